Context: an optimization exercise on an open-source flow, tuned for small area. The choices shown serve that exercise and are no tape-out recipe.
Where RTL was checked, it was by simulation tests only, not by an equivalence proof against the original.
The runs stand in the order in which they began. Some may have run side by side, so a run need not build on the results above it, and the first need not be the original design.
Some runs may be left out. An edit can pass the tests and still lose a function that they never use.
The RTL of runs 5, 8 and 12 was laid out without a check of its function.

## flow/config.mk

```make
export PLATFORM = sky130hd
export DESIGN_NAME = pid
export DESIGN_NICKNAME = pid
export VERILOG_FILES = /design/flow/design.v
export SDC_FILE = /design/flow/constraint.sdc
export NUM_CORES = 4
export LEC_CHECK = 0
export CAP_MARGIN = 20
export CORE_MARGIN = 2
export CORE_UTILIZATION = 40
export SLEW_MARGIN = 20
```

## flow/constraint.sdc

```tcl
create_clock -name core_clock -period 12.0 [get_ports {clock}]
set_input_delay 2.4000 -clock core_clock [delete_from_list [all_inputs] [get_ports {clock}]]
set_output_delay 2.4000 -clock core_clock [all_outputs]
set_load 0.01 [all_outputs]
```

## flow/design.v

```verilog
module calculate_delta (
    input               reset_n,         
    input               clock,           
    input               enable_calc,     
    input       [11:0]  target_angle,    
    input       [11:0]  current_angle,   
    output  reg         dir_shortest,    
    output  reg [11:0]  delta_angle,     
    output  reg         calc_updated     
);
localparam IDLE         = 4'd0;
localparam CALC_DELTA   = 4'd1;
localparam CALC_MIN     = 4'd2;
localparam REPORT       = 4'd3;
localparam UPDATED      = 4'd4;
reg   [3:0]     ps, ns;
reg   [1:0]     calc_cnt;
reg  [12:0]     calc1, calc2, calc3, calc4;
reg  [11:0]     delta_angle_int;
reg             dir_shortest_int;
always @(posedge clock or negedge reset_n) begin
    if(~reset_n) begin
        ps                      <= IDLE;
        calc1[12:0]             <= 13'b0;
        calc2[12:0]             <= 13'b0;
        calc3[12:0]             <= 13'b0;
        calc4[12:0]             <= 13'b0;
        calc_cnt[1:0]           <= 2'b0;
        delta_angle_int[11:0]   <= 12'b0;
        dir_shortest_int        <= 1'b0;
        delta_angle[11:0]       <= 12'b0;
        dir_shortest            <= 1'b0;
    end 
    else begin
        ps              <= ns;
        calc_updated    <= 1'b0;
        if(ps == CALC_DELTA) begin
            calc1[12:0] <= current_angle - target_angle;
            calc2[12:0] <= target_angle - current_angle;
            calc3[12:0] <= (4096 - target_angle) + current_angle;
            calc4[12:0] <= (4096 - current_angle) + target_angle;
        end
        else if(ps == CALC_MIN) begin
            case(calc_cnt[1:0])
                2'b00: begin
                    delta_angle_int         <= calc1[11:0];
                    dir_shortest_int        <= 1'b1;  
                end
                2'b01: begin
                    if(calc2[11:0] < delta_angle_int) begin
                        delta_angle_int     <= calc2[11:0];
                        dir_shortest_int    <= 1'b0;  
                    end
                end
                2'b10: begin
                    if(calc3[11:0] < delta_angle_int) begin
                        delta_angle_int     <= calc3[11:0];
                        dir_shortest_int    <= 1'b1;  
                    end
                end
                2'b11: begin
                    if(calc4[11:0] < delta_angle_int) begin
                        delta_angle_int     <= calc4[11:0];
                        dir_shortest_int    <= 1'b0;  
                    end
                end
            endcase
            calc_cnt[1:0] <= calc_cnt[1:0] + 2'b1;
        end
        else if(ps == REPORT) begin
            delta_angle[11:0]   <= delta_angle_int[11:0];
            dir_shortest        <= dir_shortest_int;
        end
        else if(ps == UPDATED) begin
            calc_updated        <= 1'b1;
        end
    end
end
always @(*) begin
    case(ps) 
        IDLE: begin
            if(enable_calc)
                ns = CALC_DELTA;
            else
                ns = IDLE;
        end
        CALC_DELTA: begin
            ns = CALC_MIN;
        end 
        CALC_MIN: begin
            if(calc_cnt[1:0] == 2'b11)
                ns = REPORT;
            else
                ns = CALC_MIN;
        end
        REPORT: begin
            ns = UPDATED;
        end
        UPDATED: begin
            ns = IDLE;
        end
        default: ns = IDLE;
    endcase
end
endmodule
module pid(
    input               reset_n,             
    input               clock,               
    input       [11:0]  target_angle,        
    input       [11:0]  current_angle,       
    input               pwm_enable,          
    input               pwm_done,            
    input               i2c_rd_done,         
    input               angle_update,        
    input               abort_angle,         
    input               enable_stall_chk,    
    output reg          stalled,             
    input       [7:0]   kp,                  
    input       [3:0]   ki,                  
    input       [3:0]   kd,                  
    output      [15:0]  debug_signals,  
    output reg          angle_done,          
    output reg          pwm_update,          
    output reg  [7:0]   pwm_ratio,           
    output              pwm_direction        
);
localparam          IDLE    = 2'b00;
localparam          ACCEL   = 2'b01;
localparam          CRUISE  = 2'b10;
localparam          DECEL   = 2'b11; 
reg     [1:0]       state;
reg     [5:0]       curr_step;
wire    [31:0]      proportional_error;              
wire    [31:0]      integral_error;                  
wire    [31:0]      derivative_error;                
reg     [15:0]      elapsed_time;                    
wire    [19:0]      delta_12p8;                      
reg     [19:0]      last_delta_12p8;                 
wire    [11:0]      delta_angle;                     
wire                calc_updated;                    
reg                 rd_done, i2c_rd_done_ff;         
wire    [15:0]      ratio_int;
assign delta_12p8   = delta_angle << 8;
assign debug_signals[15:0] = {7'b0, curr_step[5:0], pwm_direction, state[1:0]};
always @(negedge reset_n or posedge clock) begin
    if(~reset_n) begin
        angle_done          <= 1'b0; 
        pwm_update          <= 1'b0; 
        stalled             <= 1'b0; 
        elapsed_time        <= 16'b1;
        last_delta_12p8     <= 20'b0;
        rd_done             <= 1'b0;
        i2c_rd_done_ff      <= 1'b0;
        state               <= IDLE;
        curr_step           <= 6'b0;
        pwm_ratio           <= 8'b0;
    end
    else begin
        i2c_rd_done_ff  <= i2c_rd_done;
        rd_done         <= !i2c_rd_done_ff & i2c_rd_done; 
        case (state)
            IDLE: begin
                if(angle_update) begin
                    state       <= ACCEL;
                    angle_done  <= 1'b0;
                end
                pwm_update  <= 1'b0; 
                curr_step   <= 6'b0;
                pwm_ratio   <= 8'b0;
            end
            ACCEL: begin
                if(~pwm_enable)
                    state <= IDLE;
                pwm_update  <= 1'b1; 
                if(rd_done) begin
                    if(curr_step[5:3] <= 3'b111) begin
                        case(curr_step)
                            3'b000, 3'b001, 3'b010: pwm_ratio   <= (ratio_int >> 8) & 8'hFF;
                            3'b011, 3'b100: pwm_ratio           <= (ratio_int >> 7) & 8'hFF;
                            3'b101, 3'b110: pwm_ratio           <= (ratio_int >> 6) & 8'hFF;
                            default:        pwm_ratio           <= (ratio_int >> 5) & 8'hFF;   
                        endcase
                    end
                    if(curr_step[5:0] < 6'b111111) 
                        curr_step <= curr_step + 6'b1;    
                    else
                        state <= CRUISE;
                end
            end 
            CRUISE: begin
                if(~pwm_enable)
                    state <= IDLE;
                if(delta_angle < 12'd40)
                    state <= DECEL;
                pwm_ratio <= (ratio_int >> 5) & 8'hFF;
            end 
            DECEL: begin
                if(~pwm_enable)
                    state <= IDLE;
                if(delta_angle > 12'd30)
                    pwm_ratio   <= ratio_int >> 6;
                else if(delta_angle > 12'd20)
                    pwm_ratio   <= ratio_int >> 7;
                else if(delta_angle > 12'd10) begin
                    state       <= IDLE;
                    angle_done  <= 1'b1;
                    pwm_ratio <= (ratio_int >> 6) & 8'hFF;
                end
                else 
                    pwm_ratio <= (ratio_int >> 5) & 8'hFF;
            end 
            default: 
                state <= IDLE;
        endcase
        if (rd_done) begin
            elapsed_time            <= elapsed_time + 16'b1;
            last_delta_12p8         <= delta_12p8;
        end 
    end
end
assign proportional_error       = (kp << 4) * delta_12p8;
assign integral_error           = '0; 
assign derivative_error         =  kd * (last_delta_12p8 - delta_12p8);  
assign ratio_int                = derivative_error[31] ?    ((proportional_error + integral_error + (~derivative_error[30:0])) >> 16): 
                                                            ((proportional_error + integral_error - derivative_error) >> 16);
calculate_delta calc (
    .reset_n        (reset_n),      
    .clock          (clock),        
    .enable_calc    (rd_done),  
    .target_angle   (target_angle[11:0]), 
    .current_angle  (current_angle[11:0]),
    .dir_shortest   (pwm_direction), 
    .delta_angle    (delta_angle[11:0]),  
    .calc_updated   (calc_updated)
);
endmodule
```

## flow/run.sh

```bash
#!/bin/bash
# synth_recipe.tcl (not shown) runs the flow's synth.tcl, then flattens the netlist and writes it again
# the make line also repeats each setting of config.mk as NAME=value (left out here)
make -C /OpenROAD-flow-scripts/flow DESIGN_CONFIG=/design/flow/config.mk WORK_HOME=/design/flow/orfs CLKGATE_MAP_FILE= SYNTH_SCRIPT=/design/flow/synth_recipe.tcl finish
```

==> results of run 1 <==
[final timing paths]
check                               startpoint       endpoint  slack [ns]  depth (start not counted)
hold / removal                  i2c_rd_done_ff        rd_done        0.40                          1
setup / recovery                         kp[7]   pwm_ratio[5]        2.52                         21
min in group asynchronous              reset_n   pwm_ratio[1]        2.04                          1
hold reg to reg                 i2c_rd_done_ff        rd_done        0.40                          1
setup reg to reg           calc.delta_angle[2]   pwm_ratio[3]        3.42                         33
max in group asynchronous              reset_n  calc.calc4[5]        8.99                          2
[routing by layer]
layer | vias to the layer above | wire, µm | track usage
li1 | 4660 | - | -
met1 | 4520 | 12400 | 0.236
met2 | 139 | 13300 | 0.331
met3 | 37 | 625 | 0.0146
met4 | 0 | 546 | 0.0497
met5 | - | 0 | 0
[flip-flops by register name (all words and copies together) (netlist names), 2 cells and up]
register,cells
calc.calc1,12
calc.calc4,10
calc.calc_cnt,2
calc.delta_angle,12
calc.delta_angle_int,12
calc.ps,3
curr_step,6
last_delta_12p8,12
pwm_ratio,8
state,2
[cells in the mapped netlist, types with 4 or more instances]
| cell | instances | area [µm²] |
|---|---|---|
| and2_1 | 86 | 538 |
| dfrtp_1 | 86 | 2150 |
| o21a_1 | 9 | 67.6 |
| or2_2 | 6 | 37.5 |
| a21o_1 | 25 | 188 |
| or3_1 | 7 | 43.8 |
| o211ai_1 | 12 | 90.1 |
| a211oi_1 | 8 | 60.1 |
| a31oi_1 | 6 | 37.5 |
| a211o_1 | 5 | 43.8 |
| mux2i_1 | 14 | 140 |
| a31o_2 | 5 | 43.8 |
| xor2_1 | 19 | 166 |
| o221ai_1 | 5 | 43.8 |
| nor2b_1 | 25 | 156 |
| a22oi_1 | 13 | 97.6 |
| mux2_2 | 11 | 124 |
| a21boi_0 | 6 | 45.0 |
| inv_1 | 177 | 664 |
| a21oi_1 | 61 | 305 |
| o21ai_0 | 72 | 360 |
| a221o_1 | 5 | 50.1 |
| nand4_1 | 6 | 37.5 |
| and3_1 | 11 | 68.8 |
| o31ai_1 | 12 | 90.1 |
| ha_1 | 142 | 1780 |
| nand2_1 | 159 | 597 |
| o22ai_1 | 6 | 37.5 |
| nor2_1 | 74 | 278 |
| o21bai_1 | 4 | 30.0 |
| buf_4 | 10 | 75.1 |
| nand3_1 | 26 | 130 |
| nor3b_1 | 4 | 30.0 |
| xnor2_1 | 41 | 359 |
| nor3_1 | 17 | 85.1 |
| clkbuf_1 | 50 | 188 |
| fa_1 | 91 | 1820 |
| nand2b_1 | 15 | 93.8 |
[layout make-up]
type | instances | share of cell area
Inverter | 177 | 0.0520
Sequential cell | 86 | 0.168
Multi-Input combinational cell | 1066 | 0.671
Tap cell | 384 | 0.0376
Clock inverter | 6 | 0.00411
Clock buffer | 10 | 0.0187
Timing Repair Buffer | 62 | 0.0480
[cell families (layout without fill, tap and decap cells)]
logic type / count (synthesis) / count (layout) / share of synthesized area
fa+ha+maj: 233 / 233 / 0.309
buf+inv: 242 / 255 / 0.0820
compound gates: 287 / 287 / 0.164
mux: 25 / 25 / 0.0227
simple gates: 452 / 452 / 0.191
flops: 86 / 86 / 0.185
xor+xnor: 61 / 61 / 0.0465
other cells: 1 / 8 / 0.000322
[critical path, stage by stage]
cell and delay [ns]:
clkdlybuf4s50_1 0.74, nand2_1 0.14, fa_1 0.55, inv_1 0.06, fa_1 0.50, fa_1 0.52
fa_1 0.50, ha_1 0.38, nand3_1 0.11, o211ai_1 0.12, o41ai_1 0.60, o211ai_1 0.31
or2_2 0.35, a21oi_1 0.18, xnor2_1 0.17, ha_1 0.37, nor2b_1 0.19, a2111oi_0 0.55
o311ai_2 0.31, a221o_1 0.42, a22o_1 0.25
[through the flow]
stage	std cells	utilization	hold slack [ns]	cell area (µm²)	worst slack, ns
after global placement	1775	0.435	0.381	12500	2.19
final	1791	0.445	0.399	12800	2.52
after CTS	1791	0.445	0.401	12800	2.52
after floorplan	1394	-	0.378	11700	3.38
after global routing	1791	0.445	0.417	12800	1.98
after detailed placement	1775	0.435	0.394	12500	2.17
==> impl_metrics.tcl, run 1 <==
set metrics [dict create \
    seq_area_frac_synth 0.185 \
    area.growth.synth_to_final_pct 9.61 \
    synth-edff-count 0 \
    cts_inserted_buffers 9 \
    tns_ns 0 \
    nNetsFinal 1683 \
    grt_usage 0.184 \
    end_kind "flip-flop" \
    clock_sinks 86 \
    mostFrequentLayoutCells "inv_1 (177), nand2_1 (159), ha_1 (142)" \
    relSlewSlack 0.395 \
    route.detailed.drc 0 \
    avgViaCountPerCell 5.22 \
    first_pass_iters 5 \
    worst_pin_slew_ns 0.908 \
    first_global_vias 9415 \
    clockBufferDepth 2 \
    finClkSkew_ns 0.00911 \
    seq_area_mm2 0.00215 \
    drt-total-wl_mm 26.9 \
    drv_slew 0 \
    cts_tree "done" \
    ys_async_sr_fraction 1.00 \
    pin_count 76 \
    hold_path_class "reg -> reg" \
    io_buffers 60 \
    cts_root_buf "clkbuf_16" \
    max_cap_violations 0 \
    ys.flop_type "dfrtp_1" \
    grt_max_degree 46 \
    diodes 0 \
    timing.fmax_mhz 105 \
    synth_area_mm2 0.0117 \
    synth_cells 1387 \
    via_count 9356 \
    finalCritPeriodShare 0.790 \
    wl_per_cell_um 15.0 \
    die_w_um 175 \
    min_period_ns 9.48 \
    grt_pass1_wl_mm 46.2 \
    gp_congestion 0.879 \
    synth_cell_type_count 78 \
    gr-total-overflow 0 \
    dieHeight_um 175 \
    rows 62 \
    design.die.area_mm2 0.0305 \
    core_area_mm2 0.0287 \
    multi_input_area_mm2 0.00857 \
    start_util 0.406 \
    hold_buffers 0 \
    critPathKind "in -> reg" \
    status "complete, no violations" \
    antenna_left 0 \
    finalSetupViolations 0 \
    start_kind "input pin" \
    clk_latency_ns 0.35 \
    arrival_ns 9.72 \
    ys_ff_latch 86 \
    drtIter0Drc 480 \
    antenna_found_initial 0 \
    fill_cells 2827 \
    htreeDepth 3 \
    path_max_fanout 12 \
    rsz0062_at_grt "no" \
    yosys_warnings 2 \
    cts_setup_buffers 0 \
    finalHoldViolCount 0 \
    clk_pin_slew_ns 0.07 \
    dp_hpwl_mm 21.4 \
    crit_required_ns 12.24 \
    cts_resized 0 \
    syn_avg_cell_area_um2 8.40 \
    layout_commonest_cell "inv_1" \
    drive_above_1_share 0.0377 \
]
Power of run 1 is left out: the tool's default activity adds up to more than one toggle a clock period on the data nets, which glitch-free logic cannot reach.
==> inputs of run 2 (changes only) <==
==> flow/design.v (replaced) <==
module pid_fa (input a, input b, input c, output s, output co);
    assign s  = a ^ b ^ c;
    assign co = (a & b) | (a & c) | (b & c);
endmodule
module pid_ha (input a, input b, output s, output co);
    assign s  = a ^ b;
    assign co = a & b;
endmodule
module pid(
    input               reset_n,             
    input               clock,               
    input       [11:0]  target_angle,
    input       [11:0]  current_angle,
    input               pwm_enable,
    input               pwm_done,
    input               i2c_rd_done,
    input               angle_update,
    input               abort_angle,
    input               enable_stall_chk,
    output              stalled,
    input       [7:0]   kp,
    input       [3:0]   ki,
    input       [3:0]   kd,
    output      [15:0]  debug_signals,
    output reg          angle_done,
    output reg          pwm_update,
    output reg  [7:0]   pwm_ratio,
    output reg          pwm_direction
);
localparam          IDLE    = 2'b00;
localparam          ACCEL   = 2'b01;
localparam          CRUISE  = 2'b10;
localparam          DECEL   = 2'b11;
reg     [1:0]       state;
reg     [5:0]       curr_step;
reg                 rd_done, i2c_rd_done_ff;
reg     [11:0]      delta_angle;         
reg     [2:0]       seq;                 
reg     [11:0]      diff;                
reg     [12:0]      e;
assign stalled = 1'b0;
assign debug_signals = {7'b0, curr_step, pwm_direction, state};
wire    [11:0]      diff_in;
wire    [12:0]      e_new;
wire                dmin_dir = ~diff[11] | (diff[10:0] == 11'd0);
wire    [11:0]      dmin     = dmin_dir ? diff : (12'd0 - diff);
wire                c = (|kd) & ~e[12] & (|e[11:0]);
wire    [23:13]     x;
    wire ds438;
    wire dc439;
    pid_fa u_ds438 (.a(current_angle[0]), .b(~target_angle[0]), .c(1'b1), .s(ds438), .co(dc439));
    wire ds440;
    wire dc441;
    pid_fa u_ds440 (.a(current_angle[1]), .b(~target_angle[1]), .c(dc439), .s(ds440), .co(dc441));
    wire ds442;
    wire dc443;
    pid_fa u_ds442 (.a(current_angle[2]), .b(~target_angle[2]), .c(dc441), .s(ds442), .co(dc443));
    wire ds444;
    wire dc445;
    pid_fa u_ds444 (.a(current_angle[3]), .b(~target_angle[3]), .c(dc443), .s(ds444), .co(dc445));
    wire ds446;
    wire dc447;
    pid_fa u_ds446 (.a(current_angle[4]), .b(~target_angle[4]), .c(dc445), .s(ds446), .co(dc447));
    wire ds448;
    wire dc449;
    pid_fa u_ds448 (.a(current_angle[5]), .b(~target_angle[5]), .c(dc447), .s(ds448), .co(dc449));
    wire ds450;
    wire dc451;
    pid_fa u_ds450 (.a(current_angle[6]), .b(~target_angle[6]), .c(dc449), .s(ds450), .co(dc451));
    wire ds452;
    wire dc453;
    pid_fa u_ds452 (.a(current_angle[7]), .b(~target_angle[7]), .c(dc451), .s(ds452), .co(dc453));
    wire ds454;
    wire dc455;
    pid_fa u_ds454 (.a(current_angle[8]), .b(~target_angle[8]), .c(dc453), .s(ds454), .co(dc455));
    wire ds456;
    wire dc457;
    pid_fa u_ds456 (.a(current_angle[9]), .b(~target_angle[9]), .c(dc455), .s(ds456), .co(dc457));
    wire ds458;
    wire dc459;
    pid_fa u_ds458 (.a(current_angle[10]), .b(~target_angle[10]), .c(dc457), .s(ds458), .co(dc459));
    wire ds460;
    wire dc461;
    pid_fa u_ds460 (.a(current_angle[11]), .b(~target_angle[11]), .c(dc459), .s(ds460), .co(dc461));
    assign diff_in = {ds460, ds458, ds456, ds454, ds452, ds450, ds448, ds446, ds444, ds442, ds440, ds438};
    wire fs462;
    wire fc463;
    pid_fa u_fs462 (.a(~dmin[0]), .b(delta_angle[0]), .c(1'b0), .s(fs462), .co(fc463));
    wire fs464;
    wire fc465;
    pid_fa u_fs464 (.a(~dmin[1]), .b(delta_angle[1]), .c(fc463), .s(fs464), .co(fc465));
    wire fs466;
    wire fc467;
    pid_fa u_fs466 (.a(~dmin[2]), .b(delta_angle[2]), .c(fc465), .s(fs466), .co(fc467));
    wire fs468;
    wire fc469;
    pid_fa u_fs468 (.a(~dmin[3]), .b(delta_angle[3]), .c(fc467), .s(fs468), .co(fc469));
    wire fs470;
    wire fc471;
    pid_fa u_fs470 (.a(~dmin[4]), .b(delta_angle[4]), .c(fc469), .s(fs470), .co(fc471));
    wire fs472;
    wire fc473;
    pid_fa u_fs472 (.a(~dmin[5]), .b(delta_angle[5]), .c(fc471), .s(fs472), .co(fc473));
    wire fs474;
    wire fc475;
    pid_fa u_fs474 (.a(~dmin[6]), .b(delta_angle[6]), .c(fc473), .s(fs474), .co(fc475));
    wire fs476;
    wire fc477;
    pid_fa u_fs476 (.a(~dmin[7]), .b(delta_angle[7]), .c(fc475), .s(fs476), .co(fc477));
    wire fs478;
    wire fc479;
    pid_fa u_fs478 (.a(~dmin[8]), .b(delta_angle[8]), .c(fc477), .s(fs478), .co(fc479));
    wire fs480;
    wire fc481;
    pid_fa u_fs480 (.a(~dmin[9]), .b(delta_angle[9]), .c(fc479), .s(fs480), .co(fc481));
    wire fs482;
    wire fc483;
    pid_fa u_fs482 (.a(~dmin[10]), .b(delta_angle[10]), .c(fc481), .s(fs482), .co(fc483));
    wire fs484;
    wire fc485;
    pid_fa u_fs484 (.a(~dmin[11]), .b(delta_angle[11]), .c(fc483), .s(fs484), .co(fc485));
    assign e_new = {fc485, ~fs484, ~fs482, ~fs480, ~fs478, ~fs476, ~fs474, ~fs472, ~fs470, ~fs468, ~fs466, ~fs464, ~fs462};
    wire p1;
    assign p1 = ~(kp[0] & delta_angle[0]);
    wire p2;
    assign p2 = ~(kp[0] & delta_angle[1]);
    wire p3;
    assign p3 = ~(kp[0] & delta_angle[2]);
    wire p4;
    assign p4 = ~(kp[0] & delta_angle[3]);
    wire p5;
    assign p5 = ~(kp[0] & delta_angle[4]);
    wire p6;
    assign p6 = ~(kp[0] & delta_angle[5]);
    wire p7;
    assign p7 = ~(kp[0] & delta_angle[6]);
    wire p8;
    assign p8 = ~(kp[0] & delta_angle[7]);
    wire p9;
    assign p9 = ~(kp[0] & delta_angle[8]);
    wire p10;
    assign p10 = ~(kp[0] & delta_angle[9]);
    wire p11;
    assign p11 = ~(kp[0] & delta_angle[10]);
    wire p12;
    assign p12 = ~(kp[0] & delta_angle[11]);
    wire p13;
    assign p13 = ~(kp[1] & delta_angle[0]);
    wire p14;
    assign p14 = ~(kp[1] & delta_angle[1]);
    wire p15;
    assign p15 = ~(kp[1] & delta_angle[2]);
    wire p16;
    assign p16 = ~(kp[1] & delta_angle[3]);
    wire p17;
    assign p17 = ~(kp[1] & delta_angle[4]);
    wire p18;
    assign p18 = ~(kp[1] & delta_angle[5]);
    wire p19;
    assign p19 = ~(kp[1] & delta_angle[6]);
    wire p20;
    assign p20 = ~(kp[1] & delta_angle[7]);
    wire p21;
    assign p21 = ~(kp[1] & delta_angle[8]);
    wire p22;
    assign p22 = ~(kp[1] & delta_angle[9]);
    wire p23;
    assign p23 = ~(kp[1] & delta_angle[10]);
    wire p24;
    assign p24 = ~(kp[1] & delta_angle[11]);
    wire p25;
    assign p25 = ~(kp[2] & delta_angle[0]);
    wire p26;
    assign p26 = ~(kp[2] & delta_angle[1]);
    wire p27;
    assign p27 = ~(kp[2] & delta_angle[2]);
    wire p28;
    assign p28 = ~(kp[2] & delta_angle[3]);
    wire p29;
    assign p29 = ~(kp[2] & delta_angle[4]);
    wire p30;
    assign p30 = ~(kp[2] & delta_angle[5]);
    wire p31;
    assign p31 = ~(kp[2] & delta_angle[6]);
    wire p32;
    assign p32 = ~(kp[2] & delta_angle[7]);
    wire p33;
    assign p33 = ~(kp[2] & delta_angle[8]);
    wire p34;
    assign p34 = ~(kp[2] & delta_angle[9]);
    wire p35;
    assign p35 = ~(kp[2] & delta_angle[10]);
    wire p36;
    assign p36 = ~(kp[2] & delta_angle[11]);
    wire p37;
    assign p37 = ~(kp[3] & delta_angle[0]);
    wire p38;
    assign p38 = ~(kp[3] & delta_angle[1]);
    wire p39;
    assign p39 = ~(kp[3] & delta_angle[2]);
    wire p40;
    assign p40 = ~(kp[3] & delta_angle[3]);
    wire p41;
    assign p41 = ~(kp[3] & delta_angle[4]);
    wire p42;
    assign p42 = ~(kp[3] & delta_angle[5]);
    wire p43;
    assign p43 = ~(kp[3] & delta_angle[6]);
    wire p44;
    assign p44 = ~(kp[3] & delta_angle[7]);
    wire p45;
    assign p45 = ~(kp[3] & delta_angle[8]);
    wire p46;
    assign p46 = ~(kp[3] & delta_angle[9]);
    wire p47;
    assign p47 = ~(kp[3] & delta_angle[10]);
    wire p48;
    assign p48 = ~(kp[3] & delta_angle[11]);
    wire p49;
    assign p49 = ~(kp[4] & delta_angle[0]);
    wire p50;
    assign p50 = ~(kp[4] & delta_angle[1]);
    wire p51;
    assign p51 = ~(kp[4] & delta_angle[2]);
    wire p52;
    assign p52 = ~(kp[4] & delta_angle[3]);
    wire p53;
    assign p53 = ~(kp[4] & delta_angle[4]);
    wire p54;
    assign p54 = ~(kp[4] & delta_angle[5]);
    wire p55;
    assign p55 = ~(kp[4] & delta_angle[6]);
    wire p56;
    assign p56 = ~(kp[4] & delta_angle[7]);
    wire p57;
    assign p57 = ~(kp[4] & delta_angle[8]);
    wire p58;
    assign p58 = ~(kp[4] & delta_angle[9]);
    wire p59;
    assign p59 = ~(kp[4] & delta_angle[10]);
    wire p60;
    assign p60 = ~(kp[4] & delta_angle[11]);
    wire p61;
    assign p61 = ~(kp[5] & delta_angle[0]);
    wire p62;
    assign p62 = ~(kp[5] & delta_angle[1]);
    wire p63;
    assign p63 = ~(kp[5] & delta_angle[2]);
    wire p64;
    assign p64 = ~(kp[5] & delta_angle[3]);
    wire p65;
    assign p65 = ~(kp[5] & delta_angle[4]);
    wire p66;
    assign p66 = ~(kp[5] & delta_angle[5]);
    wire p67;
    assign p67 = ~(kp[5] & delta_angle[6]);
    wire p68;
    assign p68 = ~(kp[5] & delta_angle[7]);
    wire p69;
    assign p69 = ~(kp[5] & delta_angle[8]);
    wire p70;
    assign p70 = ~(kp[5] & delta_angle[9]);
    wire p71;
    assign p71 = ~(kp[5] & delta_angle[10]);
    wire p72;
    assign p72 = ~(kp[5] & delta_angle[11]);
    wire p73;
    assign p73 = ~(kp[6] & delta_angle[0]);
    wire p74;
    assign p74 = ~(kp[6] & delta_angle[1]);
    wire p75;
    assign p75 = ~(kp[6] & delta_angle[2]);
    wire p76;
    assign p76 = ~(kp[6] & delta_angle[3]);
    wire p77;
    assign p77 = ~(kp[6] & delta_angle[4]);
    wire p78;
    assign p78 = ~(kp[6] & delta_angle[5]);
    wire p79;
    assign p79 = ~(kp[6] & delta_angle[6]);
    wire p80;
    assign p80 = ~(kp[6] & delta_angle[7]);
    wire p81;
    assign p81 = ~(kp[6] & delta_angle[8]);
    wire p82;
    assign p82 = ~(kp[6] & delta_angle[9]);
    wire p83;
    assign p83 = ~(kp[6] & delta_angle[10]);
    wire p84;
    assign p84 = ~(kp[6] & delta_angle[11]);
    wire p85;
    assign p85 = ~(kp[7] & delta_angle[0]);
    wire p86;
    assign p86 = ~(kp[7] & delta_angle[1]);
    wire p87;
    assign p87 = ~(kp[7] & delta_angle[2]);
    wire p88;
    assign p88 = ~(kp[7] & delta_angle[3]);
    wire p89;
    assign p89 = ~(kp[7] & delta_angle[4]);
    wire p90;
    assign p90 = ~(kp[7] & delta_angle[5]);
    wire p91;
    assign p91 = ~(kp[7] & delta_angle[6]);
    wire p92;
    assign p92 = ~(kp[7] & delta_angle[7]);
    wire p93;
    assign p93 = ~(kp[7] & delta_angle[8]);
    wire p94;
    assign p94 = ~(kp[7] & delta_angle[9]);
    wire p95;
    assign p95 = ~(kp[7] & delta_angle[10]);
    wire p96;
    assign p96 = ~(kp[7] & delta_angle[11]);
    wire q97;
    assign q97 = ~(kd[0] & e[0]);
    wire q98;
    assign q98 = ~(kd[0] & e[1]);
    wire q99;
    assign q99 = ~(kd[0] & e[2]);
    wire q100;
    assign q100 = ~(kd[0] & e[3]);
    wire q101;
    assign q101 = ~(kd[0] & e[4]);
    wire q102;
    assign q102 = ~(kd[0] & e[5]);
    wire q103;
    assign q103 = ~(kd[0] & e[6]);
    wire q104;
    assign q104 = ~(kd[0] & e[7]);
    wire q105;
    assign q105 = ~(kd[0] & e[8]);
    wire q106;
    assign q106 = ~(kd[0] & e[9]);
    wire q107;
    assign q107 = ~(kd[0] & e[10]);
    wire q108;
    assign q108 = ~(kd[0] & e[11]);
    wire q109;
    assign q109 = kd[0] & e[12];
    wire q110;
    assign q110 = ~(kd[1] & e[0]);
    wire q111;
    assign q111 = ~(kd[1] & e[1]);
    wire q112;
    assign q112 = ~(kd[1] & e[2]);
    wire q113;
    assign q113 = ~(kd[1] & e[3]);
    wire q114;
    assign q114 = ~(kd[1] & e[4]);
    wire q115;
    assign q115 = ~(kd[1] & e[5]);
    wire q116;
    assign q116 = ~(kd[1] & e[6]);
    wire q117;
    assign q117 = ~(kd[1] & e[7]);
    wire q118;
    assign q118 = ~(kd[1] & e[8]);
    wire q119;
    assign q119 = ~(kd[1] & e[9]);
    wire q120;
    assign q120 = ~(kd[1] & e[10]);
    wire q121;
    assign q121 = ~(kd[1] & e[11]);
    wire q122;
    assign q122 = kd[1] & e[12];
    wire q123;
    assign q123 = ~(kd[2] & e[0]);
    wire q124;
    assign q124 = ~(kd[2] & e[1]);
    wire q125;
    assign q125 = ~(kd[2] & e[2]);
    wire q126;
    assign q126 = ~(kd[2] & e[3]);
    wire q127;
    assign q127 = ~(kd[2] & e[4]);
    wire q128;
    assign q128 = ~(kd[2] & e[5]);
    wire q129;
    assign q129 = ~(kd[2] & e[6]);
    wire q130;
    assign q130 = ~(kd[2] & e[7]);
    wire q131;
    assign q131 = ~(kd[2] & e[8]);
    wire q132;
    assign q132 = ~(kd[2] & e[9]);
    wire q133;
    assign q133 = ~(kd[2] & e[10]);
    wire q134;
    assign q134 = ~(kd[2] & e[11]);
    wire q135;
    assign q135 = kd[2] & e[12];
    wire q136;
    assign q136 = ~(kd[3] & e[0]);
    wire q137;
    assign q137 = ~(kd[3] & e[1]);
    wire q138;
    assign q138 = ~(kd[3] & e[2]);
    wire q139;
    assign q139 = ~(kd[3] & e[3]);
    wire q140;
    assign q140 = ~(kd[3] & e[4]);
    wire q141;
    assign q141 = ~(kd[3] & e[5]);
    wire q142;
    assign q142 = ~(kd[3] & e[6]);
    wire q143;
    assign q143 = ~(kd[3] & e[7]);
    wire q144;
    assign q144 = ~(kd[3] & e[8]);
    wire q145;
    assign q145 = ~(kd[3] & e[9]);
    wire q146;
    assign q146 = ~(kd[3] & e[10]);
    wire q147;
    assign q147 = ~(kd[3] & e[11]);
    wire q148;
    assign q148 = kd[3] & e[12];
    wire s149;
    wire k150;
    pid_ha u_s149 (.a(q97), .b(c), .s(s149), .co(k150));
    wire s151;
    wire k152;
    pid_ha u_s151 (.a(q98), .b(q110), .s(s151), .co(k152));
    wire s153;
    wire k154;
    pid_ha u_s153 (.a(q99), .b(q111), .s(s153), .co(k154));
    wire s155;
    wire k156;
    pid_fa u_s155 (.a(q123), .b(k152), .c(s153), .s(s155), .co(k156));
    wire s157;
    wire k158;
    pid_ha u_s157 (.a(q100), .b(q112), .s(s157), .co(k158));
    wire s159;
    wire k160;
    pid_fa u_s159 (.a(q124), .b(q136), .c(k154), .s(s159), .co(k160));
    wire s161;
    wire k162;
    pid_fa u_s161 (.a(s157), .b(k156), .c(s159), .s(s161), .co(k162));
    wire s163;
    wire k164;
    pid_ha u_s163 (.a(p1), .b(q101), .s(s163), .co(k164));
    wire s165;
    wire k166;
    pid_fa u_s165 (.a(q113), .b(q125), .c(q137), .s(s165), .co(k166));
    wire s167;
    wire k168;
    pid_fa u_s167 (.a(k158), .b(s163), .c(s165), .s(s167), .co(k168));
    wire s169;
    wire k170;
    pid_fa u_s169 (.a(k160), .b(s167), .c(k162), .s(s169), .co(k170));
    wire s171;
    wire k172;
    pid_ha u_s171 (.a(p2), .b(p13), .s(s171), .co(k172));
    wire s173;
    wire k174;
    pid_fa u_s173 (.a(q102), .b(q114), .c(q126), .s(s173), .co(k174));
    wire s175;
    wire k176;
    pid_fa u_s175 (.a(q138), .b(k164), .c(s171), .s(s175), .co(k176));
    wire s177;
    wire k178;
    pid_fa u_s177 (.a(k166), .b(s173), .c(s175), .s(s177), .co(k178));
    wire s179;
    wire k180;
    pid_fa u_s179 (.a(k168), .b(s177), .c(k170), .s(s179), .co(k180));
    wire s181;
    wire k182;
    pid_ha u_s181 (.a(p3), .b(p14), .s(s181), .co(k182));
    wire s183;
    wire k184;
    pid_fa u_s183 (.a(p25), .b(q103), .c(q115), .s(s183), .co(k184));
    wire s185;
    wire k186;
    pid_fa u_s185 (.a(q127), .b(q139), .c(k172), .s(s185), .co(k186));
    wire s187;
    wire k188;
    pid_fa u_s187 (.a(s181), .b(k174), .c(s183), .s(s187), .co(k188));
    wire s189;
    wire k190;
    pid_fa u_s189 (.a(k176), .b(s185), .c(s187), .s(s189), .co(k190));
    wire s191;
    wire k192;
    pid_fa u_s191 (.a(k178), .b(s189), .c(k180), .s(s191), .co(k192));
    wire s193;
    wire k194;
    pid_ha u_s193 (.a(p4), .b(p15), .s(s193), .co(k194));
    wire s195;
    wire k196;
    pid_fa u_s195 (.a(p26), .b(p37), .c(q104), .s(s195), .co(k196));
    wire s197;
    wire k198;
    pid_fa u_s197 (.a(q116), .b(q128), .c(q140), .s(s197), .co(k198));
    wire s199;
    wire k200;
    pid_fa u_s199 (.a(k182), .b(s193), .c(k184), .s(s199), .co(k200));
    wire s201;
    wire k202;
    pid_fa u_s201 (.a(s195), .b(s197), .c(k186), .s(s201), .co(k202));
    wire s203;
    wire k204;
    pid_fa u_s203 (.a(k188), .b(s199), .c(s201), .s(s203), .co(k204));
    wire s205;
    wire k206;
    pid_fa u_s205 (.a(k190), .b(s203), .c(k192), .s(s205), .co(k206));
    wire s207;
    wire k208;
    pid_ha u_s207 (.a(p5), .b(p16), .s(s207), .co(k208));
    wire s209;
    wire k210;
    pid_fa u_s209 (.a(p27), .b(p38), .c(p49), .s(s209), .co(k210));
    wire s211;
    wire k212;
    pid_fa u_s211 (.a(q105), .b(q117), .c(q129), .s(s211), .co(k212));
    wire s213;
    wire k214;
    pid_fa u_s213 (.a(q141), .b(k194), .c(s207), .s(s213), .co(k214));
    wire s215;
    wire k216;
    pid_fa u_s215 (.a(k196), .b(k198), .c(s209), .s(s215), .co(k216));
    wire s217;
    wire k218;
    pid_fa u_s217 (.a(s211), .b(s213), .c(k200), .s(s217), .co(k218));
    wire s219;
    wire k220;
    pid_fa u_s219 (.a(s215), .b(k202), .c(s217), .s(s219), .co(k220));
    wire s221;
    wire k222;
    pid_fa u_s221 (.a(k204), .b(s219), .c(k206), .s(s221), .co(k222));
    wire s223;
    wire k224;
    pid_ha u_s223 (.a(p6), .b(p17), .s(s223), .co(k224));
    wire s225;
    wire k226;
    pid_fa u_s225 (.a(p28), .b(p39), .c(p50), .s(s225), .co(k226));
    wire s227;
    wire k228;
    pid_fa u_s227 (.a(p61), .b(q106), .c(q118), .s(s227), .co(k228));
    wire s229;
    wire k230;
    pid_fa u_s229 (.a(q130), .b(q142), .c(k208), .s(s229), .co(k230));
    wire s231;
    wire k232;
    pid_fa u_s231 (.a(s223), .b(k210), .c(k212), .s(s231), .co(k232));
    wire s233;
    wire k234;
    pid_fa u_s233 (.a(s225), .b(s227), .c(k214), .s(s233), .co(k234));
    wire s235;
    wire k236;
    pid_fa u_s235 (.a(s229), .b(k216), .c(s231), .s(s235), .co(k236));
    wire s237;
    wire k238;
    pid_fa u_s237 (.a(s233), .b(k218), .c(s235), .s(s237), .co(k238));
    wire s239;
    wire k240;
    pid_fa u_s239 (.a(k220), .b(s237), .c(k222), .s(s239), .co(k240));
    wire s241;
    wire k242;
    pid_ha u_s241 (.a(p7), .b(p18), .s(s241), .co(k242));
    wire s243;
    wire k244;
    pid_fa u_s243 (.a(p29), .b(p40), .c(p51), .s(s243), .co(k244));
    wire s245;
    wire k246;
    pid_fa u_s245 (.a(p62), .b(p73), .c(q107), .s(s245), .co(k246));
    wire s247;
    wire k248;
    pid_fa u_s247 (.a(q119), .b(q131), .c(q143), .s(s247), .co(k248));
    wire s249;
    wire k250;
    pid_fa u_s249 (.a(k224), .b(s241), .c(k226), .s(s249), .co(k250));
    wire s251;
    wire k252;
    pid_fa u_s251 (.a(k228), .b(s243), .c(s245), .s(s251), .co(k252));
    wire s253;
    wire k254;
    pid_fa u_s253 (.a(s247), .b(k230), .c(k232), .s(s253), .co(k254));
    wire s255;
    wire k256;
    pid_fa u_s255 (.a(s249), .b(s251), .c(k234), .s(s255), .co(k256));
    wire s257;
    wire k258;
    pid_fa u_s257 (.a(k236), .b(s253), .c(s255), .s(s257), .co(k258));
    wire s259;
    wire k260;
    pid_fa u_s259 (.a(k238), .b(s257), .c(k240), .s(s259), .co(k260));
    wire s261;
    wire k262;
    pid_ha u_s261 (.a(p8), .b(p19), .s(s261), .co(k262));
    wire s263;
    wire k264;
    pid_fa u_s263 (.a(p30), .b(p41), .c(p52), .s(s263), .co(k264));
    wire s265;
    wire k266;
    pid_fa u_s265 (.a(p63), .b(p74), .c(p85), .s(s265), .co(k266));
    wire s267;
    wire k268;
    pid_fa u_s267 (.a(q108), .b(q120), .c(q132), .s(s267), .co(k268));
    wire s269;
    wire k270;
    pid_fa u_s269 (.a(q144), .b(k242), .c(s261), .s(s269), .co(k270));
    wire s271;
    wire k272;
    pid_fa u_s271 (.a(k244), .b(k246), .c(k248), .s(s271), .co(k272));
    wire s273;
    wire k274;
    pid_fa u_s273 (.a(s263), .b(s265), .c(s267), .s(s273), .co(k274));
    wire s275;
    wire k276;
    pid_fa u_s275 (.a(s269), .b(k250), .c(k252), .s(s275), .co(k276));
    wire s277;
    wire k278;
    pid_fa u_s277 (.a(s271), .b(s273), .c(k254), .s(s277), .co(k278));
    wire s279;
    wire k280;
    pid_fa u_s279 (.a(s275), .b(k256), .c(s277), .s(s279), .co(k280));
    wire s281;
    wire k282;
    pid_fa u_s281 (.a(k258), .b(s279), .c(k260), .s(s281), .co(k282));
    wire s283;
    wire k284;
    pid_fa u_s283 (.a(p9), .b(p20), .c(p31), .s(s283), .co(k284));
    wire s285;
    wire k286;
    pid_fa u_s285 (.a(p42), .b(p53), .c(p64), .s(s285), .co(k286));
    wire s287;
    wire k288;
    pid_fa u_s287 (.a(p75), .b(p86), .c(q109), .s(s287), .co(k288));
    wire s289;
    wire k290;
    pid_fa u_s289 (.a(q121), .b(q133), .c(q145), .s(s289), .co(k290));
    wire s291;
    wire k292;
    pid_fa u_s291 (.a(k262), .b(k264), .c(k266), .s(s291), .co(k292));
    wire s293;
    wire k294;
    pid_fa u_s293 (.a(k268), .b(s283), .c(s285), .s(s293), .co(k294));
    wire s295;
    wire k296;
    pid_fa u_s295 (.a(s287), .b(s289), .c(k270), .s(s295), .co(k296));
    wire s297;
    wire k298;
    pid_fa u_s297 (.a(k272), .b(k274), .c(s291), .s(s297), .co(k298));
    wire s299;
    wire k300;
    pid_fa u_s299 (.a(s293), .b(s295), .c(k276), .s(s299), .co(k300));
    wire s301;
    wire k302;
    pid_fa u_s301 (.a(s297), .b(k278), .c(s299), .s(s301), .co(k302));
    wire s303;
    wire k304;
    pid_fa u_s303 (.a(k280), .b(s301), .c(k282), .s(s303), .co(k304));
    wire s305;
    wire k306;
    pid_fa u_s305 (.a(p10), .b(p21), .c(p32), .s(s305), .co(k306));
    wire s307;
    wire k308;
    pid_fa u_s307 (.a(p43), .b(p54), .c(p65), .s(s307), .co(k308));
    wire s309;
    wire k310;
    pid_fa u_s309 (.a(p76), .b(p87), .c(q122), .s(s309), .co(k310));
    wire s311;
    wire k312;
    pid_fa u_s311 (.a(q134), .b(q146), .c(k284), .s(s311), .co(k312));
    wire s313;
    wire k314;
    pid_fa u_s313 (.a(k286), .b(k288), .c(k290), .s(s313), .co(k314));
    wire s315;
    wire k316;
    pid_fa u_s315 (.a(s305), .b(s307), .c(s309), .s(s315), .co(k316));
    wire s317;
    wire k318;
    pid_fa u_s317 (.a(k292), .b(k294), .c(s311), .s(s317), .co(k318));
    wire s319;
    wire k320;
    pid_fa u_s319 (.a(s313), .b(s315), .c(k296), .s(s319), .co(k320));
    wire s321;
    wire k322;
    pid_fa u_s321 (.a(k298), .b(s317), .c(s319), .s(s321), .co(k322));
    wire s323;
    wire k324;
    pid_fa u_s323 (.a(k300), .b(s321), .c(k302), .s(s323), .co(k324));
    wire s325;
    wire k326;
    pid_fa u_s325 (.a(p11), .b(p22), .c(p33), .s(s325), .co(k326));
    wire s327;
    wire k328;
    pid_fa u_s327 (.a(p44), .b(p55), .c(p66), .s(s327), .co(k328));
    wire s329;
    wire k330;
    pid_fa u_s329 (.a(p77), .b(p88), .c(q135), .s(s329), .co(k330));
    wire s331;
    wire k332;
    pid_fa u_s331 (.a(q147), .b(k306), .c(k308), .s(s331), .co(k332));
    wire s333;
    wire k334;
    pid_fa u_s333 (.a(k310), .b(s325), .c(s327), .s(s333), .co(k334));
    wire s335;
    wire k336;
    pid_fa u_s335 (.a(s329), .b(k312), .c(k314), .s(s335), .co(k336));
    wire s337;
    wire k338;
    pid_fa u_s337 (.a(k316), .b(s331), .c(s333), .s(s337), .co(k338));
    wire s339;
    wire k340;
    pid_fa u_s339 (.a(k318), .b(s335), .c(s337), .s(s339), .co(k340));
    wire s341;
    wire k342;
    pid_fa u_s341 (.a(k320), .b(s339), .c(k322), .s(s341), .co(k342));
    wire s343;
    wire k344;
    pid_fa u_s343 (.a(p12), .b(p23), .c(p34), .s(s343), .co(k344));
    wire s345;
    wire k346;
    pid_fa u_s345 (.a(p45), .b(p56), .c(p67), .s(s345), .co(k346));
    wire s347;
    wire k348;
    pid_fa u_s347 (.a(p78), .b(p89), .c(q148), .s(s347), .co(k348));
    wire s349;
    wire k350;
    pid_fa u_s349 (.a(k326), .b(k328), .c(k330), .s(s349), .co(k350));
    wire s351;
    wire k352;
    pid_fa u_s351 (.a(s343), .b(s345), .c(s347), .s(s351), .co(k352));
    wire s353;
    wire k354;
    pid_fa u_s353 (.a(k332), .b(k334), .c(s349), .s(s353), .co(k354));
    wire s355;
    wire k356;
    pid_fa u_s355 (.a(s351), .b(k336), .c(k338), .s(s355), .co(k356));
    wire s357;
    wire k358;
    pid_fa u_s357 (.a(s353), .b(k340), .c(s355), .s(s357), .co(k358));
    wire s359;
    wire k360;
    pid_ha u_s359 (.a(p24), .b(p35), .s(s359), .co(k360));
    wire s361;
    wire k362;
    pid_fa u_s361 (.a(p46), .b(p57), .c(p68), .s(s361), .co(k362));
    wire s363;
    wire k364;
    pid_fa u_s363 (.a(p79), .b(p90), .c(s359), .s(s363), .co(k364));
    wire s365;
    wire k366;
    pid_fa u_s365 (.a(k344), .b(k346), .c(k348), .s(s365), .co(k366));
    wire s367;
    wire k368;
    pid_fa u_s367 (.a(s361), .b(s363), .c(k350), .s(s367), .co(k368));
    wire s369;
    wire k370;
    pid_fa u_s369 (.a(k352), .b(s365), .c(k354), .s(s369), .co(k370));
    wire s371;
    wire k372;
    pid_fa u_s371 (.a(s367), .b(s369), .c(k356), .s(s371), .co(k372));
    wire s373;
    wire k374;
    pid_ha u_s373 (.a(p36), .b(p47), .s(s373), .co(k374));
    wire s375;
    wire k376;
    pid_fa u_s375 (.a(p58), .b(p69), .c(p80), .s(s375), .co(k376));
    wire s377;
    wire k378;
    pid_fa u_s377 (.a(p91), .b(k360), .c(s373), .s(s377), .co(k378));
    wire s379;
    wire k380;
    pid_fa u_s379 (.a(k362), .b(s375), .c(k364), .s(s379), .co(k380));
    wire s381;
    wire k382;
    pid_fa u_s381 (.a(s377), .b(k366), .c(s379), .s(s381), .co(k382));
    wire s383;
    wire k384;
    pid_fa u_s383 (.a(k368), .b(s381), .c(k370), .s(s383), .co(k384));
    wire s385;
    wire k386;
    pid_ha u_s385 (.a(p48), .b(p59), .s(s385), .co(k386));
    wire s387;
    wire k388;
    pid_fa u_s387 (.a(p70), .b(p81), .c(p92), .s(s387), .co(k388));
    wire s389;
    wire k390;
    pid_fa u_s389 (.a(k374), .b(s385), .c(k376), .s(s389), .co(k390));
    wire s391;
    wire k392;
    pid_fa u_s391 (.a(s387), .b(k378), .c(s389), .s(s391), .co(k392));
    wire s393;
    wire k394;
    pid_fa u_s393 (.a(k380), .b(s391), .c(k382), .s(s393), .co(k394));
    wire s395;
    wire k396;
    pid_ha u_s395 (.a(p60), .b(p71), .s(s395), .co(k396));
    wire s397;
    wire k398;
    pid_fa u_s397 (.a(p82), .b(p93), .c(k386), .s(s397), .co(k398));
    wire s399;
    wire k400;
    pid_fa u_s399 (.a(s395), .b(k388), .c(s397), .s(s399), .co(k400));
    wire s401;
    wire k402;
    pid_fa u_s401 (.a(k390), .b(s399), .c(k392), .s(s401), .co(k402));
    wire s403;
    wire k404;
    pid_ha u_s403 (.a(p72), .b(p83), .s(s403), .co(k404));
    wire s405;
    wire k406;
    pid_fa u_s405 (.a(p94), .b(k396), .c(s403), .s(s405), .co(k406));
    wire s407;
    wire k408;
    pid_fa u_s407 (.a(k398), .b(s405), .c(k400), .s(s407), .co(k408));
    wire s409;
    wire k410;
    pid_ha u_s409 (.a(p84), .b(p95), .s(s409), .co(k410));
    wire s411;
    wire k412;
    pid_fa u_s411 (.a(k404), .b(s409), .c(k406), .s(s411), .co(k412));
    wire s413;
    wire k414;
    pid_ha u_s413 (.a(p96), .b(k410), .s(s413), .co(k414));
    wire y415;
    assign y415 = 1'b0;
    wire y416;
    assign y416 = (~k150 & ~s151) | (y415 & (~k150 | ~s151));
    wire y417;
    assign y417 = ~s155 & y416;
    wire y418;
    assign y418 = ~s161 & y417;
    wire y419;
    assign y419 = ~s169 & y418;
    wire y420;
    assign y420 = ~s179 & y419;
    wire y421;
    assign y421 = ~s191 & y420;
    wire y422;
    assign y422 = ~s205 & y421;
    wire y423;
    assign y423 = ~s221 & y422;
    wire y424;
    assign y424 = ~s239 & y423;
    wire y425;
    assign y425 = ~s259 & y424;
    wire y426;
    assign y426 = ~s281 & y425;
    wire y427;
    assign y427 = ~s303 & y426;
    assign x[13] = ~k304 ^ ~s323 ^ y427;
    wire y428;
    assign y428 = (~k304 & ~s323) | (y427 & (~k304 | ~s323));
    assign x[14] = ~k324 ^ ~s341 ^ y428;
    wire y429;
    assign y429 = (~k324 & ~s341) | (y428 & (~k324 | ~s341));
    assign x[15] = ~k342 ^ ~s357 ^ y429;
    wire y430;
    assign y430 = (~k342 & ~s357) | (y429 & (~k342 | ~s357));
    assign x[16] = ~k358 ^ ~s371 ^ y430;
    wire y431;
    assign y431 = (~k358 & ~s371) | (y430 & (~k358 | ~s371));
    assign x[17] = ~k372 ^ ~s383 ^ y431;
    wire y432;
    assign y432 = (~k372 & ~s383) | (y431 & (~k372 | ~s383));
    assign x[18] = ~k384 ^ ~s393 ^ y432;
    wire y433;
    assign y433 = (~k384 & ~s393) | (y432 & (~k384 | ~s393));
    assign x[19] = ~k394 ^ ~s401 ^ y433;
    wire y434;
    assign y434 = (~k394 & ~s401) | (y433 & (~k394 | ~s401));
    assign x[20] = ~k402 ^ ~s407 ^ y434;
    wire y435;
    assign y435 = (~k402 & ~s407) | (y434 & (~k402 | ~s407));
    assign x[21] = ~k408 ^ ~s411 ^ y435;
    wire y436;
    assign y436 = (~k408 & ~s411) | (y435 & (~k408 | ~s411));
    assign x[22] = ~k412 ^ ~s413 ^ y436;
    wire y437;
    assign y437 = (~k412 & ~s413) | (y436 & (~k412 | ~s413));
    assign x[23] = 1'b1 ^ ~k414 ^ y437;
wire    [7:0]       r5  = x[20:13];
wire    [7:0]       r6  = x[21:14];
wire    [7:0]       r7  = x[22:15];
wire    [7:0]       r8  = {x[23] ^ c, x[22:16]};
always @(posedge clock) begin
    if(seq == 3'd1)
        diff <= diff_in;
end
always @(negedge reset_n or posedge clock) begin
    if(~reset_n) begin
        angle_done          <= 1'b0;
        pwm_update          <= 1'b0;
        e                   <= 13'b0;
        rd_done             <= 1'b0;
        i2c_rd_done_ff      <= 1'b0;
        state               <= IDLE;
        curr_step           <= 6'b0;
        pwm_ratio           <= 8'b0;
        seq                 <= 3'd0;
        delta_angle         <= 12'b0;
        pwm_direction       <= 1'b0;
    end
    else begin
        i2c_rd_done_ff  <= i2c_rd_done;
        rd_done         <= !i2c_rd_done_ff & i2c_rd_done;
        if(seq != 3'd0 || rd_done)
            seq <= seq + 3'd1;
        if(seq == 3'd6) begin
            delta_angle   <= dmin;
            pwm_direction <= dmin_dir;
            e             <= e_new;
        end
        else if(rd_done)
            e             <= 13'b0;
        case (state)
            IDLE: begin
                if(angle_update) begin
                    state       <= ACCEL;
                    angle_done  <= 1'b0;
                end
                pwm_update  <= 1'b0;
                curr_step   <= 6'b0;
                pwm_ratio   <= 8'b0;
            end
            ACCEL: begin
                if(~pwm_enable)
                    state <= IDLE;
                pwm_update  <= 1'b1;
                if(rd_done) begin
                    if(curr_step < 6'd3)        pwm_ratio <= r8;
                    else if(curr_step < 6'd5)   pwm_ratio <= r7;
                    else if(curr_step < 6'd7)   pwm_ratio <= r6;
                    else                        pwm_ratio <= r5;
                    if(curr_step != 6'b111111)
                        curr_step <= curr_step + 6'b1;
                    else
                        state <= CRUISE;
                end
            end
            CRUISE: begin
                if(~pwm_enable)
                    state <= IDLE;
                if(delta_angle < 12'd40)
                    state <= DECEL;
                pwm_ratio <= r5;
            end
            DECEL: begin
                if(~pwm_enable)
                    state <= IDLE;
                if(delta_angle > 12'd30)
                    pwm_ratio   <= r6;
                else if(delta_angle > 12'd20)
                    pwm_ratio   <= r7;
                else if(delta_angle > 12'd10) begin
                    state       <= IDLE;
                    angle_done  <= 1'b1;
                    pwm_ratio   <= r6;
                end
                else
                    pwm_ratio   <= r5;
            end
        endcase
    end
end
endmodule
--- a/flow/config.mk
+++ b/flow/config.mk
@@ -9,3 +9,4 @@
 export CORE_MARGIN = 2
 export CORE_UTILIZATION = 40
 export SLEW_MARGIN = 20
+export SYNTH_HIERARCHICAL = 1
==> run 2 against run 1 <==
- count of clock-buffer cells in the layout is the same
- hold slack got worse by 0.0067 ns
- core utilization grew 2.6 points
- die area decreased by 34%
- still clean on timing, DRC and antenna
- synthesized area is 35% lower
- clock skew is 0.0012 ns lower
- synthesized cell count down 45%
- via count down 38%
- critical path type unchanged
==> impl_metrics.tcl, run 2 <==
set metrics [dict create \
    antenna_left 0 \
    cpPeakStageDelay_ns 0.45 \
    arrival_ns 11.76 \
    first_global_vias 5849 \
    relSlewSlack 0.363 \
    via_count 5808 \
    gr-total-overflow 0 \
    seq_area_frac_synth 0.209 \
    top_register "e" \
    min_from "i2c_rd_done_ff" \
    regToRegEndpoint "pwm_ratio[6]" \
    drive_above_1_share 0.0883 \
    cp_common_cell "fa_1" \
    cts_inserted_buffers 9 \
    status "complete, no violations" \
    min_period_ns 11.58 \
    core_area_mm2 0.0186 \
    layout_commonest_cell "nand2_1" \
    hold_path_class "reg -> reg" \
    final_cell_count_no_fill 1049 \
    start_util 0.406 \
    synth_top_area_frac 0.391 \
    synth-edff-count 12 \
    diodes 0 \
    route.detailed.drc 0 \
    grt_usage 0.200 \
    drv_slew 0 \
    htreeDepth 3 \
    clockBufferDepth 2 \
    finalCritPeriodShare 0.965 \
    ys_async_sr_fraction 0.803 \
    grt_pass1_wl_mm 31.1 \
    finalHoldViolCount 0 \
    io_buffers 60 \
    design.die.area_mm2 0.0201 \
    die_w_um 142 \
    antenna_found_initial 0 \
    hold_depth 1 \
    synth_cell_type_count 63 \
    cts_tree "done" \
    min_to "rd_done" \
    end_kind "flip-flop" \
    ys_ff_latch 61 \
    clock_sinks 61 \
    finalSetupViolations 0 \
    synth_cells 759 \
    start_kind "input pin" \
    pin_count 76 \
    timing.fmax_mhz 86.4 \
    grt_max_degree 52 \
    clk_latency_ns 0.34 \
    r2r_slack_ns 2.17 \
    timing.rr.start "e[2]" \
    crit_required_ns 12.19 \
    dp_hpwl_mm 15.0 \
    fill_cells 1768 \
    syn_avg_cell_area_um2 9.98 \
    critPathKind "in -> reg" \
    drt-total-wl_mm 19.2 \
    post-route-util 0.471 \
    first_pass_iters 7 \
    max_cap_violations 0 \
    worst_path_max_delay_cell "fa_1" \
    reg.largest.list "e x13, delta_angle x12, diff x12" \
    synth_area_mm2 0.00758 \
    rsz0062_at_grt "no" \
    dieHeight_um 142 \
    place_inst 1033 \
    yosysTopAreaCell "fa_1" \
    synth_most_common_cell "nand2_1" \
    cts_setup_buffers 0 \
    ys.flop_type "dfrtp_1" \
    path_max_fanout 4 \
    synth_common_cells "nand2_1 (175), fa_1 (148), o21ai_0 (58), dfrtp_1 (49), nor2_1 (37)" \
    area.growth.synth_to_final_pct 15.9 \
    largest_reg_flops 13 \
    wl_per_cell_um 18.3 \
    gp_congestion 0.861 \
    reg2reg_depth 34 \
    avgViaCountPerCell 5.54 \
    yosys_warnings 7 \
    nNetsFinal 1032 \
    synth.area.top_cells "fa_1 (39%), dfrtp_1 (16%), nand2_1 (8.7%), edfxtp_1 (4.8%), ha_1 (4.3%)" \
    drtIter0Drc 437 \
    cts_root_buf "clkbuf_16" \
    worst_pin_slew_ns 0.954 \
    rows 50 \
    clk_pin_slew_ns 0.06 \
    finClkSkew_ns 0.00787 \
    mostFrequentLayoutCells "nand2_1 (175), fa_1 (139), o21ai_0 (58)" \
]
==> run 2: routing by layer <==
layer / vias to the layer above / track usage / wire (µm)
li1: 2620 / - / -
met1: 2929 / 0.281 / 8490
met2: 236 / 0.319 / 9040
met3: 23 / 0.0415 / 1320
met4: 0 / 0.0489 / 325
met5: - / 0 / 0
==> run 2: layout make-up <==
cell class / count / area (µm²) / area share
multi-input cells: 615 / 5650 / 0.644
inverters: 37 / 139 / 0.0158
repair buffers: 86 / 790 / 0.0899
clock inverters: 6 / 87.6 / 0.00998
clock buffers: 10 / 229 / 0.0261
well taps: 234 / 293 / 0.0334
flip-flops and latches: 61 / 1590 / 0.181
==> run 2: cells by family after synthesis <==
family | count (synthesis) | share of synthesized area
flops | 61 | 0.209
other cells | 2 | 0.000991
xor+xnor | 11 | 0.0127
simple gates | 277 | 0.158
fa+ha+maj | 174 | 0.434
buf+inv | 91 | 0.0528
mux | 7 | 0.0101
compound gates | 136 | 0.122
==> run 2: modules after synthesis (local to each module, per instance) <==
module  times used  cell area, µm²  flops+latches  cells inside
pid_ha          19            12.5              0             1
pid              1            4580             61           602
pid_fa         138            20.0              0             1
==> run 2: worst max path at each step <==
stage | start | to | slack, ns
global route | kd[0] | pwm_ratio[6] | 0.02
finish | kd[0] | pwm_ratio[6] | 0.42
floorplan | kd[0] | pwm_ratio[6] | 0.009
CTS | kp[2] | pwm_ratio[6] | 0.004
detailed placement | kd[1] | pwm_ratio[6] | -0.87
global placement | kd[1] | pwm_ratio[6] | -0.81
==> run 2: critical path, delay by kind of cell <==
kind            cells  cell delay, ns
buf+inv             6            0.62
compound gates      2            0.22
simple gates        5            0.83
fa+ha+maj          22            7.70
==> run 2: timing repair <==
action                                  in CTS  in global routing
gates resized for setup                     19                  8
endpoints found under the setup margin       3                  3
hold buffers                                 0                  0
pin swaps                                    2                  2
==> run 2: per-stage QoR <==
step	hold WS (ns)	worst slack, ns	area (µm²)	TNS, ns
2_1_floorplan	0.378	0.00931	7610	0
3_3_place_gp	0.381	-0.806	8430	-2.11
3_5_place_dp	0.389	-0.870	8430	-2.42
4_1_cts	0.397	0.00428	8760	0
5_1_grt	0.426	0.0221	8780	0
6_report	0.392	0.424	8780	0
Power of run 2 is left out for the same reason.
==> inputs of run 3 (changes only) <==
--- a/flow/design.v
+++ b/flow/design.v
@@ -48,7 +48,8 @@
 wire    [23:13]     x;
     wire ds438;
     wire dc439;
-    pid_fa u_ds438 (.a(current_angle[0]), .b(~target_angle[0]), .c(1'b1), .s(ds438), .co(dc439));
+    assign ds438 = current_angle[0] ^ target_angle[0];
+    assign dc439 = current_angle[0] | ~target_angle[0];
     wire ds440;
     wire dc441;
     pid_fa u_ds440 (.a(current_angle[1]), .b(~target_angle[1]), .c(dc439), .s(ds440), .co(dc441));
@@ -85,7 +86,8 @@
     assign diff_in = {ds460, ds458, ds456, ds454, ds452, ds450, ds448, ds446, ds444, ds442, ds440, ds438};
     wire fs462;
     wire fc463;
-    pid_fa u_fs462 (.a(~dmin[0]), .b(delta_angle[0]), .c(1'b0), .s(fs462), .co(fc463));
+    assign fs462 = ~dmin[0] ^ delta_angle[0];
+    assign fc463 = ~dmin[0] & delta_angle[0];
     wire fs464;
     wire fc465;
     pid_fa u_fs464 (.a(~dmin[1]), .b(delta_angle[1]), .c(fc463), .s(fs464), .co(fc465));
--- a/flow/config.mk
+++ b/flow/config.mk
@@ -8,5 +8,6 @@
 export CAP_MARGIN = 20
 export CORE_MARGIN = 2
 export CORE_UTILIZATION = 40
+export CTS_BUF_LIST = sky130_fd_sc_hd__clkbuf_4
 export SLEW_MARGIN = 20
 export SYNTH_HIERARCHICAL = 1
==> run 3 against run 2 <==
- still clean on timing, DRC and antenna
- cell area down 4.2%
- non-clock buffer count down 7
- core utilization down 0.45 points
- clock skew up 0.0086 ns
- via count down 4.6%
- routed wire length down 4.9%
- synthesized cell count down 4.0%
- flip-flop and latch count unchanged
==> impl_metrics.tcl, run 3 <==
set metrics [dict create \
    met1_usage 0.263 \
    nNetsFinal 993 \
    min_to "rd_done" \
    avgViaCountPerCell 5.51 \
    mostFrequentLayoutCells "nand2_1 (179), fa_1 (140), clkdlybuf4s50_1 (55)" \
    drt-total-wl_mm 18.2 \
    arrival_ns 11.98 \
    htreeDepth 3 \
    tns_ns 0 \
    dpl_cell_area_mm2 0.00819 \
    pin_count 76 \
    cp_common_cell "fa_1" \
    seq_area_frac_synth 0.214 \
    stdcell_area_mm2 0.00841 \
    wl_per_cell_um 18.1 \
    seq_area_mm2 0.00159 \
    grt_usage 0.196 \
    gr-total-overflow 0 \
    synth_area_mm2 0.00740 \
    hold_path_class "reg -> reg" \
    timing.rr.start "delta_angle[0]" \
    end_kind "flip-flop" \
    grt_max_degree 52 \
    path_max_fanout 3 \
    synth_top_area_frac 0.395 \
    antenna_found_initial 1 \
    finClkSkew_ns 0.0165 \
    rsz0062_at_grt "no" \
    start_util 0.410 \
    use_met3 0.0393 \
    rows 49 \
    drive_above_1_share 0.0722 \
    synth_cell_type_count 55 \
    design.die.area_mm2 0.0196 \
    worst_path_max_delay_cell "clkdlybuf4s50_1" \
    ys_async_sr_fraction 0.803 \
    die_w_um 140 \
    ys.flop_type "dfrtp_1" \
    io_buffers 60 \
    max_cap_violations 0 \
    via_count 5540 \
    min_from "i2c_rd_done_ff" \
    ys_ff_latch 61 \
    crit_start "kp[0]" \
    drv_slew 0 \
    first_pass_iters 5 \
    clk_latency_ns 0.46 \
    largest_reg_flops 13 \
    finalSetupViolations 0 \
    core_area_mm2 0.0180 \
    route.detailed.drc 0 \
    timing.fmax_mhz 85.8 \
    regToRegEndpoint "pwm_ratio[7]" \
    yosysTopAreaCell "fa_1" \
    cpPeakStageDelay_ns 0.52 \
    multi_input_area_mm2 0.00549 \
    clock_sinks 61 \
    cts_tree "done" \
    grt_pass1_wl_mm 30.6 \
    relSlewSlack 0.313 \
    status "complete, no violations" \
    dp_hpwl_mm 14.4 \
    synth.area.top_cells "fa_1 (40%), dfrtp_1 (17%), nand2_1 (9.1%), edfxtp_1 (4.9%), ha_1 (4.7%)" \
    clockBufferDepth 2 \
    worst_pin_slew_ns 1.02 \
    synth_cells 729 \
    gp_congestion 0.903 \
    finalCritPeriodShare 0.971 \
    antenna_left 0 \
    area.growth.synth_to_final_pct 13.7 \
    reg.largest.list "e x13, delta_angle x12, diff x12" \
    top_register "e" \
    clk_pin_slew_ns 0.11 \
    dieHeight_um 140 \
    hold_buffers 0 \
    met2_usage 0.331 \
    synth_most_common_cell "nand2_1" \
    crit_required_ns 12.33 \
    drtIter0Drc 402 \
    finalHoldViolCount 0 \
    hold_depth 1 \
    yosys_warnings 7 \
    r2r_slack_ns 1.99 \
    synth-edff-count 12 \
    start_kind "input pin" \
    fill_cells 1708 \
    cts_inserted_buffers 9 \
    reg2reg_depth 31 \
    setup_ws_ns 0.343 \
    post-place-ws_ns -0.716 \
    layout_commonest_cell "nand2_1" \
    min_period_ns 11.66 \
    worst_hold_slack_ns 0.404 \
    synth_common_cells "nand2_1 (179), fa_1 (146), dfrtp_1 (49), o21ai_0 (41), clkbuf_1 (38)" \
    cts_root_buf "clkbuf_4" \
    critPathKind "in -> reg" \
    first_global_vias 6009 \
    grt_busiest_layer "met2" \
    cts_setup_buffers 0 \
    syn_avg_cell_area_um2 10.1 \
]
[run 3: cell count changes after synthesis, sizes merged, moves of 12 or more]
cell    before  now
nor2        37   19
o311ai      13    1
nand3b       1   13
o21ai       61   42
[run 3: routing by layer]
| layer | part of all wire | vias to the layer above |
|---|---|---|
| met5 | 0 | - |
| met3 | 0.073 | 14 |
| met1 | 0.42 | 2802 |
| met4 | 0.0097 | 0 |
| met2 | 0.50 | 230 |
| li1 | - | 2494 |
[run 3: through the flow]
stage	instances	utilization
after detailed placement	989	0.454
after global placement	989	0.454
final	1006	0.466
after global routing	1006	0.466
after CTS	1005	0.464
after floorplan	736	-
[run 3: what timing repair did]
item	in CTS	in global routing
endpoints found under the hold margin	0	0
pin swaps	1	4
endpoints found under the setup margin	2	3
gates resized for setup	3	15
[run 3: per-module statistics from Yosys, one instance, submodules excluded]
module	cells	area, µm²	flops+latches
pid_ha	1	12.5	0
pid_fa	1	20.0	0
pid	574	4440	61
[run 3: cells by family after synthesis]
group           Yosys count  share of synthesized area
other cells               1                   0.000507
simple gates            262                      0.156
flops                    61                      0.214
buf+inv                  92                     0.0543
mux                       8                     0.0112
compound gates          117                      0.105
xor+xnor                 14                     0.0166
fa+ha+maj               174                      0.442
[run 3: worst max-delay path by stage]
stage	endpoint	slack, ns	cells after the start
after floorplan	pwm_ratio[7]	0.16	33
after global placement	pwm_ratio[7]	-0.63	33
after detailed placement	pwm_ratio[7]	-0.72	33
after CTS	pwm_ratio[7]	0.003	32
after global routing	pwm_ratio[7]	0.02	32
final	pwm_ratio[7]	0.34	32
[run 3: worst max-delay path, delay by kind of cell]
kind                     cells  cell delay (ns)
adder cells (fa/ha/maj)     21             7.93
buffers and inverters        5             0.79
AND/OR/NAND/NOR              3             0.47
AO/OA/AOI/OAI                3             0.37
[run 3: final cells by class]
cell class | instances | share of cell area
flip-flops and latches | 61 | 0.189
repair buffers | 79 | 0.0872
diodes | 1 | 0.000298
multi-input cells | 583 | 0.653
clock inverters | 7 | 0.0119
inverters | 37 | 0.0165
clock buffers | 9 | 0.00804
well taps | 229 | 0.0341
Power of run 3 is left out for the same reason.
==> inputs of run 4 (changes only) <==
==> flow/flow/run.sh (new file) <==
#!/bin/bash
set -euo pipefail
bash standard.sh BUFFER_PORTS_ARGS="-buffer_cell sky130_fd_sc_hd__buf_1" finish > flow_make.log 2>&1
==> flow/standard.sh (new file) <==
#!/bin/bash
# synth_recipe.tcl (not shown) runs the flow's synth.tcl, then flattens the netlist and writes it again
# the make line also repeats each setting of config.mk as NAME=value (left out here)
make -C /OpenROAD-flow-scripts/flow DESIGN_CONFIG=/design/flow/config.mk WORK_HOME=/design/flow/orfs CLKGATE_MAP_FILE= SYNTH_SCRIPT=/design/flow/synth_recipe.tcl "${@:-finish}"
removed: flow/run.sh
==> run 4 against run 3 <==
- still clean
- flip-flop and latch count is the same
- hold slack lost 0.0010 ns
- synthesized area did not move
- die area is the same
- fmax grew 0.83%
- critical path depth is 1 higher
- setup slack better by 0.096 ns
- synthesized cell count unchanged
- register-to-register slack improved by 0.02 ns
- clock skew increased by 0.00089 ns
- global-route usage shrank 0.48 points
- core utilization is 2.5 points lower
- largest cell class unchanged
==> impl_metrics.tcl, run 4 <==
set metrics [dict create \
    end_kind "flip-flop" \
    synth-edff-count 12 \
    cts_tree "done" \
    first_pass_iters 5 \
    seq_area_mm2 0.00159 \
    finalSetupViolations 0 \
    path_max_fanout 5 \
    drtIter0Drc 341 \
    yosys.area_share.xor_xnor 0.0166 \
    relSlewSlack 0.368 \
    synth_top_area_frac 0.395 \
    ys_ff_latch 61 \
    syn_avg_cell_area_um2 10.1 \
    start_kind "input pin" \
    route.detailed.drc 0 \
    synth_area_mm2 0.00740 \
    reg.largest.list "e x13, delta_angle x12, diff x12" \
    worst_hold_slack_ns 0.403 \
    mostFrequentLayoutCells "nand2_1 (179), fa_1 (141), buf_1 (56)" \
    status "complete, no violations" \
    dp_hpwl_mm 13.9 \
    ys.flop_type "dfrtp_1" \
    start_util 0.410 \
    clockBufferDepth 2 \
    fill_cells 1774 \
    r2r_slack_ns 2.01 \
    synth_top_family_by_area "adder cells" \
    synth_common_cells "nand2_1 (179), fa_1 (146), dfrtp_1 (49), o21ai_0 (41), clkbuf_1 (38)" \
    finalHoldViolCount 0 \
    core_area_mm2 0.0180 \
    avgViaCountPerCell 5.40 \
    grt_max_degree 52 \
    grt_usage 0.191 \
    synth.area.top_cells "fa_1 (40%), dfrtp_1 (17%), nand2_1 (9.1%), edfxtp_1 (4.9%), ha_1 (4.7%)" \
    stdcell_area_mm2 0.00796 \
    clock_sinks 61 \
    gp_congestion 0.875 \
    tns_ns 0 \
    drive_above_1_share 0.0682 \
    synth-simple-area-share 0.156 \
    gr-total-overflow 0 \
    drt-total-wl_mm 17.6 \
    synthMuxAreaShare 0.0112 \
    synth_cell_type_count 55 \
    synth_cells 729 \
    clk_latency_ns 0.40 \
    diodes 0 \
    cp_common_cell "fa_1" \
    nNetsFinal 995 \
    rows 49 \
    via_count 5433 \
    cts_inserted_buffers 9 \
    first_global_vias 5642 \
    hold_path_class "reg -> reg" \
    synth_most_common_cell "nand2_1" \
    arrival_ns 11.83 \
    htreeDepth 3 \
    io_buffers 60 \
    cts_root_buf "clkbuf_4" \
    multi_input_area_mm2 0.00546 \
    layout_commonest_cell "nand2_1" \
    critPathKind "in -> reg" \
    die_w_um 140 \
    drv_slew 0 \
    dieHeight_um 140 \
    dpl_cell_area_mm2 0.00784 \
    worst_pin_slew_ns 0.947 \
    worst_path_max_delay_cell "fa_1" \
    area.growth.synth_to_final_pct 7.66 \
    finClkSkew_ns 0.0174 \
    grt_pass1_wl_mm 29.8 \
    crit_required_ns 12.27 \
    max_cap_violations 0 \
    min_period_ns 11.56 \
    wl_per_cell_um 17.5 \
    seq_area_frac_synth 0.214 \
    synth_compound_area_frac 0.105 \
    finalCritPeriodShare 0.963 \
    largest_reg_flops 13 \
    design.die.area_mm2 0.0196 \
    cpPeakStageDelay_ns 0.47 \
    ys_async_sr_fraction 0.803 \
    antenna_left 0 \
    yosys_warnings 7 \
    synth_fa_ha_area_frac 0.442 \
    pin_count 76 \
    top_register "e" \
    antenna_found_initial 0 \
    rsz0062_at_grt "no" \
    clk_pin_slew_ns 0.11 \
    timing.fmax_mhz 86.5 \
    yosysTopAreaCell "fa_1" \
]
==> run 4: cell counts after synthesis <==
No cell type changed its count.
==> run 4: cells by family after synthesis <==
logic type	after synthesis
AND/OR/NAND/NOR	262
adder cells (fa/ha/maj)	174
AO/OA/AOI/OAI	117
buffers and inverters	92
flip-flops	61
XOR/XNOR	14
multiplexers	8
other	1
==> run 4: final timing paths <==
kind                                start             end  depth (start not counted)
hold reg to reg            i2c_rd_done_ff         rd_done                          1
hold / removal             i2c_rd_done_ff         rd_done                          1
setup / recovery                    kd[1]    pwm_ratio[7]                         33
setup reg to reg           delta_angle[0]    pwm_ratio[7]                         31
max in group asynchronous         reset_n  delta_angle[9]                          2
min in group asynchronous         reset_n    curr_step[5]                          2
==> run 4: repair_timing <==
item | CTS | global route
resized for setup | 0 | 10
hold buffers | 0 | 0
setup endpoints to repair | 0 | 2
setup buffers | 0 | 0
==> run 4: per-stage QoR <==
step	utilization	instances	setup slack, ns
2_1_floorplan	-	736	0.158
3_3_place_gp	0.435	991	-0.317
3_5_place_dp	0.435	991	-0.409
4_1_cts	0.440	1006	0.0300
5_1_grt	0.442	1006	0.0401
6_report	0.442	1006	0.439
==> run 4: critical path: cells and delay by family <==
family | cells | cell delay, ns
buffers and inverters | 5 | 0.46
adders and majority gates | 22 | 8.19
AOI/OAI and AO/OA | 2 | 0.34
muxes | 1 | 0.07
and+or+nand+nor | 3 | 0.39
==> run 4: layout make-up <==
class | count | area share
sequential | 61 | 0.199
clock inverter | 4 | 0.00220
tap | 229 | 0.0360
timing repair buffer | 81 | 0.0487
inverter | 37 | 0.0174
multi-input combinational | 583 | 0.686
clock buffer | 11 | 0.0104
==> run 4: per-layer routing <==
| metal | vias up | part of all wire | wire length, µm | GRT usage |
|---|---|---|---|---|
| met3 | 16 | 0.040 | 704 | 0.0236 |
| li1 | 2495 | - | - | - |
| met4 | 0 | 0.013 | 231 | 0.0400 |
| met2 | 164 | 0.50 | 8830 | 0.325 |
| met5 | - | 0 | 0 | 0 |
| met1 | 2758 | 0.44 | 7800 | 0.266 |
==> run 4: Yosys stat by module (local to each module, per instance) <==
module	flops+latches	cells inside
pid	61	574
pid_fa	0	1
pid_ha	0	1
Power of run 4 is left out for the same reason.
==> inputs of run 5 (changes only) <==
--- a/flow/design.v
+++ b/flow/design.v
@@ -42,8 +42,14 @@
 assign debug_signals = {7'b0, curr_step, pwm_direction, state};
 wire    [11:0]      diff_in;
 wire    [12:0]      e_new;
-wire                dmin_dir = ~diff[11] | (diff[10:0] == 11'd0);
-wire    [11:0]      dmin     = dmin_dir ? diff : (12'd0 - diff);
+wire    [11:0]      orp;
+assign orp[0] = 1'b0;
+genvar gi;
+generate for (gi = 1; gi < 12; gi = gi + 1) begin : g_orp
+    assign orp[gi] = orp[gi-1] | diff[gi-1];
+end endgenerate
+wire                dmin_dir = ~diff[11] | ~orp[11];
+wire    [11:0]      dmin     = diff ^ (orp & {12{~dmin_dir}});
 wire                c = (|kd) & ~e[12] & (|e[11:0]);
 wire    [23:13]     x;
     wire ds438;
==> run 5 against run 4 <==
- synthesized cell count grew 2.2%
- routed wire length grew 7.7%
- die area grew 1.7%
- non-clock buffer count grew 1
- critical path depth is the same
- cell area grew 1.9%
- synthesized area grew 1.7%
- sequential share of layout area shrank 0.36 points
- fmax shrank 0.59%
- global-route usage grew 0.97 points
- first-iteration DRC count shrank 5.0%
- largest cell class unchanged
==> impl_metrics.tcl, run 5 <==
set metrics [dict create \
    cts_inserted_buffers 9 \
    crit_start "kd[0]" \
    wl_per_cell_um 18.4 \
    core_area_mm2 0.0186 \
    worst_pin_slew_ns 0.938 \
    relSlewSlack 0.373 \
    clock_sinks 61 \
    dieHeight_um 141 \
    antenna_left 0 \
    timing.fmax_mhz 86.0 \
    clk_latency_ns 0.39 \
    hold_buffers 0 \
    drtIter0Drc 324 \
    cts_root_buf "clkbuf_4" \
    ys.flop_type "dfrtp_1" \
    pin_count 76 \
    regToRegEndpoint "pwm_ratio[7]" \
    clk_pin_slew_ns 0.11 \
    rows 50 \
    synth-edff-count 12 \
    finalSetupViolations 0 \
    fill_cells 1808 \
    first_pass_iters 5 \
    via_count 5572 \
    arrival_ns 11.97 \
    largest_reg_flops 13 \
    area.growth.synth_to_final_pct 7.80 \
    yosysTopAreaCell "fa_1" \
    drive_above_1_share 0.0984 \
    antenna_found_initial 0 \
    r2r_slack_ns 1.83 \
    crit_required_ns 12.34 \
    route.detailed.drc 0 \
    dp_hpwl_mm 14.7 \
    diodes 0 \
    endpoint "pwm_ratio[7]" \
    timing.rr.start "delta_angle[0]" \
    layout_commonest_cell "nand2_1" \
    ys_ff_latch 61 \
    worst_path_max_delay_cell "fa_1" \
    path_max_fanout 4 \
    htreeDepth 3 \
    synth_area_mm2 0.00752 \
    critPathKind "in -> reg" \
    synth_cells 745 \
    hold_path_class "reg -> reg" \
    gr-total-overflow 0 \
    min_period_ns 11.63 \
    worst_hold_slack_ns 0.403 \
    ys_async_sr_fraction 0.803 \
    nNetsFinal 1009 \
    reg2reg_depth 31 \
    drt-total-wl_mm 18.9 \
    finClkSkew_ns 0.00796 \
    design.die.area_mm2 0.0199 \
    synth_top_area_frac 0.388 \
    grt_pass1_wl_mm 31.1 \
    cpPeakStageDelay_ns 0.50 \
    cp_common_cell "fa_2" \
    end_kind "flip-flop" \
    first_global_vias 5811 \
    drv_slew 0 \
    finalCritPeriodShare 0.969 \
    cts_tree "done" \
    rsz0062_at_grt "no" \
    start_kind "input pin" \
    max_cap_violations 0 \
    grt_usage 0.201 \
    start_util 0.405 \
    synth_common_cells "nand2_1 (193), fa_1 (146), dfrtp_1 (49), o21ai_0 (42), clkbuf_1 (36)" \
    finalHoldViolCount 0 \
    die_w_um 141 \
    mostFrequentLayoutCells "nand2_1 (192), fa_1 (133), buf_1 (54)" \
    clockBufferDepth 2 \
    status "complete, no violations" \
    grt_max_degree 51 \
    yosys_warnings 7 \
    reg.largest.list "e x13, delta_angle x12, diff x12" \
    avgViaCountPerCell 5.43 \
    gp_congestion 0.854 \
    synth.area.top_cells "fa_1 (39%), dfrtp_1 (16%), nand2_1 (9.6%), edfxtp_1 (4.8%), ha_1 (4.5%)" \
    io_buffers 60 \
    syn_avg_cell_area_um2 10.1 \
    seq_area_frac_synth 0.211 \
    synth_cell_type_count 61 \
    top_register "e" \
    synth_most_common_cell "nand2_1" \
]
## run 5: changes by cell type after synthesis, moves of 6 or more
cell     previous run  this run
mux2i_1             6         0
nand3_1            14         5
inv_1              37        30
o32ai_1             7         0
nand2_1           179       193
a21oi_1            21        12
nor3_1              4        13
## run 5: worst min path at each step
stage	start	endpoint	slack (ns)	cells past startpoint
global route	i2c_rd_done_ff	rd_done	0.42	1
global placement	i2c_rd_done_ff	rd_done	0.38	1
finish	i2c_rd_done_ff	rd_done	0.40	1
detailed placement	i2c_rd_done_ff	rd_done	0.40	1
floorplan	i2c_rd_done_ff	rd_done	0.38	1
CTS	i2c_rd_done_ff	rd_done	0.41	1
## run 5: what timing repair did
item,in CTS,in global routing
pin swaps,7,7
setup buffers,0,0
endpoints found under the setup margin,1,1
gates resized for setup,11,9
cloned,0,0
## run 5: metrics by stage
step | std cells | TNS (ns) | util | instance area, µm² | worst slack (ns)
2_1_floorplan | 752 | 0 | - | 7550 | 0.00384
3_3_place_gp | 1011 | -0.830 | 0.428 | 7960 | -0.598
3_5_place_dp | 1011 | -1.14 | 0.428 | 7960 | -0.743
4_1_cts | 1027 | 0 | 0.435 | 8090 | 0.0121
5_1_grt | 1027 | 0 | 0.437 | 8110 | 0.0300
6_report | 1027 | 0 | 0.437 | 8110 | 0.369
## run 5: final cells by class
| class | instances | area, µm² | area share |
|---|---|---|---|
| clock buffers | 10 | 75.1 | 0.00925 |
| clock inverters | 6 | 30.0 | 0.00370 |
| inverters | 30 | 113 | 0.0139 |
| multi-input cells | 604 | 5620 | 0.692 |
| flip-flops and latches | 61 | 1590 | 0.196 |
| well taps | 234 | 293 | 0.0361 |
| repair buffers | 82 | 398 | 0.0491 |
## run 5: Yosys stat by module, one instance, submodules excluded
module / times used / cells inside / flops+latches
pid: 1 / 590 / 61
pid_ha: 19 / 1 / 0
pid_fa: 136 / 1 / 0
## run 5: logic make-up (layout without fill, tap and decap cells)
group | count (synthesis) | in the layout | share of synthesized area
AO/OA/AOI/OAI | 113 | 113 | 0.104
XOR/XNOR | 14 | 14 | 0.0163
adder cells (fa/ha/maj) | 173 | 173 | 0.433
buffers and inverters | 87 | 128 | 0.0517
flip-flops | 61 | 61 | 0.211
multiplexers | 7 | 7 | 0.0105
other | 1 | 8 | 0.000498
AND/OR/NAND/NOR | 289 | 289 | 0.173
## run 5: per-layer routing
metal	wire length, µm	track usage
met3	966	0.0282
met4	311	0.0537
met5	0	0
met2	9130	0.333
met1	8510	0.280
## run 5: worst max-delay path: cells and delay by family
kind	cells	cell delay (ns)
AO/OA/AOI/OAI	2	0.44
adder cells (fa/ha/maj)	22	7.84
XOR/XNOR	1	0.16
AND/OR/NAND/NOR	5	0.86
buffers and inverters	3	0.26
Power of run 5 is left out for the same reason.
==> inputs of run 6 (changes only) <==
--- a/flow/design.v
+++ b/flow/design.v
@@ -36,8 +36,10 @@
 reg                 rd_done, i2c_rd_done_ff;
 reg     [11:0]      delta_angle;         
 reg     [2:0]       seq;                 
-reg     [11:0]      diff;                
 reg     [12:0]      e;
+reg                 ez;
+wire    [11:0]      diff = e[11:0];
+wire    [3:0]       kdz  = kd & {4{~ez}};
 assign stalled = 1'b0;
 assign debug_signals = {7'b0, curr_step, pwm_direction, state};
 wire    [11:0]      diff_in;
@@ -50,7 +52,7 @@
 end endgenerate
 wire                dmin_dir = ~diff[11] | ~orp[11];
 wire    [11:0]      dmin     = diff ^ (orp & {12{~dmin_dir}});
-wire                c = (|kd) & ~e[12] & (|e[11:0]);
+wire                c = (|kdz) & ~e[12] & (|e[11:0]);
 wire    [23:13]     x;
     wire ds438;
     wire dc439;
@@ -321,109 +323,109 @@
     wire p96;
     assign p96 = ~(kp[7] & delta_angle[11]);
     wire q97;
-    assign q97 = ~(kd[0] & e[0]);
+    assign q97 = ~(kdz[0] & e[0]);
     wire q98;
-    assign q98 = ~(kd[0] & e[1]);
+    assign q98 = ~(kdz[0] & e[1]);
     wire q99;
-    assign q99 = ~(kd[0] & e[2]);
+    assign q99 = ~(kdz[0] & e[2]);
     wire q100;
-    assign q100 = ~(kd[0] & e[3]);
+    assign q100 = ~(kdz[0] & e[3]);
     wire q101;
-    assign q101 = ~(kd[0] & e[4]);
+    assign q101 = ~(kdz[0] & e[4]);
     wire q102;
-    assign q102 = ~(kd[0] & e[5]);
+    assign q102 = ~(kdz[0] & e[5]);
     wire q103;
-    assign q103 = ~(kd[0] & e[6]);
+    assign q103 = ~(kdz[0] & e[6]);
     wire q104;
-    assign q104 = ~(kd[0] & e[7]);
+    assign q104 = ~(kdz[0] & e[7]);
     wire q105;
-    assign q105 = ~(kd[0] & e[8]);
+    assign q105 = ~(kdz[0] & e[8]);
     wire q106;
-    assign q106 = ~(kd[0] & e[9]);
+    assign q106 = ~(kdz[0] & e[9]);
     wire q107;
-    assign q107 = ~(kd[0] & e[10]);
+    assign q107 = ~(kdz[0] & e[10]);
     wire q108;
-    assign q108 = ~(kd[0] & e[11]);
+    assign q108 = ~(kdz[0] & e[11]);
     wire q109;
-    assign q109 = kd[0] & e[12];
+    assign q109 = kdz[0] & e[12];
     wire q110;
-    assign q110 = ~(kd[1] & e[0]);
+    assign q110 = ~(kdz[1] & e[0]);
     wire q111;
-    assign q111 = ~(kd[1] & e[1]);
+    assign q111 = ~(kdz[1] & e[1]);
     wire q112;
-    assign q112 = ~(kd[1] & e[2]);
+    assign q112 = ~(kdz[1] & e[2]);
     wire q113;
-    assign q113 = ~(kd[1] & e[3]);
+    assign q113 = ~(kdz[1] & e[3]);
     wire q114;
-    assign q114 = ~(kd[1] & e[4]);
+    assign q114 = ~(kdz[1] & e[4]);
     wire q115;
-    assign q115 = ~(kd[1] & e[5]);
+    assign q115 = ~(kdz[1] & e[5]);
     wire q116;
-    assign q116 = ~(kd[1] & e[6]);
+    assign q116 = ~(kdz[1] & e[6]);
     wire q117;
-    assign q117 = ~(kd[1] & e[7]);
+    assign q117 = ~(kdz[1] & e[7]);
     wire q118;
-    assign q118 = ~(kd[1] & e[8]);
+    assign q118 = ~(kdz[1] & e[8]);
     wire q119;
-    assign q119 = ~(kd[1] & e[9]);
+    assign q119 = ~(kdz[1] & e[9]);
     wire q120;
-    assign q120 = ~(kd[1] & e[10]);
+    assign q120 = ~(kdz[1] & e[10]);
     wire q121;
-    assign q121 = ~(kd[1] & e[11]);
+    assign q121 = ~(kdz[1] & e[11]);
     wire q122;
-    assign q122 = kd[1] & e[12];
+    assign q122 = kdz[1] & e[12];
     wire q123;
-    assign q123 = ~(kd[2] & e[0]);
+    assign q123 = ~(kdz[2] & e[0]);
     wire q124;
-    assign q124 = ~(kd[2] & e[1]);
+    assign q124 = ~(kdz[2] & e[1]);
     wire q125;
-    assign q125 = ~(kd[2] & e[2]);
+    assign q125 = ~(kdz[2] & e[2]);
     wire q126;
-    assign q126 = ~(kd[2] & e[3]);
+    assign q126 = ~(kdz[2] & e[3]);
     wire q127;
-    assign q127 = ~(kd[2] & e[4]);
+    assign q127 = ~(kdz[2] & e[4]);
     wire q128;
-    assign q128 = ~(kd[2] & e[5]);
+    assign q128 = ~(kdz[2] & e[5]);
     wire q129;
-    assign q129 = ~(kd[2] & e[6]);
+    assign q129 = ~(kdz[2] & e[6]);
     wire q130;
-    assign q130 = ~(kd[2] & e[7]);
+    assign q130 = ~(kdz[2] & e[7]);
     wire q131;
-    assign q131 = ~(kd[2] & e[8]);
+    assign q131 = ~(kdz[2] & e[8]);
     wire q132;
-    assign q132 = ~(kd[2] & e[9]);
+    assign q132 = ~(kdz[2] & e[9]);
     wire q133;
-    assign q133 = ~(kd[2] & e[10]);
+    assign q133 = ~(kdz[2] & e[10]);
     wire q134;
-    assign q134 = ~(kd[2] & e[11]);
+    assign q134 = ~(kdz[2] & e[11]);
     wire q135;
-    assign q135 = kd[2] & e[12];
+    assign q135 = kdz[2] & e[12];
     wire q136;
-    assign q136 = ~(kd[3] & e[0]);
+    assign q136 = ~(kdz[3] & e[0]);
     wire q137;
-    assign q137 = ~(kd[3] & e[1]);
+    assign q137 = ~(kdz[3] & e[1]);
     wire q138;
-    assign q138 = ~(kd[3] & e[2]);
+    assign q138 = ~(kdz[3] & e[2]);
     wire q139;
-    assign q139 = ~(kd[3] & e[3]);
+    assign q139 = ~(kdz[3] & e[3]);
     wire q140;
-    assign q140 = ~(kd[3] & e[4]);
+    assign q140 = ~(kdz[3] & e[4]);
     wire q141;
-    assign q141 = ~(kd[3] & e[5]);
+    assign q141 = ~(kdz[3] & e[5]);
     wire q142;
-    assign q142 = ~(kd[3] & e[6]);
+    assign q142 = ~(kdz[3] & e[6]);
     wire q143;
-    assign q143 = ~(kd[3] & e[7]);
+    assign q143 = ~(kdz[3] & e[7]);
     wire q144;
-    assign q144 = ~(kd[3] & e[8]);
+    assign q144 = ~(kdz[3] & e[8]);
     wire q145;
-    assign q145 = ~(kd[3] & e[9]);
+    assign q145 = ~(kdz[3] & e[9]);
     wire q146;
-    assign q146 = ~(kd[3] & e[10]);
+    assign q146 = ~(kdz[3] & e[10]);
     wire q147;
-    assign q147 = ~(kd[3] & e[11]);
+    assign q147 = ~(kdz[3] & e[11]);
     wire q148;
-    assign q148 = kd[3] & e[12];
+    assign q148 = kdz[3] & e[12];
     wire s149;
     wire k150;
     pid_ha u_s149 (.a(q97), .b(c), .s(s149), .co(k150));
@@ -886,13 +888,15 @@
 wire    [7:0]       r8  = {x[23] ^ c, x[22:16]};
 always @(posedge clock) begin
     if(seq == 3'd1)
-        diff <= diff_in;
+        e <= {1'b0, diff_in};
+    else if(seq == 3'd6)
+        e <= e_new;
 end
 always @(negedge reset_n or posedge clock) begin
     if(~reset_n) begin
         angle_done          <= 1'b0;
         pwm_update          <= 1'b0;
-        e                   <= 13'b0;
+        ez                  <= 1'b1;
         rd_done             <= 1'b0;
         i2c_rd_done_ff      <= 1'b0;
         state               <= IDLE;
@@ -910,10 +914,10 @@
         if(seq == 3'd6) begin
             delta_angle   <= dmin;
             pwm_direction <= dmin_dir;
-            e             <= e_new;
+            ez            <= 1'b0;
         end
         else if(rd_done)
-            e             <= 13'b0;
+            ez            <= 1'b1;
         case (state)
             IDLE: begin
                 if(angle_update) begin
--- a/flow/config.mk
+++ b/flow/config.mk
@@ -8,6 +8,6 @@
 export CAP_MARGIN = 20
 export CORE_MARGIN = 2
 export CORE_UTILIZATION = 40
-export CTS_BUF_LIST = sky130_fd_sc_hd__clkbuf_4
+export CTS_BUF_LIST = sky130_fd_sc_hd__clkbuf_8
 export SLEW_MARGIN = 20
 export SYNTH_HIERARCHICAL = 1
==> run 6 against run 5 <==
- routed wire length is 6.5% lower
- clock skew is 0.0045 ns higher
- synthesized area shrank 5.4%
- flip-flop and latch count decreased by 11
- register-to-register slack improved by 0.31 ns
- cell area fell by 4.5%
- largest cell class unchanged
==> impl_metrics.tcl, run 6 <==
set metrics [dict create \
    status "complete, no violations" \
    clockBufferDepth 2 \
    design.die.area_mm2 0.0189 \
    critPathKind "in -> reg" \
    io_buffers 60 \
    drtIter0Drc 500 \
    gr-total-overflow 0 \
    largest_reg_flops 13 \
    clk_latency_ns 0.34 \
    finalSetupViolations 0 \
    grt_max_degree 38 \
    wl_per_cell_um 17.6 \
    finClkSkew_ns 0.0125 \
    worst_path_max_delay_cell "fa_1" \
    rsz0062_at_grt "yes" \
    die_w_um 137 \
    fill_cells 1673 \
    seq_area_mm2 0.00131 \
    arrival_ns 11.78 \
    path_max_fanout 4 \
    core_area_mm2 0.0174 \
    clk_pin_slew_ns 0.10 \
    cts_inserted_buffers 5 \
    drt-total-wl_mm 17.7 \
    ys_async_sr_fraction 0.740 \
    yosysTopAreaCell "fa_1" \
    synth_cell_type_count 63 \
    ys_ff_latch 50 \
    min_period_ns 11.55 \
    start_kind "input pin" \
    cts_tree "done" \
    crit_required_ns 12.23 \
    area.growth.synth_to_final_pct 8.88 \
    syn_avg_cell_area_um2 9.62 \
    synth_cells 740 \
    tns_ns 0 \
    hold_path_class "reg -> reg" \
    cp_common_cell "fa_2" \
    worst_hold_slack_ns 0.396 \
    first_pass_iters 5 \
    pin_count 76 \
    ys.flop_type "dfrtp_1" \
    yosys_warnings 7 \
    start_util 0.410 \
    end_kind "flip-flop" \
    clock_sinks 50 \
    grt_pass1_wl_mm 29.6 \
    top_register "e" \
    worst_pin_slew_ns 0.944 \
    synth-edff-count 12 \
    antenna_left 0 \
    multi_input_area_mm2 0.00549 \
    synth_common_cells "nand2_1 (195), fa_1 (146), clkbuf_1 (48), o21ai_0 (46), inv_1 (40)" \
    drive_above_1_share 0.0783 \
    first_global_vias 5737 \
    finalCritPeriodShare 0.963 \
    layout_commonest_cell "nand2_1" \
    dp_hpwl_mm 13.8 \
    route.detailed.drc 0 \
    cts_root_buf "clkbuf_8" \
    nNetsFinal 999 \
    dieHeight_um 137 \
    antenna_found_initial 0 \
    synth_area_mm2 0.00712 \
    grt_usage 0.205 \
    relSlewSlack 0.371 \
    post-route-util 0.446 \
    avgViaCountPerCell 5.43 \
    drv_slew 0 \
    synth_top_area_frac 0.411 \
    max_cap_violations 0 \
    mostFrequentLayoutCells "nand2_1 (195), fa_1 (133), buf_1 (59)" \
    reg.largest.list "e x13, delta_angle x12, pwm_ratio x8" \
    hold_buffers 0 \
    htreeDepth 2 \
    timing.fmax_mhz 86.6 \
    gp_congestion 0.837 \
    synth.area.top_cells "fa_1 (41%), dfrtp_1 (13%), nand2_1 (10%), edfxtp_1 (5.1%), ha_1 (4.7%)" \
    seq_area_frac_synth 0.184 \
    cpPeakStageDelay_ns 0.58 \
    synth_most_common_cell "nand2_1" \
    via_count 5454 \
    diodes 0 \
    finalHoldViolCount 0 \
    rows 48 \
]
==> run 6: cells by family (layout without fill, tap and decap cells) <==
kind of cell | Yosys count | after routing | synth area share
fa+ha+maj | 173 | 173 | 0.458
mux | 2 | 2 | 0.00299
other cells | 1 | 8 | 0.000527
compound gates | 128 | 128 | 0.115
flops | 50 | 50 | 0.184
xor+xnor | 15 | 15 | 0.0195
buf+inv | 99 | 131 | 0.0582
simple gates | 272 | 272 | 0.162
==> run 6: worst paths after layout <==
path | from | to | slack (ns) | depth (start not counted)
min in group asynchronous | reset_n | curr_step[3] | 2.20 | 1
max in group asynchronous | reset_n | delta_angle[7] | 9.21 | 1
hold / removal | i2c_rd_done_ff | rd_done | 0.40 | 1
hold reg to reg | i2c_rd_done_ff | rd_done | 0.40 | 1
setup / recovery | kd[1] | pwm_ratio[7] | 0.45 | 35
setup reg to reg | ez | pwm_ratio[7] | 2.14 | 34
==> run 6: cell type report <==
| cell class | count | area share |
|---|---|---|
| Tap cell | 225 | 0.0363 |
| Clock inverter | 3 | 0.00630 |
| Clock buffer | 5 | 0.00888 |
| Multi-Input combinational cell | 598 | 0.709 |
| Timing Repair Buffer | 83 | 0.0515 |
| Inverter | 40 | 0.0194 |
| Sequential cell | 50 | 0.169 |
==> run 6: modules after synthesis, one instance, submodules excluded <==
module  cells inside  copies in the design  flops+latches
pid_ha             1                    19              0
pid              585                     1             50
pid_fa             1                   136              0
==> run 6: critical path: cells and delay by family <==
family / cells / cell delay, ns
adders and majority gates: 21 / 7.71
and+or+nand+nor: 5 / 0.65
buffers and inverters: 7 / 0.56
AOI/OAI and AO/OA: 2 / 0.43
==> run 6: what timing repair did <==
| item | CTS | global route |
|---|---|---|
| buffers inserted | 1 | 1 |
| gates resized for setup | 16 | 5 |
| endpoints found under the setup margin | 2 | 3 |
| pin swaps | 8 | 8 |
==> run 6: per-layer routing <==
metal | wire length (µm) | global-route usage | vias up
met3 | 816 | 0.0235 | 31
met2 | 8740 | 0.347 | 183
met1 | 7780 | 0.283 | 2766
met5 | 0 | 0 | -
li1 | - | - | 2474
met4 | 340 | 0.0510 | 0
==> run 6: metrics by stage <==
step	instance area (µm²)	std cells	setup WS [ns]
2_1_floorplan	7160	747	0.0970
3_3_place_gp	7550	994	-0.588
3_5_place_dp	7550	994	-0.702
4_1_cts	7720	1003	0.0388
5_1_grt	7750	1004	-0.0407
6_report	7750	1004	0.450
Power of run 6 is left out for the same reason.
==> inputs of run 7 (changes only) <==
--- a/flow/config.mk
+++ b/flow/config.mk
@@ -5,9 +5,10 @@
 export SDC_FILE = /design/flow/constraint.sdc
 export NUM_CORES = 4
 export LEC_CHECK = 0
-export CAP_MARGIN = 20
+export CAP_MARGIN = 0
 export CORE_MARGIN = 2
 export CORE_UTILIZATION = 40
 export CTS_BUF_LIST = sky130_fd_sc_hd__clkbuf_8
-export SLEW_MARGIN = 20
+export GPL_TIMING_DRIVEN = 0
+export SLEW_MARGIN = 0
 export SYNTH_HIERARCHICAL = 1
==> run 7 against run 6 <==
- hold slack improved by 0.0020 ns
- critical endpoint unchanged
- count of clock-buffer cells in the layout did not move
- critical path depth unchanged
- highest routed layer unchanged
- non-clock buffer count up 43
- synthesized cell count did not move
- cell area grew 2.8%
==> impl_metrics.tcl, run 7 <==
set metrics [dict create \
    first_global_vias 5939 \
    final_cell_count_no_fill 1047 \
    regToRegEndpoint "pwm_ratio[7]" \
    nNetsFinal 1042 \
    drtIter0Drc 408 \
    gp_congestion 0.879 \
    synth-edff-count 12 \
    wl_per_cell_um 17.8 \
    cts_inserted_buffers 5 \
    avgViaCountPerCell 5.41 \
    reg.largest.list "e x13, delta_angle x12, pwm_ratio x8" \
    cts_tree "done" \
    synth_most_common_cell "nand2_1" \
    clockBufferDepth 2 \
    worst_pin_slew_ns 0.897 \
    critPathKind "in -> reg" \
    r2r_slack_ns 1.88 \
    clk_pin_slew_ns 0.09 \
    arrival_ns 11.91 \
    grt_max_degree 38 \
    clk_latency_ns 0.33 \
    seq_area_mm2 0.00131 \
    top_register "e" \
    pin_count 76 \
    crit_required_ns 12.21 \
    path_max_fanout 3 \
    start_kind "input pin" \
    cpPeakStageDelay_ns 0.57 \
    synth_top_family_by_area "adder cells" \
    drive_above_1_share 0.0852 \
    timing.fmax_mhz 85.5 \
    io_buffers 60 \
    grt_pass1_wl_mm 31.0 \
    gr-total-overflow 0 \
    core_area_mm2 0.0174 \
    grt_usage 0.214 \
    area.growth.synth_to_final_pct 11.9 \
    cp_common_cell "fa_2" \
    synth_fa_ha_area_frac 0.458 \
    yosys_warnings 7 \
    first_pass_iters 5 \
    worst_hold_slack_ns 0.398 \
    synth-simple-area-share 0.162 \
    post-route-util 0.459 \
    die_w_um 137 \
    dp_hpwl_mm 14.7 \
    rsz0062_at_grt "no" \
    synth_common_cells "nand2_1 (195), fa_1 (146), clkbuf_1 (48), o21ai_0 (46), inv_1 (40)" \
    largest_reg_flops 13 \
    status "complete, no violations" \
    synth_cells 740 \
    max_cap_violations 0 \
    mostFrequentLayoutCells "nand2_1 (193), fa_1 (128), buf_1 (59)" \
    yosysTopAreaCell "fa_1" \
    ys_ff_latch 50 \
    synth_area_mm2 0.00712 \
    relSlewSlack 0.402 \
    crit_start "kd[3]" \
    finClkSkew_ns 0.0126 \
    multi_input_area_mm2 0.00554 \
    synth_top_area_frac 0.411 \
    drv_slew 0 \
    hold_path_class "reg -> reg" \
    yosys.area_share.xor_xnor 0.0195 \
    rows 48 \
    diodes 0 \
    reg2reg_depth 35 \
    cts_root_buf "clkbuf_8" \
    antenna_left 0 \
    endpoint "pwm_ratio[7]" \
    dieHeight_um 137 \
    ys_async_sr_fraction 0.740 \
    timing.rr.start "ez" \
    ys.flop_type "dfrtp_1" \
    route.detailed.drc 0 \
    finalCritPeriodShare 0.975 \
    min_period_ns 11.70 \
    antenna_found_initial 0 \
    layout_commonest_cell "nand2_1" \
    via_count 5669 \
    tns_ns 0 \
    syn_avg_cell_area_um2 9.62 \
    drt-total-wl_mm 18.6 \
    synth_compound_area_frac 0.115 \
    synthMuxAreaShare 0.00299 \
    place_inst 1032 \
    synth_cell_type_count 63 \
    seq_area_frac_synth 0.184 \
    finalHoldViolCount 0 \
    design.die.area_mm2 0.0189 \
    synth.area.top_cells "fa_1 (41%), dfrtp_1 (13%), nand2_1 (10%), edfxtp_1 (5.1%), ha_1 (4.7%)" \
    clock_sinks 50 \
    fill_cells 1652 \
    worst_path_max_delay_cell "fa_1" \
    start_util 0.410 \
    finalSetupViolations 0 \
    htreeDepth 2 \
    end_kind "flip-flop" \
]
[run 7: changes by cell type in the layout (fill, tap and decap cells not counted), sizes merged]
cell	before	now
clkbuf	5	50
clkinvlp	1	0
clkinv	0	1
buf	83	81
[run 7: how the worst min path moves through the flow]
stage,depth (start not counted),end,start,slack (ns)
global placement,1,rd_done,i2c_rd_done_ff,0.39
CTS,1,rd_done,i2c_rd_done_ff,0.41
floorplan,1,rd_done,i2c_rd_done_ff,0.38
global route,1,rd_done,i2c_rd_done_ff,0.41
detailed placement,1,rd_done,i2c_rd_done_ff,0.39
finish,1,rd_done,i2c_rd_done_ff,0.40
[run 7: cells by family after synthesis]
family	count (synthesis)
flops	50
buf+inv	99
simple gates	272
compound gates	128
mux	2
other cells	1
fa+ha+maj	173
xor+xnor	15
[run 7: layout make-up]
cell class,instances,area share
Tap cell,225,0.0353
Multi-Input combinational cell,598,0.695
Clock inverter,3,0.00534
Clock buffer,5,0.00864
Sequential cell,50,0.164
Inverter,40,0.0189
Timing Repair Buffer,69,0.0369
Buffer,57,0.0353
[run 7: Yosys stat by module (local to each module, per instance)]
module,cells,cell area [µm²]
pid,585,4160
pid_ha,1,12.5
pid_fa,1,20.0
[run 7: per-layer routing]
layer  vias up  routed length (µm)  track usage
met3        24                 898       0.0166
met5         -                   0            0
li1       2559                   -            -
met2       175                8790        0.348
met1      2911                8540        0.314
met4         0                 397       0.0521
[run 7: critical path, delay by kind of cell]
kind / cells / cell delay [ns]
buffers and inverters: 7 / 0.55
and+or+nand+nor: 5 / 0.85
AOI/OAI and AO/OA: 2 / 0.47
adders and majority gates: 21 / 7.60
[run 7: timing repair]
item	4_1_cts	5_1_grt
endpoints found under the hold margin	0	0
endpoints found under the setup margin	4	2
pin swaps	11	15
setup buffers	6	3
resized for setup	34	8
hold buffers	0	0
[run 7: stage by stage]
step | worst slack (ns) | cell area (µm²)
5_1_grt | 0.0169 | 7960
4_1_cts | -0.0583 | 7950
6_report | 0.300 | 7960
3_3_place_gp | -1.25 | 7670
2_1_floorplan | 0.0970 | 7160
3_5_place_dp | -1.28 | 7670
Power of run 7 is left out for the same reason.
==> inputs of run 8 (changes only) <==
--- a/flow/design.v
+++ b/flow/design.v
@@ -882,10 +882,20 @@
     wire y437;
     assign y437 = (~k412 & ~s413) | (y436 & (~k412 | ~s413));
     assign x[23] = 1'b1 ^ ~k414 ^ y437;
-wire    [7:0]       r5  = x[20:13];
-wire    [7:0]       r6  = x[21:14];
-wire    [7:0]       r7  = x[22:15];
-wire    [7:0]       r8  = {x[23] ^ c, x[22:16]};
+wire    [10:0]      xx = {x[23] ^ c, x[22:13]};
+reg     [1:0]       sh;
+always @(*) begin
+    if(state == ACCEL)
+        sh = (curr_step < 6'd3) ? 2'd3 : (curr_step < 6'd5) ? 2'd2 :
+             (curr_step < 6'd7) ? 2'd1 : 2'd0;
+    else if(state == DECEL)
+        sh = (delta_angle > 12'd30) ? 2'd1 : (delta_angle > 12'd20) ? 2'd2 :
+             (delta_angle > 12'd10) ? 2'd1 : 2'd0;
+    else
+        sh = 2'd0;
+end
+wire    [9:0]       xs1 = sh[0] ? xx[10:1] : xx[9:0];
+wire    [7:0]       rsel = sh[1] ? xs1[9:2] : xs1[7:0];
 always @(posedge clock) begin
     if(seq == 3'd1)
         e <= {1'b0, diff_in};
@@ -933,10 +943,7 @@
                     state <= IDLE;
                 pwm_update  <= 1'b1;
                 if(rd_done) begin
-                    if(curr_step < 6'd3)        pwm_ratio <= r8;
-                    else if(curr_step < 6'd5)   pwm_ratio <= r7;
-                    else if(curr_step < 6'd7)   pwm_ratio <= r6;
-                    else                        pwm_ratio <= r5;
+                    pwm_ratio <= rsel;
                     if(curr_step != 6'b111111)
                         curr_step <= curr_step + 6'b1;
                     else
@@ -948,22 +955,16 @@
                     state <= IDLE;
                 if(delta_angle < 12'd40)
                     state <= DECEL;
-                pwm_ratio <= r5;
+                pwm_ratio <= rsel;
             end
             DECEL: begin
                 if(~pwm_enable)
                     state <= IDLE;
-                if(delta_angle > 12'd30)
-                    pwm_ratio   <= r6;
-                else if(delta_angle > 12'd20)
-                    pwm_ratio   <= r7;
-                else if(delta_angle > 12'd10) begin
+                pwm_ratio <= rsel;
+                if(delta_angle <= 12'd20 && delta_angle > 12'd10) begin
                     state       <= IDLE;
                     angle_done  <= 1'b1;
-                    pwm_ratio   <= r6;
                 end
-                else
-                    pwm_ratio   <= r5;
             end
         endcase
     end
==> flow/config.mk (replaced) <==
export PLATFORM = sky130hd
export DESIGN_NAME = pid
export DESIGN_NICKNAME = pid
export VERILOG_FILES = /design/flow/design.v
export SDC_FILE = /design/flow/constraint.sdc
export NUM_CORES = 4
export LEC_CHECK = 0
export CAP_MARGIN = 20
export CORE_MARGIN = 2
export CORE_UTILIZATION = 40
export CTS_BUF_LIST = sky130_fd_sc_hd__clkbuf_8
export SLEW_MARGIN = 20
export SYNTH_HIERARCHICAL = 1
==> run 8 against run 7 <==
- critical endpoint unchanged
- first-iteration DRC count decreased by 28%
- setup slack improved by 0.043 ns
- sequential share of layout area increased by 1.4 points
- cell area fell by 7.7%
- routed wire length shrank 10%
- highest routed layer unchanged
==> impl_metrics.tcl, run 8 <==
set metrics [dict create \
    rows 47 \
    wl_per_cell_um 18.1 \
    hold_path_class "reg -> reg" \
    drive_above_1_share 0.0866 \
    largest_reg_flops 13 \
    ys_async_sr_fraction 0.740 \
    first_global_vias 5577 \
    syn_avg_cell_area_um2 10.2 \
    top_register "e" \
    grt_pass1_wl_mm 27.6 \
    die_w_um 134 \
    gr-total-overflow 0 \
    synth_cell_type_count 54 \
    io_buffers 60 \
    synth_cells 662 \
    nNetsFinal 924 \
    dieHeight_um 134 \
    ys_ff_latch 50 \
    arrival_ns 11.89 \
    yosys_warnings 7 \
    avgViaCountPerCell 5.30 \
    cp_num_buf_inv 3 \
    seq_area_frac_synth 0.193 \
    gp_congestion 0.840 \
    max_cap_violations 0 \
    start_kind "input pin" \
    cts_inserted_buffers 5 \
    htreeDepth 2 \
    first_pass_iters 7 \
    critPathKind "in -> reg" \
    drtIter0Drc 293 \
    route.detailed.drc 0 \
    core_area_mm2 0.0166 \
    clk_latency_ns 0.32 \
    ys.flop_type "dfrtp_1" \
    finalCritPeriodShare 0.971 \
    reg.largest.list "e x13, delta_angle x12, pwm_ratio x8" \
    synth_area_mm2 0.00677 \
    rsz0062_at_grt "no" \
    drv_slew 0 \
    finalHoldViolCount 0 \
    synth_common_cells "nand2_1 (180), fa_1 (146), dfrtp_1 (36), clkbuf_1 (35), inv_1 (28)" \
    worst_pin_slew_ns 0.955 \
    finalSetupViolations 0 \
    mostFrequentLayoutCells "nand2_1 (180), fa_1 (132), buf_1 (56)" \
    antenna_left 0 \
    end_kind "flip-flop" \
    via_count 4894 \
    pin_count 76 \
    dpl_cell_area_mm2 0.00718 \
    relSlewSlack 0.363 \
    finClkSkew_ns 0.0119 \
    path_max_fanout 5 \
    worst_path_max_delay_cell "fa_1" \
    critical-path-top-delay-family "adder cells" \
    grt_max_degree 38 \
    synth_most_common_cell "nand2_1" \
    clk_pin_slew_ns 0.10 \
    cts_root_buf "clkbuf_8" \
    design.die.area_mm2 0.0180 \
    area.growth.synth_to_final_pct 8.62 \
    synth_top_area_frac 0.432 \
    status "complete, no violations" \
    cpPeakStageDelay_ns 0.57 \
    yosysTopAreaCell "fa_1" \
    dp_hpwl_mm 13.3 \
    cts_tree "done" \
    drt-total-wl_mm 16.7 \
    cp_common_cell "fa_2" \
    synth.area.top_cells "fa_1 (43%), dfrtp_1 (13%), nand2_1 (10%), edfxtp_1 (5.3%), ha_1 (5.0%)" \
    clockBufferDepth 2 \
    diodes 0 \
    clock_sinks 50 \
    crit_required_ns 12.23 \
    stdcell_area_mm2 0.00735 \
    min_period_ns 11.66 \
    layout_commonest_cell "nand2_1" \
    timing.fmax_mhz 85.8 \
    start_util 0.408 \
    grt_usage 0.197 \
    antenna_found_initial 0 \
    synth-edff-count 12 \
]
## run 8: changes by cell type in the layout (fill, tap and decap cells not counted), moves of 6 or more
cell	before	now
clkbuf_1	41	0
a32oi_1	6	0
o21ai_0	46	23
inv_1	40	29
nand2_1	193	180
a21oi_1	28	21
## run 8: worst paths after layout
| path | to | cells past startpoint | start | slack, ns |
|---|---|---|---|---|
| max | pwm_ratio[7] | 32 | kd[1] | 0.34 |
| min | rd_done | 1 | i2c_rd_done_ff | 0.41 |
| max reg2reg | pwm_ratio[7] | 32 | ez | 1.96 |
| min reg2reg | rd_done | 1 | i2c_rd_done_ff | 0.41 |
| max in group asynchronous | delta_angle[2] | 1 | reset_n | 9.19 |
| min in group asynchronous | pwm_ratio[6] | 1 | reset_n | 2.21 |
## run 8: cell families (layout without fill, tap and decap cells)
kind of cell | count (synthesis) | in the layout | synth area share
buffers and inverters | 79 | 114 | 0.0523
other | 1 | 8 | 0.000554
flip-flops | 50 | 50 | 0.193
AO/OA/AOI/OAI | 80 | 80 | 0.0782
multiplexers | 7 | 7 | 0.0117
adder cells (fa/ha/maj) | 173 | 173 | 0.482
XOR/XNOR | 15 | 15 | 0.0194
AND/OR/NAND/NOR | 257 | 257 | 0.163
## run 8: layer usage
metal / wire (µm) / part of all wire / track usage
met5: 0 / 0 / 0
met4: 470 / 0.028 / 0.0620
met3: 872 / 0.052 / 0.0302
met2: 8430 / 0.51 / 0.332
met1: 6920 / 0.41 / 0.263
## run 8: Yosys stat by module (local to each module, per instance)
| module | area (µm²) | flops+latches | copies in the design | cells inside |
|---|---|---|---|---|
| pid_ha | 12.5 | 0 | 19 | 1 |
| pid | 3800 | 50 | 1 | 507 |
| pid_fa | 20.0 | 0 | 136 | 1 |
## run 8: what timing repair did
action / CTS / global route
setup endpoints to repair: 2 / 2
gates cloned: 0 / 0
gates resized for setup: 17 / 7
endpoints found under the hold margin: 0 / 0
hold buffers: 0 / 0
pin swaps: 4 / 6
buffers inserted: 1 / 0
## run 8: layout make-up
class,instances,area (µm²)
inverter,28,105
timing repair buffer,78,365
multi-input combinational,540,5210
tap,220,275
clock inverter,3,17.5
clock buffer,5,68.8
fill,1601,9240
sequential,50,1310
## run 8: stage by stage
stage	hold slack, ns	instances	util	worst slack [ns]	setup TNS, ns
final	0.408	924	0.443	0.343	0
after CTS	0.411	924	0.442	0.0375	0
after detailed placement	0.398	915	0.433	-0.706	-1.32
after global routing	0.417	924	0.443	0.00885	0
after floorplan	0.378	669	-	0.0136	0
after global placement	0.386	915	0.433	-0.489	-0.751
Power of run 8 is left out for the same reason.
==> inputs of run 9 (changes only) <==
==> flow/design.v (replaced) <==
module pid_fa (input a, input b, input c, output s, output co);
    assign s  = a ^ b ^ c;
    assign co = (a & b) | (a & c) | (b & c);
endmodule
module pid_ha (input a, input b, output s, output co);
    assign s  = a ^ b;
    assign co = a & b;
endmodule
module pid(
    input               reset_n,             
    input               clock,               
    input       [11:0]  target_angle,
    input       [11:0]  current_angle,
    input               pwm_enable,
    input               pwm_done,
    input               i2c_rd_done,
    input               angle_update,
    input               abort_angle,
    input               enable_stall_chk,
    output              stalled,
    input       [7:0]   kp,
    input       [3:0]   ki,
    input       [3:0]   kd,
    output      [15:0]  debug_signals,
    output reg          angle_done,
    output reg          pwm_update,
    output reg  [7:0]   pwm_ratio,
    output reg          pwm_direction
);
localparam          IDLE    = 2'b00;
localparam          ACCEL   = 2'b01;
localparam          CRUISE  = 2'b10;
localparam          DECEL   = 2'b11;
reg     [1:0]       state;
reg     [5:0]       curr_step;
reg                 rd_done, i2c_rd_done_ff;
reg     [11:0]      delta_angle;         
reg     [2:0]       seq;                 
reg     [12:0]      e;
reg                 ez;
wire    [11:0]      diff = e[11:0];
wire    [3:0]       kdz  = kd & {4{~ez}};
assign stalled = 1'b0;
assign debug_signals = {7'b0, curr_step, pwm_direction, state};
wire    [11:0]      diff_in;
wire    [12:0]      e_new;
wire    [11:0]      orp;
assign orp[0] = 1'b0;
genvar gi;
generate for (gi = 1; gi < 12; gi = gi + 1) begin : g_orp
    assign orp[gi] = orp[gi-1] | diff[gi-1];
end endgenerate
wire                dmin_dir = ~diff[11] | ~orp[11];
wire    [11:0]      dmin     = diff ^ (orp & {12{~dmin_dir}});
wire                c = (|kdz) & ~e[12] & (|e[11:0]);
wire    [23:13]     x;
    wire ds436;
    wire dc437;
    assign ds436 = current_angle[0] ^ target_angle[0];
    assign dc437 = current_angle[0] | ~target_angle[0];
    wire ds438;
    wire dc439;
    pid_fa u_ds438 (.a(current_angle[1]), .b(~target_angle[1]), .c(dc437), .s(ds438), .co(dc439));
    wire ds440;
    wire dc441;
    pid_fa u_ds440 (.a(current_angle[2]), .b(~target_angle[2]), .c(dc439), .s(ds440), .co(dc441));
    wire ds442;
    wire dc443;
    pid_fa u_ds442 (.a(current_angle[3]), .b(~target_angle[3]), .c(dc441), .s(ds442), .co(dc443));
    wire ds444;
    wire dc445;
    pid_fa u_ds444 (.a(current_angle[4]), .b(~target_angle[4]), .c(dc443), .s(ds444), .co(dc445));
    wire ds446;
    wire dc447;
    pid_fa u_ds446 (.a(current_angle[5]), .b(~target_angle[5]), .c(dc445), .s(ds446), .co(dc447));
    wire ds448;
    wire dc449;
    pid_fa u_ds448 (.a(current_angle[6]), .b(~target_angle[6]), .c(dc447), .s(ds448), .co(dc449));
    wire ds450;
    wire dc451;
    pid_fa u_ds450 (.a(current_angle[7]), .b(~target_angle[7]), .c(dc449), .s(ds450), .co(dc451));
    wire ds452;
    wire dc453;
    pid_fa u_ds452 (.a(current_angle[8]), .b(~target_angle[8]), .c(dc451), .s(ds452), .co(dc453));
    wire ds454;
    wire dc455;
    pid_fa u_ds454 (.a(current_angle[9]), .b(~target_angle[9]), .c(dc453), .s(ds454), .co(dc455));
    wire ds456;
    wire dc457;
    pid_fa u_ds456 (.a(current_angle[10]), .b(~target_angle[10]), .c(dc455), .s(ds456), .co(dc457));
    wire ds458;
    wire dc459;
    pid_fa u_ds458 (.a(current_angle[11]), .b(~target_angle[11]), .c(dc457), .s(ds458), .co(dc459));
    assign diff_in = {ds458, ds456, ds454, ds452, ds450, ds448, ds446, ds444, ds442, ds440, ds438, ds436};
    wire fs460;
    wire fc461;
    assign fs460 = ~dmin[0] ^ delta_angle[0];
    assign fc461 = ~dmin[0] & delta_angle[0];
    wire fs462;
    wire fc463;
    pid_fa u_fs462 (.a(~dmin[1]), .b(delta_angle[1]), .c(fc461), .s(fs462), .co(fc463));
    wire fs464;
    wire fc465;
    pid_fa u_fs464 (.a(~dmin[2]), .b(delta_angle[2]), .c(fc463), .s(fs464), .co(fc465));
    wire fs466;
    wire fc467;
    pid_fa u_fs466 (.a(~dmin[3]), .b(delta_angle[3]), .c(fc465), .s(fs466), .co(fc467));
    wire fs468;
    wire fc469;
    pid_fa u_fs468 (.a(~dmin[4]), .b(delta_angle[4]), .c(fc467), .s(fs468), .co(fc469));
    wire fs470;
    wire fc471;
    pid_fa u_fs470 (.a(~dmin[5]), .b(delta_angle[5]), .c(fc469), .s(fs470), .co(fc471));
    wire fs472;
    wire fc473;
    pid_fa u_fs472 (.a(~dmin[6]), .b(delta_angle[6]), .c(fc471), .s(fs472), .co(fc473));
    wire fs474;
    wire fc475;
    pid_fa u_fs474 (.a(~dmin[7]), .b(delta_angle[7]), .c(fc473), .s(fs474), .co(fc475));
    wire fs476;
    wire fc477;
    pid_fa u_fs476 (.a(~dmin[8]), .b(delta_angle[8]), .c(fc475), .s(fs476), .co(fc477));
    wire fs478;
    wire fc479;
    pid_fa u_fs478 (.a(~dmin[9]), .b(delta_angle[9]), .c(fc477), .s(fs478), .co(fc479));
    wire fs480;
    wire fc481;
    pid_fa u_fs480 (.a(~dmin[10]), .b(delta_angle[10]), .c(fc479), .s(fs480), .co(fc481));
    wire fs482;
    wire fc483;
    pid_fa u_fs482 (.a(~dmin[11]), .b(delta_angle[11]), .c(fc481), .s(fs482), .co(fc483));
    assign e_new = {fc483, ~fs482, ~fs480, ~fs478, ~fs476, ~fs474, ~fs472, ~fs470, ~fs468, ~fs466, ~fs464, ~fs462, ~fs460};
    wire p1;
    assign p1 = ~(kp[0] & delta_angle[0]);
    wire p2;
    assign p2 = ~(kp[0] & delta_angle[1]);
    wire p3;
    assign p3 = ~(kp[0] & delta_angle[2]);
    wire p4;
    assign p4 = ~(kp[0] & delta_angle[3]);
    wire p5;
    assign p5 = ~(kp[0] & delta_angle[4]);
    wire p6;
    assign p6 = ~(kp[0] & delta_angle[5]);
    wire p7;
    assign p7 = ~(kp[0] & delta_angle[6]);
    wire p8;
    assign p8 = ~(kp[0] & delta_angle[7]);
    wire p9;
    assign p9 = ~(kp[0] & delta_angle[8]);
    wire p10;
    assign p10 = ~(kp[0] & delta_angle[9]);
    wire p11;
    assign p11 = ~(kp[0] & delta_angle[10]);
    wire p12;
    assign p12 = ~(kp[0] & delta_angle[11]);
    wire p13;
    assign p13 = ~(kp[1] & delta_angle[0]);
    wire p14;
    assign p14 = ~(kp[1] & delta_angle[1]);
    wire p15;
    assign p15 = ~(kp[1] & delta_angle[2]);
    wire p16;
    assign p16 = ~(kp[1] & delta_angle[3]);
    wire p17;
    assign p17 = ~(kp[1] & delta_angle[4]);
    wire p18;
    assign p18 = ~(kp[1] & delta_angle[5]);
    wire p19;
    assign p19 = ~(kp[1] & delta_angle[6]);
    wire p20;
    assign p20 = ~(kp[1] & delta_angle[7]);
    wire p21;
    assign p21 = ~(kp[1] & delta_angle[8]);
    wire p22;
    assign p22 = ~(kp[1] & delta_angle[9]);
    wire p23;
    assign p23 = ~(kp[1] & delta_angle[10]);
    wire p24;
    assign p24 = ~(kp[1] & delta_angle[11]);
    wire p25;
    assign p25 = ~(kp[2] & delta_angle[0]);
    wire p26;
    assign p26 = ~(kp[2] & delta_angle[1]);
    wire p27;
    assign p27 = ~(kp[2] & delta_angle[2]);
    wire p28;
    assign p28 = ~(kp[2] & delta_angle[3]);
    wire p29;
    assign p29 = ~(kp[2] & delta_angle[4]);
    wire p30;
    assign p30 = ~(kp[2] & delta_angle[5]);
    wire p31;
    assign p31 = ~(kp[2] & delta_angle[6]);
    wire p32;
    assign p32 = ~(kp[2] & delta_angle[7]);
    wire p33;
    assign p33 = ~(kp[2] & delta_angle[8]);
    wire p34;
    assign p34 = ~(kp[2] & delta_angle[9]);
    wire p35;
    assign p35 = ~(kp[2] & delta_angle[10]);
    wire p36;
    assign p36 = ~(kp[2] & delta_angle[11]);
    wire p37;
    assign p37 = ~(kp[3] & delta_angle[0]);
    wire p38;
    assign p38 = ~(kp[3] & delta_angle[1]);
    wire p39;
    assign p39 = ~(kp[3] & delta_angle[2]);
    wire p40;
    assign p40 = ~(kp[3] & delta_angle[3]);
    wire p41;
    assign p41 = ~(kp[3] & delta_angle[4]);
    wire p42;
    assign p42 = ~(kp[3] & delta_angle[5]);
    wire p43;
    assign p43 = ~(kp[3] & delta_angle[6]);
    wire p44;
    assign p44 = ~(kp[3] & delta_angle[7]);
    wire p45;
    assign p45 = ~(kp[3] & delta_angle[8]);
    wire p46;
    assign p46 = ~(kp[3] & delta_angle[9]);
    wire p47;
    assign p47 = ~(kp[3] & delta_angle[10]);
    wire p48;
    assign p48 = ~(kp[3] & delta_angle[11]);
    wire p49;
    assign p49 = ~(kp[4] & delta_angle[0]);
    wire p50;
    assign p50 = ~(kp[4] & delta_angle[1]);
    wire p51;
    assign p51 = ~(kp[4] & delta_angle[2]);
    wire p52;
    assign p52 = ~(kp[4] & delta_angle[3]);
    wire p53;
    assign p53 = ~(kp[4] & delta_angle[4]);
    wire p54;
    assign p54 = ~(kp[4] & delta_angle[5]);
    wire p55;
    assign p55 = ~(kp[4] & delta_angle[6]);
    wire p56;
    assign p56 = ~(kp[4] & delta_angle[7]);
    wire p57;
    assign p57 = ~(kp[4] & delta_angle[8]);
    wire p58;
    assign p58 = ~(kp[4] & delta_angle[9]);
    wire p59;
    assign p59 = ~(kp[4] & delta_angle[10]);
    wire p60;
    assign p60 = ~(kp[4] & delta_angle[11]);
    wire p61;
    assign p61 = ~(kp[5] & delta_angle[0]);
    wire p62;
    assign p62 = ~(kp[5] & delta_angle[1]);
    wire p63;
    assign p63 = ~(kp[5] & delta_angle[2]);
    wire p64;
    assign p64 = ~(kp[5] & delta_angle[3]);
    wire p65;
    assign p65 = ~(kp[5] & delta_angle[4]);
    wire p66;
    assign p66 = ~(kp[5] & delta_angle[5]);
    wire p67;
    assign p67 = ~(kp[5] & delta_angle[6]);
    wire p68;
    assign p68 = ~(kp[5] & delta_angle[7]);
    wire p69;
    assign p69 = ~(kp[5] & delta_angle[8]);
    wire p70;
    assign p70 = ~(kp[5] & delta_angle[9]);
    wire p71;
    assign p71 = ~(kp[5] & delta_angle[10]);
    wire p72;
    assign p72 = ~(kp[5] & delta_angle[11]);
    wire p73;
    assign p73 = ~(kp[6] & delta_angle[0]);
    wire p74;
    assign p74 = ~(kp[6] & delta_angle[1]);
    wire p75;
    assign p75 = ~(kp[6] & delta_angle[2]);
    wire p76;
    assign p76 = ~(kp[6] & delta_angle[3]);
    wire p77;
    assign p77 = ~(kp[6] & delta_angle[4]);
    wire p78;
    assign p78 = ~(kp[6] & delta_angle[5]);
    wire p79;
    assign p79 = ~(kp[6] & delta_angle[6]);
    wire p80;
    assign p80 = ~(kp[6] & delta_angle[7]);
    wire p81;
    assign p81 = ~(kp[6] & delta_angle[8]);
    wire p82;
    assign p82 = ~(kp[6] & delta_angle[9]);
    wire p83;
    assign p83 = ~(kp[6] & delta_angle[10]);
    wire p84;
    assign p84 = ~(kp[6] & delta_angle[11]);
    wire p85;
    assign p85 = ~(kp[7] & delta_angle[0]);
    wire p86;
    assign p86 = ~(kp[7] & delta_angle[1]);
    wire p87;
    assign p87 = ~(kp[7] & delta_angle[2]);
    wire p88;
    assign p88 = ~(kp[7] & delta_angle[3]);
    wire p89;
    assign p89 = ~(kp[7] & delta_angle[4]);
    wire p90;
    assign p90 = ~(kp[7] & delta_angle[5]);
    wire p91;
    assign p91 = ~(kp[7] & delta_angle[6]);
    wire p92;
    assign p92 = ~(kp[7] & delta_angle[7]);
    wire p93;
    assign p93 = ~(kp[7] & delta_angle[8]);
    wire p94;
    assign p94 = ~(kp[7] & delta_angle[9]);
    wire p95;
    assign p95 = ~(kp[7] & delta_angle[10]);
    wire p96;
    assign p96 = ~(kp[7] & delta_angle[11]);
    wire q97;
    assign q97 = ~(kdz[0] & e[0]);
    wire q98;
    assign q98 = ~(kdz[0] & e[1]);
    wire q99;
    assign q99 = ~(kdz[0] & e[2]);
    wire q100;
    assign q100 = ~(kdz[0] & e[3]);
    wire q101;
    assign q101 = ~(kdz[0] & e[4]);
    wire q102;
    assign q102 = ~(kdz[0] & e[5]);
    wire q103;
    assign q103 = ~(kdz[0] & e[6]);
    wire q104;
    assign q104 = ~(kdz[0] & e[7]);
    wire q105;
    assign q105 = ~(kdz[0] & e[8]);
    wire q106;
    assign q106 = ~(kdz[0] & e[9]);
    wire q107;
    assign q107 = ~(kdz[0] & e[10]);
    wire q108;
    assign q108 = ~(kdz[0] & e[11]);
    wire q109;
    assign q109 = kdz[0] & e[12];
    wire q110;
    assign q110 = ~(kdz[1] & e[0]);
    wire q111;
    assign q111 = ~(kdz[1] & e[1]);
    wire q112;
    assign q112 = ~(kdz[1] & e[2]);
    wire q113;
    assign q113 = ~(kdz[1] & e[3]);
    wire q114;
    assign q114 = ~(kdz[1] & e[4]);
    wire q115;
    assign q115 = ~(kdz[1] & e[5]);
    wire q116;
    assign q116 = ~(kdz[1] & e[6]);
    wire q117;
    assign q117 = ~(kdz[1] & e[7]);
    wire q118;
    assign q118 = ~(kdz[1] & e[8]);
    wire q119;
    assign q119 = ~(kdz[1] & e[9]);
    wire q120;
    assign q120 = ~(kdz[1] & e[10]);
    wire q121;
    assign q121 = ~(kdz[1] & e[11]);
    wire q122;
    assign q122 = kdz[1] & e[12];
    wire q123;
    assign q123 = ~(kdz[2] & e[0]);
    wire q124;
    assign q124 = ~(kdz[2] & e[1]);
    wire q125;
    assign q125 = ~(kdz[2] & e[2]);
    wire q126;
    assign q126 = ~(kdz[2] & e[3]);
    wire q127;
    assign q127 = ~(kdz[2] & e[4]);
    wire q128;
    assign q128 = ~(kdz[2] & e[5]);
    wire q129;
    assign q129 = ~(kdz[2] & e[6]);
    wire q130;
    assign q130 = ~(kdz[2] & e[7]);
    wire q131;
    assign q131 = ~(kdz[2] & e[8]);
    wire q132;
    assign q132 = ~(kdz[2] & e[9]);
    wire q133;
    assign q133 = ~(kdz[2] & e[10]);
    wire q134;
    assign q134 = ~(kdz[2] & e[11]);
    wire q135;
    assign q135 = kdz[2] & e[12];
    wire q136;
    assign q136 = ~(kdz[3] & e[0]);
    wire q137;
    assign q137 = ~(kdz[3] & e[1]);
    wire q138;
    assign q138 = ~(kdz[3] & e[2]);
    wire q139;
    assign q139 = ~(kdz[3] & e[3]);
    wire q140;
    assign q140 = ~(kdz[3] & e[4]);
    wire q141;
    assign q141 = ~(kdz[3] & e[5]);
    wire q142;
    assign q142 = ~(kdz[3] & e[6]);
    wire q143;
    assign q143 = ~(kdz[3] & e[7]);
    wire q144;
    assign q144 = ~(kdz[3] & e[8]);
    wire q145;
    assign q145 = ~(kdz[3] & e[9]);
    wire q146;
    assign q146 = ~(kdz[3] & e[10]);
    wire q147;
    assign q147 = ~(kdz[3] & e[11]);
    wire q148;
    assign q148 = kdz[3] & e[12];
    wire s149;
    wire k150;
    assign s149 = q98 ^ q110;
    assign k150 = q98 | q110;
    wire s151;
    wire k152;
    pid_fa u_s151 (.a(q99), .b(q111), .c(q123), .s(s151), .co(k152));
    wire s153;
    wire k154;
    assign s153 = k150 ^ s151;
    assign k154 = k150 | s151;
    wire s155;
    wire k156;
    pid_fa u_s155 (.a(q100), .b(q112), .c(q124), .s(s155), .co(k156));
    wire s157;
    wire k158;
    pid_fa u_s157 (.a(q136), .b(k152), .c(s155), .s(s157), .co(k158));
    wire s159;
    wire k160;
    assign s159 = k154 ^ s157;
    assign k160 = k154 | s157;
    wire s161;
    wire k162;
    pid_fa u_s161 (.a(p1), .b(q101), .c(q113), .s(s161), .co(k162));
    wire s163;
    wire k164;
    pid_fa u_s163 (.a(q125), .b(q137), .c(k156), .s(s163), .co(k164));
    wire s165;
    wire k166;
    pid_fa u_s165 (.a(s161), .b(k158), .c(s163), .s(s165), .co(k166));
    wire s167;
    wire k168;
    assign s167 = k160 ^ s165;
    assign k168 = k160 | s165;
    wire s169;
    wire k170;
    pid_fa u_s169 (.a(p2), .b(p13), .c(q102), .s(s169), .co(k170));
    wire s171;
    wire k172;
    pid_fa u_s171 (.a(q114), .b(q126), .c(q138), .s(s171), .co(k172));
    wire s173;
    wire k174;
    pid_fa u_s173 (.a(k162), .b(s169), .c(s171), .s(s173), .co(k174));
    wire s175;
    wire k176;
    pid_fa u_s175 (.a(k164), .b(s173), .c(k166), .s(s175), .co(k176));
    wire s177;
    wire k178;
    assign s177 = k168 ^ s175;
    assign k178 = k168 | s175;
    wire s179;
    wire k180;
    pid_fa u_s179 (.a(p3), .b(p14), .c(p25), .s(s179), .co(k180));
    wire s181;
    wire k182;
    pid_fa u_s181 (.a(q103), .b(q115), .c(q127), .s(s181), .co(k182));
    wire s183;
    wire k184;
    pid_fa u_s183 (.a(q139), .b(k170), .c(k172), .s(s183), .co(k184));
    wire s185;
    wire k186;
    pid_fa u_s185 (.a(s179), .b(s181), .c(k174), .s(s185), .co(k186));
    wire s187;
    wire k188;
    pid_fa u_s187 (.a(s183), .b(s185), .c(k176), .s(s187), .co(k188));
    wire s189;
    wire k190;
    assign s189 = k178 ^ s187;
    assign k190 = k178 | s187;
    wire s191;
    wire k192;
    pid_fa u_s191 (.a(p4), .b(p15), .c(p26), .s(s191), .co(k192));
    wire s193;
    wire k194;
    pid_fa u_s193 (.a(p37), .b(q104), .c(q116), .s(s193), .co(k194));
    wire s195;
    wire k196;
    pid_fa u_s195 (.a(q128), .b(q140), .c(k180), .s(s195), .co(k196));
    wire s197;
    wire k198;
    pid_fa u_s197 (.a(k182), .b(s191), .c(s193), .s(s197), .co(k198));
    wire s199;
    wire k200;
    pid_fa u_s199 (.a(k184), .b(s195), .c(s197), .s(s199), .co(k200));
    wire s201;
    wire k202;
    pid_fa u_s201 (.a(k186), .b(s199), .c(k188), .s(s201), .co(k202));
    wire s203;
    wire k204;
    assign s203 = k190 ^ s201;
    assign k204 = k190 | s201;
    wire s205;
    wire k206;
    pid_fa u_s205 (.a(p5), .b(p16), .c(p27), .s(s205), .co(k206));
    wire s207;
    wire k208;
    pid_fa u_s207 (.a(p38), .b(p49), .c(q105), .s(s207), .co(k208));
    wire s209;
    wire k210;
    pid_fa u_s209 (.a(q117), .b(q129), .c(q141), .s(s209), .co(k210));
    wire s211;
    wire k212;
    pid_fa u_s211 (.a(k192), .b(k194), .c(s205), .s(s211), .co(k212));
    wire s213;
    wire k214;
    pid_fa u_s213 (.a(s207), .b(s209), .c(k196), .s(s213), .co(k214));
    wire s215;
    wire k216;
    pid_fa u_s215 (.a(k198), .b(s211), .c(s213), .s(s215), .co(k216));
    wire s217;
    wire k218;
    pid_fa u_s217 (.a(k200), .b(s215), .c(k202), .s(s217), .co(k218));
    wire s219;
    wire k220;
    assign s219 = k204 ^ s217;
    assign k220 = k204 | s217;
    wire s221;
    wire k222;
    pid_fa u_s221 (.a(p6), .b(p17), .c(p28), .s(s221), .co(k222));
    wire s223;
    wire k224;
    pid_fa u_s223 (.a(p39), .b(p50), .c(p61), .s(s223), .co(k224));
    wire s225;
    wire k226;
    pid_fa u_s225 (.a(q106), .b(q118), .c(q130), .s(s225), .co(k226));
    wire s227;
    wire k228;
    pid_fa u_s227 (.a(q142), .b(k206), .c(k208), .s(s227), .co(k228));
    wire s229;
    wire k230;
    pid_fa u_s229 (.a(k210), .b(s221), .c(s223), .s(s229), .co(k230));
    wire s231;
    wire k232;
    pid_fa u_s231 (.a(s225), .b(k212), .c(s227), .s(s231), .co(k232));
    wire s233;
    wire k234;
    pid_fa u_s233 (.a(s229), .b(k214), .c(s231), .s(s233), .co(k234));
    wire s235;
    wire k236;
    pid_fa u_s235 (.a(k216), .b(s233), .c(k218), .s(s235), .co(k236));
    wire s237;
    wire k238;
    assign s237 = k220 ^ s235;
    assign k238 = k220 | s235;
    wire s239;
    wire k240;
    pid_fa u_s239 (.a(p7), .b(p18), .c(p29), .s(s239), .co(k240));
    wire s241;
    wire k242;
    pid_fa u_s241 (.a(p40), .b(p51), .c(p62), .s(s241), .co(k242));
    wire s243;
    wire k244;
    pid_fa u_s243 (.a(p73), .b(q107), .c(q119), .s(s243), .co(k244));
    wire s245;
    wire k246;
    pid_fa u_s245 (.a(q131), .b(q143), .c(k222), .s(s245), .co(k246));
    wire s247;
    wire k248;
    pid_fa u_s247 (.a(k224), .b(k226), .c(s239), .s(s247), .co(k248));
    wire s249;
    wire k250;
    pid_fa u_s249 (.a(s241), .b(s243), .c(k228), .s(s249), .co(k250));
    wire s251;
    wire k252;
    pid_fa u_s251 (.a(k230), .b(s245), .c(s247), .s(s251), .co(k252));
    wire s253;
    wire k254;
    pid_fa u_s253 (.a(k232), .b(s249), .c(s251), .s(s253), .co(k254));
    wire s255;
    wire k256;
    pid_fa u_s255 (.a(k234), .b(s253), .c(k236), .s(s255), .co(k256));
    wire s257;
    wire k258;
    assign s257 = k238 ^ s255;
    assign k258 = k238 | s255;
    wire s259;
    wire k260;
    pid_fa u_s259 (.a(p8), .b(p19), .c(p30), .s(s259), .co(k260));
    wire s261;
    wire k262;
    pid_fa u_s261 (.a(p41), .b(p52), .c(p63), .s(s261), .co(k262));
    wire s263;
    wire k264;
    pid_fa u_s263 (.a(p74), .b(p85), .c(q108), .s(s263), .co(k264));
    wire s265;
    wire k266;
    pid_fa u_s265 (.a(q120), .b(q132), .c(q144), .s(s265), .co(k266));
    wire s267;
    wire k268;
    pid_fa u_s267 (.a(k240), .b(k242), .c(k244), .s(s267), .co(k268));
    wire s269;
    wire k270;
    pid_fa u_s269 (.a(s259), .b(s261), .c(s263), .s(s269), .co(k270));
    wire s271;
    wire k272;
    pid_fa u_s271 (.a(s265), .b(k246), .c(k248), .s(s271), .co(k272));
    wire s273;
    wire k274;
    pid_fa u_s273 (.a(s267), .b(s269), .c(k250), .s(s273), .co(k274));
    wire s275;
    wire k276;
    pid_fa u_s275 (.a(k252), .b(s271), .c(s273), .s(s275), .co(k276));
    wire s277;
    wire k278;
    pid_fa u_s277 (.a(k254), .b(s275), .c(k256), .s(s277), .co(k278));
    wire s279;
    wire k280;
    assign s279 = k258 ^ s277;
    assign k280 = k258 | s277;
    wire s281;
    wire k282;
    pid_fa u_s281 (.a(p9), .b(p20), .c(p31), .s(s281), .co(k282));
    wire s283;
    wire k284;
    pid_fa u_s283 (.a(p42), .b(p53), .c(p64), .s(s283), .co(k284));
    wire s285;
    wire k286;
    pid_fa u_s285 (.a(p75), .b(p86), .c(q109), .s(s285), .co(k286));
    wire s287;
    wire k288;
    pid_fa u_s287 (.a(q121), .b(q133), .c(q145), .s(s287), .co(k288));
    wire s289;
    wire k290;
    pid_fa u_s289 (.a(k260), .b(k262), .c(k264), .s(s289), .co(k290));
    wire s291;
    wire k292;
    pid_fa u_s291 (.a(k266), .b(s281), .c(s283), .s(s291), .co(k292));
    wire s293;
    wire k294;
    pid_fa u_s293 (.a(s285), .b(s287), .c(k268), .s(s293), .co(k294));
    wire s295;
    wire k296;
    pid_fa u_s295 (.a(k270), .b(s289), .c(s291), .s(s295), .co(k296));
    wire s297;
    wire k298;
    pid_fa u_s297 (.a(k272), .b(s293), .c(s295), .s(s297), .co(k298));
    wire s299;
    wire k300;
    pid_fa u_s299 (.a(k274), .b(s297), .c(k276), .s(s299), .co(k300));
    wire s301;
    wire k302;
    pid_fa u_s301 (.a(s299), .b(k278), .c(k280), .s(s301), .co(k302));
    wire s303;
    wire k304;
    pid_fa u_s303 (.a(p10), .b(p21), .c(p32), .s(s303), .co(k304));
    wire s305;
    wire k306;
    pid_fa u_s305 (.a(p43), .b(p54), .c(p65), .s(s305), .co(k306));
    wire s307;
    wire k308;
    pid_fa u_s307 (.a(p76), .b(p87), .c(q122), .s(s307), .co(k308));
    wire s309;
    wire k310;
    pid_fa u_s309 (.a(q134), .b(q146), .c(k282), .s(s309), .co(k310));
    wire s311;
    wire k312;
    pid_fa u_s311 (.a(k284), .b(k286), .c(k288), .s(s311), .co(k312));
    wire s313;
    wire k314;
    pid_fa u_s313 (.a(s303), .b(s305), .c(s307), .s(s313), .co(k314));
    wire s315;
    wire k316;
    pid_fa u_s315 (.a(k290), .b(k292), .c(s309), .s(s315), .co(k316));
    wire s317;
    wire k318;
    pid_fa u_s317 (.a(s311), .b(s313), .c(k294), .s(s317), .co(k318));
    wire s319;
    wire k320;
    pid_fa u_s319 (.a(k296), .b(s315), .c(s317), .s(s319), .co(k320));
    wire s321;
    wire k322;
    pid_fa u_s321 (.a(k298), .b(s319), .c(k300), .s(s321), .co(k322));
    wire s323;
    wire k324;
    pid_fa u_s323 (.a(p11), .b(p22), .c(p33), .s(s323), .co(k324));
    wire s325;
    wire k326;
    pid_fa u_s325 (.a(p44), .b(p55), .c(p66), .s(s325), .co(k326));
    wire s327;
    wire k328;
    pid_fa u_s327 (.a(p77), .b(p88), .c(q135), .s(s327), .co(k328));
    wire s329;
    wire k330;
    pid_fa u_s329 (.a(q147), .b(k304), .c(k306), .s(s329), .co(k330));
    wire s331;
    wire k332;
    pid_fa u_s331 (.a(k308), .b(s323), .c(s325), .s(s331), .co(k332));
    wire s333;
    wire k334;
    pid_fa u_s333 (.a(s327), .b(k310), .c(k312), .s(s333), .co(k334));
    wire s335;
    wire k336;
    pid_fa u_s335 (.a(k314), .b(s329), .c(s331), .s(s335), .co(k336));
    wire s337;
    wire k338;
    pid_fa u_s337 (.a(k316), .b(s333), .c(s335), .s(s337), .co(k338));
    wire s339;
    wire k340;
    pid_fa u_s339 (.a(k318), .b(s337), .c(k320), .s(s339), .co(k340));
    wire s341;
    wire k342;
    pid_fa u_s341 (.a(p12), .b(p23), .c(p34), .s(s341), .co(k342));
    wire s343;
    wire k344;
    pid_fa u_s343 (.a(p45), .b(p56), .c(p67), .s(s343), .co(k344));
    wire s345;
    wire k346;
    pid_fa u_s345 (.a(p78), .b(p89), .c(q148), .s(s345), .co(k346));
    wire s347;
    wire k348;
    pid_fa u_s347 (.a(k324), .b(k326), .c(k328), .s(s347), .co(k348));
    wire s349;
    wire k350;
    pid_fa u_s349 (.a(s341), .b(s343), .c(s345), .s(s349), .co(k350));
    wire s351;
    wire k352;
    pid_fa u_s351 (.a(k330), .b(k332), .c(s347), .s(s351), .co(k352));
    wire s353;
    wire k354;
    pid_fa u_s353 (.a(s349), .b(k334), .c(k336), .s(s353), .co(k354));
    wire s355;
    wire k356;
    pid_fa u_s355 (.a(s351), .b(k338), .c(s353), .s(s355), .co(k356));
    wire s357;
    wire k358;
    pid_fa u_s357 (.a(p24), .b(p35), .c(p46), .s(s357), .co(k358));
    wire s359;
    wire k360;
    pid_fa u_s359 (.a(p57), .b(p68), .c(p79), .s(s359), .co(k360));
    wire s361;
    wire k362;
    pid_fa u_s361 (.a(p90), .b(k342), .c(k344), .s(s361), .co(k362));
    wire s363;
    wire k364;
    pid_fa u_s363 (.a(k346), .b(s357), .c(s359), .s(s363), .co(k364));
    wire s365;
    wire k366;
    pid_fa u_s365 (.a(k348), .b(k350), .c(s361), .s(s365), .co(k366));
    wire s367;
    wire k368;
    pid_fa u_s367 (.a(s363), .b(k352), .c(s365), .s(s367), .co(k368));
    wire s369;
    wire k370;
    pid_fa u_s369 (.a(k354), .b(s367), .c(k356), .s(s369), .co(k370));
    wire s371;
    wire k372;
    pid_fa u_s371 (.a(p36), .b(p47), .c(p58), .s(s371), .co(k372));
    wire s373;
    wire k374;
    pid_fa u_s373 (.a(p69), .b(p80), .c(p91), .s(s373), .co(k374));
    wire s375;
    wire k376;
    pid_fa u_s375 (.a(k358), .b(k360), .c(s371), .s(s375), .co(k376));
    wire s377;
    wire k378;
    pid_fa u_s377 (.a(s373), .b(k362), .c(k364), .s(s377), .co(k378));
    wire s379;
    wire k380;
    pid_fa u_s379 (.a(s375), .b(k366), .c(s377), .s(s379), .co(k380));
    wire s381;
    wire k382;
    pid_fa u_s381 (.a(k368), .b(s379), .c(k370), .s(s381), .co(k382));
    wire s383;
    wire k384;
    pid_fa u_s383 (.a(p48), .b(p59), .c(p70), .s(s383), .co(k384));
    wire s385;
    wire k386;
    pid_fa u_s385 (.a(p81), .b(p92), .c(k372), .s(s385), .co(k386));
    wire s387;
    wire k388;
    pid_fa u_s387 (.a(k374), .b(s383), .c(k376), .s(s387), .co(k388));
    wire s389;
    wire k390;
    pid_fa u_s389 (.a(s385), .b(k378), .c(s387), .s(s389), .co(k390));
    wire s391;
    wire k392;
    pid_fa u_s391 (.a(k380), .b(s389), .c(k382), .s(s391), .co(k392));
    wire s393;
    wire k394;
    pid_fa u_s393 (.a(p60), .b(p71), .c(p82), .s(s393), .co(k394));
    wire s395;
    wire k396;
    pid_fa u_s395 (.a(p93), .b(k384), .c(s393), .s(s395), .co(k396));
    wire s397;
    wire k398;
    pid_fa u_s397 (.a(k386), .b(s395), .c(k388), .s(s397), .co(k398));
    wire s399;
    wire k400;
    pid_fa u_s399 (.a(s397), .b(k390), .c(k392), .s(s399), .co(k400));
    wire s401;
    wire k402;
    pid_fa u_s401 (.a(p72), .b(p83), .c(p94), .s(s401), .co(k402));
    wire s403;
    wire k404;
    pid_fa u_s403 (.a(k394), .b(s401), .c(k396), .s(s403), .co(k404));
    wire s405;
    wire k406;
    pid_fa u_s405 (.a(s403), .b(k398), .c(k400), .s(s405), .co(k406));
    wire s407;
    wire k408;
    pid_fa u_s407 (.a(p84), .b(p95), .c(k402), .s(s407), .co(k408));
    wire s409;
    wire k410;
    pid_fa u_s409 (.a(s407), .b(k404), .c(k406), .s(s409), .co(k410));
    wire s411;
    wire k412;
    pid_fa u_s411 (.a(p96), .b(k408), .c(k410), .s(s411), .co(k412));
    wire y413;
    assign y413 = q97 & c;
    wire y414;
    assign y414 = ~s149 & y413;
    wire y415;
    assign y415 = ~s153 & y414;
    wire y416;
    assign y416 = ~s159 & y415;
    wire y417;
    assign y417 = ~s167 & y416;
    wire y418;
    assign y418 = ~s177 & y417;
    wire y419;
    assign y419 = ~s189 & y418;
    wire y420;
    assign y420 = ~s203 & y419;
    wire y421;
    assign y421 = ~s219 & y420;
    wire y422;
    assign y422 = ~s237 & y421;
    wire y423;
    assign y423 = ~s257 & y422;
    wire y424;
    assign y424 = ~s279 & y423;
    wire y425;
    assign y425 = (1'b1 & s301) | (y424 & (1'b1 | s301));
    assign x[13] = ~(k302 ^ s321 ^ y425);
    wire y426;
    assign y426 = (k302 & s321) | (y425 & (k302 | s321));
    assign x[14] = ~(k322 ^ s339 ^ y426);
    wire y427;
    assign y427 = (k322 & s339) | (y426 & (k322 | s339));
    assign x[15] = ~(k340 ^ s355 ^ y427);
    wire y428;
    assign y428 = (k340 & s355) | (y427 & (k340 | s355));
    assign x[16] = ~(s369 ^ y428);
    wire y429;
    assign y429 = s369 & y428;
    assign x[17] = ~(s381 ^ y429);
    wire y430;
    assign y430 = s381 & y429;
    assign x[18] = ~(s391 ^ y430);
    wire y431;
    assign y431 = s391 & y430;
    assign x[19] = ~(s399 ^ y431);
    wire y432;
    assign y432 = s399 & y431;
    assign x[20] = ~(s405 ^ y432);
    wire y433;
    assign y433 = s405 & y432;
    assign x[21] = ~(s409 ^ y433);
    wire y434;
    assign y434 = s409 & y433;
    assign x[22] = ~(s411 ^ y434);
    wire y435;
    assign y435 = s411 & y434;
    assign x[23] = ~(k412 ^ y435);
wire    [10:0]      xx = {x[23] ^ c, x[22:13]};
reg     [1:0]       sh;
always @(*) begin
    if(state == ACCEL)
        sh = (curr_step < 6'd3) ? 2'd3 : (curr_step < 6'd5) ? 2'd2 :
             (curr_step < 6'd7) ? 2'd1 : 2'd0;
    else if(state == DECEL)
        sh = (delta_angle > 12'd30) ? 2'd1 : (delta_angle > 12'd20) ? 2'd2 :
             (delta_angle > 12'd10) ? 2'd1 : 2'd0;
    else
        sh = 2'd0;
end
wire    [9:0]       xs1 = sh[0] ? xx[10:1] : xx[9:0];
wire    [7:0]       rsel = sh[1] ? xs1[9:2] : xs1[7:0];
always @(posedge clock) begin
    if(seq == 3'd1)
        e <= {1'b0, diff_in};
    else if(seq == 3'd6)
        e <= e_new;
end
always @(negedge reset_n or posedge clock) begin
    if(~reset_n) begin
        angle_done          <= 1'b0;
        pwm_update          <= 1'b0;
        ez                  <= 1'b1;
        rd_done             <= 1'b0;
        i2c_rd_done_ff      <= 1'b0;
        state               <= IDLE;
        curr_step           <= 6'b0;
        pwm_ratio           <= 8'b0;
        seq                 <= 3'd0;
        delta_angle         <= 12'b0;
        pwm_direction       <= 1'b0;
    end
    else begin
        i2c_rd_done_ff  <= i2c_rd_done;
        rd_done         <= !i2c_rd_done_ff & i2c_rd_done;
        if(seq != 3'd0 || rd_done)
            seq <= seq + 3'd1;
        if(seq == 3'd6) begin
            delta_angle   <= dmin;
            pwm_direction <= dmin_dir;
            ez            <= 1'b0;
        end
        else if(rd_done)
            ez            <= 1'b1;
        case (state)
            IDLE: begin
                if(angle_update) begin
                    state       <= ACCEL;
                    angle_done  <= 1'b0;
                end
                pwm_update  <= 1'b0;
                curr_step   <= 6'b0;
                pwm_ratio   <= 8'b0;
            end
            ACCEL: begin
                if(~pwm_enable)
                    state <= IDLE;
                pwm_update  <= 1'b1;
                if(rd_done) begin
                    pwm_ratio <= rsel;
                    if(curr_step != 6'b111111)
                        curr_step <= curr_step + 6'b1;
                    else
                        state <= CRUISE;
                end
            end
            CRUISE: begin
                if(~pwm_enable)
                    state <= IDLE;
                if(delta_angle < 12'd40)
                    state <= DECEL;
                pwm_ratio <= rsel;
            end
            DECEL: begin
                if(~pwm_enable)
                    state <= IDLE;
                pwm_ratio <= rsel;
                if(delta_angle <= 12'd20 && delta_angle > 12'd10) begin
                    state       <= IDLE;
                    angle_done  <= 1'b1;
                end
            end
        endcase
    end
end
endmodule
==> run 9 against run 8 <==
- sequential share of layout area rose by 0.18 points
- global-route usage down 0.28 points
- synthesized cell count grew 1.8%
- largest cell class unchanged
- critical path depth increased by 2
- non-clock buffer count fell by 9
- critical path type unchanged
- register-to-register slack better by 0.91 ns
- flip-flop and latch count stayed put
- critical endpoint unchanged
==> impl_metrics.tcl, run 9 <==
set metrics [dict create \
    clock_sinks 50 \
    rows 47 \
    grt_usage 0.194 \
    regToRegEndpoint "pwm_ratio[7]" \
    largest_reg_flops 13 \
    synth-edff-count 12 \
    reg2reg_depth 33 \
    cts_setup_buffers 0 \
    gr-total-overflow 0 \
    ys_ff_latch 50 \
    ys.flop_type "dfrtp_1" \
    synth.area.top_cells "fa_1 (43%), dfrtp_1 (13%), nand2_1 (10%), edfxtp_1 (5.3%), ha_1 (4.8%)" \
    tns_ns 0 \
    relSlewSlack 0.413 \
    cpPeakStageDelay_ns 0.51 \
    cts_inserted_buffers 5 \
    yosysTopAreaCell "fa_1" \
    hold_depth 1 \
    finalSetupViolations 0 \
    clockBufferDepth 2 \
    layout_commonest_cell "nand2_1" \
    drive_above_1_share 0.0451 \
    arrival_ns 11.25 \
    start_kind "input pin" \
    synth_most_common_cell "nand2_1" \
    route.detailed.drc 0 \
    hold_buffers 0 \
    timing.rr.start "ez" \
    max_cap_violations 0 \
    avgViaCountPerCell 5.32 \
    yosys_warnings 7 \
    end_kind "flip-flop" \
    rsz0062_at_grt "no" \
    dieHeight_um 135 \
    seq_area_frac_synth 0.191 \
    finalHoldViolCount 0 \
    grt_pass1_wl_mm 27.5 \
    critPathKind "in -> reg" \
    synth_top_area_frac 0.427 \
    design.die.area_mm2 0.0182 \
    stdcell_area_mm2 0.00727 \
    htreeDepth 2 \
    setup_ws_ns 0.999 \
    endpoint "pwm_ratio[7]" \
    synth_area_mm2 0.00684 \
    crit_required_ns 12.25 \
    drt-total-wl_mm 15.8 \
    grt_max_degree 38 \
    clk_pin_slew_ns 0.11 \
    r2r_slack_ns 2.87 \
    syn_avg_cell_area_um2 10.1 \
    drtIter0Drc 237 \
    cts_tree "done" \
    cts_resized 0 \
    synth_cell_type_count 60 \
    nNetsFinal 929 \
    worst_pin_slew_ns 0.881 \
    path_max_fanout 4 \
    via_count 4952 \
    antenna_found_initial 0 \
    critical-path-top-delay-family "adder cells" \
    start_util 0.411 \
    cp_common_cell "fa_1" \
    cp_num_buf_inv 5 \
    gp_congestion 0.874 \
    post-place-ws_ns 0.669 \
    timing.fmax_mhz 90.9 \
    dpl_cell_area_mm2 0.00718 \
    synth_common_cells "nand2_1 (185), fa_1 (146), inv_1 (44), dfrtp_1 (36)" \
    min_period_ns 11.00 \
    reg.largest.list "e x13, delta_angle x12, pwm_ratio x8" \
    first_global_vias 5585 \
    synth_cells 674 \
    cp.depth 34 \
    mostFrequentLayoutCells "nand2_1 (185), fa_1 (146), buf_1 (59)" \
    pin_count 76 \
    cts_root_buf "clkbuf_8" \
    antenna_left 0 \
    min_from "i2c_rd_done_ff" \
    first_pass_iters 4 \
    wl_per_cell_um 17.0 \
    die_w_um 135 \
    ys_async_sr_fraction 0.740 \
    top_register "e" \
    diodes 0 \
    dp_hpwl_mm 12.4 \
    core_area_mm2 0.0166 \
    finClkSkew_ns 0.0173 \
    io_buffers 60 \
    area.growth.synth_to_final_pct 6.35 \
    drv_slew 0 \
    finalCritPeriodShare 0.917 \
    status "complete, no violations" \
    worst_path_max_delay_cell "fa_1" \
    hold_path_class "reg -> reg" \
    clk_latency_ns 0.33 \
    crit_start "kd[0]" \
]
[run 9: changes by cell type after synthesis, moves of 4 or more]
cell,before,now
nand2_1,180,185
a22oi_1,0,7
a21boi_0,5,0
a221o_1,4,0
buf_2,1,6
nor2_1,26,22
mux2i_1,3,11
clkbuf_1,35,26
inv_1,28,44
o21ai_1,1,9
[run 9: worst min path at each step]
stage,endpoint,slack (ns)
finish,rd_done,0.40
CTS,rd_done,0.41
floorplan,rd_done,0.38
global placement,rd_done,0.39
global route,rd_done,0.42
detailed placement,rd_done,0.39
[run 9: area by class of cell]
class	instances	area, µm²
fill	1627	9370
multi-input combinational	539	5140
sequential	50	1310
timing repair buffer	69	294
tap	220	275
inverter	44	165
clock buffer	5	68.8
clock inverter	3	26.3
[run 9: kinds of logic after synthesis]
group	count (synthesis)	share of synthesized area
simple gates	253	0.161
fa+ha+maj	172	0.475
buf+inv	92	0.0617
compound gates	79	0.0730
flops	50	0.191
xor+xnor	15	0.0203
mux	12	0.0177
other cells	1	0.000548
[run 9: Yosys stat by module, one instance, submodules excluded]
module,flip-flops and latches,cell area [µm²],cells,times used
pid,50,3980,531,1
pid_fa,0,20.0,1,143
[run 9: worst register-to-register path: cells and delay by family (launching register included)]
kind            cells  cell delay [ns]
flops               1             0.41
buf+inv             4             0.23
xor+xnor            2             0.32
fa+ha+maj          22             6.97
simple gates        2             0.58
compound gates      3             0.52
[run 9: routing by layer]
metal  track usage  routed length [µm]
met1         0.259                6710
met2         0.329                7880
met3        0.0252                 784
met4        0.0678                 469
met5             0                   0
[run 9: stage by stage]
stage | std cells | hold WS [ns] | utilization
6_report | 930 | 0.403 | 0.437
4_1_cts | 930 | 0.407 | 0.437
3_5_place_dp | 922 | 0.390 | 0.431
5_1_grt | 930 | 0.419 | 0.437
2_1_floorplan | 681 | 0.378 | -
3_3_place_gp | 922 | 0.387 | 0.431
Power of run 9 is left out for the same reason.
==> inputs of run 10 (changes only) <==
==> flow/design.v (replaced) <==
module pid_fa (input a, input b, input c, output s, output co);
    assign s  = a ^ b ^ c;
    assign co = (a & b) | (a & c) | (b & c);
endmodule
module pid_ha (input a, input b, output s, output co);
    assign s  = a ^ b;
    assign co = a & b;
endmodule
module pid(
    input               reset_n,             
    input               clock,               
    input       [11:0]  target_angle,
    input       [11:0]  current_angle,
    input               pwm_enable,
    input               pwm_done,
    input               i2c_rd_done,
    input               angle_update,
    input               abort_angle,
    input               enable_stall_chk,
    output              stalled,
    input       [7:0]   kp,
    input       [3:0]   ki,
    input       [3:0]   kd,
    output      [15:0]  debug_signals,
    output reg          angle_done,
    output reg          pwm_update,
    output reg  [7:0]   pwm_ratio,
    output reg          pwm_direction
);
localparam          IDLE    = 2'b00;
localparam          ACCEL   = 2'b01;
localparam          CRUISE  = 2'b10;
localparam          DECEL   = 2'b11;
reg     [1:0]       state;
reg     [5:0]       curr_step;
reg                 rd_done, i2c_rd_done_ff;
reg     [11:0]      delta_angle;         
reg     [2:0]       seq;                 
reg     [12:0]      e;
reg                 ez;
wire    [11:0]      diff = e[11:0];
wire    [3:0]       kdz  = kd & {4{~ez}};
assign stalled = 1'b0;
assign debug_signals = {7'b0, curr_step, pwm_direction, state};
wire    [11:0]      diff_in;
wire    [12:0]      e_new;
wire    [11:0]      orp;
assign orp[0] = 1'b0;
genvar gi;
generate for (gi = 1; gi < 12; gi = gi + 1) begin : g_orp
    assign orp[gi] = orp[gi-1] | diff[gi-1];
end endgenerate
wire                dmin_dir = ~diff[11] | ~orp[11];
wire    [11:0]      dmin     = diff ^ (orp & {12{~dmin_dir}});
wire                c = (|kdz) & ~e[12] & (|e[11:0]);
wire    [23:13]     x;
    wire ds431;
    wire dc432;
    assign ds431 = current_angle[0] ^ target_angle[0];
    assign dc432 = current_angle[0] | ~target_angle[0];
    wire ds433;
    wire dc434;
    pid_fa u_ds433 (.a(current_angle[1]), .b(~target_angle[1]), .c(dc432), .s(ds433), .co(dc434));
    wire ds435;
    wire dc436;
    pid_fa u_ds435 (.a(current_angle[2]), .b(~target_angle[2]), .c(dc434), .s(ds435), .co(dc436));
    wire ds437;
    wire dc438;
    pid_fa u_ds437 (.a(current_angle[3]), .b(~target_angle[3]), .c(dc436), .s(ds437), .co(dc438));
    wire ds439;
    wire dc440;
    pid_fa u_ds439 (.a(current_angle[4]), .b(~target_angle[4]), .c(dc438), .s(ds439), .co(dc440));
    wire ds441;
    wire dc442;
    pid_fa u_ds441 (.a(current_angle[5]), .b(~target_angle[5]), .c(dc440), .s(ds441), .co(dc442));
    wire ds443;
    wire dc444;
    pid_fa u_ds443 (.a(current_angle[6]), .b(~target_angle[6]), .c(dc442), .s(ds443), .co(dc444));
    wire ds445;
    wire dc446;
    pid_fa u_ds445 (.a(current_angle[7]), .b(~target_angle[7]), .c(dc444), .s(ds445), .co(dc446));
    wire ds447;
    wire dc448;
    pid_fa u_ds447 (.a(current_angle[8]), .b(~target_angle[8]), .c(dc446), .s(ds447), .co(dc448));
    wire ds449;
    wire dc450;
    pid_fa u_ds449 (.a(current_angle[9]), .b(~target_angle[9]), .c(dc448), .s(ds449), .co(dc450));
    wire ds451;
    wire dc452;
    pid_fa u_ds451 (.a(current_angle[10]), .b(~target_angle[10]), .c(dc450), .s(ds451), .co(dc452));
    wire ds453;
    wire dc454;
    pid_fa u_ds453 (.a(current_angle[11]), .b(~target_angle[11]), .c(dc452), .s(ds453), .co(dc454));
    assign diff_in = {ds453, ds451, ds449, ds447, ds445, ds443, ds441, ds439, ds437, ds435, ds433, ds431};
    wire fs455;
    wire fc456;
    assign fs455 = ~dmin[0] ^ delta_angle[0];
    assign fc456 = ~dmin[0] & delta_angle[0];
    wire fs457;
    wire fc458;
    pid_fa u_fs457 (.a(~dmin[1]), .b(delta_angle[1]), .c(fc456), .s(fs457), .co(fc458));
    wire fs459;
    wire fc460;
    pid_fa u_fs459 (.a(~dmin[2]), .b(delta_angle[2]), .c(fc458), .s(fs459), .co(fc460));
    wire fs461;
    wire fc462;
    pid_fa u_fs461 (.a(~dmin[3]), .b(delta_angle[3]), .c(fc460), .s(fs461), .co(fc462));
    wire fs463;
    wire fc464;
    pid_fa u_fs463 (.a(~dmin[4]), .b(delta_angle[4]), .c(fc462), .s(fs463), .co(fc464));
    wire fs465;
    wire fc466;
    pid_fa u_fs465 (.a(~dmin[5]), .b(delta_angle[5]), .c(fc464), .s(fs465), .co(fc466));
    wire fs467;
    wire fc468;
    pid_fa u_fs467 (.a(~dmin[6]), .b(delta_angle[6]), .c(fc466), .s(fs467), .co(fc468));
    wire fs469;
    wire fc470;
    pid_fa u_fs469 (.a(~dmin[7]), .b(delta_angle[7]), .c(fc468), .s(fs469), .co(fc470));
    wire fs471;
    wire fc472;
    pid_fa u_fs471 (.a(~dmin[8]), .b(delta_angle[8]), .c(fc470), .s(fs471), .co(fc472));
    wire fs473;
    wire fc474;
    pid_fa u_fs473 (.a(~dmin[9]), .b(delta_angle[9]), .c(fc472), .s(fs473), .co(fc474));
    wire fs475;
    wire fc476;
    pid_fa u_fs475 (.a(~dmin[10]), .b(delta_angle[10]), .c(fc474), .s(fs475), .co(fc476));
    wire fs477;
    wire fc478;
    pid_fa u_fs477 (.a(~dmin[11]), .b(delta_angle[11]), .c(fc476), .s(fs477), .co(fc478));
    assign e_new = {fc478, ~fs477, ~fs475, ~fs473, ~fs471, ~fs469, ~fs467, ~fs465, ~fs463, ~fs461, ~fs459, ~fs457, ~fs455};
    wire p1;
    assign p1 = ~(kp[0] & delta_angle[0]);
    wire p2;
    assign p2 = ~(kp[0] & delta_angle[1]);
    wire p3;
    assign p3 = ~(kp[0] & delta_angle[2]);
    wire p4;
    assign p4 = ~(kp[0] & delta_angle[3]);
    wire p5;
    assign p5 = ~(kp[0] & delta_angle[4]);
    wire p6;
    assign p6 = ~(kp[0] & delta_angle[5]);
    wire p7;
    assign p7 = ~(kp[0] & delta_angle[6]);
    wire p8;
    assign p8 = ~(kp[0] & delta_angle[7]);
    wire p9;
    assign p9 = ~(kp[0] & delta_angle[8]);
    wire p10;
    assign p10 = ~(kp[0] & delta_angle[9]);
    wire p11;
    assign p11 = ~(kp[0] & delta_angle[10]);
    wire p12;
    assign p12 = ~(kp[1] & delta_angle[0]);
    wire p13;
    assign p13 = ~(kp[1] & delta_angle[1]);
    wire p14;
    assign p14 = ~(kp[1] & delta_angle[2]);
    wire p15;
    assign p15 = ~(kp[1] & delta_angle[3]);
    wire p16;
    assign p16 = ~(kp[1] & delta_angle[4]);
    wire p17;
    assign p17 = ~(kp[1] & delta_angle[5]);
    wire p18;
    assign p18 = ~(kp[1] & delta_angle[6]);
    wire p19;
    assign p19 = ~(kp[1] & delta_angle[7]);
    wire p20;
    assign p20 = ~(kp[1] & delta_angle[8]);
    wire p21;
    assign p21 = ~(kp[1] & delta_angle[9]);
    wire p22;
    assign p22 = ~((kp[1] & delta_angle[10]) | (kp[0] & delta_angle[11]));
    wire p23;
    assign p23 = ~(kp[2] & delta_angle[0]);
    wire p24;
    assign p24 = ~(kp[2] & delta_angle[1]);
    wire p25;
    assign p25 = ~(kp[2] & delta_angle[2]);
    wire p26;
    assign p26 = ~(kp[2] & delta_angle[3]);
    wire p27;
    assign p27 = ~(kp[2] & delta_angle[4]);
    wire p28;
    assign p28 = ~(kp[2] & delta_angle[5]);
    wire p29;
    assign p29 = ~(kp[2] & delta_angle[6]);
    wire p30;
    assign p30 = ~(kp[2] & delta_angle[7]);
    wire p31;
    assign p31 = ~(kp[2] & delta_angle[8]);
    wire p32;
    assign p32 = ~(kp[2] & delta_angle[9]);
    wire p33;
    assign p33 = ~((kp[2] & delta_angle[10]) | (kp[1] & delta_angle[11]));
    wire p34;
    assign p34 = ~(kp[3] & delta_angle[0]);
    wire p35;
    assign p35 = ~(kp[3] & delta_angle[1]);
    wire p36;
    assign p36 = ~(kp[3] & delta_angle[2]);
    wire p37;
    assign p37 = ~(kp[3] & delta_angle[3]);
    wire p38;
    assign p38 = ~(kp[3] & delta_angle[4]);
    wire p39;
    assign p39 = ~(kp[3] & delta_angle[5]);
    wire p40;
    assign p40 = ~(kp[3] & delta_angle[6]);
    wire p41;
    assign p41 = ~(kp[3] & delta_angle[7]);
    wire p42;
    assign p42 = ~(kp[3] & delta_angle[8]);
    wire p43;
    assign p43 = ~(kp[3] & delta_angle[9]);
    wire p44;
    assign p44 = ~((kp[3] & delta_angle[10]) | (kp[2] & delta_angle[11]));
    wire p45;
    assign p45 = ~(kp[4] & delta_angle[0]);
    wire p46;
    assign p46 = ~(kp[4] & delta_angle[1]);
    wire p47;
    assign p47 = ~(kp[4] & delta_angle[2]);
    wire p48;
    assign p48 = ~(kp[4] & delta_angle[3]);
    wire p49;
    assign p49 = ~(kp[4] & delta_angle[4]);
    wire p50;
    assign p50 = ~(kp[4] & delta_angle[5]);
    wire p51;
    assign p51 = ~(kp[4] & delta_angle[6]);
    wire p52;
    assign p52 = ~(kp[4] & delta_angle[7]);
    wire p53;
    assign p53 = ~(kp[4] & delta_angle[8]);
    wire p54;
    assign p54 = ~(kp[4] & delta_angle[9]);
    wire p55;
    assign p55 = ~((kp[4] & delta_angle[10]) | (kp[3] & delta_angle[11]));
    wire p56;
    assign p56 = ~(kp[5] & delta_angle[0]);
    wire p57;
    assign p57 = ~(kp[5] & delta_angle[1]);
    wire p58;
    assign p58 = ~(kp[5] & delta_angle[2]);
    wire p59;
    assign p59 = ~(kp[5] & delta_angle[3]);
    wire p60;
    assign p60 = ~(kp[5] & delta_angle[4]);
    wire p61;
    assign p61 = ~(kp[5] & delta_angle[5]);
    wire p62;
    assign p62 = ~(kp[5] & delta_angle[6]);
    wire p63;
    assign p63 = ~(kp[5] & delta_angle[7]);
    wire p64;
    assign p64 = ~(kp[5] & delta_angle[8]);
    wire p65;
    assign p65 = ~(kp[5] & delta_angle[9]);
    wire p66;
    assign p66 = ~((kp[5] & delta_angle[10]) | (kp[4] & delta_angle[11]));
    wire p67;
    assign p67 = ~(kp[6] & delta_angle[0]);
    wire p68;
    assign p68 = ~(kp[6] & delta_angle[1]);
    wire p69;
    assign p69 = ~(kp[6] & delta_angle[2]);
    wire p70;
    assign p70 = ~(kp[6] & delta_angle[3]);
    wire p71;
    assign p71 = ~(kp[6] & delta_angle[4]);
    wire p72;
    assign p72 = ~(kp[6] & delta_angle[5]);
    wire p73;
    assign p73 = ~(kp[6] & delta_angle[6]);
    wire p74;
    assign p74 = ~(kp[6] & delta_angle[7]);
    wire p75;
    assign p75 = ~(kp[6] & delta_angle[8]);
    wire p76;
    assign p76 = ~(kp[6] & delta_angle[9]);
    wire p77;
    assign p77 = ~((kp[6] & delta_angle[10]) | (kp[5] & delta_angle[11]));
    wire p78;
    assign p78 = ~(kp[7] & delta_angle[0]);
    wire p79;
    assign p79 = ~(kp[7] & delta_angle[1]);
    wire p80;
    assign p80 = ~(kp[7] & delta_angle[2]);
    wire p81;
    assign p81 = ~(kp[7] & delta_angle[3]);
    wire p82;
    assign p82 = ~(kp[7] & delta_angle[4]);
    wire p83;
    assign p83 = ~(kp[7] & delta_angle[5]);
    wire p84;
    assign p84 = ~(kp[7] & delta_angle[6]);
    wire p85;
    assign p85 = ~(kp[7] & delta_angle[7]);
    wire p86;
    assign p86 = ~(kp[7] & delta_angle[8]);
    wire p87;
    assign p87 = ~(kp[7] & delta_angle[9]);
    wire p88;
    assign p88 = ~((kp[7] & delta_angle[10]) | (kp[6] & delta_angle[11]));
    wire p89;
    assign p89 = ~(kp[7] & delta_angle[11]);
    wire q90;
    assign q90 = ~(kdz[0] & e[0]);
    wire q91;
    assign q91 = ~(kdz[0] & e[1]);
    wire q92;
    assign q92 = ~(kdz[0] & e[2]);
    wire q93;
    assign q93 = ~(kdz[0] & e[3]);
    wire q94;
    assign q94 = ~(kdz[0] & e[4]);
    wire q95;
    assign q95 = ~(kdz[0] & e[5]);
    wire q96;
    assign q96 = ~(kdz[0] & e[6]);
    wire q97;
    assign q97 = ~(kdz[0] & e[7]);
    wire q98;
    assign q98 = ~(kdz[0] & e[8]);
    wire q99;
    assign q99 = ~(kdz[0] & e[9]);
    wire q100;
    assign q100 = ~(kdz[0] & e[10]);
    wire q101;
    assign q101 = ~(kdz[0] & e[11]);
    wire q102;
    assign q102 = kdz[0] & e[12];
    wire q103;
    assign q103 = ~(kdz[1] & e[0]);
    wire q104;
    assign q104 = ~(kdz[1] & e[1]);
    wire q105;
    assign q105 = ~(kdz[1] & e[2]);
    wire q106;
    assign q106 = ~(kdz[1] & e[3]);
    wire q107;
    assign q107 = ~(kdz[1] & e[4]);
    wire q108;
    assign q108 = ~(kdz[1] & e[5]);
    wire q109;
    assign q109 = ~(kdz[1] & e[6]);
    wire q110;
    assign q110 = ~(kdz[1] & e[7]);
    wire q111;
    assign q111 = ~(kdz[1] & e[8]);
    wire q112;
    assign q112 = ~(kdz[1] & e[9]);
    wire q113;
    assign q113 = ~(kdz[1] & e[10]);
    wire q114;
    assign q114 = ~(kdz[1] & e[11]);
    wire q115;
    assign q115 = kdz[1] & e[12];
    wire q116;
    assign q116 = ~(kdz[2] & e[0]);
    wire q117;
    assign q117 = ~(kdz[2] & e[1]);
    wire q118;
    assign q118 = ~(kdz[2] & e[2]);
    wire q119;
    assign q119 = ~(kdz[2] & e[3]);
    wire q120;
    assign q120 = ~(kdz[2] & e[4]);
    wire q121;
    assign q121 = ~(kdz[2] & e[5]);
    wire q122;
    assign q122 = ~(kdz[2] & e[6]);
    wire q123;
    assign q123 = ~(kdz[2] & e[7]);
    wire q124;
    assign q124 = ~(kdz[2] & e[8]);
    wire q125;
    assign q125 = ~(kdz[2] & e[9]);
    wire q126;
    assign q126 = ~(kdz[2] & e[10]);
    wire q127;
    assign q127 = ~(kdz[2] & e[11]);
    wire q128;
    assign q128 = kdz[2] & e[12];
    wire q129;
    assign q129 = ~(kdz[3] & e[0]);
    wire q130;
    assign q130 = ~(kdz[3] & e[1]);
    wire q131;
    assign q131 = ~(kdz[3] & e[2]);
    wire q132;
    assign q132 = ~(kdz[3] & e[3]);
    wire q133;
    assign q133 = ~(kdz[3] & e[4]);
    wire q134;
    assign q134 = ~(kdz[3] & e[5]);
    wire q135;
    assign q135 = ~(kdz[3] & e[6]);
    wire q136;
    assign q136 = ~(kdz[3] & e[7]);
    wire q137;
    assign q137 = ~(kdz[3] & e[8]);
    wire q138;
    assign q138 = ~(kdz[3] & e[9]);
    wire q139;
    assign q139 = ~(kdz[3] & e[10]);
    wire q140;
    assign q140 = ~(kdz[3] & e[11]);
    wire q141;
    assign q141 = kdz[3] & e[12];
    wire s142;
    wire k143;
    pid_ha u_s142 (.a(q90), .b(c), .s(s142), .co(k143));
    wire s144;
    wire k145;
    pid_ha u_s144 (.a(q91), .b(q103), .s(s144), .co(k145));
    wire s146;
    wire k147;
    pid_ha u_s146 (.a(q92), .b(q104), .s(s146), .co(k147));
    wire s148;
    wire k149;
    pid_fa u_s148 (.a(q116), .b(k145), .c(s146), .s(s148), .co(k149));
    wire s150;
    wire k151;
    pid_ha u_s150 (.a(q93), .b(q105), .s(s150), .co(k151));
    wire s152;
    wire k153;
    pid_fa u_s152 (.a(q117), .b(q129), .c(k147), .s(s152), .co(k153));
    wire s154;
    wire k155;
    pid_fa u_s154 (.a(s150), .b(k149), .c(s152), .s(s154), .co(k155));
    wire s156;
    wire k157;
    pid_ha u_s156 (.a(p1), .b(q94), .s(s156), .co(k157));
    wire s158;
    wire k159;
    pid_fa u_s158 (.a(q106), .b(q118), .c(q130), .s(s158), .co(k159));
    wire s160;
    wire k161;
    pid_fa u_s160 (.a(k151), .b(s156), .c(s158), .s(s160), .co(k161));
    wire s162;
    wire k163;
    pid_fa u_s162 (.a(k153), .b(s160), .c(k155), .s(s162), .co(k163));
    wire s164;
    wire k165;
    pid_ha u_s164 (.a(p2), .b(p12), .s(s164), .co(k165));
    wire s166;
    wire k167;
    pid_fa u_s166 (.a(q95), .b(q107), .c(q119), .s(s166), .co(k167));
    wire s168;
    wire k169;
    pid_fa u_s168 (.a(q131), .b(k157), .c(s164), .s(s168), .co(k169));
    wire s170;
    wire k171;
    pid_fa u_s170 (.a(k159), .b(s166), .c(s168), .s(s170), .co(k171));
    wire s172;
    wire k173;
    pid_fa u_s172 (.a(k161), .b(s170), .c(k163), .s(s172), .co(k173));
    wire s174;
    wire k175;
    pid_ha u_s174 (.a(p3), .b(p13), .s(s174), .co(k175));
    wire s176;
    wire k177;
    pid_fa u_s176 (.a(p23), .b(q96), .c(q108), .s(s176), .co(k177));
    wire s178;
    wire k179;
    pid_fa u_s178 (.a(q120), .b(q132), .c(k165), .s(s178), .co(k179));
    wire s180;
    wire k181;
    pid_fa u_s180 (.a(s174), .b(k167), .c(s176), .s(s180), .co(k181));
    wire s182;
    wire k183;
    pid_fa u_s182 (.a(k169), .b(s178), .c(s180), .s(s182), .co(k183));
    wire s184;
    wire k185;
    pid_fa u_s184 (.a(k171), .b(s182), .c(k173), .s(s184), .co(k185));
    wire s186;
    wire k187;
    pid_ha u_s186 (.a(p4), .b(p14), .s(s186), .co(k187));
    wire s188;
    wire k189;
    pid_fa u_s188 (.a(p24), .b(p34), .c(q97), .s(s188), .co(k189));
    wire s190;
    wire k191;
    pid_fa u_s190 (.a(q109), .b(q121), .c(q133), .s(s190), .co(k191));
    wire s192;
    wire k193;
    pid_fa u_s192 (.a(k175), .b(s186), .c(k177), .s(s192), .co(k193));
    wire s194;
    wire k195;
    pid_fa u_s194 (.a(s188), .b(s190), .c(k179), .s(s194), .co(k195));
    wire s196;
    wire k197;
    pid_fa u_s196 (.a(k181), .b(s192), .c(s194), .s(s196), .co(k197));
    wire s198;
    wire k199;
    pid_fa u_s198 (.a(k183), .b(s196), .c(k185), .s(s198), .co(k199));
    wire s200;
    wire k201;
    pid_ha u_s200 (.a(p5), .b(p15), .s(s200), .co(k201));
    wire s202;
    wire k203;
    pid_fa u_s202 (.a(p25), .b(p35), .c(p45), .s(s202), .co(k203));
    wire s204;
    wire k205;
    pid_fa u_s204 (.a(q98), .b(q110), .c(q122), .s(s204), .co(k205));
    wire s206;
    wire k207;
    pid_fa u_s206 (.a(q134), .b(k187), .c(s200), .s(s206), .co(k207));
    wire s208;
    wire k209;
    pid_fa u_s208 (.a(k189), .b(k191), .c(s202), .s(s208), .co(k209));
    wire s210;
    wire k211;
    pid_fa u_s210 (.a(s204), .b(s206), .c(k193), .s(s210), .co(k211));
    wire s212;
    wire k213;
    pid_fa u_s212 (.a(s208), .b(k195), .c(s210), .s(s212), .co(k213));
    wire s214;
    wire k215;
    pid_fa u_s214 (.a(k197), .b(s212), .c(k199), .s(s214), .co(k215));
    wire s216;
    wire k217;
    pid_ha u_s216 (.a(p6), .b(p16), .s(s216), .co(k217));
    wire s218;
    wire k219;
    pid_fa u_s218 (.a(p26), .b(p36), .c(p46), .s(s218), .co(k219));
    wire s220;
    wire k221;
    pid_fa u_s220 (.a(p56), .b(q99), .c(q111), .s(s220), .co(k221));
    wire s222;
    wire k223;
    pid_fa u_s222 (.a(q123), .b(q135), .c(k201), .s(s222), .co(k223));
    wire s224;
    wire k225;
    pid_fa u_s224 (.a(s216), .b(k203), .c(k205), .s(s224), .co(k225));
    wire s226;
    wire k227;
    pid_fa u_s226 (.a(s218), .b(s220), .c(k207), .s(s226), .co(k227));
    wire s228;
    wire k229;
    pid_fa u_s228 (.a(s222), .b(k209), .c(s224), .s(s228), .co(k229));
    wire s230;
    wire k231;
    pid_fa u_s230 (.a(s226), .b(k211), .c(s228), .s(s230), .co(k231));
    wire s232;
    wire k233;
    pid_fa u_s232 (.a(k213), .b(s230), .c(k215), .s(s232), .co(k233));
    wire s234;
    wire k235;
    pid_ha u_s234 (.a(p7), .b(p17), .s(s234), .co(k235));
    wire s236;
    wire k237;
    pid_fa u_s236 (.a(p27), .b(p37), .c(p47), .s(s236), .co(k237));
    wire s238;
    wire k239;
    pid_fa u_s238 (.a(p57), .b(p67), .c(q100), .s(s238), .co(k239));
    wire s240;
    wire k241;
    pid_fa u_s240 (.a(q112), .b(q124), .c(q136), .s(s240), .co(k241));
    wire s242;
    wire k243;
    pid_fa u_s242 (.a(k217), .b(s234), .c(k219), .s(s242), .co(k243));
    wire s244;
    wire k245;
    pid_fa u_s244 (.a(k221), .b(s236), .c(s238), .s(s244), .co(k245));
    wire s246;
    wire k247;
    pid_fa u_s246 (.a(s240), .b(k223), .c(k225), .s(s246), .co(k247));
    wire s248;
    wire k249;
    pid_fa u_s248 (.a(s242), .b(s244), .c(k227), .s(s248), .co(k249));
    wire s250;
    wire k251;
    pid_fa u_s250 (.a(k229), .b(s246), .c(s248), .s(s250), .co(k251));
    wire s252;
    wire k253;
    pid_fa u_s252 (.a(k231), .b(s250), .c(k233), .s(s252), .co(k253));
    wire s254;
    wire k255;
    pid_ha u_s254 (.a(p8), .b(p18), .s(s254), .co(k255));
    wire s256;
    wire k257;
    pid_fa u_s256 (.a(p28), .b(p38), .c(p48), .s(s256), .co(k257));
    wire s258;
    wire k259;
    pid_fa u_s258 (.a(p58), .b(p68), .c(p78), .s(s258), .co(k259));
    wire s260;
    wire k261;
    pid_fa u_s260 (.a(q101), .b(q113), .c(q125), .s(s260), .co(k261));
    wire s262;
    wire k263;
    pid_fa u_s262 (.a(q137), .b(k235), .c(s254), .s(s262), .co(k263));
    wire s264;
    wire k265;
    pid_fa u_s264 (.a(k237), .b(k239), .c(k241), .s(s264), .co(k265));
    wire s266;
    wire k267;
    pid_fa u_s266 (.a(s256), .b(s258), .c(s260), .s(s266), .co(k267));
    wire s268;
    wire k269;
    pid_fa u_s268 (.a(s262), .b(k243), .c(k245), .s(s268), .co(k269));
    wire s270;
    wire k271;
    pid_fa u_s270 (.a(s264), .b(s266), .c(k247), .s(s270), .co(k271));
    wire s272;
    wire k273;
    pid_fa u_s272 (.a(s268), .b(k249), .c(s270), .s(s272), .co(k273));
    wire s274;
    wire k275;
    pid_fa u_s274 (.a(k251), .b(s272), .c(k253), .s(s274), .co(k275));
    wire s276;
    wire k277;
    pid_fa u_s276 (.a(p9), .b(p19), .c(p29), .s(s276), .co(k277));
    wire s278;
    wire k279;
    pid_fa u_s278 (.a(p39), .b(p49), .c(p59), .s(s278), .co(k279));
    wire s280;
    wire k281;
    pid_fa u_s280 (.a(p69), .b(p79), .c(q102), .s(s280), .co(k281));
    wire s282;
    wire k283;
    pid_fa u_s282 (.a(q114), .b(q126), .c(q138), .s(s282), .co(k283));
    wire s284;
    wire k285;
    pid_fa u_s284 (.a(k255), .b(k257), .c(k259), .s(s284), .co(k285));
    wire s286;
    wire k287;
    pid_fa u_s286 (.a(k261), .b(s276), .c(s278), .s(s286), .co(k287));
    wire s288;
    wire k289;
    pid_fa u_s288 (.a(s280), .b(s282), .c(k263), .s(s288), .co(k289));
    wire s290;
    wire k291;
    pid_fa u_s290 (.a(k265), .b(k267), .c(s284), .s(s290), .co(k291));
    wire s292;
    wire k293;
    pid_fa u_s292 (.a(s286), .b(s288), .c(k269), .s(s292), .co(k293));
    wire s294;
    wire k295;
    pid_fa u_s294 (.a(s290), .b(k271), .c(s292), .s(s294), .co(k295));
    wire s296;
    wire k297;
    pid_fa u_s296 (.a(k273), .b(s294), .c(k275), .s(s296), .co(k297));
    wire s298;
    wire k299;
    pid_fa u_s298 (.a(p10), .b(p20), .c(p30), .s(s298), .co(k299));
    wire s300;
    wire k301;
    pid_fa u_s300 (.a(p40), .b(p50), .c(p60), .s(s300), .co(k301));
    wire s302;
    wire k303;
    pid_fa u_s302 (.a(p70), .b(p80), .c(q115), .s(s302), .co(k303));
    wire s304;
    wire k305;
    pid_fa u_s304 (.a(q127), .b(q139), .c(k277), .s(s304), .co(k305));
    wire s306;
    wire k307;
    pid_fa u_s306 (.a(k279), .b(k281), .c(k283), .s(s306), .co(k307));
    wire s308;
    wire k309;
    pid_fa u_s308 (.a(s298), .b(s300), .c(s302), .s(s308), .co(k309));
    wire s310;
    wire k311;
    pid_fa u_s310 (.a(k285), .b(k287), .c(s304), .s(s310), .co(k311));
    wire s312;
    wire k313;
    pid_fa u_s312 (.a(s306), .b(s308), .c(k289), .s(s312), .co(k313));
    wire s314;
    wire k315;
    pid_fa u_s314 (.a(k291), .b(s310), .c(s312), .s(s314), .co(k315));
    wire s316;
    wire k317;
    pid_fa u_s316 (.a(k293), .b(s314), .c(k295), .s(s316), .co(k317));
    wire s318;
    wire k319;
    pid_fa u_s318 (.a(p11), .b(p21), .c(p31), .s(s318), .co(k319));
    wire s320;
    wire k321;
    pid_fa u_s320 (.a(p41), .b(p51), .c(p61), .s(s320), .co(k321));
    wire s322;
    wire k323;
    pid_fa u_s322 (.a(p71), .b(p81), .c(q128), .s(s322), .co(k323));
    wire s324;
    wire k325;
    pid_fa u_s324 (.a(q140), .b(k299), .c(k301), .s(s324), .co(k325));
    wire s326;
    wire k327;
    pid_fa u_s326 (.a(k303), .b(s318), .c(s320), .s(s326), .co(k327));
    wire s328;
    wire k329;
    pid_fa u_s328 (.a(s322), .b(k305), .c(k307), .s(s328), .co(k329));
    wire s330;
    wire k331;
    pid_fa u_s330 (.a(k309), .b(s324), .c(s326), .s(s330), .co(k331));
    wire s332;
    wire k333;
    pid_fa u_s332 (.a(k311), .b(s328), .c(s330), .s(s332), .co(k333));
    wire s334;
    wire k335;
    pid_fa u_s334 (.a(k313), .b(s332), .c(k315), .s(s334), .co(k335));
    wire s336;
    wire k337;
    pid_fa u_s336 (.a(p22), .b(p32), .c(p42), .s(s336), .co(k337));
    wire s338;
    wire k339;
    pid_fa u_s338 (.a(p52), .b(p62), .c(p72), .s(s338), .co(k339));
    wire s340;
    wire k341;
    pid_fa u_s340 (.a(p82), .b(q141), .c(k319), .s(s340), .co(k341));
    wire s342;
    wire k343;
    pid_fa u_s342 (.a(k321), .b(k323), .c(s336), .s(s342), .co(k343));
    wire s344;
    wire k345;
    pid_fa u_s344 (.a(s338), .b(k325), .c(k327), .s(s344), .co(k345));
    wire s346;
    wire k347;
    pid_fa u_s346 (.a(s340), .b(s342), .c(k329), .s(s346), .co(k347));
    wire s348;
    wire k349;
    pid_fa u_s348 (.a(k331), .b(s344), .c(s346), .s(s348), .co(k349));
    wire s350;
    wire k351;
    pid_fa u_s350 (.a(k333), .b(s348), .c(k335), .s(s350), .co(k351));
    wire s352;
    wire k353;
    pid_ha u_s352 (.a(p33), .b(p43), .s(s352), .co(k353));
    wire s354;
    wire k355;
    pid_fa u_s354 (.a(p53), .b(p63), .c(p73), .s(s354), .co(k355));
    wire s356;
    wire k357;
    pid_fa u_s356 (.a(p83), .b(s352), .c(k337), .s(s356), .co(k357));
    wire s358;
    wire k359;
    pid_fa u_s358 (.a(k339), .b(s354), .c(k341), .s(s358), .co(k359));
    wire s360;
    wire k361;
    pid_fa u_s360 (.a(k343), .b(s356), .c(k345), .s(s360), .co(k361));
    wire s362;
    wire k363;
    pid_fa u_s362 (.a(s358), .b(k347), .c(s360), .s(s362), .co(k363));
    wire s364;
    wire k365;
    pid_fa u_s364 (.a(k349), .b(s362), .c(k351), .s(s364), .co(k365));
    wire s366;
    wire k367;
    pid_ha u_s366 (.a(p44), .b(p54), .s(s366), .co(k367));
    wire s368;
    wire k369;
    pid_fa u_s368 (.a(p64), .b(p74), .c(p84), .s(s368), .co(k369));
    wire s370;
    wire k371;
    pid_fa u_s370 (.a(k353), .b(s366), .c(k355), .s(s370), .co(k371));
    wire s372;
    wire k373;
    pid_fa u_s372 (.a(s368), .b(k357), .c(s370), .s(s372), .co(k373));
    wire s374;
    wire k375;
    pid_fa u_s374 (.a(k359), .b(s372), .c(k361), .s(s374), .co(k375));
    wire s376;
    wire k377;
    pid_fa u_s376 (.a(k363), .b(s374), .c(k365), .s(s376), .co(k377));
    wire s378;
    wire k379;
    pid_ha u_s378 (.a(p55), .b(p65), .s(s378), .co(k379));
    wire s380;
    wire k381;
    pid_fa u_s380 (.a(p75), .b(p85), .c(k367), .s(s380), .co(k381));
    wire s382;
    wire k383;
    pid_fa u_s382 (.a(s378), .b(k369), .c(s380), .s(s382), .co(k383));
    wire s384;
    wire k385;
    pid_fa u_s384 (.a(k371), .b(s382), .c(k373), .s(s384), .co(k385));
    wire s386;
    wire k387;
    pid_fa u_s386 (.a(s384), .b(k375), .c(k377), .s(s386), .co(k387));
    wire s388;
    wire k389;
    pid_ha u_s388 (.a(p66), .b(p76), .s(s388), .co(k389));
    wire s390;
    wire k391;
    pid_fa u_s390 (.a(p86), .b(k379), .c(s388), .s(s390), .co(k391));
    wire s392;
    wire k393;
    pid_fa u_s392 (.a(k381), .b(s390), .c(k383), .s(s392), .co(k393));
    wire s394;
    wire k395;
    pid_fa u_s394 (.a(s392), .b(k385), .c(k387), .s(s394), .co(k395));
    wire s396;
    wire k397;
    pid_ha u_s396 (.a(p77), .b(p87), .s(s396), .co(k397));
    wire s398;
    wire k399;
    pid_fa u_s398 (.a(k389), .b(s396), .c(k391), .s(s398), .co(k399));
    wire s400;
    wire k401;
    pid_fa u_s400 (.a(s398), .b(k393), .c(k395), .s(s400), .co(k401));
    wire s402;
    wire k403;
    pid_ha u_s402 (.a(p88), .b(k397), .s(s402), .co(k403));
    wire s404;
    wire k405;
    pid_fa u_s404 (.a(s402), .b(k399), .c(k401), .s(s404), .co(k405));
    wire s406;
    wire k407;
    pid_ha u_s406 (.a(p89), .b(k403), .s(s406), .co(k407));
    wire y408;
    assign y408 = 1'b0;
    wire y409;
    assign y409 = (~k143 & ~s144) | (y408 & (~k143 | ~s144));
    wire y410;
    assign y410 = ~s148 & y409;
    wire y411;
    assign y411 = ~s154 & y410;
    wire y412;
    assign y412 = ~s162 & y411;
    wire y413;
    assign y413 = ~s172 & y412;
    wire y414;
    assign y414 = ~s184 & y413;
    wire y415;
    assign y415 = ~s198 & y414;
    wire y416;
    assign y416 = ~s214 & y415;
    wire y417;
    assign y417 = ~s232 & y416;
    wire y418;
    assign y418 = ~s252 & y417;
    wire y419;
    assign y419 = ~s274 & y418;
    wire y420;
    assign y420 = ~s296 & y419;
    assign x[13] = ~k297 ^ ~s316 ^ y420;
    wire y421;
    assign y421 = (~k297 & ~s316) | (y420 & (~k297 | ~s316));
    assign x[14] = ~k317 ^ ~s334 ^ y421;
    wire y422;
    assign y422 = (~k317 & ~s334) | (y421 & (~k317 | ~s334));
    assign x[15] = ~s350 ^ y422;
    wire y423;
    assign y423 = ~s350 & y422;
    assign x[16] = ~s364 ^ y423;
    wire y424;
    assign y424 = ~s364 & y423;
    assign x[17] = ~s376 ^ y424;
    wire y425;
    assign y425 = ~s376 & y424;
    assign x[18] = ~s386 ^ y425;
    wire y426;
    assign y426 = ~s386 & y425;
    assign x[19] = ~s394 ^ y426;
    wire y427;
    assign y427 = ~s394 & y426;
    assign x[20] = ~s400 ^ y427;
    wire y428;
    assign y428 = ~s400 & y427;
    assign x[21] = ~s404 ^ y428;
    wire y429;
    assign y429 = ~s404 & y428;
    assign x[22] = ~k405 ^ ~s406 ^ y429;
    wire y430;
    assign y430 = (~k405 & ~s406) | (y429 & (~k405 | ~s406));
    assign x[23] = 1'b1 ^ ~k407 ^ y430;
wire    [10:0]      xx = {x[23] ^ c, x[22:13]};
reg     [1:0]       sh;
always @(*) begin
    if(state == ACCEL)
        sh = (curr_step < 6'd3) ? 2'd3 : (curr_step < 6'd5) ? 2'd2 :
             (curr_step < 6'd7) ? 2'd1 : 2'd0;
    else if(state == DECEL)
        sh = (delta_angle > 12'd30) ? 2'd1 : (delta_angle > 12'd20) ? 2'd2 :
             (delta_angle > 12'd10) ? 2'd1 : 2'd0;
    else
        sh = 2'd0;
end
wire    [9:0]       xs1 = sh[0] ? xx[10:1] : xx[9:0];
wire    [7:0]       rsel = sh[1] ? xs1[9:2] : xs1[7:0];
always @(posedge clock) begin
    if(seq == 3'd1)
        e <= {1'b0, diff_in};
    else if(seq == 3'd6)
        e <= e_new;
end
always @(negedge reset_n or posedge clock) begin
    if(~reset_n) begin
        angle_done          <= 1'b0;
        pwm_update          <= 1'b0;
        ez                  <= 1'b1;
        rd_done             <= 1'b0;
        i2c_rd_done_ff      <= 1'b0;
        state               <= IDLE;
        curr_step           <= 6'b0;
        pwm_ratio           <= 8'b0;
        seq                 <= 3'd0;
        delta_angle         <= 12'b0;
        pwm_direction       <= 1'b0;
    end
    else begin
        i2c_rd_done_ff  <= i2c_rd_done;
        rd_done         <= !i2c_rd_done_ff & i2c_rd_done;
        if(seq != 3'd0 || rd_done)
            seq <= seq + 3'd1;
        if(seq == 3'd6) begin
            delta_angle   <= dmin;
            pwm_direction <= dmin_dir;
            ez            <= 1'b0;
        end
        else if(rd_done)
            ez            <= 1'b1;
        case (state)
            IDLE: begin
                if(angle_update) begin
                    state       <= ACCEL;
                    angle_done  <= 1'b0;
                end
                pwm_update  <= 1'b0;
                curr_step   <= 6'b0;
                pwm_ratio   <= 8'b0;
            end
            ACCEL: begin
                if(~pwm_enable)
                    state <= IDLE;
                pwm_update  <= 1'b1;
                if(rd_done) begin
                    pwm_ratio <= rsel;
                    if(curr_step != 6'b111111)
                        curr_step <= curr_step + 6'b1;
                    else
                        state <= CRUISE;
                end
            end
            CRUISE: begin
                if(~pwm_enable)
                    state <= IDLE;
                if(delta_angle < 12'd40)
                    state <= DECEL;
                pwm_ratio <= rsel;
            end
            DECEL: begin
                if(~pwm_enable)
                    state <= IDLE;
                pwm_ratio <= rsel;
                if(delta_angle <= 12'd20 && delta_angle > 12'd10) begin
                    state       <= IDLE;
                    angle_done  <= 1'b1;
                end
            end
        endcase
    end
end
endmodule
==> run 10 against run 9 <==
- synthesized cell count fell by 0.45%
- global-route usage down 0.35 points
- synthesized area down 0.97%
- first-iteration DRC count decreased by 5.5%
- die area fell by 0.94%
- still clean
- via count fell by 1.4%
- final cell count fell by 0.97%
- fmax grew 1.7%
- largest cell class unchanged
- clock skew is 0.0099 ns lower
==> impl_metrics.tcl, run 10 <==
set metrics [dict create \
    status "complete, no violations" \
    finClkSkew_ns 0.00744 \
    rows 47 \
    reg.largest.list "e x13, delta_angle x12, pwm_ratio x8" \
    antenna_left 0 \
    via_count 4884 \
    synth_cells 671 \
    drt-total-wl_mm 16.0 \
    ys_ff_latch 50 \
    pin_count 76 \
    hold_path_class "reg -> reg" \
    avgViaCountPerCell 5.30 \
    synth.area.top_cells "fa_1 (41%), dfrtp_1 (13%), nand2_1 (9.7%), ha_1 (6.3%), edfxtp_1 (5.3%)" \
    synth_top_area_frac 0.411 \
    grt_max_degree 38 \
    reg2reg_depth 31 \
    antenna_found_initial 0 \
    r2r_slack_ns 3.09 \
    io_buffers 60 \
    finalSetupViolations 0 \
    clk_pin_slew_ns 0.09 \
    critPathKind "in -> reg" \
    finalCritPeriodShare 0.902 \
    yosysTopAreaCell "fa_1" \
    use_met3 0.0253 \
    wl_per_cell_um 17.4 \
    arrival_ns 11.06 \
    core_area_mm2 0.0166 \
    mostFrequentLayoutCells "nand2_1 (175), fa_1 (139), buf_1 (59)" \
    layout_commonest_cell "nand2_1" \
    cts_inserted_buffers 5 \
    crit_required_ns 12.24 \
    drive_above_1_share 0.0357 \
    grt_pass1_wl_mm 26.9 \
    nNetsFinal 921 \
    synth_most_common_cell "nand2_1" \
    grt_busiest_layer "met2" \
    rsz0062_at_grt "no" \
    regToRegEndpoint "pwm_ratio[7]" \
    start_util 0.408 \
    die_w_um 134 \
    worst_path_max_delay_cell "fa_1" \
    seq_area_mm2 0.00131 \
    route.detailed.drc 0 \
    dp_hpwl_mm 12.6 \
    ys.flop_type "dfrtp_1" \
    multi_input_area_mm2 0.00509 \
    synth_common_cells "nand2_1 (175), fa_1 (139), inv_1 (37), dfrtp_1 (36), ha_1 (34)" \
    min_to "rd_done" \
    area.growth.synth_to_final_pct 6.11 \
    relSlewSlack 0.326 \
    worst_pin_slew_ns 1.01 \
    ys_async_sr_fraction 0.740 \
    seq_area_frac_synth 0.193 \
    drv_slew 0 \
    min_from "i2c_rd_done_ff" \
    drtIter0Drc 224 \
    met1_usage 0.252 \
    timing.fmax_mhz 92.4 \
    clock_sinks 50 \
    first_pass_iters 5 \
    largest_reg_flops 13 \
    top_register "e" \
    synth_cell_type_count 56 \
    timing.rr.start "ez" \
    clk_latency_ns 0.31 \
    first_global_vias 5428 \
    start_kind "input pin" \
    cpPeakStageDelay_ns 0.52 \
    gp_congestion 0.881 \
    yosys_warnings 7 \
    hold_depth 1 \
    max_cap_violations 0 \
    syn_avg_cell_area_um2 10.1 \
    grt_usage 0.191 \
    end_kind "flip-flop" \
    path_max_fanout 5 \
    diodes 0 \
    gr-total-overflow 0 \
    hold_buffers 0 \
    design.die.area_mm2 0.0180 \
    synth_area_mm2 0.00677 \
    finalHoldViolCount 0 \
    cp_common_cell "fa_1" \
    fill_cells 1666 \
    min_period_ns 10.82 \
    tns_ns 0 \
    dieHeight_um 134 \
    clockBufferDepth 2 \
    cts_root_buf "clkbuf_8" \
    htreeDepth 2 \
    synth-edff-count 12 \
    cts_resized 0 \
    cts_tree "done" \
    met2_usage 0.334 \
    cts_setup_buffers 0 \
]
-- run 10: cell types whose count changed in the layout (fill, tap and decap cells not counted), moves of 4 or more --
cell      delta
o211ai_1     +4
fa_1         -7
nand2_1     -10
inv_1        -6
nand3_1      -4
o21ai_0      +9
o21ai_1      -7
ha_1         +8
-- run 10: routing by layer --
layer | up-vias | share of wire
li1 | 2204 | -
met1 | 2508 | 0.41
met2 | 148 | 0.51
met3 | 24 | 0.050
met4 | 0 | 0.023
met5 | - | 0
-- run 10: modules after synthesis (local to each module, per instance) --
| module | times used | flip-flops and latches |
|---|---|---|
| pid_fa | 136 | 0 |
| pid | 1 | 50 |
| pid_ha | 19 | 0 |
-- run 10: worst max-delay path by stage --
stage / startpoint / to / slack [ns]
2_1_floorplan: kd[0] / pwm_ratio[7] / 1.57
3_3_place_gp: kd[1] / pwm_ratio[7] / 1.04
3_5_place_dp: kd[1] / pwm_ratio[7] / 0.86
4_1_cts: kd[1] / pwm_ratio[7] / 1.22
5_1_grt: kd[1] / pwm_ratio[7] / 0.85
6_report: kd[1] / pwm_ratio[7] / 1.18
-- run 10: through the flow --
stage | hold WS, ns | setup slack, ns | area, µm² | std cells | util
floorplan | 0.378 | 1.57 | 6800 | 678 | -
global placement | 0.384 | 1.04 | 7100 | 913 | 0.428
detailed placement | 0.396 | 0.860 | 7100 | 913 | 0.428
CTS | 0.409 | 1.22 | 7190 | 921 | 0.433
global route | 0.417 | 0.853 | 7190 | 921 | 0.433
finish | 0.404 | 1.18 | 7190 | 921 | 0.433
-- run 10: layout make-up --
class | count | area share
Clock buffer | 6 | 0.0115
Sequential cell | 50 | 0.182
Inverter | 37 | 0.0193
Tap cell | 220 | 0.0383
Clock inverter | 2 | 0.00122
Timing Repair Buffer | 68 | 0.0399
Multi-Input combinational cell | 538 | 0.708
-- run 10: kinds of logic after synthesis --
| logic type | share of synthesized area |
|---|---|
| AOI/OAI and AO/OA | 0.0837 |
| xor gates and xnor gates | 0.0168 |
| adders and majority gates | 0.474 |
| buffers and inverters | 0.0597 |
| DFF | 0.193 |
| muxes | 0.0150 |
| other | 0.000554 |
| and+or+nand+nor | 0.158 |
-- run 10: worst max-delay path: cells and delay by family --
family / cells / cell delay [ns]
fa+ha+maj: 22 / 7.08
simple gates: 4 / 0.76
mux: 1 / 0.09
compound gates: 1 / 0.12
buf+inv: 2 / 0.22
xor+xnor: 2 / 0.40
Power of run 10 is left out for the same reason.
==> inputs of run 11 (changes only) <==
--- a/flow/config.mk
+++ b/flow/config.mk
@@ -8,6 +8,8 @@
 export CAP_MARGIN = 20
 export CORE_MARGIN = 2
 export CORE_UTILIZATION = 40
-export CTS_BUF_LIST = sky130_fd_sc_hd__clkbuf_8
+export CTS_BUF_LIST = sky130_fd_sc_hd__clkbuf_16
+export CTS_CLUSTER_DIAMETER = 200
+export CTS_CLUSTER_SIZE = 50
 export SLEW_MARGIN = 20
 export SYNTH_HIERARCHICAL = 1
==> run 11 against run 10 <==
- fmax shrank 0.28%
- flip-flop and latch count stayed put
- count of clock-buffer cells in the layout decreased by 1
- synthesized cell count is the same
- die area unchanged
- hold slack got worse by 0.0036 ns
- sequential share of layout area is 0.12 points lower
- largest cell class unchanged
- highest routed layer unchanged
==> impl_metrics.tcl, run 11 <==
set metrics [dict create \
    core_area_mm2 0.0166 \
    reg.largest.list "e x13, delta_angle x12, pwm_ratio x8" \
    first_pass_iters 6 \
    mostFrequentLayoutCells "nand2_1 (175), fa_1 (139), buf_1 (59)" \
    fill_cells 1658 \
    critPathKind "in -> reg" \
    largest_reg_flops 13 \
    gp_congestion 0.881 \
    synth_top_area_frac 0.411 \
    design.die.area_mm2 0.0180 \
    drtIter0Drc 221 \
    synth_most_common_cell "nand2_1" \
    route.detailed.drc 0 \
    ys_ff_latch 50 \
    cts_inserted_buffers 5 \
    yosysTopAreaCell "fa_1" \
    pin_count 76 \
    ys.flop_type "dfrtp_1" \
    grt_usage 0.191 \
    die_w_um 134 \
    path_max_fanout 5 \
    via_count 4898 \
    antenna_left 0 \
    cts_tree "done" \
    nNetsFinal 921 \
    rsz0062_at_grt "no" \
    dieHeight_um 134 \
    synth.area.top_cells "fa_1 (41%), dfrtp_1 (13%), nand2_1 (9.7%), ha_1 (6.3%), edfxtp_1 (5.3%)" \
    synth_cell_type_count 56 \
    start_util 0.408 \
    cts_resized 0 \
    yosys_warnings 7 \
    hold_path_class "reg -> reg" \
    tns_ns 0 \
    cts_setup_buffers 0 \
    finalHoldViolCount 0 \
    syn_avg_cell_area_um2 10.1 \
    finClkSkew_ns 0.00491 \
    ys_async_sr_fraction 0.740 \
    synth_common_cells "nand2_1 (175), fa_1 (139), inv_1 (37), dfrtp_1 (36), ha_1 (34)" \
    cpPeakStageDelay_ns 0.52 \
    arrival_ns 11.07 \
    timing.fmax_mhz 92.2 \
    dp_hpwl_mm 12.6 \
    clk_latency_ns 0.29 \
    diodes 0 \
    drive_above_1_share 0.0357 \
    grt_pass1_wl_mm 27.0 \
    grt_max_degree 38 \
    clockBufferDepth 2 \
    critical-path-top-delay-family "adder cells" \
    drt-total-wl_mm 16.1 \
    clock_sinks 50 \
    cp_num_buf_inv 2 \
    cp_common_cell "fa_1" \
    gr-total-overflow 0 \
    status "complete, no violations" \
    avgViaCountPerCell 5.32 \
    antenna_found_initial 0 \
    worst_pin_slew_ns 0.999 \
    rows 47 \
    area.growth.synth_to_final_pct 6.80 \
    synth_cells 671 \
    clk_pin_slew_ns 0.06 \
    htreeDepth 2 \
    finalSetupViolations 0 \
    max_cap_violations 0 \
    start_kind "input pin" \
    synth-edff-count 12 \
    end_kind "flip-flop" \
    min_period_ns 10.85 \
    crit_required_ns 12.22 \
    layout_commonest_cell "nand2_1" \
    finalCritPeriodShare 0.904 \
    drv_slew 0 \
    seq_area_frac_synth 0.193 \
    top_register "e" \
    hold_buffers 0 \
    relSlewSlack 0.334 \
    io_buffers 60 \
    cts_root_buf "clkbuf_16" \
    synth_area_mm2 0.00677 \
    wl_per_cell_um 17.5 \
    first_global_vias 5416 \
    worst_path_max_delay_cell "fa_1" \
]
run 11: Yosys stat by module, one instance, submodules excluded:
module | times used | area, µm²
pid | 1 | 3810
pid_fa | 136 | 20.0
pid_ha | 19 | 12.5
run 11: cells by family (layout without fill, tap and decap cells):
group,count (synthesis),after routing,synth area share
XOR/XNOR,13,13,0.0168
other,1,8,0.000554
buffers and inverters,90,113,0.0597
adder cells (fa/ha/maj),173,173,0.474
flip-flops,50,50,0.193
AO/OA/AOI/OAI,88,88,0.0837
multiplexers,10,10,0.0150
AND/OR/NAND/NOR,246,246,0.158
run 11: final timing paths:
kind / cells past startpoint / to / slack (ns) / startpoint
worst max-delay path: 32 / pwm_ratio[7] / 1.15 / kd[1]
min in group asynchronous: 1 / pwm_ratio[1] / 2.26 / reset_n
worst max register to register: 31 / pwm_ratio[7] / 3.08 / ez
worst min register to register: 1 / rd_done / 0.40 / i2c_rd_done_ff
max in group asynchronous: 1 / delta_angle[9] / 9.11 / reset_n
worst min-delay path: 1 / rd_done / 0.40 / i2c_rd_done_ff
run 11: layer usage:
metal,wire length [µm],vias to the layer above,GRT usage,share of wire
li1,-,2209,-,-
met5,0,-,0,0
met3,788,18,0.0295,0.049
met1,6700,2532,0.249,0.42
met2,8290,139,0.337,0.52
met4,317,0,0.0474,0.020
run 11: layout make-up:
cell class,instances,area [µm²],share of cell area
Multi-Input combinational cell,538,5090,0.703
Tap cell,220,275,0.0381
Timing Repair Buffer,68,287,0.0396
Sequential cell,50,1310,0.181
Inverter,37,139,0.0192
Clock inverter,3,12.5,0.00173
Clock buffer,5,125,0.0173
run 11: through the flow:
stage,setup WS (ns),util,hold WS [ns],cells,area [µm²]
detailed placement,0.860,0.428,0.396,913,7100
CTS,1.19,0.436,0.405,921,7230
global placement,1.04,0.428,0.384,913,7100
finish,1.15,0.436,0.400,921,7230
floorplan,1.57,-,0.378,678,6800
global route,0.820,0.436,0.412,921,7230
run 11: worst register-to-register path, delay by kind of cell (launching register included):
family	cells	cell delay [ns]
compound gates	1	0.12
xor+xnor	2	0.40
fa+ha+maj	22	7.09
mux	1	0.09
buf+inv	1	0.06
flops	1	0.39
simple gates	4	0.72
Power of run 11 is left out for the same reason.
==> inputs of run 12 (changes only) <==
--- a/flow/design.v
+++ b/flow/design.v
@@ -42,7 +42,7 @@
 wire    [3:0]       kdz  = kd & {4{~ez}};
 assign stalled = 1'b0;
 assign debug_signals = {7'b0, curr_step, pwm_direction, state};
-wire    [11:0]      diff_in;
+wire    [11:0]      diff_in_n;           
 wire    [12:0]      e_new;
 wire    [11:0]      orp;
 assign orp[0] = 1'b0;
@@ -56,42 +56,42 @@
 wire    [23:13]     x;
     wire ds431;
     wire dc432;
-    assign ds431 = current_angle[0] ^ target_angle[0];
-    assign dc432 = current_angle[0] | ~target_angle[0];
+    assign ds431 = ~current_angle[0] ^ target_angle[0];
+    assign dc432 = ~current_angle[0] & target_angle[0];
     wire ds433;
     wire dc434;
-    pid_fa u_ds433 (.a(current_angle[1]), .b(~target_angle[1]), .c(dc432), .s(ds433), .co(dc434));
+    pid_fa u_ds433 (.a(~current_angle[1]), .b(target_angle[1]), .c(dc432), .s(ds433), .co(dc434));
     wire ds435;
     wire dc436;
-    pid_fa u_ds435 (.a(current_angle[2]), .b(~target_angle[2]), .c(dc434), .s(ds435), .co(dc436));
+    pid_fa u_ds435 (.a(~current_angle[2]), .b(target_angle[2]), .c(dc434), .s(ds435), .co(dc436));
     wire ds437;
     wire dc438;
-    pid_fa u_ds437 (.a(current_angle[3]), .b(~target_angle[3]), .c(dc436), .s(ds437), .co(dc438));
+    pid_fa u_ds437 (.a(~current_angle[3]), .b(target_angle[3]), .c(dc436), .s(ds437), .co(dc438));
     wire ds439;
     wire dc440;
-    pid_fa u_ds439 (.a(current_angle[4]), .b(~target_angle[4]), .c(dc438), .s(ds439), .co(dc440));
+    pid_fa u_ds439 (.a(~current_angle[4]), .b(target_angle[4]), .c(dc438), .s(ds439), .co(dc440));
     wire ds441;
     wire dc442;
-    pid_fa u_ds441 (.a(current_angle[5]), .b(~target_angle[5]), .c(dc440), .s(ds441), .co(dc442));
+    pid_fa u_ds441 (.a(~current_angle[5]), .b(target_angle[5]), .c(dc440), .s(ds441), .co(dc442));
     wire ds443;
     wire dc444;
-    pid_fa u_ds443 (.a(current_angle[6]), .b(~target_angle[6]), .c(dc442), .s(ds443), .co(dc444));
+    pid_fa u_ds443 (.a(~current_angle[6]), .b(target_angle[6]), .c(dc442), .s(ds443), .co(dc444));
     wire ds445;
     wire dc446;
-    pid_fa u_ds445 (.a(current_angle[7]), .b(~target_angle[7]), .c(dc444), .s(ds445), .co(dc446));
+    pid_fa u_ds445 (.a(~current_angle[7]), .b(target_angle[7]), .c(dc444), .s(ds445), .co(dc446));
     wire ds447;
     wire dc448;
-    pid_fa u_ds447 (.a(current_angle[8]), .b(~target_angle[8]), .c(dc446), .s(ds447), .co(dc448));
+    pid_fa u_ds447 (.a(~current_angle[8]), .b(target_angle[8]), .c(dc446), .s(ds447), .co(dc448));
     wire ds449;
     wire dc450;
-    pid_fa u_ds449 (.a(current_angle[9]), .b(~target_angle[9]), .c(dc448), .s(ds449), .co(dc450));
+    pid_fa u_ds449 (.a(~current_angle[9]), .b(target_angle[9]), .c(dc448), .s(ds449), .co(dc450));
     wire ds451;
     wire dc452;
-    pid_fa u_ds451 (.a(current_angle[10]), .b(~target_angle[10]), .c(dc450), .s(ds451), .co(dc452));
+    pid_fa u_ds451 (.a(~current_angle[10]), .b(target_angle[10]), .c(dc450), .s(ds451), .co(dc452));
     wire ds453;
     wire dc454;
-    pid_fa u_ds453 (.a(current_angle[11]), .b(~target_angle[11]), .c(dc452), .s(ds453), .co(dc454));
-    assign diff_in = {ds453, ds451, ds449, ds447, ds445, ds443, ds441, ds439, ds437, ds435, ds433, ds431};
+    pid_fa u_ds453 (.a(~current_angle[11]), .b(target_angle[11]), .c(dc452), .s(ds453), .co(dc454));
+    assign diff_in_n = {ds453, ds451, ds449, ds447, ds445, ds443, ds441, ds439, ds437, ds435, ds433, ds431};
     wire fs455;
     wire fc456;
     assign fs455 = ~dmin[0] ^ delta_angle[0];
@@ -884,7 +884,7 @@
 wire    [7:0]       rsel = sh[1] ? xs1[9:2] : xs1[7:0];
 always @(posedge clock) begin
     if(seq == 3'd1)
-        e <= {1'b0, diff_in};
+        e <= {1'b0, ~diff_in_n};
     else if(seq == 3'd6)
         e <= e_new;
 end
--- a/flow/config.mk
+++ b/flow/config.mk
@@ -8,8 +8,6 @@
 export CAP_MARGIN = 20
 export CORE_MARGIN = 2
 export CORE_UTILIZATION = 40
-export CTS_BUF_LIST = sky130_fd_sc_hd__clkbuf_16
-export CTS_CLUSTER_DIAMETER = 200
-export CTS_CLUSTER_SIZE = 50
+export CTS_BUF_LIST = sky130_fd_sc_hd__clkbuf_8
 export SLEW_MARGIN = 20
 export SYNTH_HIERARCHICAL = 1
==> run 12 against run 11 <==
- still clean on timing, DRC and antenna
- final cell count shrank 0.87%
- core utilization grew 0.22 points
- critical path depth is the same
- synthesized cell count shrank 1.3%
- sequential share of layout area shrank 0.22 points
- routed wire length shrank 1.7%
- clock skew grew 0.015 ns
- die area grew 1.3%
- fmax shrank 0.13%
- global-route usage shrank 0.29 points
- non-clock buffer count grew 1
- hold slack gained 0.0030 ns
- critical path type unchanged
- highest routed layer is now met5
==> impl_metrics.tcl, run 12 <==
set metrics [dict create \
    status "complete, no violations" \
    synth_top_area_frac 0.405 \
    rows 47 \
    yosys.area_share.xor_xnor 0.0166 \
    avgViaCountPerCell 5.36 \
    antenna_left 0 \
    area.growth.synth_to_final_pct 6.63 \
    reg2reg_depth 31 \
    nNetsFinal 913 \
    synth_cell_type_count 58 \
    diodes 0 \
    grt_usage 0.188 \
    mostFrequentLayoutCells "nand2_1 (175), fa_1 (139), buf_1 (59)" \
    cp_common_cell "fa_1" \
    gp_congestion 0.888 \
    clk_latency_ns 0.33 \
    crit_required_ns 12.21 \
    syn_avg_cell_area_um2 10.4 \
    finClkSkew_ns 0.0202 \
    final_cell_count_no_fill 913 \
    cts_setup_buffers 0 \
    clock_sinks 50 \
    cts_root_buf "clkbuf_8" \
    seq_area_frac_synth 0.190 \
    clockBufferDepth 2 \
    min_to "rd_done" \
    start_util 0.411 \
    synth_compound_area_frac 0.0782 \
    r2r_slack_ns 2.99 \
    htreeDepth 2 \
    synth-edff-count 12 \
    dieHeight_um 135 \
    yosys_warnings 7 \
    rsz0062_at_grt "no" \
    io_buffers 60 \
    synth_fa_ha_area_frac 0.467 \
    grt_max_degree 38 \
    die_w_um 135 \
    min_from "i2c_rd_done_ff" \
    synthMuxAreaShare 0.0401 \
    clk_pin_slew_ns 0.11 \
    timing.fmax_mhz 92.0 \
    wl_per_cell_um 17.3 \
    hold_path_class "reg -> reg" \
    finalSetupViolations 0 \
    cts_inserted_buffers 5 \
    drive_above_1_share 0.0491 \
    cpPeakStageDelay_ns 0.52 \
    drtIter0Drc 256 \
    worst_hold_slack_ns 0.403 \
    antenna_found_initial 1 \
    core_area_mm2 0.0167 \
    worst_pin_slew_ns 0.979 \
    regToRegEndpoint "pwm_ratio[7]" \
    synth-simple-area-share 0.152 \
    finalHoldViolCount 0 \
    tns_ns 0 \
    grt_pass1_wl_mm 26.9 \
    path_max_fanout 5 \
    gr-total-overflow 0 \
    ys_async_sr_fraction 0.740 \
    yosysTopAreaCell "fa_1" \
    first_pass_iters 5 \
    pin_count 76 \
    synth.area.top_cells "fa_1 (41%), dfrtp_1 (13%), nand2_1 (9.6%), ha_1 (6.2%), edfxtp_1 (5.2%)" \
    synth_top_family_by_area "adder cells" \
    synth_area_mm2 0.00687 \
    route.detailed.drc 0 \
    drv_slew 0 \
    synth_most_common_cell "nand2_1" \
    place_inst 905 \
    layout_commonest_cell "nand2_1" \
    drt-total-wl_mm 15.8 \
    synth_common_cells "nand2_1 (175), fa_1 (139), clkbuf_1 (36), dfrtp_1 (36), ha_1 (34)" \
    via_count 4892 \
    ys.flop_type "dfrtp_1" \
    max_cap_violations 0 \
    relSlewSlack 0.347 \
    synth_cells 662 \
    critPathKind "in -> reg" \
    largest_reg_flops 13 \
    hold_buffers 0 \
    arrival_ns 11.08 \
    dp_hpwl_mm 12.6 \
    min_period_ns 10.87 \
    worst_path_max_delay_cell "fa_1" \
    timing.rr.start "ez" \
    finalCritPeriodShare 0.905 \
    cts_tree "done" \
    design.die.area_mm2 0.0182 \
    start_kind "input pin" \
    hold_depth 1 \
    end_kind "flip-flop" \
    top_register "e" \
    first_global_vias 5336 \
    cts_resized 0 \
    reg.largest.list "e x13, delta_angle x12, pwm_ratio x8" \
    ys_ff_latch 50 \
]
[run 12: cell count changes after synthesis, moves of 5 or more]
cell	change
nor2_1	-11
clkbuf_1	+7
buf_2	-6
o21ai_0	-5
inv_1	-5
a221o_1	+5
mux2i_1	+11
a21oi_1	-12
[run 12: cell families after synthesis]
logic type	count (synthesis)
simple gates	238
fa+ha+maj	173
buf+inv	85
compound gates	76
flops	50
mux	26
xor+xnor	13
other cells	1
[run 12: through the flow]
| stage | utilization | cell area, µm² | setup slack (ns) |
|---|---|---|---|
| global route | 0.438 | 7320 | 0.732 |
| global placement | 0.431 | 7200 | 0.863 |
| finish | 0.438 | 7320 | 1.13 |
| floorplan | - | 6890 | 1.41 |
| CTS | 0.438 | 7320 | 1.12 |
| detailed placement | 0.431 | 7200 | 0.763 |
[run 12: layout make-up]
class                      count  area (µm²)
clock buffer                   5        68.8
clock inverter                 3        47.5
fill                        1652        9380
inverter                      32         120
multi-input combinational    534        5210
sequential                    50        1310
tap                          220         275
timing repair buffer          69         294
[run 12: worst max path at each step]
stage	from	to	slack (ns)	cells after the start
global route	kd[1]	pwm_ratio[7]	0.73	32
CTS	kd[1]	pwm_ratio[7]	1.12	32
global placement	kd[1]	pwm_ratio[7]	0.86	32
detailed placement	kd[1]	pwm_ratio[7]	0.76	32
floorplan	kd[0]	pwm_ratio[7]	1.41	32
finish	kd[1]	pwm_ratio[7]	1.13	32
[run 12: worst max-delay path, delay by kind of cell]
kind / cells / cell delay [ns]
AOI/OAI and AO/OA: 1 / 0.28
xor gates and xnor gates: 2 / 0.35
adders and majority gates: 22 / 7.10
buffers and inverters: 2 / 0.18
and+or+nand+nor: 5 / 0.79
[run 12: modules after synthesis (local to each module, per instance)]
module | flops+latches | copies in the design
pid | 50 | 1
pid_ha | 0 | 19
pid_fa | 0 | 136
[run 12: metal layers]
metal,track usage,vias up,wire [µm]
met5,0,-,13
met3,0.0300,28,794
met1,0.251,2506,6720
met4,0.0463,2,321
met2,0.324,152,7970
li1,-,2204,-
Power of run 12 is left out for the same reason.
==> inputs of run 13 (changes only) <==
==> flow/design.v: back to that of run 10 <==
--- a/flow/config.mk
+++ b/flow/config.mk
@@ -9,5 +9,7 @@
 export CORE_MARGIN = 2
 export CORE_UTILIZATION = 40
 export CTS_BUF_LIST = sky130_fd_sc_hd__clkbuf_8
+export CTS_CLUSTER_DIAMETER = 100
+export CTS_CLUSTER_SIZE = 20
 export SLEW_MARGIN = 20
 export SYNTH_HIERARCHICAL = 1
==> run 13 against run 12 <==
- cell area fell by 1.8%
- fmax rose by 0.41%
- critical endpoint unchanged
- final cell count rose by 0.88%
- global-route usage rose by 0.23 points
- hold slack improved by 0.00057 ns
- die area fell by 1.3%
- synthesized cell count rose by 1.4%
- register-to-register slack improved by 0.10 ns
- setup slack improved by 0.044 ns
- first-iteration DRC count fell by 13%
- still clean on timing, DRC and antenna
==> impl_metrics.tcl, run 13 <==
set metrics [dict create \
    multi_input_area_mm2 0.00509 \
    drive_above_1_share 0.0357 \
    max_cap_violations 0 \
    start_kind "input pin" \
    synth_area_mm2 0.00677 \
    syn_avg_cell_area_um2 10.1 \
    timing.fmax_mhz 92.4 \
    crit_start "kd[1]" \
    synth_top_area_frac 0.411 \
    top_register "e" \
    synth-edff-count 12 \
    design.die.area_mm2 0.0180 \
    cts_setup_buffers 0 \
    reg2reg_depth 31 \
    timing.rr.start "ez" \
    pin_count 76 \
    antenna_left 0 \
    hold_path_class "reg -> reg" \
    yosys_warnings 7 \
    cts_tree "done" \
    avgViaCountPerCell 5.30 \
    antenna_found_initial 0 \
    clockBufferDepth 2 \
    cp_common_cell "fa_1" \
    clk_latency_ns 0.31 \
    gp_congestion 0.881 \
    layout_commonest_cell "nand2_1" \
    synth_most_common_cell "nand2_1" \
    synth_cell_type_count 56 \
    mostFrequentLayoutCells "nand2_1 (175), fa_1 (139), buf_1 (59)" \
    min_period_ns 10.82 \
    clock_sinks 50 \
    diodes 0 \
    min_from "i2c_rd_done_ff" \
    crit_required_ns 12.24 \
    synth_cells 671 \
    hold_buffers 0 \
    r2r_slack_ns 3.09 \
    synth.area.top_cells "fa_1 (41%), dfrtp_1 (13%), nand2_1 (9.7%), ha_1 (6.3%), edfxtp_1 (5.3%)" \
    cts_inserted_buffers 5 \
    grt_pass1_wl_mm 26.9 \
    area.growth.synth_to_final_pct 6.11 \
    yosysTopAreaCell "fa_1" \
    core_area_mm2 0.0166 \
    start_util 0.408 \
    ys.flop_type "dfrtp_1" \
    drt-total-wl_mm 16.0 \
    hold_depth 1 \
    cts_root_buf "clkbuf_8" \
    ys_ff_latch 50 \
    wl_per_cell_um 17.4 \
    grt_max_degree 38 \
    drtIter0Drc 224 \
    rsz0062_at_grt "no" \
    synth_common_cells "nand2_1 (175), fa_1 (139), inv_1 (37), dfrtp_1 (36), ha_1 (34)" \
    clk_pin_slew_ns 0.09 \
    status "complete, no violations" \
    io_buffers 60 \
    min_to "rd_done" \
    grt_usage 0.191 \
    regToRegEndpoint "pwm_ratio[7]" \
    relSlewSlack 0.326 \
    finalCritPeriodShare 0.902 \
    htreeDepth 2 \
    cts_resized 0 \
    end_kind "flip-flop" \
    drv_slew 0 \
    route.detailed.drc 0 \
    first_pass_iters 5 \
    finalSetupViolations 0 \
    reg.largest.list "e x13, delta_angle x12, pwm_ratio x8" \
    seq_area_mm2 0.00131 \
    nNetsFinal 921 \
    finClkSkew_ns 0.00744 \
    path_max_fanout 5 \
    first_global_vias 5428 \
    arrival_ns 11.06 \
    tns_ns 0 \
    cpPeakStageDelay_ns 0.52 \
    largest_reg_flops 13 \
    worst_path_max_delay_cell "fa_1" \
    via_count 4884 \
    ys_async_sr_fraction 0.740 \
    die_w_um 134 \
    finalHoldViolCount 0 \
    gr-total-overflow 0 \
    dp_hpwl_mm 12.6 \
    worst_pin_slew_ns 1.01 \
    dieHeight_um 134 \
    fill_cells 1666 \
    seq_area_frac_synth 0.193 \
    rows 47 \
    critPathKind "in -> reg" \
]
-- run 13: per-stage QoR --
stage,instances,utilization,setup slack (ns),cell area [µm²],hold slack [ns]
after CTS,921,0.433,1.22,7190,0.409
after detailed placement,913,0.428,0.860,7100,0.396
after global routing,921,0.433,0.853,7190,0.417
final,921,0.433,1.18,7190,0.404
after floorplan,678,-,1.57,6800,0.378
after global placement,913,0.428,1.04,7100,0.384
-- run 13: worst max-delay path by stage --
| stage | end | slack, ns | cells past startpoint |
|---|---|---|---|
| after CTS | pwm_ratio[7] | 1.22 | 32 |
| after floorplan | pwm_ratio[7] | 1.57 | 32 |
| after global routing | pwm_ratio[7] | 0.85 | 32 |
| after global placement | pwm_ratio[7] | 1.04 | 32 |
| after detailed placement | pwm_ratio[7] | 0.86 | 32 |
| final | pwm_ratio[7] | 1.18 | 32 |
-- run 13: logic make-up after synthesis --
| group | synth area share |
|---|---|
| simple gates | 0.158 |
| fa+ha+maj | 0.474 |
| buf+inv | 0.0597 |
| compound gates | 0.0837 |
| flops | 0.193 |
| xor+xnor | 0.0168 |
| mux | 0.0150 |
| other cells | 0.000554 |
-- run 13: per-module statistics from Yosys (local to each module, per instance) --
module  cells inside  flip-flops and latches  copies in the design
pid              516                      50                     1
pid_fa             1                       0                   136
pid_ha             1                       0                    19
-- run 13: critical path, delay by kind of cell --
kind / cells / cell delay, ns
buffers and inverters: 2 / 0.22
muxes: 1 / 0.09
adders and majority gates: 22 / 7.08
and+or+nand+nor: 4 / 0.76
AOI/OAI and AO/OA: 1 / 0.12
xor gates and xnor gates: 2 / 0.40
-- run 13: cell type report --
type	count	share of cell area
Timing Repair Buffer	68	0.0399
Clock buffer	6	0.0115
Tap cell	220	0.0383
Inverter	37	0.0193
Multi-Input combinational cell	538	0.708
Clock inverter	2	0.00122
Sequential cell	50	0.182
-- run 13: layer usage --
metal,up-vias,wire [µm],part of all wire,global-route usage
li1,2204,-,-,-
met1,2508,6630,0.41,0.252
met2,148,8240,0.51,0.334
met3,24,809,0.050,0.0253
met4,0,365,0.023,0.0474
met5,-,0,0,0
Power of run 13 is left out for the same reason.
==> inputs of run 14 (changes only) <==
==> flow/design.v (replaced) <==
module pid_fa (input a, input b, input c, output s, output co);
    assign s  = a ^ b ^ c;
    assign co = (a & b) | (a & c) | (b & c);
endmodule
module pid_ha (input a, input b, output s, output co);
    assign s  = a ^ b;
    assign co = a & b;
endmodule
module pid(
    input               reset_n,             
    input               clock,               
    input       [11:0]  target_angle,
    input       [11:0]  current_angle,
    input               pwm_enable,
    input               pwm_done,
    input               i2c_rd_done,
    input               angle_update,
    input               abort_angle,
    input               enable_stall_chk,
    output              stalled,
    input       [7:0]   kp,
    input       [3:0]   ki,
    input       [3:0]   kd,
    output      [15:0]  debug_signals,
    output reg          angle_done,
    output reg          pwm_update,
    output reg  [7:0]   pwm_ratio,
    output reg          pwm_direction
);
localparam          IDLE    = 2'b00;
localparam          ACCEL   = 2'b01;
localparam          CRUISE  = 2'b10;
localparam          DECEL   = 2'b11;
reg     [1:0]       state;
reg     [5:0]       curr_step;
reg                 rd_done, i2c_rd_done_ff;
reg     [11:0]      delta_angle;         
reg     [2:0]       seq;                 
reg     [12:0]      e;
reg                 ez;
wire    [11:0]      diff = e[11:0];
wire    [3:0]       kdz  = kd & {4{~ez}};
assign stalled = 1'b0;
assign debug_signals = {7'b0, curr_step, pwm_direction, state};
wire    [11:0]      diff_in;
wire    [12:0]      e_new;
wire    [11:0]      orp;
assign orp[0] = 1'b0;
genvar gi;
generate for (gi = 1; gi < 12; gi = gi + 1) begin : g_orp
    assign orp[gi] = orp[gi-1] | diff[gi-1];
end endgenerate
wire                dmin_dir = ~diff[11] | ~orp[11];
wire    [11:0]      dmin     = diff ^ (orp & {12{~dmin_dir}});
wire                c = (|kdz) & ~e[12];
wire    [3:0]       kv = c ? kdz - 4'd1 : kdz;
wire    [23:13]     x;
    wire ds413;
    wire dc414;
    assign ds413 = current_angle[0] ^ target_angle[0];
    assign dc414 = current_angle[0] | ~target_angle[0];
    wire ds415;
    wire dc416;
    pid_fa u_ds415 (.a(current_angle[1]), .b(~target_angle[1]), .c(dc414), .s(ds415), .co(dc416));
    wire ds417;
    wire dc418;
    pid_fa u_ds417 (.a(current_angle[2]), .b(~target_angle[2]), .c(dc416), .s(ds417), .co(dc418));
    wire ds419;
    wire dc420;
    pid_fa u_ds419 (.a(current_angle[3]), .b(~target_angle[3]), .c(dc418), .s(ds419), .co(dc420));
    wire ds421;
    wire dc422;
    pid_fa u_ds421 (.a(current_angle[4]), .b(~target_angle[4]), .c(dc420), .s(ds421), .co(dc422));
    wire ds423;
    wire dc424;
    pid_fa u_ds423 (.a(current_angle[5]), .b(~target_angle[5]), .c(dc422), .s(ds423), .co(dc424));
    wire ds425;
    wire dc426;
    pid_fa u_ds425 (.a(current_angle[6]), .b(~target_angle[6]), .c(dc424), .s(ds425), .co(dc426));
    wire ds427;
    wire dc428;
    pid_fa u_ds427 (.a(current_angle[7]), .b(~target_angle[7]), .c(dc426), .s(ds427), .co(dc428));
    wire ds429;
    wire dc430;
    pid_fa u_ds429 (.a(current_angle[8]), .b(~target_angle[8]), .c(dc428), .s(ds429), .co(dc430));
    wire ds431;
    wire dc432;
    pid_fa u_ds431 (.a(current_angle[9]), .b(~target_angle[9]), .c(dc430), .s(ds431), .co(dc432));
    wire ds433;
    wire dc434;
    pid_fa u_ds433 (.a(current_angle[10]), .b(~target_angle[10]), .c(dc432), .s(ds433), .co(dc434));
    wire ds435;
    wire dc436;
    pid_fa u_ds435 (.a(current_angle[11]), .b(~target_angle[11]), .c(dc434), .s(ds435), .co(dc436));
    assign diff_in = {ds435, ds433, ds431, ds429, ds427, ds425, ds423, ds421, ds419, ds417, ds415, ds413};
    wire fs437;
    wire fc438;
    assign fs437 = dmin[0] ^ delta_angle[0];
    assign fc438 = ~dmin[0] | delta_angle[0];
    wire fs439;
    wire fc440;
    pid_fa u_fs439 (.a(~dmin[1]), .b(delta_angle[1]), .c(fc438), .s(fs439), .co(fc440));
    wire fs441;
    wire fc442;
    pid_fa u_fs441 (.a(~dmin[2]), .b(delta_angle[2]), .c(fc440), .s(fs441), .co(fc442));
    wire fs443;
    wire fc444;
    pid_fa u_fs443 (.a(~dmin[3]), .b(delta_angle[3]), .c(fc442), .s(fs443), .co(fc444));
    wire fs445;
    wire fc446;
    pid_fa u_fs445 (.a(~dmin[4]), .b(delta_angle[4]), .c(fc444), .s(fs445), .co(fc446));
    wire fs447;
    wire fc448;
    pid_fa u_fs447 (.a(~dmin[5]), .b(delta_angle[5]), .c(fc446), .s(fs447), .co(fc448));
    wire fs449;
    wire fc450;
    pid_fa u_fs449 (.a(~dmin[6]), .b(delta_angle[6]), .c(fc448), .s(fs449), .co(fc450));
    wire fs451;
    wire fc452;
    pid_fa u_fs451 (.a(~dmin[7]), .b(delta_angle[7]), .c(fc450), .s(fs451), .co(fc452));
    wire fs453;
    wire fc454;
    pid_fa u_fs453 (.a(~dmin[8]), .b(delta_angle[8]), .c(fc452), .s(fs453), .co(fc454));
    wire fs455;
    wire fc456;
    pid_fa u_fs455 (.a(~dmin[9]), .b(delta_angle[9]), .c(fc454), .s(fs455), .co(fc456));
    wire fs457;
    wire fc458;
    pid_fa u_fs457 (.a(~dmin[10]), .b(delta_angle[10]), .c(fc456), .s(fs457), .co(fc458));
    wire fs459;
    wire fc460;
    pid_fa u_fs459 (.a(~dmin[11]), .b(delta_angle[11]), .c(fc458), .s(fs459), .co(fc460));
    assign e_new = {fc460, ~fs459, ~fs457, ~fs455, ~fs453, ~fs451, ~fs449, ~fs447, ~fs445, ~fs443, ~fs441, ~fs439, ~fs437};
    wire p1;
    assign p1 = ~(kp[0] & delta_angle[0]);
    wire p2;
    assign p2 = ~(kp[0] & delta_angle[1]);
    wire p3;
    assign p3 = ~(kp[0] & delta_angle[2]);
    wire p4;
    assign p4 = ~(kp[0] & delta_angle[3]);
    wire p5;
    assign p5 = ~(kp[0] & delta_angle[4]);
    wire p6;
    assign p6 = ~(kp[0] & delta_angle[5]);
    wire p7;
    assign p7 = ~(kp[0] & delta_angle[6]);
    wire p8;
    assign p8 = ~(kp[0] & delta_angle[7]);
    wire p9;
    assign p9 = ~(kp[0] & delta_angle[8]);
    wire p10;
    assign p10 = ~(kp[0] & delta_angle[9]);
    wire p11;
    assign p11 = ~(kp[0] & delta_angle[10]);
    wire p12;
    assign p12 = ~(kp[1] & delta_angle[0]);
    wire p13;
    assign p13 = ~(kp[1] & delta_angle[1]);
    wire p14;
    assign p14 = ~(kp[1] & delta_angle[2]);
    wire p15;
    assign p15 = ~(kp[1] & delta_angle[3]);
    wire p16;
    assign p16 = ~(kp[1] & delta_angle[4]);
    wire p17;
    assign p17 = ~(kp[1] & delta_angle[5]);
    wire p18;
    assign p18 = ~(kp[1] & delta_angle[6]);
    wire p19;
    assign p19 = ~(kp[1] & delta_angle[7]);
    wire p20;
    assign p20 = ~(kp[1] & delta_angle[8]);
    wire p21;
    assign p21 = ~(kp[1] & delta_angle[9]);
    wire p22;
    assign p22 = ~((kp[1] & delta_angle[10]) | (kp[0] & delta_angle[11]));
    wire p23;
    assign p23 = ~(kp[2] & delta_angle[0]);
    wire p24;
    assign p24 = ~(kp[2] & delta_angle[1]);
    wire p25;
    assign p25 = ~(kp[2] & delta_angle[2]);
    wire p26;
    assign p26 = ~(kp[2] & delta_angle[3]);
    wire p27;
    assign p27 = ~(kp[2] & delta_angle[4]);
    wire p28;
    assign p28 = ~(kp[2] & delta_angle[5]);
    wire p29;
    assign p29 = ~(kp[2] & delta_angle[6]);
    wire p30;
    assign p30 = ~(kp[2] & delta_angle[7]);
    wire p31;
    assign p31 = ~(kp[2] & delta_angle[8]);
    wire p32;
    assign p32 = ~(kp[2] & delta_angle[9]);
    wire p33;
    assign p33 = ~((kp[2] & delta_angle[10]) | (kp[1] & delta_angle[11]));
    wire p34;
    assign p34 = ~(kp[3] & delta_angle[0]);
    wire p35;
    assign p35 = ~(kp[3] & delta_angle[1]);
    wire p36;
    assign p36 = ~(kp[3] & delta_angle[2]);
    wire p37;
    assign p37 = ~(kp[3] & delta_angle[3]);
    wire p38;
    assign p38 = ~(kp[3] & delta_angle[4]);
    wire p39;
    assign p39 = ~(kp[3] & delta_angle[5]);
    wire p40;
    assign p40 = ~(kp[3] & delta_angle[6]);
    wire p41;
    assign p41 = ~(kp[3] & delta_angle[7]);
    wire p42;
    assign p42 = ~(kp[3] & delta_angle[8]);
    wire p43;
    assign p43 = ~(kp[3] & delta_angle[9]);
    wire p44;
    assign p44 = ~((kp[3] & delta_angle[10]) | (kp[2] & delta_angle[11]));
    wire p45;
    assign p45 = ~(kp[4] & delta_angle[0]);
    wire p46;
    assign p46 = ~(kp[4] & delta_angle[1]);
    wire p47;
    assign p47 = ~(kp[4] & delta_angle[2]);
    wire p48;
    assign p48 = ~(kp[4] & delta_angle[3]);
    wire p49;
    assign p49 = ~(kp[4] & delta_angle[4]);
    wire p50;
    assign p50 = ~(kp[4] & delta_angle[5]);
    wire p51;
    assign p51 = ~(kp[4] & delta_angle[6]);
    wire p52;
    assign p52 = ~(kp[4] & delta_angle[7]);
    wire p53;
    assign p53 = ~(kp[4] & delta_angle[8]);
    wire p54;
    assign p54 = ~(kp[4] & delta_angle[9]);
    wire p55;
    assign p55 = ~((kp[4] & delta_angle[10]) | (kp[3] & delta_angle[11]));
    wire p56;
    assign p56 = ~(kp[5] & delta_angle[0]);
    wire p57;
    assign p57 = ~(kp[5] & delta_angle[1]);
    wire p58;
    assign p58 = ~(kp[5] & delta_angle[2]);
    wire p59;
    assign p59 = ~(kp[5] & delta_angle[3]);
    wire p60;
    assign p60 = ~(kp[5] & delta_angle[4]);
    wire p61;
    assign p61 = ~(kp[5] & delta_angle[5]);
    wire p62;
    assign p62 = ~(kp[5] & delta_angle[6]);
    wire p63;
    assign p63 = ~(kp[5] & delta_angle[7]);
    wire p64;
    assign p64 = ~(kp[5] & delta_angle[8]);
    wire p65;
    assign p65 = ~(kp[5] & delta_angle[9]);
    wire p66;
    assign p66 = ~((kp[5] & delta_angle[10]) | (kp[4] & delta_angle[11]));
    wire p67;
    assign p67 = ~(kp[6] & delta_angle[0]);
    wire p68;
    assign p68 = ~(kp[6] & delta_angle[1]);
    wire p69;
    assign p69 = ~(kp[6] & delta_angle[2]);
    wire p70;
    assign p70 = ~(kp[6] & delta_angle[3]);
    wire p71;
    assign p71 = ~(kp[6] & delta_angle[4]);
    wire p72;
    assign p72 = ~(kp[6] & delta_angle[5]);
    wire p73;
    assign p73 = ~(kp[6] & delta_angle[6]);
    wire p74;
    assign p74 = ~(kp[6] & delta_angle[7]);
    wire p75;
    assign p75 = ~(kp[6] & delta_angle[8]);
    wire p76;
    assign p76 = ~(kp[6] & delta_angle[9]);
    wire p77;
    assign p77 = ~((kp[6] & delta_angle[10]) | (kp[5] & delta_angle[11]));
    wire p78;
    assign p78 = ~(kp[7] & delta_angle[0]);
    wire p79;
    assign p79 = ~(kp[7] & delta_angle[1]);
    wire p80;
    assign p80 = ~(kp[7] & delta_angle[2]);
    wire p81;
    assign p81 = ~(kp[7] & delta_angle[3]);
    wire p82;
    assign p82 = ~(kp[7] & delta_angle[4]);
    wire p83;
    assign p83 = ~(kp[7] & delta_angle[5]);
    wire p84;
    assign p84 = ~(kp[7] & delta_angle[6]);
    wire p85;
    assign p85 = ~(kp[7] & delta_angle[7]);
    wire p86;
    assign p86 = ~(kp[7] & delta_angle[8]);
    wire p87;
    assign p87 = ~(kp[7] & delta_angle[9]);
    wire p88;
    assign p88 = ~((kp[7] & delta_angle[10]) | (kp[6] & delta_angle[11]));
    wire p89;
    assign p89 = ~(kp[7] & delta_angle[11]);
    wire q90;
    assign q90 = ~(kdz[0] & e[0]);
    wire q91;
    assign q91 = ~(kdz[0] & e[1]);
    wire q92;
    assign q92 = ~(kdz[0] & e[2]);
    wire q93;
    assign q93 = ~(kdz[0] & e[3]);
    wire q94;
    assign q94 = ~(kdz[0] & e[4]);
    wire q95;
    assign q95 = ~(kdz[0] & e[5]);
    wire q96;
    assign q96 = ~(kdz[0] & e[6]);
    wire q97;
    assign q97 = ~(kdz[0] & e[7]);
    wire q98;
    assign q98 = ~(kdz[0] & e[8]);
    wire q99;
    assign q99 = ~(kdz[0] & e[9]);
    wire q100;
    assign q100 = ~(kdz[0] & e[10]);
    wire q101;
    assign q101 = ~(kdz[0] & e[11]);
    wire q102;
    assign q102 = kdz[0] & e[12];
    wire q103;
    assign q103 = ~(kdz[1] & e[0]);
    wire q104;
    assign q104 = ~(kdz[1] & e[1]);
    wire q105;
    assign q105 = ~(kdz[1] & e[2]);
    wire q106;
    assign q106 = ~(kdz[1] & e[3]);
    wire q107;
    assign q107 = ~(kdz[1] & e[4]);
    wire q108;
    assign q108 = ~(kdz[1] & e[5]);
    wire q109;
    assign q109 = ~(kdz[1] & e[6]);
    wire q110;
    assign q110 = ~(kdz[1] & e[7]);
    wire q111;
    assign q111 = ~(kdz[1] & e[8]);
    wire q112;
    assign q112 = ~(kdz[1] & e[9]);
    wire q113;
    assign q113 = ~(kdz[1] & e[10]);
    wire q114;
    assign q114 = ~(kdz[1] & e[11]);
    wire q115;
    assign q115 = kdz[1] & e[12];
    wire q116;
    assign q116 = ~(kdz[2] & e[0]);
    wire q117;
    assign q117 = ~(kdz[2] & e[1]);
    wire q118;
    assign q118 = ~(kdz[2] & e[2]);
    wire q119;
    assign q119 = ~(kdz[2] & e[3]);
    wire q120;
    assign q120 = ~(kdz[2] & e[4]);
    wire q121;
    assign q121 = ~(kdz[2] & e[5]);
    wire q122;
    assign q122 = ~(kdz[2] & e[6]);
    wire q123;
    assign q123 = ~(kdz[2] & e[7]);
    wire q124;
    assign q124 = ~(kdz[2] & e[8]);
    wire q125;
    assign q125 = ~(kdz[2] & e[9]);
    wire q126;
    assign q126 = ~(kdz[2] & e[10]);
    wire q127;
    assign q127 = ~(kdz[2] & e[11]);
    wire q128;
    assign q128 = kdz[2] & e[12];
    wire q129;
    assign q129 = ~(kdz[3] & e[0]);
    wire q130;
    assign q130 = ~(kdz[3] & e[1]);
    wire q131;
    assign q131 = ~(kdz[3] & e[2]);
    wire q132;
    assign q132 = ~(kdz[3] & e[3]);
    wire q133;
    assign q133 = ~(kdz[3] & e[4]);
    wire q134;
    assign q134 = ~(kdz[3] & e[5]);
    wire q135;
    assign q135 = ~(kdz[3] & e[6]);
    wire q136;
    assign q136 = ~(kdz[3] & e[7]);
    wire q137;
    assign q137 = ~(kdz[3] & e[8]);
    wire q138;
    assign q138 = ~(kdz[3] & e[9]);
    wire q139;
    assign q139 = ~(kdz[3] & e[10]);
    wire q140;
    assign q140 = ~(kdz[3] & e[11]);
    wire q141;
    assign q141 = kdz[3] & e[12];
    wire s142;
    wire k143;
    pid_fa u_s142 (.a(q91), .b(q103), .c(~kv[1]), .s(s142), .co(k143));
    wire s144;
    wire k145;
    pid_fa u_s144 (.a(q92), .b(q104), .c(q116), .s(s144), .co(k145));
    wire s146;
    wire k147;
    pid_fa u_s146 (.a(~kv[2]), .b(s144), .c(k143), .s(s146), .co(k147));
    wire s148;
    wire k149;
    pid_fa u_s148 (.a(q93), .b(q105), .c(q117), .s(s148), .co(k149));
    wire s150;
    wire k151;
    pid_fa u_s150 (.a(q129), .b(k145), .c(s148), .s(s150), .co(k151));
    wire s152;
    wire k153;
    pid_fa u_s152 (.a(~kv[3]), .b(s150), .c(k147), .s(s152), .co(k153));
    wire s154;
    wire k155;
    pid_fa u_s154 (.a(p1), .b(q94), .c(q106), .s(s154), .co(k155));
    wire s156;
    wire k157;
    pid_fa u_s156 (.a(q118), .b(q130), .c(k149), .s(s156), .co(k157));
    wire s158;
    wire k159;
    pid_fa u_s158 (.a(s154), .b(k151), .c(s156), .s(s158), .co(k159));
    wire s160;
    wire k161;
    pid_fa u_s160 (.a(p2), .b(p12), .c(q95), .s(s160), .co(k161));
    wire s162;
    wire k163;
    pid_fa u_s162 (.a(q107), .b(q119), .c(q131), .s(s162), .co(k163));
    wire s164;
    wire k165;
    pid_fa u_s164 (.a(k155), .b(s160), .c(s162), .s(s164), .co(k165));
    wire s166;
    wire k167;
    pid_fa u_s166 (.a(k157), .b(s164), .c(k159), .s(s166), .co(k167));
    wire s168;
    wire k169;
    pid_fa u_s168 (.a(p3), .b(p13), .c(p23), .s(s168), .co(k169));
    wire s170;
    wire k171;
    pid_fa u_s170 (.a(q96), .b(q108), .c(q120), .s(s170), .co(k171));
    wire s172;
    wire k173;
    pid_fa u_s172 (.a(q132), .b(k161), .c(k163), .s(s172), .co(k173));
    wire s174;
    wire k175;
    pid_fa u_s174 (.a(s168), .b(s170), .c(k165), .s(s174), .co(k175));
    wire s176;
    wire k177;
    pid_fa u_s176 (.a(s172), .b(s174), .c(k167), .s(s176), .co(k177));
    wire s178;
    wire k179;
    pid_fa u_s178 (.a(p4), .b(p14), .c(p24), .s(s178), .co(k179));
    wire s180;
    wire k181;
    pid_fa u_s180 (.a(p34), .b(q97), .c(q109), .s(s180), .co(k181));
    wire s182;
    wire k183;
    pid_fa u_s182 (.a(q121), .b(q133), .c(k169), .s(s182), .co(k183));
    wire s184;
    wire k185;
    pid_fa u_s184 (.a(k171), .b(s178), .c(s180), .s(s184), .co(k185));
    wire s186;
    wire k187;
    pid_fa u_s186 (.a(k173), .b(s182), .c(s184), .s(s186), .co(k187));
    wire s188;
    wire k189;
    pid_fa u_s188 (.a(k175), .b(s186), .c(k177), .s(s188), .co(k189));
    wire s190;
    wire k191;
    pid_fa u_s190 (.a(p5), .b(p15), .c(p25), .s(s190), .co(k191));
    wire s192;
    wire k193;
    pid_fa u_s192 (.a(p35), .b(p45), .c(q98), .s(s192), .co(k193));
    wire s194;
    wire k195;
    pid_fa u_s194 (.a(q110), .b(q122), .c(q134), .s(s194), .co(k195));
    wire s196;
    wire k197;
    pid_fa u_s196 (.a(k179), .b(k181), .c(s190), .s(s196), .co(k197));
    wire s198;
    wire k199;
    pid_fa u_s198 (.a(s192), .b(s194), .c(k183), .s(s198), .co(k199));
    wire s200;
    wire k201;
    pid_fa u_s200 (.a(k185), .b(s196), .c(s198), .s(s200), .co(k201));
    wire s202;
    wire k203;
    pid_fa u_s202 (.a(k187), .b(s200), .c(k189), .s(s202), .co(k203));
    wire s204;
    wire k205;
    pid_fa u_s204 (.a(p6), .b(p16), .c(p26), .s(s204), .co(k205));
    wire s206;
    wire k207;
    pid_fa u_s206 (.a(p36), .b(p46), .c(p56), .s(s206), .co(k207));
    wire s208;
    wire k209;
    pid_fa u_s208 (.a(q99), .b(q111), .c(q123), .s(s208), .co(k209));
    wire s210;
    wire k211;
    pid_fa u_s210 (.a(q135), .b(k191), .c(k193), .s(s210), .co(k211));
    wire s212;
    wire k213;
    pid_fa u_s212 (.a(k195), .b(s204), .c(s206), .s(s212), .co(k213));
    wire s214;
    wire k215;
    pid_fa u_s214 (.a(s208), .b(k197), .c(s210), .s(s214), .co(k215));
    wire s216;
    wire k217;
    pid_fa u_s216 (.a(s212), .b(k199), .c(s214), .s(s216), .co(k217));
    wire s218;
    wire k219;
    pid_fa u_s218 (.a(k201), .b(s216), .c(k203), .s(s218), .co(k219));
    wire s220;
    wire k221;
    pid_fa u_s220 (.a(p7), .b(p17), .c(p27), .s(s220), .co(k221));
    wire s222;
    wire k223;
    pid_fa u_s222 (.a(p37), .b(p47), .c(p57), .s(s222), .co(k223));
    wire s224;
    wire k225;
    pid_fa u_s224 (.a(p67), .b(q100), .c(q112), .s(s224), .co(k225));
    wire s226;
    wire k227;
    pid_fa u_s226 (.a(q124), .b(q136), .c(k205), .s(s226), .co(k227));
    wire s228;
    wire k229;
    pid_fa u_s228 (.a(k207), .b(k209), .c(s220), .s(s228), .co(k229));
    wire s230;
    wire k231;
    pid_fa u_s230 (.a(s222), .b(s224), .c(k211), .s(s230), .co(k231));
    wire s232;
    wire k233;
    pid_fa u_s232 (.a(k213), .b(s226), .c(s228), .s(s232), .co(k233));
    wire s234;
    wire k235;
    pid_fa u_s234 (.a(k215), .b(s230), .c(s232), .s(s234), .co(k235));
    wire s236;
    wire k237;
    pid_fa u_s236 (.a(k217), .b(s234), .c(k219), .s(s236), .co(k237));
    wire s238;
    wire k239;
    pid_fa u_s238 (.a(p8), .b(p18), .c(p28), .s(s238), .co(k239));
    wire s240;
    wire k241;
    pid_fa u_s240 (.a(p38), .b(p48), .c(p58), .s(s240), .co(k241));
    wire s242;
    wire k243;
    pid_fa u_s242 (.a(p68), .b(p78), .c(q101), .s(s242), .co(k243));
    wire s244;
    wire k245;
    pid_fa u_s244 (.a(q113), .b(q125), .c(q137), .s(s244), .co(k245));
    wire s246;
    wire k247;
    pid_fa u_s246 (.a(k221), .b(k223), .c(k225), .s(s246), .co(k247));
    wire s248;
    wire k249;
    pid_fa u_s248 (.a(s238), .b(s240), .c(s242), .s(s248), .co(k249));
    wire s250;
    wire k251;
    pid_fa u_s250 (.a(s244), .b(k227), .c(k229), .s(s250), .co(k251));
    wire s252;
    wire k253;
    pid_fa u_s252 (.a(s246), .b(s248), .c(k231), .s(s252), .co(k253));
    wire s254;
    wire k255;
    pid_fa u_s254 (.a(k233), .b(s250), .c(s252), .s(s254), .co(k255));
    wire s256;
    wire k257;
    pid_fa u_s256 (.a(k235), .b(s254), .c(k237), .s(s256), .co(k257));
    wire s258;
    wire k259;
    pid_ha u_s258 (.a(p9), .b(p19), .s(s258), .co(k259));
    wire s260;
    wire k261;
    pid_fa u_s260 (.a(p29), .b(p39), .c(p49), .s(s260), .co(k261));
    wire s262;
    wire k263;
    pid_fa u_s262 (.a(p59), .b(p69), .c(p79), .s(s262), .co(k263));
    wire s264;
    wire k265;
    pid_fa u_s264 (.a(q102), .b(q114), .c(q126), .s(s264), .co(k265));
    wire s266;
    wire k267;
    pid_fa u_s266 (.a(q138), .b(s258), .c(k239), .s(s266), .co(k267));
    wire s268;
    wire k269;
    pid_fa u_s268 (.a(k241), .b(k243), .c(k245), .s(s268), .co(k269));
    wire s270;
    wire k271;
    pid_fa u_s270 (.a(s260), .b(s262), .c(s264), .s(s270), .co(k271));
    wire s272;
    wire k273;
    pid_fa u_s272 (.a(k247), .b(k249), .c(s266), .s(s272), .co(k273));
    wire s274;
    wire k275;
    pid_fa u_s274 (.a(s268), .b(s270), .c(k251), .s(s274), .co(k275));
    wire s276;
    wire k277;
    pid_fa u_s276 (.a(s272), .b(k253), .c(s274), .s(s276), .co(k277));
    wire s278;
    wire k279;
    pid_fa u_s278 (.a(k255), .b(s276), .c(k257), .s(s278), .co(k279));
    wire s280;
    wire k281;
    pid_fa u_s280 (.a(p10), .b(p20), .c(p30), .s(s280), .co(k281));
    wire s282;
    wire k283;
    pid_fa u_s282 (.a(p40), .b(p50), .c(p60), .s(s282), .co(k283));
    wire s284;
    wire k285;
    pid_fa u_s284 (.a(p70), .b(p80), .c(q115), .s(s284), .co(k285));
    wire s286;
    wire k287;
    pid_fa u_s286 (.a(q127), .b(q139), .c(k259), .s(s286), .co(k287));
    wire s288;
    wire k289;
    pid_fa u_s288 (.a(k261), .b(k263), .c(k265), .s(s288), .co(k289));
    wire s290;
    wire k291;
    pid_fa u_s290 (.a(s280), .b(s282), .c(s284), .s(s290), .co(k291));
    wire s292;
    wire k293;
    pid_fa u_s292 (.a(s286), .b(k267), .c(k269), .s(s292), .co(k293));
    wire s294;
    wire k295;
    pid_fa u_s294 (.a(k271), .b(s288), .c(s290), .s(s294), .co(k295));
    wire s296;
    wire k297;
    pid_fa u_s296 (.a(k273), .b(s292), .c(s294), .s(s296), .co(k297));
    wire s298;
    wire k299;
    pid_fa u_s298 (.a(k275), .b(s296), .c(k277), .s(s298), .co(k299));
    wire s300;
    wire k301;
    pid_fa u_s300 (.a(p11), .b(p21), .c(p31), .s(s300), .co(k301));
    wire s302;
    wire k303;
    pid_fa u_s302 (.a(p41), .b(p51), .c(p61), .s(s302), .co(k303));
    wire s304;
    wire k305;
    pid_fa u_s304 (.a(p71), .b(p81), .c(q128), .s(s304), .co(k305));
    wire s306;
    wire k307;
    pid_fa u_s306 (.a(q140), .b(k281), .c(k283), .s(s306), .co(k307));
    wire s308;
    wire k309;
    pid_fa u_s308 (.a(k285), .b(s300), .c(s302), .s(s308), .co(k309));
    wire s310;
    wire k311;
    pid_fa u_s310 (.a(s304), .b(k287), .c(k289), .s(s310), .co(k311));
    wire s312;
    wire k313;
    pid_fa u_s312 (.a(k291), .b(s306), .c(s308), .s(s312), .co(k313));
    wire s314;
    wire k315;
    pid_fa u_s314 (.a(k293), .b(s310), .c(k295), .s(s314), .co(k315));
    wire s316;
    wire k317;
    pid_fa u_s316 (.a(s312), .b(k297), .c(s314), .s(s316), .co(k317));
    wire s318;
    wire k319;
    pid_fa u_s318 (.a(p22), .b(p32), .c(p42), .s(s318), .co(k319));
    wire s320;
    wire k321;
    pid_fa u_s320 (.a(p52), .b(p62), .c(p72), .s(s320), .co(k321));
    wire s322;
    wire k323;
    pid_fa u_s322 (.a(p82), .b(q141), .c(k301), .s(s322), .co(k323));
    wire s324;
    wire k325;
    pid_fa u_s324 (.a(k303), .b(k305), .c(s318), .s(s324), .co(k325));
    wire s326;
    wire k327;
    pid_fa u_s326 (.a(s320), .b(k307), .c(k309), .s(s326), .co(k327));
    wire s328;
    wire k329;
    pid_fa u_s328 (.a(s322), .b(s324), .c(k311), .s(s328), .co(k329));
    wire s330;
    wire k331;
    pid_fa u_s330 (.a(k313), .b(s326), .c(s328), .s(s330), .co(k331));
    wire s332;
    wire k333;
    pid_fa u_s332 (.a(k315), .b(s330), .c(k317), .s(s332), .co(k333));
    wire s334;
    wire k335;
    pid_ha u_s334 (.a(p33), .b(p43), .s(s334), .co(k335));
    wire s336;
    wire k337;
    pid_fa u_s336 (.a(p53), .b(p63), .c(p73), .s(s336), .co(k337));
    wire s338;
    wire k339;
    pid_fa u_s338 (.a(p83), .b(s334), .c(k319), .s(s338), .co(k339));
    wire s340;
    wire k341;
    pid_fa u_s340 (.a(k321), .b(s336), .c(k323), .s(s340), .co(k341));
    wire s342;
    wire k343;
    pid_fa u_s342 (.a(k325), .b(s338), .c(k327), .s(s342), .co(k343));
    wire s344;
    wire k345;
    pid_fa u_s344 (.a(s340), .b(k329), .c(s342), .s(s344), .co(k345));
    wire s346;
    wire k347;
    pid_fa u_s346 (.a(k331), .b(s344), .c(k333), .s(s346), .co(k347));
    wire s348;
    wire k349;
    pid_ha u_s348 (.a(p44), .b(p54), .s(s348), .co(k349));
    wire s350;
    wire k351;
    pid_fa u_s350 (.a(p64), .b(p74), .c(p84), .s(s350), .co(k351));
    wire s352;
    wire k353;
    pid_fa u_s352 (.a(k335), .b(s348), .c(k337), .s(s352), .co(k353));
    wire s354;
    wire k355;
    pid_fa u_s354 (.a(s350), .b(k339), .c(s352), .s(s354), .co(k355));
    wire s356;
    wire k357;
    pid_fa u_s356 (.a(k341), .b(s354), .c(k343), .s(s356), .co(k357));
    wire s358;
    wire k359;
    pid_fa u_s358 (.a(k345), .b(s356), .c(k347), .s(s358), .co(k359));
    wire s360;
    wire k361;
    pid_ha u_s360 (.a(p55), .b(p65), .s(s360), .co(k361));
    wire s362;
    wire k363;
    pid_fa u_s362 (.a(p75), .b(p85), .c(k349), .s(s362), .co(k363));
    wire s364;
    wire k365;
    pid_fa u_s364 (.a(s360), .b(k351), .c(s362), .s(s364), .co(k365));
    wire s366;
    wire k367;
    pid_fa u_s366 (.a(k353), .b(s364), .c(k355), .s(s366), .co(k367));
    wire s368;
    wire k369;
    pid_fa u_s368 (.a(s366), .b(k357), .c(k359), .s(s368), .co(k369));
    wire s370;
    wire k371;
    pid_ha u_s370 (.a(p66), .b(p76), .s(s370), .co(k371));
    wire s372;
    wire k373;
    pid_fa u_s372 (.a(p86), .b(k361), .c(s370), .s(s372), .co(k373));
    wire s374;
    wire k375;
    pid_fa u_s374 (.a(k363), .b(s372), .c(k365), .s(s374), .co(k375));
    wire s376;
    wire k377;
    pid_fa u_s376 (.a(s374), .b(k367), .c(k369), .s(s376), .co(k377));
    wire s378;
    wire k379;
    pid_ha u_s378 (.a(p77), .b(p87), .s(s378), .co(k379));
    wire s380;
    wire k381;
    pid_fa u_s380 (.a(k371), .b(s378), .c(k373), .s(s380), .co(k381));
    wire s382;
    wire k383;
    pid_fa u_s382 (.a(s380), .b(k375), .c(k377), .s(s382), .co(k383));
    wire s384;
    wire k385;
    pid_ha u_s384 (.a(p88), .b(k379), .s(s384), .co(k385));
    wire s386;
    wire k387;
    pid_fa u_s386 (.a(s384), .b(k381), .c(k383), .s(s386), .co(k387));
    wire s388;
    wire k389;
    pid_ha u_s388 (.a(p89), .b(k385), .s(s388), .co(k389));
    wire y390;
    assign y390 = ~q90 & kv[0];
    wire y391;
    assign y391 = ~s142 & y390;
    wire y392;
    assign y392 = ~s146 & y391;
    wire y393;
    assign y393 = ~s152 & y392;
    wire y394;
    assign y394 = (~k153 & ~s158) | (y393 & (~k153 | ~s158));
    wire y395;
    assign y395 = ~s166 & y394;
    wire y396;
    assign y396 = ~s176 & y395;
    wire y397;
    assign y397 = ~s188 & y396;
    wire y398;
    assign y398 = ~s202 & y397;
    wire y399;
    assign y399 = ~s218 & y398;
    wire y400;
    assign y400 = ~s236 & y399;
    wire y401;
    assign y401 = ~s256 & y400;
    wire y402;
    assign y402 = ~s278 & y401;
    assign x[13] = ~k279 ^ ~s298 ^ y402;
    wire y403;
    assign y403 = (~k279 & ~s298) | (y402 & (~k279 | ~s298));
    assign x[14] = ~k299 ^ ~s316 ^ y403;
    wire y404;
    assign y404 = (~k299 & ~s316) | (y403 & (~k299 | ~s316));
    assign x[15] = ~s332 ^ y404;
    wire y405;
    assign y405 = ~s332 & y404;
    assign x[16] = ~s346 ^ y405;
    wire y406;
    assign y406 = ~s346 & y405;
    assign x[17] = ~s358 ^ y406;
    wire y407;
    assign y407 = ~s358 & y406;
    assign x[18] = ~s368 ^ y407;
    wire y408;
    assign y408 = ~s368 & y407;
    assign x[19] = ~s376 ^ y408;
    wire y409;
    assign y409 = ~s376 & y408;
    assign x[20] = ~s382 ^ y409;
    wire y410;
    assign y410 = ~s382 & y409;
    assign x[21] = ~s386 ^ y410;
    wire y411;
    assign y411 = ~s386 & y410;
    assign x[22] = ~k387 ^ ~s388 ^ y411;
    wire y412;
    assign y412 = (~k387 & ~s388) | (y411 & (~k387 | ~s388));
    assign x[23] = 1'b1 ^ ~k389 ^ y412;
wire    [10:0]      xx = {x[23] ^ c, x[22:13]};
reg     [1:0]       sh;
always @(*) begin
    if(state == ACCEL)
        sh = (curr_step < 6'd3) ? 2'd3 : (curr_step < 6'd5) ? 2'd2 :
             (curr_step < 6'd7) ? 2'd1 : 2'd0;
    else if(state == DECEL)
        sh = (delta_angle > 12'd30) ? 2'd1 : (delta_angle > 12'd20) ? 2'd2 :
             (delta_angle > 12'd10) ? 2'd1 : 2'd0;
    else
        sh = 2'd0;
end
wire    [9:0]       xs1 = sh[0] ? xx[10:1] : xx[9:0];
wire    [7:0]       rsel = sh[1] ? xs1[9:2] : xs1[7:0];
always @(posedge clock) begin
    if(seq == 3'd1)
        e <= {1'b0, diff_in};
    else if(seq == 3'd6)
        e <= e_new;
end
always @(negedge reset_n or posedge clock) begin
    if(~reset_n) begin
        angle_done          <= 1'b0;
        pwm_update          <= 1'b0;
        ez                  <= 1'b1;
        rd_done             <= 1'b0;
        i2c_rd_done_ff      <= 1'b0;
        state               <= IDLE;
        curr_step           <= 6'b0;
        pwm_ratio           <= 8'b0;
        seq                 <= 3'd0;
        delta_angle         <= 12'b0;
        pwm_direction       <= 1'b0;
    end
    else begin
        i2c_rd_done_ff  <= i2c_rd_done;
        rd_done         <= !i2c_rd_done_ff & i2c_rd_done;
        if(seq != 3'd0 || rd_done)
            seq <= seq + 3'd1;
        if(seq == 3'd6) begin
            delta_angle   <= dmin;
            pwm_direction <= dmin_dir;
            ez            <= 1'b0;
        end
        else if(rd_done)
            ez            <= 1'b1;
        case (state)
            IDLE: begin
                if(angle_update) begin
                    state       <= ACCEL;
                    angle_done  <= 1'b0;
                end
                pwm_update  <= 1'b0;
                curr_step   <= 6'b0;
                pwm_ratio   <= 8'b0;
            end
            ACCEL: begin
                if(~pwm_enable)
                    state <= IDLE;
                pwm_update  <= 1'b1;
                if(rd_done) begin
                    pwm_ratio <= rsel;
                    if(curr_step != 6'b111111)
                        curr_step <= curr_step + 6'b1;
                    else
                        state <= CRUISE;
                end
            end
            CRUISE: begin
                if(~pwm_enable)
                    state <= IDLE;
                if(delta_angle < 12'd40)
                    state <= DECEL;
                pwm_ratio <= rsel;
            end
            DECEL: begin
                if(~pwm_enable)
                    state <= IDLE;
                pwm_ratio <= rsel;
                if(delta_angle <= 12'd20 && delta_angle > 12'd10) begin
                    state       <= IDLE;
                    angle_done  <= 1'b1;
                end
            end
        endcase
    end
end
endmodule
--- a/flow/config.mk
+++ b/flow/config.mk
@@ -9,7 +9,5 @@
 export CORE_MARGIN = 2
 export CORE_UTILIZATION = 40
 export CTS_BUF_LIST = sky130_fd_sc_hd__clkbuf_8
-export CTS_CLUSTER_DIAMETER = 100
-export CTS_CLUSTER_SIZE = 20
 export SLEW_MARGIN = 20
 export SYNTH_HIERARCHICAL = 1
==> run 14 against run 13 <==
- critical path depth decreased by 1
- largest cell class unchanged
- critical endpoint unchanged
- core utilization about the same
- first-iteration DRC count increased by 12%
- clock skew increased by 0.0060 ns
==> impl_metrics.tcl, run 14 <==
set metrics [dict create \
    synth-simple-area-share 0.150 \
    design.die.area_mm2 0.0177 \
    hold_buffers 0 \
    clk_latency_ns 0.32 \
    largest_reg_flops 13 \
    diodes 0 \
    via_count 4821 \
    finalSetupViolations 0 \
    gp_congestion 0.861 \
    antenna_left 0 \
    status "complete, no violations" \
    htreeDepth 2 \
    fill_cells 1594 \
    nNetsFinal 897 \
    multi_input_area_mm2 0.00499 \
    place_inst 897 \
    path_max_fanout 7 \
    synth_most_common_cell "nand2_1" \
    mostFrequentLayoutCells "nand2_1 (169), fa_1 (141), buf_1 (59)" \
    first_pass_iters 5 \
    yosys_warnings 7 \
    top_register "e" \
    finalHoldViolCount 0 \
    post-route-util 0.433 \
    cts_tree "done" \
    drv_slew 0 \
    clk_pin_slew_ns 0.10 \
    timing.rr.start "ez" \
    ys_ff_latch 50 \
    hold_path_class "reg -> reg" \
    reg.largest.list "e x13, delta_angle x12, pwm_ratio x8" \
    gr-total-overflow 0 \
    layout_commonest_cell "nand2_1" \
    yosys.area_share.xor_xnor 0.0222 \
    relSlewSlack 0.388 \
    crit_start "kd[1]" \
    synth-edff-count 12 \
    grt_pass1_wl_mm 27.1 \
    synth.area.top_cells "fa_1 (42%), dfrtp_1 (14%), nand2_1 (9.5%), edfxtp_1 (5.4%), ha_1 (4.5%)" \
    avgViaCountPerCell 5.33 \
    seq_area_mm2 0.00131 \
    cp_common_cell "fa_1" \
    area.growth.synth_to_final_pct 6.85 \
    synth_area_mm2 0.00665 \
    tns_ns 0 \
    synth_compound_area_frac 0.0760 \
    synth_common_cells "nand2_1 (169), fa_1 (141), inv_1 (38), dfrtp_1 (36), clkbuf_1 (32)" \
    finalCritPeriodShare 0.881 \
    yosysTopAreaCell "fa_1" \
    finClkSkew_ns 0.0134 \
    syn_avg_cell_area_um2 10.2 \
    max_cap_violations 0 \
    seq_area_frac_synth 0.197 \
    core_area_mm2 0.0164 \
    grt_max_degree 38 \
    min_from "i2c_rd_done_ff" \
    synth_cells 653 \
    synth_cell_type_count 55 \
    wl_per_cell_um 17.5 \
    cts_root_buf "clkbuf_8" \
    synth_top_family_by_area "adder cells" \
    final_cell_count_no_fill 905 \
    synth_fa_ha_area_frac 0.471 \
    critPathKind "in -> reg" \
    worst_pin_slew_ns 0.918 \
    antenna_found_initial 0 \
    dp_hpwl_mm 12.4 \
    clock_sinks 50 \
    rows 47 \
    rsz0062_at_grt "no" \
    grt_usage 0.194 \
    clockBufferDepth 2 \
    pin_count 76 \
    drive_above_1_share 0.0453 \
    start_kind "input pin" \
    start_util 0.405 \
    synthMuxAreaShare 0.0269 \
    ys_async_sr_fraction 0.740 \
    route.detailed.drc 0 \
    die_w_um 133 \
    cts_inserted_buffers 5 \
    timing.fmax_mhz 94.6 \
    drtIter0Drc 251 \
    crit_required_ns 12.23 \
    arrival_ns 10.81 \
    first_global_vias 5304 \
    cpPeakStageDelay_ns 0.50 \
    synth_top_area_frac 0.424 \
    worst_hold_slack_ns 0.407 \
    io_buffers 60 \
    cts_setup_buffers 0 \
    drt-total-wl_mm 15.8 \
    worst_path_max_delay_cell "fa_1" \
    ys.flop_type "dfrtp_1" \
    dieHeight_um 133 \
    cts_resized 0 \
    end_kind "flip-flop" \
    min_period_ns 10.58 \
]
-- run 14: worst paths after layout --
path	end	slack, ns	cells after the start
worst min register to register	rd_done	0.41	1
worst min-delay path	rd_done	0.41	1
max in group asynchronous	delta_angle[3]	9.22	1
worst max-delay path	pwm_ratio[7]	1.42	31
min in group asynchronous	pwm_ratio[2]	2.20	1
worst max register to register	pwm_ratio[7]	3.15	30
-- run 14: critical path, delay by kind of cell --
kind	cells	cell delay (ns)
fa+ha+maj	21	6.85
simple gates	4	0.78
xor+xnor	2	0.36
compound gates	1	0.20
buf+inv	2	0.12
mux	1	0.09
-- run 14: modules after synthesis, one instance, submodules excluded --
module,copies in the design,cells
pid,1,507
pid_fa,138,1
pid_ha,8,1
-- run 14: area by class of cell --
type / count / share of cell area
clock buffer: 5 / 0.00968
timing repair buffer: 67 / 0.0393
inverter: 38 / 0.0201
sequential: 50 / 0.184
clock inverter: 3 / 0.00563
multi-input combinational: 522 / 0.703
tap: 220 / 0.0387
-- run 14: cell families (layout without fill, tap and decap cells) --
logic type	count (synthesis)	in the layout
AOI/OAI and AO/OA	81	81
buffers and inverters	88	113
other	1	8
muxes	17	17
and+or+nand+nor	234	234
xor gates and xnor gates	16	16
adders and majority gates	166	166
DFF	50	50
-- run 14: per-layer routing --
metal | routed length [µm] | vias up | share of wire | global-route usage
li1 | - | 2131 | - | -
met2 | 7770 | 183 | 0.49 | 0.324
met4 | 246 | 0 | 0.016 | 0.0424
met1 | 6860 | 2484 | 0.43 | 0.270
met3 | 917 | 23 | 0.058 | 0.0295
met5 | 0 | - | 0 | 0
-- run 14: stage by stage --
| step | worst slack, ns | instance area, µm² |
|---|---|---|
| floorplan | 1.62 | 6680 |
| global placement | 1.22 | 7000 |
| detailed placement | 1.02 | 7000 |
| CTS | 1.37 | 7110 |
| global route | 0.963 | 7110 |
| finish | 1.42 | 7110 |
Power of run 14 is left out for the same reason.
==> inputs of run 15 (changes only) <==
--- a/flow/config.mk
+++ b/flow/config.mk
@@ -7,7 +7,7 @@
 export LEC_CHECK = 0
 export CAP_MARGIN = 20
 export CORE_MARGIN = 2
-export CORE_UTILIZATION = 40
+export CORE_UTILIZATION = 60
 export CTS_BUF_LIST = sky130_fd_sc_hd__clkbuf_8
 export SLEW_MARGIN = 20
 export SYNTH_HIERARCHICAL = 1
==> run 15 against run 14 <==
- still clean
- first-iteration DRC count increased by 22%
- fmax increased by 2.1%
- cell area decreased by 1.8%
- sequential share of layout area increased by 0.33 points
- final cell count decreased by 9.0%
- synthesized area unchanged
- critical endpoint unchanged
- highest routed layer unchanged
==> impl_metrics.tcl, run 15 <==
set metrics [dict create \
    status "complete, no violations" \
    dpl_cell_area_mm2 0.00689 \
    drtIter0Drc 306 \
    max_cap_violations 0 \
    top_register "e" \
    arrival_ns 10.57 \
    hold_buffers 0 \
    gp_congestion 0.825 \
    grt_usage 0.268 \
    rsz0062_at_grt "no" \
    syn_avg_cell_area_um2 10.2 \
    synth_top_area_frac 0.424 \
    grt_max_degree 38 \
    drv_slew 0 \
    start_kind "input pin" \
    hold_path_class "reg -> reg" \
    antenna_found_initial 0 \
    synth_common_cells "nand2_1 (169), fa_1 (141), inv_1 (38), dfrtp_1 (36), clkbuf_1 (32)" \
    multi_input_area_mm2 0.00499 \
    synth_cell_type_count 55 \
    clk_pin_slew_ns 0.09 \
    cts_setup_buffers 0 \
    gr-total-overflow 0 \
    dieHeight_um 109 \
    die_w_um 109 \
    worst_path_max_delay_cell "fa_1" \
    antenna_left 0 \
    fill_cells 930 \
    cpPeakStageDelay_ns 0.52 \
    end_kind "flip-flop" \
    mostFrequentLayoutCells "nand2_1 (169), fa_1 (141), buf_1 (59)" \
    largest_reg_flops 13 \
    seq_area_frac_synth 0.197 \
    pin_count 76 \
    finalCritPeriodShare 0.864 \
    yosys_warnings 7 \
    finalSetupViolations 0 \
    stdcell_area_mm2 0.00698 \
    ys.flop_type "dfrtp_1" \
    reg.largest.list "e x13, delta_angle x12, pwm_ratio x8" \
    via_count 4747 \
    dp_hpwl_mm 11.5 \
    finalHoldViolCount 0 \
    synth_most_common_cell "nand2_1" \
    worst_pin_slew_ns 0.866 \
    drt-total-wl_mm 14.7 \
    tns_ns 0 \
    cts_resized 0 \
    cp_common_cell "fa_1" \
    cts_inserted_buffers 5 \
    synth_area_mm2 0.00665 \
    first_pass_iters 4 \
    timing.fmax_mhz 96.5 \
    nNetsFinal 896 \
    route.detailed.drc 0 \
    path_max_fanout 13 \
    cts_root_buf "clkbuf_8" \
    wl_per_cell_um 17.8 \
    final_cell_count_no_fill 824 \
    diodes 0 \
    synth-edff-count 12 \
    synth_cells 653 \
    avgViaCountPerCell 5.76 \
    first_global_vias 4970 \
    min_period_ns 10.36 \
    place_inst 816 \
    design.die.area_mm2 0.0119 \
    drive_above_1_share 0.0439 \
    io_buffers 60 \
    critPathKind "in -> reg" \
    synth.area.top_cells "fa_1 (42%), dfrtp_1 (14%), nand2_1 (9.5%), edfxtp_1 (5.4%), ha_1 (4.5%)" \
    yosysTopAreaCell "fa_1" \
    grt_pass1_wl_mm 24.5 \
    ys_ff_latch 50 \
    seq_area_mm2 0.00131 \
    crit_required_ns 12.21 \
    relSlewSlack 0.423 \
    clk_latency_ns 0.30 \
    start_util 0.614 \
    core_area_mm2 0.0108 \
    htreeDepth 2 \
    ys_async_sr_fraction 0.740 \
    clockBufferDepth 2 \
    finClkSkew_ns 0.00911 \
    layout_commonest_cell "nand2_1" \
    clock_sinks 50 \
    area.growth.synth_to_final_pct 4.97 \
    cts_tree "done" \
    rows 38 \
]
-- run 15: cell counts after synthesis --
Identical to the previous run, type by type.
-- run 15: critical path: cells and delay by family --
kind	cells	cell delay (ns)
and+or+nand+nor	4	0.37
adders and majority gates	21	6.81
AOI/OAI and AO/OA	1	0.22
muxes	1	0.09
buffers and inverters	3	0.32
xor gates and xnor gates	2	0.33
-- run 15: cell type report --
type | instances | area share
clock buffer | 6 | 0.0118
clock inverter | 2 | 0.00125
inverter | 38 | 0.0204
multi-input combinational | 522 | 0.715
sequential | 50 | 0.187
tap | 140 | 0.0251
timing repair buffer | 66 | 0.0389
-- run 15: metrics by stage --
step / utilization / worst slack (ns) / hold WS [ns]
floorplan: - / 1.62 / 0.378
global placement: 0.636 / 1.42 / 0.384
detailed placement: 0.636 / 1.31 / 0.397
CTS: 0.644 / 1.60 / 0.411
global route: 0.644 / 1.30 / 0.436
finish: 0.644 / 1.64 / 0.405
-- run 15: path summary, 6_finish.rpt --
check | depth (start not counted) | slack (ns) | from | endpoint
min in group asynchronous | 1 | 2.20 | reset_n | curr_step[5]
max in group asynchronous | 1 | 9.24 | reset_n | delta_angle[4]
min | 1 | 0.40 | i2c_rd_done_ff | rd_done
max | 32 | 1.64 | kd[0] | pwm_ratio[7]
max reg2reg | 31 | 3.35 | ez | pwm_ratio[7]
min reg2reg | 1 | 0.40 | i2c_rd_done_ff | rd_done
-- run 15: cell families (layout without fill, tap and decap cells) --
group | count (synthesis) | count (layout) | synth area share
mux | 17 | 17 | 0.0269
fa+ha+maj | 166 | 166 | 0.471
flops | 50 | 50 | 0.197
compound gates | 81 | 81 | 0.0760
simple gates | 234 | 234 | 0.150
buf+inv | 88 | 112 | 0.0566
xor+xnor | 16 | 16 | 0.0222
other cells | 1 | 8 | 0.000564
-- run 15: Yosys stat by module, one instance, submodules excluded --
module / flops+latches / area [µm²]
pid: 50 / 3790
pid_fa: 0 / 20.0
pid_ha: 0 / 12.5
-- run 15: layer usage --
layer  vias to the layer above  GRT usage  part of all wire
met4                         0     0.0380            0.0087
met1                      2468      0.362              0.42
met2                       134      0.474              0.52
met5                         -          0                 0
met3                        12     0.0415             0.052
li1                       2133          -                 -
Power of run 15 is left out for the same reason.
==> inputs of run 16 (changes only) <==
--- a/flow/config.mk
+++ b/flow/config.mk
@@ -7,7 +7,7 @@
 export LEC_CHECK = 0
 export CAP_MARGIN = 20
 export CORE_MARGIN = 2
-export CORE_UTILIZATION = 60
+export CORE_UTILIZATION = 75
 export CTS_BUF_LIST = sky130_fd_sc_hd__clkbuf_8
 export SLEW_MARGIN = 20
 export SYNTH_HIERARCHICAL = 1
==> run 16 against run 15 <==
- synthesized cell count did not move
- hold slack improved by 0.0016 ns
- setup slack got worse by 0.014 ns
- die area is 19% lower
- non-clock buffer count is the same
- sequential share of layout area increased by 0.11 points
- flip-flop and latch count did not move
- global-route usage increased by 6.5 points
- fmax decreased by 0.13%
- via count up 2.7%
- routed wire length is 1.1% higher
- critical path type unchanged
==> impl_metrics.tcl, run 16 <==
set metrics [dict create \
    worst_path_max_delay_cell "fa_1" \
    grt_max_degree 38 \
    drt-total-wl_mm 14.8 \
    top_register "e" \
    synth_common_cells "nand2_1 (169), fa_1 (141), inv_1 (38), dfrtp_1 (36), clkbuf_1 (32)" \
    max_cap_violations 0 \
    ys_async_sr_fraction 0.740 \
    nNetsFinal 896 \
    core_area_mm2 0.00868 \
    clockBufferDepth 2 \
    ys.flop_type "dfrtp_1" \
    mostFrequentLayoutCells "nand2_1 (169), fa_1 (141), buf_1 (59)" \
    clk_latency_ns 0.31 \
    cts_resized 0 \
    grt_pass1_wl_mm 25.1 \
    synth_top_area_frac 0.424 \
    hold_path_class "reg -> reg" \
    start_util 0.767 \
    synth.area.top_cells "fa_1 (42%), dfrtp_1 (14%), nand2_1 (9.5%), edfxtp_1 (5.4%), ha_1 (4.5%)" \
    via_count 4876 \
    arrival_ns 10.59 \
    path_max_fanout 13 \
    gp_congestion 0.913 \
    cts_inserted_buffers 5 \
    rows 34 \
    pin_count 76 \
    end_kind "flip-flop" \
    wl_per_cell_um 18.7 \
    cp_common_cell "fa_1" \
    min_period_ns 10.38 \
    synth_cell_type_count 55 \
    cts_setup_buffers 0 \
    worst_hold_slack_ns 0.406 \
    grt_usage 0.334 \
    layout_commonest_cell "nand2_1" \
    antenna_left 0 \
    first_global_vias 5393 \
    start_kind "input pin" \
    critPathKind "in -> reg" \
    crit_required_ns 12.21 \
    io_buffers 60 \
    drtIter0Drc 295 \
    cpPeakStageDelay_ns 0.52 \
    ys_ff_latch 50 \
    tns_ns 0 \
    hold_buffers 0 \
    finalSetupViolations 0 \
    area.growth.synth_to_final_pct 4.34 \
    die_w_um 98.2 \
    timing.fmax_mhz 96.4 \
    route.detailed.drc 0 \
    finClkSkew_ns 0.00950 \
    dieHeight_um 98.2 \
    finalHoldViolCount 0 \
    fill_cells 559 \
    clock_sinks 50 \
    seq_area_mm2 0.00131 \
    relSlewSlack 0.353 \
    finalCritPeriodShare 0.865 \
    first_pass_iters 7 \
    design.die.area_mm2 0.00964 \
    multi_input_area_mm2 0.00499 \
    status "complete, no violations" \
    syn_avg_cell_area_um2 10.2 \
    yosys_warnings 7 \
    cts_tree "done" \
    cts_root_buf "clkbuf_8" \
    largest_reg_flops 13 \
    clk_pin_slew_ns 0.09 \
    drv_slew 0 \
    antenna_found_initial 0 \
    dp_hpwl_mm 11.4 \
    gr-total-overflow 0 \
    rsz0062_at_grt "no" \
    htreeDepth 2 \
    synth-edff-count 12 \
    synth_cells 653 \
    reg.largest.list "e x13, delta_angle x12, pwm_ratio x8" \
    seq_area_frac_synth 0.197 \
    synth_area_mm2 0.00665 \
    drive_above_1_share 0.0424 \
    avgViaCountPerCell 6.16 \
    worst_pin_slew_ns 0.970 \
    synth_most_common_cell "nand2_1" \
    yosysTopAreaCell "fa_1" \
    diodes 0 \
]
==> run 16: cell counts after synthesis <==
Identical to the previous run, type by type.
==> run 16: through the flow <==
step | instance area (µm²) | setup WS (ns) | cells | util
floorplan | 6680 | 1.62 | 660 | -
global placement | 6850 | 1.48 | 784 | 0.790
detailed placement | 6850 | 1.35 | 784 | 0.790
CTS | 6940 | 1.62 | 792 | 0.800
global route | 6940 | 1.27 | 792 | 0.800
finish | 6940 | 1.62 | 792 | 0.800
==> run 16: cells by family (layout without fill, tap and decap cells) <==
family                     Yosys count  in the layout  share of synthesized area
other                                1              8                   0.000564
and+or+nand+nor                    234            234                      0.150
DFF                                 50             50                      0.197
xor gates and xnor gates            16             16                     0.0222
buffers and inverters               88            112                     0.0566
muxes                               17             17                     0.0269
AOI/OAI and AO/OA                   81             81                     0.0760
adders and majority gates          166            166                      0.471
==> run 16: Yosys stat by module, one instance, submodules excluded <==
| module | cells inside | area, µm² |
|---|---|---|
| pid | 507 | 3790 |
| pid_fa | 1 | 20.0 |
| pid_ha | 1 | 12.5 |
==> run 16: final cells by class <==
cell class / count / area share
timing repair buffer: 66 / 0.0391
sequential: 50 / 0.188
tap: 108 / 0.0195
clock inverter: 2 / 0.00108
inverter: 38 / 0.0205
multi-input combinational: 522 / 0.720
clock buffer: 6 / 0.0119
==> run 16: path summary, 6_finish.rpt <==
path / from / to / slack [ns] / depth (start not counted)
worst max-delay path: kd[0] / pwm_ratio[7] / 1.62 / 32
worst min-delay path: i2c_rd_done_ff / rd_done / 0.41 / 1
worst max register to register: ez / pwm_ratio[7] / 3.33 / 31
worst min register to register: i2c_rd_done_ff / rd_done / 0.41 / 1
max in group asynchronous: reset_n / seq[1] / 9.16 / 1
min in group asynchronous: reset_n / pwm_update / 2.23 / 1
==> run 16: critical path, delay by kind of cell <==
kind	cells	cell delay (ns)
mux	1	0.10
simple gates	4	0.39
compound gates	1	0.22
fa+ha+maj	21	6.78
xor+xnor	2	0.35
buf+inv	3	0.32
==> run 16: per-layer routing <==
metal  vias up  wire length [µm]  track usage
li1       2131                 -            -
met1      2470              5530        0.425
met2       235              7800        0.583
met3        40              1030       0.0630
met4         0               467        0.113
met5         -                 0            0
Power of run 16 is left out for the same reason.

what the ideal ports hide:
In the flow no input, the clock included, has a driving cell. The finished layouts below were timed again as built, in two steps. Step 1: set_driving_cell puts a clkbuf_16 on clock and a buf_2 on each other input, an assumption about the parent block. Step 2 adds t to the input delays and takes it off the output delays; t is the mean of the earliest and latest rising clock arrival at the registers after step 1. Input paths then give back, and output paths get back, about the clock's delay inside the block. Three values: no drivers, after step 1, after step 2; two values: the first two.
| run | t (ns) | setup slack, ns | worst slew at a driven data input, ns | pins driven straight from the clock port |
|---|---|---|---|---|
| run 1 | 0.388 | 2.517 / 2.524 / 2.136 | 0.04 | 1 |
| run 2 | 0.370 | 0.424 / 0.428 / 0.058 | 0.04 | 1 |
| run 3 | 0.487 | 0.343 / 0.355 / -0.132 | 0.04 | 1 |
| run 4 | 0.421 | 0.439 / 0.437 / 0.016 | 0.03 | 1 |
| run 5 | 0.421 | 0.369 / 0.380 / -0.041 | 0.03 | 1 |
| run 6 | 0.367 | 0.450 / 0.462 / 0.094 | 0.04 | 1 |
| run 7 | 0.356 | 0.300 / 0.311 / -0.045 | 0.03 | 1 |
| run 8 | 0.342 | 0.343 / 0.328 / -0.014 | 0.05 | 1 |
| run 9 | 0.362 | 0.999 / 1.015 / 0.653 | 0.04 | 1 |
| run 10 | 0.339 | 1.179 / 1.187 / 0.848 | 0.03 | 1 |
| run 11 | 0.327 | 1.149 / 1.161 / 0.834 | 0.03 | 1 |
| run 12 | 0.361 | 1.135 / 1.144 / 0.782 | 0.08 | 1 |
| run 13 | 0.339 | 1.179 / 1.187 / 0.848 | 0.03 | 1 |
| run 14 | 0.349 | 1.424 / 1.434 / 1.085 | 0.04 | 1 |
| run 15 | 0.326 | 1.637 / 1.623 / 1.297 | 0.06 | 1 |
| run 16 | 0.334 | 1.623 / 1.606 / 1.272 | 0.05 | 1 |
With both steps, setup timing fails in run 3, run 5, run 7 and run 8, where it was met with ideal ports. For run 3, which loses most, drivers alone change the setup slack by +0.012 ns; drivers and shift together by -0.475 ns.
